Context: an optimization exercise on an open-source flow, tuned for a short achievable clock period and few clock cycles. The choices shown serve that exercise and are no tape-out recipe. Function was checked by simulation only, so behaviour that the tests miss may differ from the original. Order is by start time. A run may have started before the one above it ended, and the first run may already hold edits. The series may have gaps, and a smaller design here may also do less where the tests do not look. No activity file was given, so power comes from the tool's default toggle rates.

## flow/design.v

```verilog
`timescale 1ns / 1ps
module register(
    input CLK,
    input WE,
    input wire [31:0] Data,
    output reg [31:0] Dout
    );
	 always @(posedge CLK) 
		if (WE) 
			Dout<=Data;
endmodule
`timescale 1ns / 1ps
module registerPC(
    input CLK,
    input WE,
	 input reset,
    input wire [31:0] Data,
    output reg [31:0] Dout
    );
	 wire resetin;
	 assign resetin=reset;
	 always @(posedge CLK) 
		if (WE& ~resetin) 
			Dout<=Data;
		else if (resetin) begin
			Dout<=32'b0; 
		end
endmodule
`timescale 1ns / 1ps
module AND_5_input(output g,
	input a,
	input b,
	input c,
	input d,
	input e);
  and  and1(f1,a,b,c,d),
            and2(g,f1,e);
endmodule
module decoder32(
    input [4:0] Awr,
    output out0,
    output out1,
    output out2,
    output out3,
    output out4,
    output out5,
    output out6,
    output out7,
    output out8,
    output out9,
    output out10,
    output out11,
    output out12,
    output out13,
    output out14,
    output out15,
    output out16,
    output out17,
    output out18,
    output out19,
    output out20,
    output out21,
    output out22,
    output out23,
    output out24,
    output out25,
    output out26,
    output out27,
    output out28,
    output out29,
    output out30,
    output out31
    );
	not  Inv4(Nota, Awr[4]);
	not  Inv3(Notb, Awr[3]);
	not  Inv2(Notc, Awr[2]);
	not  Inv1(Notd, Awr[1]);
	not  Inv0(Note, Awr[0]);
	AND_5_input a0(out0,  Nota,Notb,Notc,Notd,Note);  
	AND_5_input a1(out1,  Nota,Notb,Notc,Notd,Awr[0]);  
	AND_5_input a2(out2,  Nota,Notb,Notc,Awr[1],Note);  
	AND_5_input a3(out3,  Nota,Notb,Notc,Awr[1],Awr[0]);
	AND_5_input a4(out4,  Nota,Notb,Awr[2],Notd,Note);
	AND_5_input a5(out5,  Nota,Notb,Awr[2],Notd,Awr[0]);
	AND_5_input a6(out6,  Nota,Notb,Awr[2],Awr[1],Note);
	AND_5_input a7(out7,  Nota,Notb,Awr[2],Awr[1],Awr[0]);
	AND_5_input a8(out8,    Nota,Awr[3],Notc,Notd,Note);
	AND_5_input a9(out9,    Nota,Awr[3],Notc,Notd,Awr[0]);
	AND_5_input a10(out10,  Nota,Awr[3],Notc,Awr[1],Note);
	AND_5_input a11(out11,  Nota,Awr[3],Notc,Awr[1],Awr[0]);
	AND_5_input a12(out12,  Nota,Awr[3],Awr[2],Notd,Note);
	AND_5_input a13(out13,  Nota,Awr[3],Awr[2],Notd,Awr[0]);
	AND_5_input a14(out14,  Nota,Awr[3],Awr[2],Awr[1],Note);
	AND_5_input a15(out15,  Nota,Awr[3],Awr[2],Awr[1],Awr[0]);
	AND_5_input a16(out16,  Awr[4],Notb,Notc,Notd,Note);
	AND_5_input a17(out17,  Awr[4],Notb,Notc,Notd,Awr[0]);
	AND_5_input a18(out18,  Awr[4],Notb,Notc,Awr[1],Note);
	AND_5_input a19(out19,  Awr[4],Notb,Notc,Awr[1],Awr[0]);
	AND_5_input a20(out20,  Awr[4],Notb,Awr[2],Notd,Note);
	AND_5_input a21(out21,  Awr[4],Notb,Awr[2],Notd,Awr[0]);
	AND_5_input a22(out22,  Awr[4],Notb,Awr[2],Awr[1],Note);
	AND_5_input a23(out23,  Awr[4],Notb,Awr[2],Awr[1],Awr[0]);
	AND_5_input a24(out24,  Awr[4],Awr[3],Notc,Notd,Note);
	AND_5_input a25(out25,  Awr[4],Awr[3],Notc,Notd,Awr[0]);
	AND_5_input a26(out26,  Awr[4],Awr[3],Notc,Awr[1],Note);
	AND_5_input a27(out27,  Awr[4],Awr[3],Notc,Awr[1],Awr[0]);
	AND_5_input a28(out28,  Awr[4],Awr[3],Awr[2],Notd,Note);
	AND_5_input a29(out29,  Awr[4],Awr[3],Awr[2],Notd,Awr[0]);
	AND_5_input a30(out30,  Awr[4],Awr[3],Awr[2],Awr[1],Note);
	AND_5_input a31(out31,  Awr[4],Awr[3],Awr[2],Awr[1],Awr[0]);  
endmodule
`timescale 1ns / 1ps
module MUX(
    output [31:0] datout,
    input [31:0] datin0,
    input [31:0] datin1,
    input [31:0] datin2,
    input [31:0] datin3,
    input [31:0] datin4,
    input [31:0] datin5,
    input [31:0] datin6,
    input [31:0] datin7,
    input [31:0] datin8,
    input [31:0] datin9,
    input [31:0] datin10,
    input [31:0] datin11,
    input [31:0] datin12,
    input [31:0] datin13,
    input [31:0] datin14,
    input [31:0] datin15,
    input [31:0] datin16,
    input [31:0] datin17,
    input [31:0] datin18,
    input [31:0] datin19,
    input [31:0] datin20,
    input [31:0] datin21,
    input [31:0] datin22,
    input [31:0] datin23,
    input [31:0] datin24,
    input [31:0] datin25,
    input [31:0] datin26,
    input [31:0] datin27,
    input [31:0] datin28,
    input [31:0] datin29,
    input [31:0] datin30,
    input [31:0] datin31,
    input [4:0] sel
    );
	assign datout = (sel==5'b00000) ? datin0 :
							(sel==5'b00001) ? datin1 :
							(sel==5'b00010) ? datin2 :
							(sel==5'b00011) ? datin3 :
							(sel==5'b00100) ? datin4 :
							(sel==5'b00101) ? datin5 :
							(sel==5'b00110) ? datin6 :
							(sel==5'b00111) ? datin7 :
							(sel==5'b01000) ? datin8 :
							(sel==5'b01001) ? datin9 :
							(sel==5'b01010) ? datin10 :
							(sel==5'b01011) ? datin11 :
							(sel==5'b01100) ? datin12 :
							(sel==5'b01101) ? datin13 :
							(sel==5'b01110) ? datin14 :
							(sel==5'b01111) ? datin15 :
							(sel==5'b10000) ? datin16 :
							(sel==5'b10001) ? datin17 :
							(sel==5'b10010) ? datin18 :
							(sel==5'b10011) ? datin19 :
							(sel==5'b10100) ? datin20 :
							(sel==5'b10101) ? datin21 :
							(sel==5'b10110) ? datin22 :
							(sel==5'b10111) ? datin23 :
							(sel==5'b11000) ? datin24 :
							(sel==5'b11001) ? datin25 :
							(sel==5'b11010) ? datin26 :
							(sel==5'b11011) ? datin27 :
							(sel==5'b11100) ? datin28 :
							(sel==5'b11101) ? datin29 :
							(sel==5'b11110) ? datin30 :
							(sel==5'b11111) ? datin31 :
							32'bX;
endmodule
`timescale 1ns / 1ps
module MUX2_1(
			input [31:0] data0, 
			input [31:0] data1, 
			input  select,
			output [31:0] dataout
    );
	assign dataout = (select==0) ? data0 : 
						  (select==1) ? data1 : 
							32'bx;
endmodule
`timescale 1ns / 1ps
module MUX2_1_5b(
    		input [4:0] data0, 
			input [4:0] data1, 
			input  select,
			output [4:0] dataout
    );
	assign dataout = (select==0) ? data0 : 
						  (select==1) ? data1 : 
							5'bx;
endmodule
`timescale 1ns / 1ps
module registerfile(
    input wire [4:0] Adr1,		 
    input wire [4:0] Adr2,
    input wire [4:0] Awr,      
    input wire [31:0] Din,		 
    input wire WrEn,          
    input wire Clk,
    output wire [31:0] Dout1,  
    output wire [31:0] Dout2  
    );
	wire wren [0:31]; 
	wire decout [0:31]; 
	decoder32 dec(Awr,decout[0],decout[1],decout[2],decout[3],decout[4],decout[5],decout[6],decout[7],decout[8],decout[9],decout[10],decout[11],decout[12],decout[13],decout[14],decout[15],decout[16],decout[17],decout[18],decout[19],decout[20],decout[21],decout[22],decout[23],decout[24],decout[25],decout[26],decout[27],decout[28],decout[29],decout[30],decout[31]);
	assign wren[1]=decout[1]&WrEn;
	assign wren[2]=decout[2]&WrEn;
	assign wren[3]=decout[3]&WrEn;
	assign wren[4]=decout[4]&WrEn;
	assign wren[5]=decout[5]&WrEn;
	assign wren[6]=decout[6]&WrEn;
	assign wren[7]=decout[7]&WrEn;
	assign wren[8]=decout[8]&WrEn;
	assign wren[9]=decout[9]&WrEn;
	assign wren[10]=decout[10]&WrEn;
	assign wren[11]=decout[11]&WrEn;
	assign wren[12]=decout[12]&WrEn;
	assign wren[13]=decout[13]&WrEn;
	assign wren[14]=decout[14]&WrEn;
	assign wren[15]=decout[15]&WrEn;
	assign wren[16]=decout[16]&WrEn;
	assign wren[17]=decout[17]&WrEn;
	assign wren[18]=decout[18]&WrEn;
	assign wren[19]=decout[19]&WrEn;
	assign wren[20]=decout[20]&WrEn;
	assign wren[21]=decout[21]&WrEn;
	assign wren[22]=decout[22]&WrEn;
	assign wren[23]=decout[23]&WrEn;
	assign wren[24]=decout[24]&WrEn;
	assign wren[25]=decout[25]&WrEn;
	assign wren[26]=decout[26]&WrEn;
	assign wren[27]=decout[27]&WrEn;
	assign wren[28]=decout[28]&WrEn;
	assign wren[29]=decout[29]&WrEn;
	assign wren[30]=decout[30]&WrEn;
	assign wren[31]=decout[31]&WrEn;
	wire [31:0] dout [0:31]; 
   register re0(Clk, 1'b1, 32'd0, dout[0]); 
	register re1(Clk, wren[1], Din, dout[1]);
	register re2(Clk, wren[2], Din, dout[2]);
	register re3(Clk, wren[3], Din, dout[3]);
	register re4(Clk, wren[4], Din, dout[4]);
	register re5(Clk, wren[5], Din, dout[5]);
	register re6(Clk, wren[6], Din, dout[6]);
	register re7(Clk, wren[7], Din, dout[7]);
	register re8(Clk, wren[8], Din, dout[8]);
	register re9(Clk, wren[9], Din, dout[9]);
	register re10(Clk, wren[10], Din, dout[10]);
	register re11(Clk, wren[11], Din, dout[11]);
	register re12(Clk, wren[12], Din, dout[12]);
	register re13(Clk, wren[13], Din, dout[13]);
	register re14(Clk, wren[14], Din, dout[14]);
	register re15(Clk, wren[15], Din, dout[15]);
	register re16(Clk, wren[16], Din, dout[16]);
	register re17(Clk, wren[17], Din, dout[17]);
	register re18(Clk, wren[18], Din, dout[18]);
	register re19(Clk, wren[19], Din, dout[19]);
	register re20(Clk, wren[20], Din, dout[20]);
	register re21(Clk, wren[21], Din, dout[21]);
	register re22(Clk, wren[22], Din, dout[22]);
	register re23(Clk, wren[23], Din, dout[23]);
	register re24(Clk, wren[24], Din, dout[24]);
	register re25(Clk, wren[25], Din, dout[25]);
	register re26(Clk, wren[26], Din, dout[26]);
	register re27(Clk, wren[27], Din, dout[27]);
	register re28(Clk, wren[28], Din, dout[28]);
	register re29(Clk, wren[29], Din, dout[29]);
	register re30(Clk, wren[30], Din, dout[30]);
	register re31(Clk, wren[31], Din, dout[31]);
	MUX mux1(Dout1,dout[0],dout[1],dout[2],dout[3],dout[4],dout[5],dout[6],dout[7],dout[8],dout[9],dout[10],dout[11],dout[12],dout[13],dout[14],dout[15],dout[16],dout[17],dout[18],dout[19],dout[20],dout[21],dout[22],dout[23],dout[24],dout[25],dout[26],dout[27],dout[28],dout[29],dout[30],dout[31] ,Adr1);
	MUX mux2(Dout2,dout[0],dout[1],dout[2],dout[3],dout[4],dout[5],dout[6],dout[7],dout[8],dout[9],dout[10],dout[11],dout[12],dout[13],dout[14],dout[15],dout[16],dout[17],dout[18],dout[19],dout[20],dout[21],dout[22],dout[23],dout[24],dout[25],dout[26],dout[27],dout[28],dout[29],dout[30],dout[31] ,Adr2);
endmodule
`timescale 1ns / 1ps
module Imm_conv_16_32(
    input wire [5:0] Opcode,
    input wire [15:0] Immed_in,
    output wire [31:0] Immed_out
    );
	 wire [31:0] pre_Immed_out;
assign pre_Immed_out = ((Opcode==6'b111000)||(Opcode==6'b110000)||(Opcode==6'b000011)||(Opcode==6'b000111)||(Opcode==6'b001111)||(Opcode==6'b011111)||(Opcode==6'b111111)||(Opcode==6'b000000)||(Opcode==6'b000001)) ? {{16{Immed_in[15]}}, Immed_in} :  
						     ((Opcode==6'b110010)||(Opcode==6'b110011)) ? {16'b0000000000000000, Immed_in} :   
							  ((Opcode==6'b111001)) ? {Immed_in, 16'b0000000000000000} :   
							  32'b0;
assign Immed_out =     ((Opcode==6'b111000)||(Opcode==6'b110000)||(Opcode==6'b000011)||(Opcode==6'b000111)||(Opcode==6'b001111)||(Opcode==6'b011111)) ? pre_Immed_out :  
						     ((Opcode==6'b110010)||(Opcode==6'b110011)) ? pre_Immed_out :   
							  ((Opcode==6'b111001)) ? pre_Immed_out :   
							  ((Opcode==6'b111111)||(Opcode==6'b000000)||(Opcode==6'b000001))? {pre_Immed_out<<2}: 
							  32'b0;
endmodule
`timescale 1ns / 1ps
module DECSTAGE(
        input wire [31:0] Instr,
    input wire RF_WrEn,
    input wire [31:0] ALU_out,
    input wire [31:0] MEM_out,
    input wire RF_WrData_sel,
    input wire RF_B_sel,
    input wire Clk,
    output wire [31:0] Immed,
    output wire [31:0] RF_A,
    output wire [31:0] RF_B
    );
wire [4:0] readre2;
wire [31:0] Writedat;
wire [4:0] Instr_part1; 
assign Instr_part1 = {Instr[15:11]};
wire [4:0] Instr_part2; 
assign Instr_part2 = {Instr[20:16]};
wire [4:0] Instr_part3; 
assign Instr_part3 = {Instr[25:21]};  
wire [15:0] Instr_part4; 
assign Instr_part4 = {Instr[15:0]};
wire [5:0] Opcode; 
assign Opcode = {Instr[31:26]};
Imm_conv_16_32 converter(Opcode,Instr_part4,Immed);
MUX2_1 mult_input(ALU_out,MEM_out,RF_WrData_sel,Writedat); 
MUX2_1_5b multi_addr(Instr_part1,Instr_part2,RF_B_sel, readre2); 
registerfile registers(Instr_part3,readre2,Instr_part2,Writedat,RF_WrEn,Clk,RF_A,RF_B);
endmodule
`timescale 1ns / 1ps
module ALU(
    input [31:0] A,
    input [31:0] B,
    input [3:0] Op,
    output reg [31:0] Out,
    output reg Zero
    );
reg [31:0] TEMP; 
always @(A or B or Op) begin
	case(Op)
	4'b0000: TEMP = (A + B);
	4'b0001: TEMP = (A - B);
	4'b0010: TEMP = (A & B);
	4'b0011: TEMP = (A | B);
	4'b0100: TEMP = ~A;
	4'b1000: TEMP = {A[31], A[31:1]};
	4'b1010: TEMP = (A >> 1);
	4'b1001: TEMP = (A << 1);
	4'b1100: TEMP = {A[30:0], A[31]};
	4'b1101: TEMP = {A[0], A[31:1]};
	default: TEMP = 32'b0;
	endcase
	Out <= TEMP;
	Zero <= ~( |TEMP);
end
endmodule
`timescale 1ns / 1ps
module ALUSTAGE(
    input [31:0] RF_A,
    input [31:0] RF_B,
    input [31:0] Immed,
    input ALU_Bin_sel,
    input [3:0] ALU_func,
    output [31:0] ALU_out
    );
reg [31:0]TEMP;
reg [31:0]TEMP2;
wire Zero;
always @(RF_B or Immed or ALU_Bin_sel) begin
	case(ALU_Bin_sel)
	1'b0: TEMP = RF_B;
	1'b1: TEMP = Immed;
	endcase
end
ALU alu_Ins(
			.A (RF_A),
			.B (TEMP),
			.Op (ALU_func),
			.Out (ALU_out),
			.Zero (Zero)
			);
endmodule
`timescale 1ns / 1ps
module Dir_or_ZeroF(
			input wire sel,
			input wire [31:0] Inp,
			output wire [31:0] Out
    );
	assign Out = (sel==1'b1) ? Inp : 
					 {{24'b000000000000000000000000}, {Inp[7:0]}}; 
endmodule
`timescale 1ns / 1ps
module IFSTAGE(
    input wire [31:0] PC_Immed,
    input wire PC_sel,
    input wire PC_LdEn,
    input wire Reset,
    input wire Clk,
    output wire [9:0] Imem_addr
    );
	wire [31:0] PCin;
	wire [31:0] PCout;
	wire [31:0] datain0;
	wire [31:0] datain1;
	wire resetin;
	assign resetin=Reset;
	registerPC PC(Clk,PC_LdEn,resetin,PCin,PCout);
	wire [31:0]adder4;
	wire [31:0]plus4;
	assign plus4 = 32'b00000000000000000000000000000100;
	assign adder4 = PCout + plus4;
	assign datain0 = adder4; 
	assign datain1 = adder4 + PC_Immed; 
	MUX2_1 multip( datain0, datain1,PC_sel,PCin);
	wire [9:0]addr10bits;
	assign addr10bits = {PCout[11:2]};
	assign Imem_addr = addr10bits;
endmodule
`timescale 1ns / 1ps
module datapath(
			input wire Clk,
			output wire [31:0] Instrsave, 
			output wire [31:0] RF_Asave,
			output wire [31:0] RF_Bsave,
			output wire [9:0] Imem_addr,
			input wire [31:0] Imem_data,
			output wire [9:0] Dmem_addr,
			output wire [31:0] Dmem_wdata,
			output wire Dmem_we,
			input wire [31:0] Dmem_rdata,
			input wire PC_sel, 
			input wire PC_LdEn, 
			input wire Reset, 
			input wire RF_B_sel, 
			input wire RF_WrEn, 
		   input wire RF_WrData_sel, 
			input wire ALU_Bin_sel, 
			input wire [3:0] ALU_func, 
			input wire MEM_WrEn, 
			input wire MEM_out_sel, 
			input wire RF_B2_seldir 
    );
	 wire [31:0] Immed; 
	 wire [31:0] Instr;
IFSTAGE ifstg(Immed,PC_sel,PC_LdEn,Reset,Clk,Imem_addr);
assign Instr = Imem_data;
wire WE;
assign WE=1'b1;
register InstrReg(Clk,WE, Instr, Instrsave);
     wire [31:0] ALU_outsave;
     wire [31:0] MEM_out2save;
     wire [31:0] RF_A;
     wire [31:0] RF_B;
DECSTAGE decstg(Instrsave ,RF_WrEn , ALU_outsave, MEM_out2save, RF_WrData_sel, RF_B_sel, Clk, Immed, RF_A, RF_B );
register RF_AReg(Clk,WE, RF_A, RF_Asave);
register RF_BReg(Clk,WE, RF_B, RF_Bsave);
wire [31:0] ALU_out;
wire [31:0] MEM_out2;
register ALU_outReg(Clk,WE, ALU_out, ALU_outsave);
register MEM_out2Reg(Clk,WE, MEM_out2, MEM_out2save);
ALUSTAGE alustg(RF_Asave, RF_Bsave, Immed, ALU_Bin_sel, ALU_func, ALU_out);
    wire [9:0] ALU_MEM_Addr;
	 assign ALU_MEM_Addr = {ALU_out[11:2]}; 
	 wire [31:0] RF_B2;
	wire [31:0] MEM_out;
	assign Dmem_addr = ALU_MEM_Addr;
	assign Dmem_wdata = RF_B2;
	assign Dmem_we = MEM_WrEn;
	assign MEM_out = Dmem_rdata;
	Dir_or_ZeroF MemOutSelection(MEM_out_sel, MEM_out,MEM_out2);
	Dir_or_ZeroF RFB2Selection(RF_B2_seldir, RF_B,RF_B2);
endmodule
`timescale 1ns / 1ps
module CONTROL(
		input wire Clk,
		input wire [31:0] Instr,
		input wire Resetin,
		input wire [31:0] RF_A,
		input wire [31:0] RF_B,
		output reg PC_sel,
		output reg PC_LdEn,
		output wire Reset,
		output reg RF_B_sel,
		output reg  RF_WrEn,
		output reg  RF_WrData_sel,
		output reg ALU_Bin_sel,
		output reg [3:0] ALU_func,
		output reg MEM_WrEn,
		output reg MEM_out_sel,
		output reg RF_B2_seldir
    );
assign Reset=Resetin;
wire [5:0] Opcode; 
assign Opcode = {Instr[31:26]};
wire is_alu    = (Opcode==6'b100000);
wire is_imm    = (Opcode==6'b111000) || (Opcode==6'b111001) || (Opcode==6'b110000) || (Opcode==6'b110010) || (Opcode==6'b110011);
wire is_load   = (Opcode==6'b000011) || (Opcode==6'b001111);
wire is_store  = (Opcode==6'b000111) || (Opcode==6'b011111);
wire is_b      = (Opcode==6'b111111);
wire is_beq    = (Opcode==6'b000000); 
wire is_bne    = (Opcode==6'b000001);
localparam S_IF  = 3'd0; 
localparam S_DEC = 3'd1; 
localparam S_EX  = 3'd2; 
localparam S_MEM = 3'd3; 
localparam S_WB  = 3'd4; 
reg [2:0] state;
reg [2:0] next_state;
always @(posedge Clk)
	if (Reset==1'b1)
		state <= S_IF;
	else
		state <= next_state;
always @(*) begin
	RF_B_sel = is_store || is_b || is_beq || is_bne; 
	ALU_Bin_sel = !is_alu; 
	if (is_alu)
		ALU_func = {Instr[3:0]}; 
	else if (Opcode==6'b110010)
		ALU_func = 4'b0010; 
	else if (Opcode==6'b110011)
		ALU_func = 4'b0011; 
	else
		ALU_func = 4'b0000; 
	MEM_out_sel = (Opcode==6'b001111); 
	RF_B2_seldir = (Opcode==6'b011111); 
	RF_WrData_sel = is_load; 
	PC_sel = 1'b0;
	PC_LdEn = 1'b0;
	RF_WrEn = 1'b0;
	MEM_WrEn = 1'b0;
	next_state = S_IF;
	case (state)
	S_IF: next_state = S_DEC;
	S_DEC: next_state = S_EX;
	S_EX: begin
		if (is_alu || is_imm || is_load || is_store)
			next_state = (is_alu || is_imm) ? S_WB : S_MEM;
		else begin
			PC_LdEn = 1'b1;
			PC_sel = is_b || (is_beq && (RF_A==RF_B)) || (is_bne && (RF_A!=RF_B));
			next_state = S_IF;
		end
	end
	S_MEM: begin
		if (is_store) begin
			MEM_WrEn = 1'b1;
			PC_LdEn = 1'b1;
			next_state = S_IF;
		end
		else
			next_state = S_WB;
	end
	S_WB: begin
		RF_WrEn = 1'b1;
		PC_LdEn = 1'b1;
		next_state = S_IF;
	end
	default: next_state = S_IF;
	endcase
end
endmodule
`timescale 1ns / 1ps
module PROCESSOR(
			input wire Clk,
			input wire Resetin,
			output wire [9:0] imem_addr,
			input wire [31:0] imem_data,
			output wire [9:0] dmem_addr,
			output wire [31:0] dmem_wdata,
			output wire dmem_we,
			input wire [31:0] dmem_rdata
    );
	wire [31:0] Instr;
	wire [31:0] RF_A;
	wire [31:0] RF_B;
	wire PC_sel;
	wire PC_LdEn;
	wire Reset;
	wire RF_B_sel;
	wire  RF_WrEn;
	wire  RF_WrData_sel;
	wire ALU_Bin_sel;
	wire [3:0] ALU_func;
	wire MEM_WrEn;
	wire MEM_out_sel;
	wire RF_B2_seldir;
	datapath DATA_PATH_STAGE(Clk, Instr, RF_A, RF_B, imem_addr, imem_data, dmem_addr, dmem_wdata, dmem_we, dmem_rdata, PC_sel, PC_LdEn, Reset, RF_B_sel, RF_WrEn, RF_WrData_sel, ALU_Bin_sel, ALU_func, MEM_WrEn, MEM_out_sel, RF_B2_seldir);
	CONTROL  control_stage(Clk, Instr, Resetin, RF_A, RF_B,PC_sel, PC_LdEn, Reset, RF_B_sel, RF_WrEn, RF_WrData_sel, ALU_Bin_sel, ALU_func, MEM_WrEn, MEM_out_sel, RF_B2_seldir);
endmodule
```

## flow/run.sh

```bash
#!/bin/bash
# synth_recipe.tcl (not shown) runs the flow's synth.tcl, then flattens the netlist and writes it again
# the make line also repeats each setting of config.mk as NAME=value (left out here)
make -C /OpenROAD-flow-scripts/flow DESIGN_CONFIG=/design/flow/config.mk WORK_HOME=/design/flow/orfs CLKGATE_MAP_FILE= SYNTH_SCRIPT=/design/flow/synth_recipe.tcl finish
```

## flow/config.mk

```make
export PLATFORM = sky130hd
export DESIGN_NAME = PROCESSOR
export DESIGN_NICKNAME = PROCESSOR
export VERILOG_FILES = /design/flow/design.v
export SDC_FILE = /design/flow/constraint.sdc
export NUM_CORES = 4
export LEC_CHECK = 0
export CAP_MARGIN = 20
export CORE_MARGIN = 2
export CORE_UTILIZATION = 40
export PLACE_DENSITY = 0.6
export SLEW_MARGIN = 20
```

## flow/constraint.sdc

```tcl
create_clock -name core_clock -period 10.0 [get_ports {Clk}]
set_input_delay 2.0000 -clock core_clock [delete_from_list [all_inputs] [get_ports {Clk}]]
set_output_delay 2.0000 -clock core_clock [all_outputs]
set_load 0.01 [all_outputs]
```

==> results of run 1 <==
==> final timing paths <==
kind                                                         from                                  end  slack [ns]  depth (start not counted)
worst min-delay path                       control_stage.state[1]               control_stage.state[0]        0.55                          1
worst max-delay path            DATA_PATH_STAGE.InstrReg.Dout[27]                        dmem_wdata[2]        1.06                         12
worst min register to register             control_stage.state[1]               control_stage.state[0]        0.55                          1
worst max register to register  DATA_PATH_STAGE.InstrReg.Dout[31]  DATA_PATH_STAGE.ALU_outReg.Dout[30]        3.13                         21
==> per-stage QoR <==
stage	setup slack (ns)	cell area, sq um
floorplan	3.754	55460
global placement	2.119	58920
detailed placement	2.065	58920
CTS	1.217	63110
global route	0.9741	63130
finish	1.059	63130
==> routing by layer <==
layer / track usage / vias to the layer above / share of wire / wire [um]
li1: - / 19040 / - / -
met1: 0.4215 / 22510 / 0.40 / 86750
met2: 0.4324 / 3503 / 0.43 / 92230
met3: 0.06389 / 536 / 0.12 / 26600
met4: 0.1293 / 6 / 0.048 / 10280
met5: 0 / - / 0.00019 / 41
==> kinds of logic after synthesis <==
family                   after synthesis  synth area share
AO/OA/AOI/OAI                       1649            0.2043
buffers and inverters                441           0.03316
multiplexers                         118           0.02211
AND/OR/NAND/NOR                     1234            0.1067
adder cells (fa/ha/maj)               67           0.01453
XOR/XNOR                             106           0.01674
flip-flops                          1167            0.6025
==> worst max-delay path, cell delays in order, from the launching register on <==
cell and delay, ns:
dfxtp_1 0.69, nand3_1 0.29, or2_0 0.35, buf_4 0.26, nand2_1 0.48, buf_4 0.33, a21o_2 0.56, buf_4 0.48
a221oi_1 0.14, a2111oi_0 1.04, nor2_1 0.36, o21ai_0 0.48, clkdlybuf4s50_1 0.63
==> synthesized netlist by cell type (14+ instances only) <==
master     instances
a221o_1           15
o22a_1            18
o31ai_1           15
inv_1             57
a2111oi_0         15
o21ai_0          228
a221oi_1         145
buf_2             39
a31oi_1           66
clkbuf_1         283
o211ai_1          32
nand4_1           58
or4_1             20
dfxtp_1          163
ha_1              46
a21oi_1          252
a21o_1            59
xnor2_1           45
nand2b_1          26
nor2b_1           20
a22oi_1          179
nand2_1          294
a311oi_1          17
a22o_1            18
o211a_1           14
a211oi_1          16
mux2_2            36
buf_4             30
nand3_1           99
a211o_1           33
o221ai_1          70
xor2_1            61
o22ai_1          331
mux2i_1           82
and3_1            30
a222oi_1          15
edfxtp_1        1004
nor3_1           123
maj3_1            19
nor4_1            66
buf_1             29
nor2_1           374
and2_1            54
==> cell type report <==
| type | instances | area (sq um) | share of cell area |
|---|---|---|---|
| well taps | 1794 | 2245 | 0.03556 |
| flip-flops and latches | 1167 | 33410 | 0.5293 |
| clock buffers | 177 | 3635 | 0.05758 |
| clock inverters | 63 | 554.3 | 0.008780 |
| repair buffers | 258 | 2240 | 0.03548 |
| inverters | 57 | 214.0 | 0.003389 |
| multi-input cells | 3174 | 20830 | 0.3299 |
==> report_power, final <==
part           total, W  internal (W)  switching [W]
logic           0.00225      0.000651        0.00160
registers       0.00621       0.00602       0.000190
clock network   0.00472       0.00264        0.00208
==> reports/metrics.csv, run 1 <==
metric,value,unit
routabilityCongestion,1.002,
cts.root.buffer_cell,clkbuf_16,
fmaxAchievable,0.1118,GHz
viasPerCell,6.815,
tritoncts,done,
hpwl,142000,um
worst_skew_pair.late_latency,0.79,ns
synth.ff_latch_count,1167,
max_cap_violations,0,
drc,0,
synth.top_cell.area_share,0.5436,
first_global_vias,42560,
drt_pre_antenna_iters,10,
fin_hold_ws,0.5474,ns
wirelength,215900,um
setup_failing_eps_final,0,
synth_edf_count,1004,
postCtsSetupRepairBufs,0,
core_region_area,137500,sq um
grt_usage,0.2957,
port-buffer-count,118,
dr.first_iter.drc_count,7792,
htreeDepth,4,
ant_nets,0,
start_util,0.4034,
critical_path_class,reg -> out,
timing.critical_path.to_type,output port,
final.setup.tns,0,ns
synthDominantAreaCellType,edfxtp_1,
utilization,0.4591,
grt.overflow.total,0,
die_w,376.4,um
mostFrequentLayoutCell,edfxtp_1,
cts.hold.buffers_added,0,
drive_gt1_frac,0.1044,
timing_max_transition_violations_final,0,
placed_cells,6449,
most_frequent_cells_in_the_layout,"1004 x edfxtp_1, 337 x nor2_1, 331 x o22ai_1, 284 x nand2_1, 249 x a21oi_1",
leakage,20.96,nW
cts_resized,0,
path_clk_slew,0.06,ns
die_y_extent,376.4,um
dieArea,141600,sq um
grt_antenna_before_repair,2,
synth_warnings,12,
final_net_count,4903,
antenna_cells_inserted,0,
synthesis.nets,4896,
timing.critical_path.arrival,6.94,ns
power-per-cell-area,208.7,nW/um^2
yosys-top-cells-area,"edfxtp_1 54%, dfxtp_1 5.9%, o22ai_1 3.7%, nor2_1 2.5%, a22oi_1 2.4%",
area_delta_synth_final,13.83,%
final.min_clock_period,8.941,ns
synth-seq-area-share,0.6025,
design.portCount,119,
syn_inst,4782,
cts_sinks,1167,
std_cell_rows,136,
critical_path.startpoint_type,register,
peak_supply_drop,0.1427,mV
final_cell_count_no_fill,6690,
max-clock-path-buffers,3,
worstPathMaxFanout,31,
vias,45590,
finalPower,0.01318,W
grt_max_degree,65,
post-route-period-util,0.8941,
run_status,timing/DRC/antenna clean,
synthArstFlopShare,0,
synth.avg_cell_area,11.60,sq um
rsz0062_at_grt,no,
grt_first_pass_wirelength,306000,um
ys.flop_type,edfxtp_1,
worst_ep_required_time,8.00,ns
worst_slew_margin_rel,0.1751,
synth_area,55460,sq um
min_path_type,reg -> reg,
hold_viol_final,0,
worst-slew-pin-transition,1.227,ns
final.setup_skew,0.03839,ns
wire_per_inst,32.27,um
synth.distinct_cells,91,
numCtsBuffers,131,
fill_cells,12300,
Testbench counts, summed over its fixed seeds: cycles 128,148.
==> inputs of run 2 (changes only) <==
==> flow/design.v (replaced) <==
`timescale 1ns / 1ps
module PROCESSOR(
			input wire Clk,
			input wire Resetin,
			output wire [9:0] imem_addr,
			input wire [31:0] imem_data,
			output wire [9:0] dmem_addr,
			output wire [31:0] dmem_wdata,
			output wire dmem_we,
			input wire [31:0] dmem_rdata
    );
localparam OP_ALU  = 6'b100000;
localparam OP_LI   = 6'b111000;
localparam OP_LUI  = 6'b111001;
localparam OP_ADDI = 6'b110000;
localparam OP_ANDI = 6'b110010;
localparam OP_ORI  = 6'b110011;
localparam OP_LB   = 6'b000011;
localparam OP_LW   = 6'b001111;
localparam OP_SB   = 6'b000111;
localparam OP_SW   = 6'b011111;
localparam OP_B    = 6'b111111;
localparam OP_BEQ  = 6'b000000;
localparam OP_BNE  = 6'b000001;
wire       stall_d;
wire       redirect_e;
reg  [9:0] rtgt_e, rtgtp1_e;
reg  [9:0] pc_f, pcp1_f;
wire [5:0] op_f   = imem_data[31:26];
wire       pred_f = (op_f == OP_B) | (((op_f == OP_BEQ) | (op_f == OP_BNE)) & imem_data[15]);
wire [9:0] tgt_f   = pcp1_f + imem_data[9:0];
wire [9:0] tgtp1_f = pcp1_f + imem_data[9:0] + 10'd1;
assign imem_addr = pc_f;
always @(posedge Clk) begin
	if (Resetin) begin
		pc_f   <= 10'd0;
		pcp1_f <= 10'd1;
	end else if (redirect_e) begin
		pc_f   <= rtgt_e;
		pcp1_f <= rtgtp1_e;
	end else if (!stall_d) begin
		if (pred_f) begin
			pc_f   <= tgt_f;
			pcp1_f <= tgtp1_f;
		end else begin
			pc_f   <= pcp1_f;
			pcp1_f <= pcp1_f + 10'd1;
		end
	end
end
reg [31:0] ir_d;
reg  [9:0] pcp1_d;
reg        v_d;
always @(posedge Clk) begin
	if (Resetin | redirect_e)
		v_d <= 1'b0;
	else if (!stall_d)
		v_d <= 1'b1;
	if (!stall_d) begin
		ir_d   <= imem_data;
		pcp1_d <= pcp1_f;
	end
end
wire [5:0] op_d = ir_d[31:26];
wire [4:0] rs_d = ir_d[25:21];
wire [4:0] rd_d = ir_d[20:16];
wire [4:0] rt_d = ir_d[15:11];
wire [3:0] fn_d = ir_d[3:0];
wire is_alu_d  = (op_d == OP_ALU);
wire is_li_d   = (op_d == OP_LI) | (op_d == OP_ADDI);
wire is_lui_d  = (op_d == OP_LUI);
wire is_andi_d = (op_d == OP_ANDI);
wire is_ori_d  = (op_d == OP_ORI);
wire is_imm_d  = is_li_d | is_lui_d | is_andi_d | is_ori_d;
wire is_lb_d   = (op_d == OP_LB);
wire is_lw_d   = (op_d == OP_LW);
wire is_ld_d   = is_lb_d | is_lw_d;
wire is_sb_d   = (op_d == OP_SB);
wire is_sw_d   = (op_d == OP_SW);
wire is_st_d   = is_sb_d | is_sw_d;
wire is_b_d    = (op_d == OP_B);
wire is_beq_d  = (op_d == OP_BEQ);
wire is_bne_d  = (op_d == OP_BNE);
wire is_br_d   = is_b_d | is_beq_d | is_bne_d;
wire f_add_d = is_alu_d & (fn_d == 4'b0000);
wire f_sub_d = is_alu_d & (fn_d == 4'b0001);
wire f_and_d = is_alu_d & (fn_d == 4'b0010);
wire f_or_d  = is_alu_d & (fn_d == 4'b0011);
wire f_not_d = is_alu_d & (fn_d == 4'b0100);
wire f_sra_d = is_alu_d & (fn_d == 4'b1000);
wire f_srl_d = is_alu_d & (fn_d == 4'b1010);
wire f_sll_d = is_alu_d & (fn_d == 4'b1001);
wire f_rol_d = is_alu_d & (fn_d == 4'b1100);
wire f_ror_d = is_alu_d & (fn_d == 4'b1101);
wire one_op_d = f_not_d | f_sra_d | f_srl_d | f_sll_d | f_rol_d | f_ror_d;
wire use1_d   = !is_b_d;
wire use2_d   = (is_alu_d & !one_op_d) | is_st_d | is_beq_d | is_bne_d;
wire [4:0] r2_d = is_alu_d ? rt_d : rd_d;
wire wr_d     = v_d & (is_alu_d | is_imm_d | is_ld_d) & (rd_d != 5'd0);
wire useimm_d = is_imm_d | is_ld_d | is_st_d;
wire [31:0] imm_d = is_lui_d ? {ir_d[15:0], 16'b0} :
                    (is_andi_d | is_ori_d) ? {16'b0, ir_d[15:0]} :
                    {{16{ir_d[15]}}, ir_d[15:0]};
wire       pred_d  = is_b_d | ((is_beq_d | is_bne_d) & ir_d[15]);
wire       nz_d    = |ir_d[9:0];
wire [9:0] tgt_d   = pcp1_d + ir_d[9:0];
wire [9:0] rtgt_d  = pred_d ? pcp1_d : tgt_d;
reg [31:0] rf [1:31];
wire [31:0] rf1 = (rs_d == 5'd0) ? 32'd0 : rf[rs_d];
wire [31:0] rf2 = (r2_d == 5'd0) ? 32'd0 : rf[r2_d];
reg        wr_m, ld_m, lb_m, we_m;
reg  [4:0] rd_m;
reg [31:0] res_m, wdata_m;
wire [31:0] ldv_m = lb_m ? {24'b0, dmem_rdata[7:0]} : dmem_rdata;
wire [31:0] wbv_m = ld_m ? ldv_m : res_m;
reg        v_e, wr_e, ld_e;
reg  [4:0] rd_e;
wire hitE1 = wr_e & (rd_e == rs_d);
wire hitE2 = wr_e & (rd_e == r2_d);
wire hitM1 = wr_m & (rd_m == rs_d);
wire hitM2 = wr_m & (rd_m == r2_d);
assign stall_d = v_d & ld_e & ((use1_d & hitE1) | (use2_d & hitE2));
wire [31:0] a_d  = hitM1 ? wbv_m : rf1;
wire [31:0] r2v_d = hitM2 ? wbv_m : rf2;
reg [31:0] a_e, b_e, r2_e;
reg        fa_e, fb_e, fr2_e;
reg        st_e, sb_e, lb_e, beq_e, bne_e, brc_e, pred_e;
reg        s_add, s_sub, s_and, s_or, s_not, s_sra, s_srl, s_sll, s_rol, s_ror;
wire go_d = v_d & !stall_d & !redirect_e;
always @(posedge Clk) begin
	if (Resetin) begin
		v_e  <= 1'b0;
		wr_e <= 1'b0;
		ld_e <= 1'b0;
		st_e <= 1'b0;
		brc_e <= 1'b0;
	end else begin
		v_e  <= go_d;
		wr_e <= go_d & wr_d;
		ld_e <= go_d & is_ld_d;
		st_e <= go_d & is_st_d;
		brc_e <= go_d & (is_beq_d | is_bne_d) & nz_d;
	end
	rd_e   <= rd_d;
	a_e    <= a_d;
	b_e    <= useimm_d ? imm_d : r2v_d;
	r2_e   <= r2v_d;
	fa_e   <= hitE1;
	fb_e   <= hitE2 & !useimm_d;
	fr2_e  <= hitE2;
	sb_e   <= is_sb_d;
	lb_e   <= is_lb_d;
	beq_e  <= is_beq_d;
	bne_e  <= is_bne_d;
	pred_e <= pred_d;
	rtgt_e <= rtgt_d;
	rtgtp1_e <= rtgt_d + 10'd1;
	s_add <= f_add_d | is_li_d | is_lui_d | is_ld_d | is_st_d;
	s_sub <= f_sub_d;
	s_and <= f_and_d | is_andi_d;
	s_or  <= f_or_d | is_ori_d;
	s_not <= f_not_d;
	s_sra <= f_sra_d;
	s_srl <= f_srl_d;
	s_sll <= f_sll_d;
	s_rol <= f_rol_d;
	s_ror <= f_ror_d;
end
wire [31:0] A  = fa_e  ? res_m : a_e;
wire [31:0] B  = fb_e  ? res_m : b_e;
wire [31:0] R2 = fr2_e ? res_m : r2_e;
wire [31:0] sum = A + B;
wire [31:0] dif = A - B;
wire [31:0] res_e = ({32{s_add}} & sum)
                  | ({32{s_sub}} & dif)
                  | ({32{s_and}} & (A & B))
                  | ({32{s_or}}  & (A | B))
                  | ({32{s_not}} & ~A)
                  | ({32{s_sra}} & {A[31], A[31:1]})
                  | ({32{s_srl}} & {1'b0, A[31:1]})
                  | ({32{s_sll}} & {A[30:0], 1'b0})
                  | ({32{s_rol}} & {A[30:0], A[31]})
                  | ({32{s_ror}} & {A[0], A[31:1]});
wire eq_e    = (A == R2);
wire taken_e = (beq_e & eq_e) | (bne_e & !eq_e);
assign redirect_e = brc_e & (taken_e != pred_e);
always @(posedge Clk) begin
	if (Resetin) begin
		wr_m <= 1'b0;
		we_m <= 1'b0;
	end else begin
		wr_m <= wr_e;
		we_m <= st_e;
	end
	ld_m    <= ld_e;
	lb_m    <= lb_e;
	rd_m    <= rd_e;
	res_m   <= res_e;
	wdata_m <= sb_e ? {24'b0, R2[7:0]} : R2;
end
always @(posedge Clk)
	if (wr_m)
		rf[rd_m] <= wbv_m;
assign dmem_addr  = res_m[11:2];
assign dmem_wdata = wdata_m;
assign dmem_we    = we_m;
endmodule
==> run 2 against run 1 <==
Still clean. Worst setup slack gained 3.2 ns. Maximum frequency grew 56%. Cell count grew 8.9%. Register-to-register slack gained 1.1 ns. Critical endpoint is now b_e[26]. Die area grew 16%. Combinational power is essentially flat. Critical path type is now reg -> reg. Sequential share of layout area shrank 3.7 points. Critical path depth shrank 2.
==> reports/metrics.csv, run 2 <==
metric,value,unit
run_status,timing/DRC/antenna clean,
timing.reg2reg.worst_path_depth,10,
grt_antenna_before_repair,2,
htreeDepth,4,
ant_nets,0,
timing.critical_path.to_type,register,
wire_per_inst,31.02,um
power_frac_comb,0.163,
synth-seq-area-share,0.5562,
synth.top_cell.area_share,0.4811,
timing.critical_path.cells,nor2_1 -> nand3_2 -> nand2_8 -> buf_4 -> mux4_2 -> a2111oi_0 -> o211ai_1 -> o211ai_1 -> o21ai_1 -> a2bb2oi_1,
setup.reg_to_reg.worst_slack,4.27,ns
leakage,25.33,nW
fill_cells,14330,
tritoncts,done,
port-buffer-count,118,
routabilityCongestion,0.9177,
cts.hold.buffers_added,0,
final_net_count,5193,
synth.ff_latch_count,1276,
power-per-cell-area,190.7,nW/um^2
syn_inst,5013,
internal_portion_of_total_power,0.01002,W
utilization,0.4551,
worst_skew_pair.late_latency,0.80,ns
power.switching,0.003896,W
post-route-period-util,0.5735,
fmaxAchievable,0.1744,GHz
worst_ep_required_time,10.67,ns
grt_usage,0.2709,
peak_supply_drop,0.1104,mV
hpwl,142100,um
critical-path-slowest-cell,nand2_8,
core_region_area,160400,sq um
area_delta_synth_final,13.10,%
most_frequent_cells_in_the_layout,"1034 x edfxtp_1, 508 x nand2_1, 324 x mux4_2, 316 x mux2i_1, 238 x a21oi_1",
max-clock-path-buffers,3,
wirelength,226100,um
hold_depth,0,
drt_pre_antenna_iters,6,
numCtsBuffers,139,
final.setup.tns,0,ns
yosys-top-cells-area,"edfxtp_1 48%, mux4_2 11%, dfxtp_1 7.5%, mux2i_1 4.9%, nand2_1 3.0%",
path_clk_slew,0.06,ns
register_with_the_most_flip_flops,rf,
vias,46540,
synth_edf_count,1034,
final.min_clock_period,5.735,ns
cts.root.buffer_cell,clkbuf_16,
critical-path-max-stage-delay,0.81,ns
setup_failing_eps_final,0,
grt_first_pass_wirelength,321600,um
synthesis.nets,5198,
synthDominantAreaCellType,edfxtp_1,
grt_max_degree,142,
ys.flop_type,edfxtp_1,
power_frac_clock,0.382,
rsz0062_at_grt,no,
critical_path.startpoint_type,register,
min_to,ld_m,
viasPerCell,6.386,
yosysMostFrequentCell,edfxtp_1,
reg2reg_from,ir_d[29],
synth.distinct_cells,93,
worst-slew-pin-transition,1.249,ns
dieArea,164600,sq um
min_path_type,reg -> reg,
synth_area,64540,sq um
std_cell_rows,147,
max_cap_violations,0,
first_global_vias,44580,
hold_viol_final,0,
critical_path_class,reg -> reg,
postCtsSetupRepairBufs,0,
drc,0,
timing_max_transition_violations_final,0,
synth_warnings,1,
cts_resized,0,
largest_register_ff_count,992,
mostFrequentLayoutCell,edfxtp_1,
worst_min_delay_path_startpoint,ld_e,
final.setup_skew,0.02872,ns
start_util,0.4024,
synth_top_cells_by_count,"1034 x edfxtp_1, 510 x nand2_1, 324 x mux4_2, 317 x mux2i_1, 259 x nor2_1",
share_seq_of_total_power,0.455,
synth.avg_cell_area,12.87,sq um
timing.critical_path.arrival,6.40,ns
critPathMostFrequentCell,o211ai_1,
die_w,405.7,um
grt.overflow.total,0,
cts_sinks,1276,
drive_gt1_frac,0.1608,
dpl_cell_area,68200,sq um
die_y_extent,405.7,um
synthArstFlopShare,0,
design.portCount,119,
dr.first_iter.drc_count,6305,
final_area,72990,sq um
worstPathMaxFanout,85,
switching_power_as_a_share_of_total_power,0.2799,
worst_slew_margin_rel,0.1672,
regToRegEndpoint,b_e[26],
## run 2: logic make-up (layout without fill, tap and decap cells)
group,after synthesis,after routing,synth area share
AO/OA/AOI/OAI,1057,1057,0.1147
other,0,3,0
multiplexers,676,676,0.1683
adder cells (fa/ha/maj),119,119,0.02354
XOR/XNOR,106,106,0.01439
AND/OR/NAND/NOR,1220,1220,0.08682
buffers and inverters,559,671,0.03600
flip-flops,1276,1276,0.5562
## run 2: stage by stage
step / setup WS (ns) / hold slack (ns) / instances / power, W
after global routing: 4.051 / 0.3454 / 7286 / 0.01432
after floorplan: 5.231 / 0.3096 / 5013 / 0.007775
after global placement: 4.176 / 0.3353 / 7019 / 0.008594
after CTS: 4.477 / 0.3439 / 7282 / 0.01388
final: 4.265 / 0.3420 / 7288 / 0.01392
after detailed placement: 4.241 / 0.3358 / 7024 / 0.008617
## run 2: layer usage
metal / vias to the layer above / share of wire / wire length (um) / GRT usage
met3: 515 / 0.11 / 25830 / 0.05924
li1: 19510 / - / - / -
met4: 2 / 0.046 / 10290 / 0.1180
met1: 23480 / 0.39 / 87940 / 0.3689
met5: - / 0.00015 / 35 / 0.002676
met2: 3031 / 0.45 / 102000 / 0.4164
## run 2: area by class of cell
cell class              count  area [sq um]  area share
clock buffers             184          3831     0.05249
multi-input cells        3178         26750      0.3664
diodes                      3         7.507   0.0001028
inverters                 173         649.4    0.008896
well taps                2160          2703     0.03702
repair buffers            240          2287     0.03133
clock inverters            74         854.6     0.01171
flip-flops and latches   1276         35920      0.4920
## run 2: worst max path at each step
stage / from / to / slack, ns
global placement: imem_data[27] / pcp1_f[8] / 4.18
detailed placement: imem_data[27] / pcp1_f[8] / 4.24
floorplan: imem_data[27] / pcp1_f[8] / 5.23
global route: ir_d[29] / b_e[26] / 4.05
CTS: ir_d[29] / b_e[26] / 4.48
finish: ir_d[29] / b_e[26] / 4.27
## run 2: power groups by stage
stage	Clock, W	Sequential [W]	Combinational, W
6_report	0.00532	0.00634	0.00226
5_1_grt	0.00555	0.00635	0.00241
3_3_place_gp	0	0.00645	0.00215
2_1_floorplan	0	0.00634	0.00144
4_1_cts	0.00537	0.00633	0.00218
3_5_place_dp	0	0.00645	0.00217
## run 2: worst max-delay path, delay by kind of cell (launching register included)
| family | cells | cell delay [ns] |
|---|---|---|
| buf+inv | 1 | 0.73 |
| mux | 1 | 0.60 |
| compound gates | 5 | 1.55 |
| flops | 1 | 0.57 |
| simple gates | 3 | 2.08 |
Testbench counts for the RTL of run 2, summed over its fixed seeds: cycles 35,596.
==> inputs of run 3 (changes only) <==
--- a/flow/design.v
+++ b/flow/design.v
@@ -48,19 +48,9 @@
 		end
 	end
 end
-reg [31:0] ir_d;
-reg  [9:0] pcp1_d;
-reg        v_d;
-always @(posedge Clk) begin
-	if (Resetin | redirect_e)
-		v_d <= 1'b0;
-	else if (!stall_d)
-		v_d <= 1'b1;
-	if (!stall_d) begin
-		ir_d   <= imem_data;
-		pcp1_d <= pcp1_f;
-	end
-end
+wire [31:0] ir_d   = imem_data;
+wire  [9:0] pcp1_d = pcp1_f;
+wire        v_d    = 1'b1;
 wire [5:0] op_d = ir_d[31:26];
 wire [4:0] rs_d = ir_d[25:21];
 wire [4:0] rd_d = ir_d[20:16];
@@ -101,10 +91,9 @@
 wire [31:0] imm_d = is_lui_d ? {ir_d[15:0], 16'b0} :
                     (is_andi_d | is_ori_d) ? {16'b0, ir_d[15:0]} :
                     {{16{ir_d[15]}}, ir_d[15:0]};
-wire       pred_d  = is_b_d | ((is_beq_d | is_bne_d) & ir_d[15]);
+wire       pred_d  = pred_f;
 wire       nz_d    = |ir_d[9:0];
-wire [9:0] tgt_d   = pcp1_d + ir_d[9:0];
-wire [9:0] rtgt_d  = pred_d ? pcp1_d : tgt_d;
+wire [9:0] rtgt_d  = pred_d ? pcp1_d : tgt_f;
 reg [31:0] rf [1:31];
 wire [31:0] rf1 = (rs_d == 5'd0) ? 32'd0 : rf[rs_d];
 wire [31:0] rf2 = (r2_d == 5'd0) ? 32'd0 : rf[r2_d];
--- a/flow/config.mk
+++ b/flow/config.mk
@@ -5,8 +5,10 @@
 export SDC_FILE = /design/flow/constraint.sdc
 export NUM_CORES = 4
 export LEC_CHECK = 0
+export ABC_CLOCK_PERIOD_IN_PS = 3000
 export CAP_MARGIN = 20
 export CORE_MARGIN = 2
 export CORE_UTILIZATION = 40
 export PLACE_DENSITY = 0.6
+export SETUP_SLACK_MARGIN = 5
 export SLEW_MARGIN = 20
==> run 3 against run 2 <==
Largest cell class unchanged. Critical path type is now in -> reg. Sequential share of layout area down 1.1 points. Sequential power down 3.6%. Clock-buffer cell count down 5. Register-to-register slack better by 0.87 ns. First-iteration DRC count up 21%. Sequential cell count down 48. Via count up 6.2%. Highest routed layer unchanged.
==> reports/metrics.csv, run 3 <==
metric,value,unit
drt_pre_antenna_iters,6,
ant_nets,0,
port-buffer-count,118,
synth_top_cells_by_count,"992 x edfxtp_1, 964 x nand2_1, 335 x mux2i_1, 323 x a21oi_1, 245 x nand3_1",
register_with_the_most_flip_flops,rf,
timing.critical_path.cells,dlygate4sd2_1 -> or4b_4 -> buf_4 -> o21ai_4 -> and2_4 -> buf_4 -> nand3_1 -> a31oi_1 -> a211oi_1 -> a21oi_2 -> a221oi_1,
yosys-top-cells-area,"edfxtp_1 47%, mux4_2 7.6%, dfxtp_1 7.5%, nand2_1 5.8%, mux2i_1 5.3%",
ys.flop_type,edfxtp_1,
syn_inst,5466,
synth_area,62740,sq um
wire_per_inst,31.95,um
die_w,400.1,um
path_clk_slew,0.06,ns
worst_min_delay_path_startpoint,lb_e,
leakage,25.48,nW
synthDominantAreaCellType,edfxtp_1,
worstPathMaxFanout,40,
viasPerCell,6.452,
first_global_vias,46850,
grt.overflow.total,0,
largest_register_ff_count,992,
std_cell_rows,145,
design.portCount,119,
dieArea,160000,sq um
numCtsBuffers,137,
cts.root.buffer_cell,clkbuf_16,
final.setup_skew,0.03381,ns
worst-slew-pin-transition,1.121,ns
critical-path-max-stage-delay,0.66,ns
synth.avg_cell_area,11.48,sq um
dr.first_iter.drc_count,7630,
post-route-period-util,0.5007,
critical_path_class,in -> reg,
reg2reg_from,fa_e,
yosysMostFrequentCell,edfxtp_1,
run_status,timing/DRC/antenna clean,
cts.hold.buffers_added,0,
grt_antenna_before_repair,8,
hpwl,144100,um
grt_max_degree,94,
timing.critical_path.from,imem_data[27],
grt_usage,0.2982,
area_delta_synth_final,14.29,%
drc,0,
routabilityCongestion,0.9651,
rsz0062_at_grt,yes,
critPathMostFrequentCell,buf_4,
worst_slew_margin_rel,0.2471,
max-clock-path-buffers,3,
synth-seq-area-share,0.5501,
power-per-cell-area,189.4,nW/um^2
die_y_extent,400.1,um
peak_supply_drop,0.1530,mV
setup_failing_eps_final,0,
timing_max_transition_violations_final,0,
cts_sinks,1228,
start_util,0.4021,
core_region_area,156000,sq um
synth.ff_latch_count,1228,
synth.top_cell.area_share,0.4748,
max_cap_violations,0,
worst_ep_required_time,10.64,ns
synthesis.nets,5641,
critical_path.startpoint_type,input pin,
timing.critical_path.arrival,5.64,ns
timing.critical_path.to_type,register,
fin_hold_ws,0.3331,ns
drive_gt1_frac,0.1309,
synth_edf_count,992,
synth_warnings,1,
wirelength,244700,um
tritoncts,done,
final_net_count,5654,
synth.distinct_cells,83,
vias,49410,
mostFrequentLayoutCell,edfxtp_1,
hold_viol_final,0,
critical-path-slowest-cell,or4b_4,
grt_first_pass_wirelength,341800,um
final.min_clock_period,5.007,ns
finalPower,0.01358,W
synthArstFlopShare,0,
min_path_type,reg -> reg,
htreeDepth,4,
worst_skew_pair.late_latency,0.80,ns
most_frequent_cells_in_the_layout,"992 x edfxtp_1, 961 x nand2_1, 325 x mux2i_1, 317 x a21oi_1, 242 x nand3_1",
final.setup.tns,0,ns
fmaxAchievable,0.1997,GHz
[run 3: cell types whose count changed in the layout (fill, tap and decap cells not counted), moves of 27 or more]
cell | before | now
nor3_1 | 54 | 81
o221ai_1 | 69 | 37
edfxtp_1 | 1034 | 992
a21oi_1 | 238 | 317
nor2_1 | 226 | 198
o21ai_0 | 129 | 158
a22oi_1 | 7 | 77
a31oi_1 | 30 | 57
nand3_1 | 120 | 242
nand2_1 | 508 | 961
and3_1 | 79 | 41
o22ai_1 | 81 | 44
mux4_2 | 324 | 213
[run 3: stage by stage]
| step | cells | worst slack (ns) | area [sq um] | utilization |
|---|---|---|---|---|
| after floorplan | 5466 | 5.009 | 62770 | - |
| after global placement | 7351 | 3.246 | 66230 | 0.4245 |
| after detailed placement | 7352 | 3.162 | 66240 | 0.4245 |
| after CTS | 7636 | 4.939 | 71410 | 0.4577 |
| after global routing | 7652 | 4.958 | 71690 | 0.4595 |
| final | 7659 | 4.993 | 71710 | 0.4596 |
[run 3: layout make-up]
| cell class | count | area [sq um] |
|---|---|---|
| Fill cell | 14020 | 84310 |
| Clock buffer | 179 | 3732 |
| Multi-Input combinational cell | 3669 | 26630 |
| Inverter | 169 | 639.4 |
| Antenna cell | 8 | 20.02 |
| Timing Repair Buffer | 274 | 2858 |
| Sequential cell | 1228 | 34520 |
| Clock inverter | 74 | 734.5 |
| Tap cell | 2058 | 2575 |
[run 3: worst paths after layout]
kind / endpoint / slack (ns) / cells after the start
max: b_e[14] / 4.99 / 11
min reg2reg: lb_m / 0.33 / 0
min: lb_m / 0.33 / 0
max reg2reg: ld_e / 5.14 / 12
[run 3: power by group]
group	switching [W]	internal, W
clock network	0.00214	0.00297
logic	0.00158	0.000770
registers	0.000213	0.00590
total	0.00394	0.00964
[run 3: repair_timing]
action                     in CTS  in global routing
pin swaps                       7                  6
gates cloned                   15                  3
setup buffers                  16                 12
gates resized for setup        55                 36
setup endpoints to repair      90                 81
[run 3: kinds of logic (layout without fill, tap and decap cells)]
group / after synthesis / after routing / synth area share
AND/OR/NAND/NOR: 1731 / 1737 / 0.1194
flip-flops: 1228 / 1228 / 0.5501
AO/OA/AOI/OAI: 1116 / 1118 / 0.1175
buffers and inverters: 577 / 696 / 0.03813
multiplexers: 573 / 573 / 0.1344
XOR/XNOR: 132 / 132 / 0.01843
adder cells (fa/ha/maj): 109 / 109 / 0.02210
other: 0 / 8 / 0
[run 3: critical path: cells and delay by family]
family,cells,cell delay [ns]
and+or+nand+nor,3,1.27
buffers and inverters,3,1.16
AOI/OAI and AO/OA,5,1.11
[run 3: layer usage]
metal	GRT usage	routed length, um	share of wire	vias up
met1	0.3850	90930	0.37	24550
met5	0	42	0.00017	-
li1	-	-	-	20620
met4	0.1658	14840	0.061	6
met2	0.4416	106700	0.44	3495
met3	0.09727	32180	0.13	744
Testbench counts for the RTL of run 3, summed over its fixed seeds: cycles 34,408.
==> inputs of run 4 (changes only) <==
==> flow/flow/run.sh (new file) <==
#!/bin/bash
# Standard layout, with repair_timing aiming for extra setup slack.
set -euo pipefail
bash standard.sh SETUP_SLACK_MARGIN=6.8 finish > standard.log 2>&1
==> flow/standard.sh (new file) <==
#!/bin/bash
# synth_recipe.tcl (not shown) runs the flow's synth.tcl, then flattens the netlist and writes it again
# the make line also repeats each setting of config.mk as NAME=value (left out here)
make -C /OpenROAD-flow-scripts/flow DESIGN_CONFIG=/design/flow/config.mk WORK_HOME=/design/flow/orfs CLKGATE_MAP_FILE= SYNTH_SCRIPT=/design/flow/synth_recipe.tcl "${@:-finish}"
--- a/flow/config.mk
+++ b/flow/config.mk
@@ -10,5 +10,4 @@
 export CORE_MARGIN = 2
 export CORE_UTILIZATION = 40
 export PLACE_DENSITY = 0.6
-export SETUP_SLACK_MARGIN = 5
 export SLEW_MARGIN = 20
removed: flow/run.sh
==> run 4 against run 3 <==
Highest routed layer unchanged. Global-route usage rose by 5.6 points. Worst setup slack improved by 0.65 ns. Still clean on timing, DRC and antenna. Critical endpoint is now b_e[4]. Maximum frequency rose by 15%. Worst hold slack got worse by 0.0066 ns. Core utilization rose by 8.2 points.
==> reports/metrics.csv, run 4 <==
metric,value,unit
die_y_extent,400.1,um
synth.top_cell.area_share,0.4748,
power.switching,0.004504,W
ys.flop_type,edfxtp_1,
wire_per_inst,36.55,um
largest_family_of_logic_cells_by_synthesized_area,multiplexers,
final_net_count,6215,
std_cell_rows,145,
tritoncts,done,
switching_power_as_a_share_of_total_power,0.3067,
post-route-period-util,0.4359,
largest_register_ff_count,992,
hold_viol_final,0,
internal_portion_of_total_power,0.01018,W
worstPathMaxFanout,32,
register_with_the_most_flip_flops,rf,
start_util,0.4021,
mostFrequentLayoutCell,edfxtp_1,
vias,55870,
setup_failing_eps_final,0,
max-clock-path-buffers,3,
die_w,400.1,um
synthAdderAreaFrac,0.02210,
synth_warnings,1,
max_cap_violations,0,
numCtsBuffers,135,
power_frac_comb,0.237,
final_area,84500,sq um
synth.avg_cell_area,11.48,sq um
synth_top_cells_by_count,"992 x edfxtp_1, 964 x nand2_1, 335 x mux2i_1, 323 x a21oi_1, 245 x nand3_1",
worst_slew_margin_rel,0.1706,
wirelength,300000,um
routabilityCongestion,0.9520,
drc,0,
yosysMostFrequentCell,edfxtp_1,
synth_area,62740,sq um
run_status,timing/DRC/antenna clean,
fraction_of_synthesized_area_in_multiplexers,0.1344,
rsz0062_at_grt,yes,
design.portCount,119,
min_path_type,reg -> reg,
synth-simple-area-share,0.1194,
final.min_clock_period,4.359,ns
grt_usage,0.3545,
cts.hold.buffers_added,0,
synthDominantAreaCellType,edfxtp_1,
timing.critical_path.to_type,register,
dr.first_iter.drc_count,10230,
first_global_vias,50840,
port-buffer-count,118,
dieArea,160000,sq um
worst-slew-pin-transition,1.243,ns
final.setup_skew,0.03078,ns
fmaxAchievable,0.2294,GHz
dpl_cell_area,66840,sq um
yosys-top-cells-area,"edfxtp_1 47%, mux4_2 7.6%, dfxtp_1 7.5%, nand2_1 5.8%, mux2i_1 5.3%",
final.setup.tns,0,ns
most_frequent_cells_in_the_layout,"992 x edfxtp_1, 920 x nand2_1, 370 x buf_4, 268 x mux2i_1, 229 x a21oi_1",
worst_ep_required_time,10.69,ns
leakage,30.65,nW
area_delta_synth_final,34.67,%
cts_sinks,1228,
syn_inst,5466,
synth_compound_area_frac,0.1175,
core_region_area,156000,sq um
grt_max_degree,73,
synth_xor_xnor_area_share,0.01843,
synth.ff_latch_count,1228,
hpwl,140900,um
worst_skew_pair.late_latency,0.82,ns
power_frac_clock,0.347,
cts.root.buffer_cell,clkbuf_16,
synth.distinct_cells,83,
htreeDepth,4,
timing_max_transition_violations_final,0,
synth_edf_count,992,
synthesis.nets,5641,
timing.critical_path.arrival,5.05,ns
viasPerCell,6.805,
drt_pre_antenna_iters,10,
critical_path_class,in -> reg,
peak_supply_drop,0.1126,mV
critical_path.startpoint_type,input pin,
finalPower,0.01469,W
ant_nets,0,
grt_antenna_before_repair,12,
grt.overflow.total,0,
path_clk_slew,0.06,ns
share_seq_of_total_power,0.416,
power-per-cell-area,173.8,nW/um^2
synthArstFlopShare,0,
synth-seq-area-share,0.5501,
grt_first_pass_wirelength,397100,um
drive_gt1_frac,0.3276,
run 4: cell counts after synthesis:
No cell type changed its count.
run 4: cell type report:
type | instances | area [sq um]
Inverter | 169 | 666.9
Tap cell | 2058 | 2575
Timing Repair inverter | 6 | 46.29
Timing Repair Buffer | 821 | 10920
Multi-Input combinational cell | 3679 | 31270
Clock buffer | 174 | 3649
Fill cell | 12480 | 71530
Antenna cell | 4 | 10.01
Clock inverter | 71 | 754.5
Sequential cell | 1228 | 34600
run 4: power groups by stage:
| stage | Sequential, W | Combinational [W] | Clock (W) |
|---|---|---|---|
| detailed placement | 0.00620 | 0.00228 | 0 |
| global route | 0.00611 | 0.00357 | 0.00527 |
| CTS | 0.00609 | 0.00298 | 0.00507 |
| finish | 0.00611 | 0.00348 | 0.00509 |
| floorplan | 0.00610 | 0.00153 | 0 |
| global placement | 0.00620 | 0.00225 | 0 |
run 4: cells by family after synthesis:
kind of cell | Yosys count
compound gates | 1116
xor+xnor | 132
fa+ha+maj | 109
buf+inv | 577
flops | 1228
mux | 573
simple gates | 1731
run 4: layer usage:
metal	GRT usage	share of wire	wire length [um]	vias up
met3	0.1338	0.16	46720	1599
met2	0.5090	0.41	123500	5301
met4	0.2753	0.10	31280	18
li1	-	-	-	21850
met5	0.01211	0.0014	421	-
met1	0.4273	0.33	98120	27100
run 4: worst max-delay path, cell delays in order:
cell and delay, ns:
buf_12 0.10, buf_4 0.14, nor4b_4 0.28, buf_6 0.17, nand2_8 0.13, a21oi_4 0.30, buf_12 0.32, buf_12 0.31
nand3_1 0.18, a31oi_4 0.34, a211oi_2 0.13, or3_4 0.35, a32o_1 0.23
run 4: worst paths after layout:
kind / from / end / slack, ns / cells after the start
setup / recovery: imem_data[30] / b_e[4] / 5.64 / 13
setup reg to reg: fa_e / pcp1_f[0] / 6.13 / 14
hold reg to reg: lb_e / lb_m / 0.33 / 0
hold / removal: lb_e / lb_m / 0.33 / 0
run 4: repair_timing:
action                     in CTS  in global routing
setup buffers                 298                182
resized for setup            1147                454
pin swaps                     220                251
setup endpoints to repair     299                641
cloned                        104                 21
run 4: stage by stage:
stage                 util  hold WS (ns)  instances  worst slack [ns]
global route        0.5415        0.3315       8209             5.681
finish              0.5416        0.3265       8210             5.641
detailed placement  0.4284        0.3138       7354             3.008
global placement    0.4284        0.3165       7354             3.172
CTS                 0.5160        0.3276       8001             5.750
floorplan                -        0.3096       5466             5.333
==> inputs of run 5 (changes only) <==
--- a/flow/design.v
+++ b/flow/design.v
@@ -26,10 +26,11 @@
 wire       redirect_e;
 reg  [9:0] rtgt_e, rtgtp1_e;
 reg  [9:0] pc_f, pcp1_f;
-wire [5:0] op_f   = imem_data[31:26];
-wire       pred_f = (op_f == OP_B) | (((op_f == OP_BEQ) | (op_f == OP_BNE)) & imem_data[15]);
-wire [9:0] tgt_f   = pcp1_f + imem_data[9:0];
-wire [9:0] tgtp1_f = pcp1_f + imem_data[9:0] + 10'd1;
+wire [31:0] ir_d = imem_data;
+wire [5:0] op_d  = ir_d[31:26];
+wire       pred_d  = (op_d == OP_B) | (((op_d == OP_BEQ) | (op_d == OP_BNE)) & ir_d[15]);
+wire [9:0] tgt_d   = pcp1_f + ir_d[9:0];
+wire [9:0] tgtp1_d = pcp1_f + ir_d[9:0] + 10'd1;
 assign imem_addr = pc_f;
 always @(posedge Clk) begin
 	if (Resetin) begin
@@ -39,19 +40,15 @@
 		pc_f   <= rtgt_e;
 		pcp1_f <= rtgtp1_e;
 	end else if (!stall_d) begin
-		if (pred_f) begin
-			pc_f   <= tgt_f;
-			pcp1_f <= tgtp1_f;
+		if (pred_d) begin
+			pc_f   <= tgt_d;
+			pcp1_f <= tgtp1_d;
 		end else begin
 			pc_f   <= pcp1_f;
 			pcp1_f <= pcp1_f + 10'd1;
 		end
 	end
 end
-wire [31:0] ir_d   = imem_data;
-wire  [9:0] pcp1_d = pcp1_f;
-wire        v_d    = 1'b1;
-wire [5:0] op_d = ir_d[31:26];
 wire [4:0] rs_d = ir_d[25:21];
 wire [4:0] rd_d = ir_d[20:16];
 wire [4:0] rt_d = ir_d[15:11];
@@ -71,7 +68,6 @@
 wire is_b_d    = (op_d == OP_B);
 wire is_beq_d  = (op_d == OP_BEQ);
 wire is_bne_d  = (op_d == OP_BNE);
-wire is_br_d   = is_b_d | is_beq_d | is_bne_d;
 wire f_add_d = is_alu_d & (fn_d == 4'b0000);
 wire f_sub_d = is_alu_d & (fn_d == 4'b0001);
 wire f_and_d = is_alu_d & (fn_d == 4'b0010);
@@ -84,38 +80,40 @@
 wire f_ror_d = is_alu_d & (fn_d == 4'b1101);
 wire one_op_d = f_not_d | f_sra_d | f_srl_d | f_sll_d | f_rol_d | f_ror_d;
 wire use1_d   = !is_b_d;
-wire use2_d   = (is_alu_d & !one_op_d) | is_st_d | is_beq_d | is_bne_d;
-wire [4:0] r2_d = is_alu_d ? rt_d : rd_d;
-wire wr_d     = v_d & (is_alu_d | is_imm_d | is_ld_d) & (rd_d != 5'd0);
+wire usert_d  = is_alu_d & !one_op_d;
+wire userd_d  = is_st_d | is_beq_d | is_bne_d;
+wire wr_d     = (is_alu_d | is_imm_d | is_ld_d) & (rd_d != 5'd0);
 wire useimm_d = is_imm_d | is_ld_d | is_st_d;
 wire [31:0] imm_d = is_lui_d ? {ir_d[15:0], 16'b0} :
                     (is_andi_d | is_ori_d) ? {16'b0, ir_d[15:0]} :
                     {{16{ir_d[15]}}, ir_d[15:0]};
-wire       pred_d  = pred_f;
-wire       nz_d    = |ir_d[9:0];
-wire [9:0] rtgt_d  = pred_d ? pcp1_d : tgt_f;
+wire       nz_d   = |ir_d[9:0];
+wire [9:0] rtgt_d = pred_d ? pcp1_f : tgt_d;
 reg [31:0] rf [1:31];
-wire [31:0] rf1 = (rs_d == 5'd0) ? 32'd0 : rf[rs_d];
-wire [31:0] rf2 = (r2_d == 5'd0) ? 32'd0 : rf[r2_d];
+wire [31:0] rf_rs = rf[rs_d];
+wire [31:0] rf_rt = rf[rt_d];
+wire [31:0] rf_rd = rf[rd_d];
 reg        wr_m, ld_m, lb_m, we_m;
 reg  [4:0] rd_m;
-reg [31:0] res_m, wdata_m;
+reg [31:0] res_m, wdata_m, wbv_w;
 wire [31:0] ldv_m = lb_m ? {24'b0, dmem_rdata[7:0]} : dmem_rdata;
 wire [31:0] wbv_m = ld_m ? ldv_m : res_m;
 reg        v_e, wr_e, ld_e;
 reg  [4:0] rd_e;
-wire hitE1 = wr_e & (rd_e == rs_d);
-wire hitE2 = wr_e & (rd_e == r2_d);
-wire hitM1 = wr_m & (rd_m == rs_d);
-wire hitM2 = wr_m & (rd_m == r2_d);
-assign stall_d = v_d & ld_e & ((use1_d & hitE1) | (use2_d & hitE2));
-wire [31:0] a_d  = hitM1 ? wbv_m : rf1;
-wire [31:0] r2v_d = hitM2 ? wbv_m : rf2;
-reg [31:0] a_e, b_e, r2_e;
-reg        fa_e, fb_e, fr2_e;
+wire hitE_s = wr_e & (rd_e == rs_d);
+wire hitE_t = wr_e & (rd_e == rt_d);
+wire hitE_d = wr_e & (rd_e == rd_d);
+wire hitM_s = wr_m & (rd_m == rs_d);
+wire hitM_t = wr_m & (rd_m == rt_d);
+wire hitM_d = wr_m & (rd_m == rd_d);
+assign stall_d = ld_e & ((use1_d & hitE_s) | (usert_d & hitE_t) | (userd_d & hitE_d));
+reg [31:0] rs_e, rt_e, rdv_e, imm_e;
+reg        a_res, a_w, a_rf;
+reg        b_res, b_w, b_rf, b_imm;
+reg        c_res, c_w, c_rf;
 reg        st_e, sb_e, lb_e, beq_e, bne_e, brc_e, pred_e;
 reg        s_add, s_sub, s_and, s_or, s_not, s_sra, s_srl, s_sll, s_rol, s_ror;
-wire go_d = v_d & !stall_d & !redirect_e;
+wire go_d = !stall_d & !redirect_e;
 always @(posedge Clk) begin
 	if (Resetin) begin
 		v_e  <= 1'b0;
@@ -131,12 +129,20 @@
 		brc_e <= go_d & (is_beq_d | is_bne_d) & nz_d;
 	end
 	rd_e   <= rd_d;
-	a_e    <= a_d;
-	b_e    <= useimm_d ? imm_d : r2v_d;
-	r2_e   <= r2v_d;
-	fa_e   <= hitE1;
-	fb_e   <= hitE2 & !useimm_d;
-	fr2_e  <= hitE2;
+	rs_e   <= rf_rs;
+	rt_e   <= rf_rt;
+	rdv_e  <= rf_rd;
+	imm_e  <= imm_d;
+	a_res  <= hitE_s;
+	a_w    <= !hitE_s & hitM_s;
+	a_rf   <= !hitE_s & !hitM_s & (rs_d != 5'd0);
+	b_imm  <= useimm_d;
+	b_res  <= !useimm_d & hitE_t;
+	b_w    <= !useimm_d & !hitE_t & hitM_t;
+	b_rf   <= !useimm_d & !hitE_t & !hitM_t & (rt_d != 5'd0);
+	c_res  <= hitE_d;
+	c_w    <= !hitE_d & hitM_d;
+	c_rf   <= !hitE_d & !hitM_d & (rd_d != 5'd0);
 	sb_e   <= is_sb_d;
 	lb_e   <= is_lb_d;
 	beq_e  <= is_beq_d;
@@ -155,9 +161,9 @@
 	s_rol <= f_rol_d;
 	s_ror <= f_ror_d;
 end
-wire [31:0] A  = fa_e  ? res_m : a_e;
-wire [31:0] B  = fb_e  ? res_m : b_e;
-wire [31:0] R2 = fr2_e ? res_m : r2_e;
+wire [31:0] A = ({32{a_res}} & res_m) | ({32{a_w}} & wbv_w) | ({32{a_rf}} & rs_e);
+wire [31:0] B = ({32{b_res}} & res_m) | ({32{b_w}} & wbv_w) | ({32{b_rf}} & rt_e) | ({32{b_imm}} & imm_e);
+wire [31:0] C = ({32{c_res}} & res_m) | ({32{c_w}} & wbv_w) | ({32{c_rf}} & rdv_e);
 wire [31:0] sum = A + B;
 wire [31:0] dif = A - B;
 wire [31:0] res_e = ({32{s_add}} & sum)
@@ -170,7 +176,7 @@
                   | ({32{s_sll}} & {A[30:0], 1'b0})
                   | ({32{s_rol}} & {A[30:0], A[31]})
                   | ({32{s_ror}} & {A[0], A[31:1]});
-wire eq_e    = (A == R2);
+wire eq_e    = (A == C);
 wire taken_e = (beq_e & eq_e) | (bne_e & !eq_e);
 assign redirect_e = brc_e & (taken_e != pred_e);
 always @(posedge Clk) begin
@@ -185,7 +191,8 @@
 	lb_m    <= lb_e;
 	rd_m    <= rd_e;
 	res_m   <= res_e;
-	wdata_m <= sb_e ? {24'b0, R2[7:0]} : R2;
+	wdata_m <= sb_e ? {24'b0, C[7:0]} : C;
+	wbv_w   <= wbv_m;
 end
 always @(posedge Clk)
 	if (wr_m)
==> run 5 against run 4 <==
Cell count decreased by 3.5%. Non-clock buffer count decreased by 203. Still clean. Clock skew increased by 0.0022 ns. Largest power group unchanged. Maximum frequency increased by 10%. Wire length decreased by 8.1%. Worst hold slack improved by 0.030 ns.
==> reports/metrics.csv, run 5 <==
metric,value,unit
core_region_area,174000,sq um
wirelength,275900,um
critical_path_class,reg -> reg,
register_with_the_most_flip_flops,rf,
wire_per_inst,34.83,um
worstPathMaxFanout,8,
synthArstFlopShare,0,
min_path_type,reg -> reg,
final_area,86650,sq um
yosys-top-cells-area,"edfxtp_1 42%, mux4_2 20%, dfxtp_1 8.8%, mux2i_1 6.2%, nor2_1 2.2%",
synth.distinct_cells,87,
hpwl,151000,um
largest_register_ff_count,992,
cp_top_family,compound AO/OA/AOI/OAI gates,
setup_failing_eps_final,0,
start_util,0.4033,
cts.hold.buffers_added,0,
design.portCount,119,
drc,0,
timing.critical_path.to_type,register,
timing.critical_path.cells,buf_12 -> buf_8 -> buf_12 -> buf_6 -> a222oi_1 -> buf_4 -> inv_4 -> ha_4 -> nor2b_4 -> o21ai_1 -> o211ai_1 -> buf_4 -> o21ai_4 -> a21oi_2 -> or3_4 -> a21oi_4 -> mux2_4 -> a211o_1,
switching_power_as_a_share_of_total_power,0.2884,
die_w,422.9,um
cts.root.buffer_cell,clkbuf_16,
run_status,timing/DRC/antenna clean,
syn_inst,5127,
timing.critical_path.arrival,4.64,ns
synth_top_cells_by_count,"992 x edfxtp_1, 623 x mux4_2, 437 x mux2i_1, 410 x nor2_1, 307 x dfxtp_1",
most_frequent_cells_in_the_layout,"992 x edfxtp_1, 623 x mux4_2, 428 x mux2i_1, 364 x nor2_1, 321 x buf_4",
drt_pre_antenna_iters,13,
synth-seq-area-share,0.5120,
synth.avg_cell_area,13.69,sq um
die_y_extent,422.9,um
critical-path-slowest-cell,or3_4,
hold_viol_final,0,
synth_edf_count,992,
cts_sinks,1299,
vias,53210,
std_cell_rows,153,
timing_max_transition_violations_final,0,
share_seq_of_total_power,0.437,
max_cap_violations,0,
dr.first_iter.drc_count,8122,
synthDominantAreaCellType,edfxtp_1,
yosysMostFrequentCell,edfxtp_1,
leakage,31.16,nW
grt_usage,0.2952,
power.switching,0.004238,W
synth.ff_latch_count,1299,
dieArea,178800,sq um
worst_slew_margin_rel,0.2824,
synthesis.nets,5302,
numCtsBuffers,142,
ant_nets,0,
max-clock-path-buffers,3,
worst_skew_pair.late_latency,0.81,ns
synth_area,70190,sq um
tritoncts,done,
dpl_cell_area,74470,sq um
power_frac_comb,0.207,
grt_antenna_before_repair,18,
path_clk_slew,0.06,ns
ys.flop_type,edfxtp_1,
worst-path-buf-inv,7,
fmaxAchievable,0.2523,GHz
mostFrequentLayoutCell,edfxtp_1,
worst-slew-pin-transition,1.072,ns
grt_first_pass_wirelength,378500,um
synth_warnings,1,
final.setup_skew,0.03299,ns
power_frac_clock,0.356,
grt_max_degree,56,
post-route-period-util,0.3964,
critical_path.startpoint_type,register,
final.setup.tns,0,ns
grt.overflow.total,0,
viasPerCell,6.718,
worst_ep_required_time,10.68,ns
htreeDepth,4,
area_delta_synth_final,23.46,%
port-buffer-count,118,
rsz0062_at_grt,yes,
final_net_count,5651,
peak_supply_drop,0.1730,mV
utilization,0.4980,
drive_gt1_frac,0.3367,
synth.top_cell.area_share,0.4244,
power-per-cell-area,169.6,nW/um^2
routabilityCongestion,0.9287,
first_global_vias,50680,
critical-path-max-stage-delay,0.39,ns
internal_portion_of_total_power,0.01046,W
final.min_clock_period,3.964,ns
-- run 5: cell types whose count changed after synthesis, moves of 71 or more --
cell / previous run / this run
dfxtp_1: 236 / 307
mux2i_1: 335 / 437
mux4_2: 213 / 623
nand2_1: 964 / 295
nand3_1: 245 / 36
nor2_1: 235 / 410
o221ai_1: 37 / 108
o31ai_1: 10 / 83
-- run 5: per-stage QoR --
| step | power (W) | cells | setup slack, ns | hold slack [ns] |
|---|---|---|---|---|
| after CTS | 0.01437 | 7782 | 6.229 | 0.3511 |
| after floorplan | 0.007949 | 5127 | 5.795 | 0.3096 |
| final | 0.01470 | 7920 | 6.036 | 0.3570 |
| after global routing | 0.01507 | 7915 | 5.958 | 0.3659 |
| after global placement | 0.008791 | 7294 | 4.562 | 0.3293 |
| after detailed placement | 0.008815 | 7294 | 4.523 | 0.3361 |
-- run 5: metal layers --
metal / vias up / track usage / share of wire
li1: 21340 / - / -
met2: 3799 / 0.4633 / 0.46
met4: 6 / 0.1770 / 0.074
met1: 27140 / 0.3708 / 0.35
met3: 919 / 0.07141 / 0.12
met5: - / 0 / 0.00015
-- run 5: repair_timing --
action,CTS,global route
setup buffers,176,112
setup endpoints to repair,310,239
gates resized for setup,798,298
pin swaps,121,136
gates cloned,55,20
-- run 5: worst paths after layout --
| check | from | slack, ns | endpoint | cells after the start |
|---|---|---|---|---|
| setup / recovery | a_w | 6.04 | res_m[31] | 18 |
| setup reg to reg | a_w | 6.04 | res_m[31] | 18 |
| hold / removal | lb_e | 0.36 | lb_m | 0 |
| hold reg to reg | lb_e | 0.36 | lb_m | 0 |
-- run 5: cell type report --
cell class              count  area [sq um]
repair buffers            618          7930
inverters                 149         596.8
clock inverters            68         618.1
clock buffers             189          3923
multi-input cells        3265         34630
repair inverters            1         3.754
fillers                 14500         87360
diodes                      6         15.01
flip-flops and latches   1299         36020
well taps                2325          2909
-- run 5: power groups by stage --
stage | Clock [W] | Combinational [W] | Sequential [W]
final | 0.00523 | 0.00305 | 0.00642
after floorplan | 0 | 0.00153 | 0.00642
after detailed placement | 0 | 0.00231 | 0.00651
after global routing | 0.00546 | 0.00318 | 0.00642
after global placement | 0 | 0.00228 | 0.00651
after CTS | 0.00526 | 0.00271 | 0.00640
-- run 5: cells by family after synthesis --
group	synth area share
flip-flops	0.5120
multiplexers	0.2637
AO/OA/AOI/OAI	0.1030
AND/OR/NAND/NOR	0.05772
buffers and inverters	0.03223
adder cells (fa/ha/maj)	0.01975
XOR/XNOR	0.01161
Testbench counts for the RTL of run 5, summed over its fixed seeds: cycles 34,408.
==> inputs of run 6 (changes only) <==
--- a/flow/design.v
+++ b/flow/design.v
@@ -22,8 +22,25 @@
 localparam OP_B    = 6'b111111;
 localparam OP_BEQ  = 6'b000000;
 localparam OP_BNE  = 6'b000001;
+function [31:0] ksadd(input [31:0] x, input [31:0] y, input cin);
+	reg [31:0] g, p, t;
+	integer i, d;
+	begin
+		g = x & y;
+		p = x ^ y;
+		t = p;
+		g[0] = g[0] | (p[0] & cin);
+		for (d = 1; d < 32; d = d * 2)
+			for (i = 31; i >= d; i = i - 1) begin
+				g[i] = g[i] | (p[i] & g[i-d]);
+				p[i] = p[i] & p[i-d];
+			end
+		ksadd = t ^ {g[30:0], cin};
+	end
+endfunction
 wire       stall_d;
-wire       redirect_e;
+wire       eq_e;
+reg        r_eq_e, r_ne_e;
 reg  [9:0] rtgt_e, rtgtp1_e;
 reg  [9:0] pc_f, pcp1_f;
 wire [31:0] ir_d = imem_data;
@@ -32,21 +49,19 @@
 wire [9:0] tgt_d   = pcp1_f + ir_d[9:0];
 wire [9:0] tgtp1_d = pcp1_f + ir_d[9:0] + 10'd1;
 assign imem_addr = pc_f;
+wire [9:0] pc_norm   = stall_d ? pc_f   : (pred_d ? tgt_d   : pcp1_f);
+wire [9:0] pcp1_norm = stall_d ? pcp1_f : (pred_d ? tgtp1_d : pcp1_f + 10'd1);
+wire [9:0] pc_eq     = r_eq_e ? rtgt_e   : pc_norm;
+wire [9:0] pc_ne     = r_ne_e ? rtgt_e   : pc_norm;
+wire [9:0] pcp1_eq   = r_eq_e ? rtgtp1_e : pcp1_norm;
+wire [9:0] pcp1_ne   = r_ne_e ? rtgtp1_e : pcp1_norm;
 always @(posedge Clk) begin
 	if (Resetin) begin
 		pc_f   <= 10'd0;
 		pcp1_f <= 10'd1;
-	end else if (redirect_e) begin
-		pc_f   <= rtgt_e;
-		pcp1_f <= rtgtp1_e;
-	end else if (!stall_d) begin
-		if (pred_d) begin
-			pc_f   <= tgt_d;
-			pcp1_f <= tgtp1_d;
-		end else begin
-			pc_f   <= pcp1_f;
-			pcp1_f <= pcp1_f + 10'd1;
-		end
+	end else begin
+		pc_f   <= eq_e ? pc_eq   : pc_ne;
+		pcp1_f <= eq_e ? pcp1_eq : pcp1_ne;
 	end
 end
 wire [4:0] rs_d = ir_d[25:21];
@@ -111,22 +126,27 @@
 reg        a_res, a_w, a_rf;
 reg        b_res, b_w, b_rf, b_imm;
 reg        c_res, c_w, c_rf;
-reg        st_e, sb_e, lb_e, beq_e, bne_e, brc_e, pred_e;
+reg        st_e, sb_e, lb_e;
 reg        s_add, s_sub, s_and, s_or, s_not, s_sra, s_srl, s_sll, s_rol, s_ror;
-wire go_d = !stall_d & !redirect_e;
+wire go_eq = !stall_d & !r_eq_e;
+wire go_ne = !stall_d & !r_ne_e;
+wire go_d  = eq_e ? go_eq : go_ne;
+wire brc_d = (is_beq_d | is_bne_d) & nz_d;
 always @(posedge Clk) begin
 	if (Resetin) begin
-		v_e  <= 1'b0;
-		wr_e <= 1'b0;
-		ld_e <= 1'b0;
-		st_e <= 1'b0;
-		brc_e <= 1'b0;
+		v_e    <= 1'b0;
+		wr_e   <= 1'b0;
+		ld_e   <= 1'b0;
+		st_e   <= 1'b0;
+		r_eq_e <= 1'b0;
+		r_ne_e <= 1'b0;
 	end else begin
-		v_e  <= go_d;
-		wr_e <= go_d & wr_d;
-		ld_e <= go_d & is_ld_d;
-		st_e <= go_d & is_st_d;
-		brc_e <= go_d & (is_beq_d | is_bne_d) & nz_d;
+		v_e    <= go_d;
+		wr_e   <= go_d & wr_d;
+		ld_e   <= go_d & is_ld_d;
+		st_e   <= go_d & is_st_d;
+		r_eq_e <= go_d & brc_d & (is_beq_d ? !pred_d : pred_d);
+		r_ne_e <= go_d & brc_d & (is_bne_d ? !pred_d : pred_d);
 	end
 	rd_e   <= rd_d;
 	rs_e   <= rf_rs;
@@ -145,9 +165,6 @@
 	c_rf   <= !hitE_d & !hitM_d & (rd_d != 5'd0);
 	sb_e   <= is_sb_d;
 	lb_e   <= is_lb_d;
-	beq_e  <= is_beq_d;
-	bne_e  <= is_bne_d;
-	pred_e <= pred_d;
 	rtgt_e <= rtgt_d;
 	rtgtp1_e <= rtgt_d + 10'd1;
 	s_add <= f_add_d | is_li_d | is_lui_d | is_ld_d | is_st_d;
@@ -164,8 +181,8 @@
 wire [31:0] A = ({32{a_res}} & res_m) | ({32{a_w}} & wbv_w) | ({32{a_rf}} & rs_e);
 wire [31:0] B = ({32{b_res}} & res_m) | ({32{b_w}} & wbv_w) | ({32{b_rf}} & rt_e) | ({32{b_imm}} & imm_e);
 wire [31:0] C = ({32{c_res}} & res_m) | ({32{c_w}} & wbv_w) | ({32{c_rf}} & rdv_e);
-wire [31:0] sum = A + B;
-wire [31:0] dif = A - B;
+wire [31:0] sum = ksadd(A, B, 1'b0);
+wire [31:0] dif = ksadd(A, ~B, 1'b1);
 wire [31:0] res_e = ({32{s_add}} & sum)
                   | ({32{s_sub}} & dif)
                   | ({32{s_and}} & (A & B))
@@ -176,9 +193,7 @@
                   | ({32{s_sll}} & {A[30:0], 1'b0})
                   | ({32{s_rol}} & {A[30:0], A[31]})
                   | ({32{s_ror}} & {A[0], A[31:1]});
-wire eq_e    = (A == C);
-wire taken_e = (beq_e & eq_e) | (bne_e & !eq_e);
-assign redirect_e = brc_e & (taken_e != pred_e);
+assign eq_e = (A == C);
 always @(posedge Clk) begin
 	if (Resetin) begin
 		wr_m <= 1'b0;
==> run 6 against run 5 <==
Critical path type unchanged. Worst setup slack improved by 0.22 ns. Wire length is 1.7% higher. Final area up 0.30%. Combinational power grew 4%. Synthesized area decreased by 1.0%.
==> reports/metrics.csv, run 6 <==
metric,value,unit
power_frac_clock,0.359,
timing.critical_path.to_type,register,
cp_top_family,compound AO/OA/AOI/OAI gates,
synth-seq-area-share,0.5166,
synth_top_cells_by_count,"992 x edfxtp_1, 692 x mux4_2, 305 x dfxtp_1, 285 x clkbuf_1, 268 x nor2_1",
final_area,86910,sq um
final.setup.tns,0,ns
critical_path_class,reg -> reg,
grt_use_met3,0.06872,
drt_pre_antenna_iters,8,
drive_gt1_frac,0.4132,
power.switching,0.004243,W
synthArstFlopShare,0,
worst_skew_pair.late_latency,0.81,ns
mostFrequentLayoutCell,edfxtp_1,
synth_area,69490,sq um
path_clk_slew,0.06,ns
area_delta_synth_final,25.08,%
grt.overflow.total,0,
wirelength,280500,um
timing.critical_path.cells,buf_12 -> buf_16 -> a222oi_1 -> buf_4 -> inv_1 -> ha_4 -> nand4_1 -> nor3_4 -> nand4_1 -> nand3_4 -> a31o_4 -> nand3_4 -> o211a_1 -> a2111oi_1 -> a31oi_1,
yosys-top-cells-area,"edfxtp_1 43%, mux4_2 22%, dfxtp_1 8.8%, mux2i_1 3.3%, mux2_2 2.6%",
wire_per_inst,37.32,um
regToRegEndpoint,res_m[27],
register_with_the_most_flip_flops,rf,
timing.reg2reg.worst_path_depth,15,
dieArea,177100,sq um
power-per-cell-area,171.5,nW/um^2
yosysMostFrequentCell,edfxtp_1,
vias,51490,
most_frequent_cells_in_the_layout,"992 x edfxtp_1, 692 x mux4_2, 318 x buf_4, 266 x dfxtp_1, 222 x mux2i_1",
core_region_area,172100,sq um
final.setup_skew,0.02875,ns
synthDominantAreaCellType,edfxtp_1,
setup_failing_eps_final,0,
ant_nets,0,
timing_max_transition_violations_final,0,
ys.flop_type,edfxtp_1,
grt_usage,0.3074,
die_y_extent,420.8,um
tritoncts,done,
design.portCount,119,
final.min_clock_period,3.741,ns
min_path_type,reg -> reg,
dpl_cell_area,74970,sq um
grt_first_pass_wirelength,381500,um
worst_slew_margin_rel,0.2444,
switching_power_as_a_share_of_total_power,0.2847,
use_met1,0.3739,
worst-slew-pin-transition,1.129,ns
htreeDepth,4,
worst_path_setup_slack_after_routing,6.259,ns
syn_inst,4728,
power_frac_comb,0.213,
critical-path-slowest-cell,dfxtp_4,
viasPerCell,6.851,
run_status,timing/DRC/antenna clean,
peak_supply_drop,0.1502,mV
critical_path.startpoint_type,register,
timing.critical_path.arrival,4.39,ns
start_util,0.4037,
first_global_vias,49440,
routabilityCongestion,0.9465,
grt_antenna_before_repair,20,
drc,0,
grt_max_degree,53,
max_cap_violations,0,
worst_setup_path_endpoint,res_m[27],
seq_area,35980,sq um
hold_viol_final,0,
worst_ep_required_time,10.65,ns
post-place-ws,4.287,ns
critical-path-max-stage-delay,0.38,ns
fin_hold_ws,0.3256,ns
cts_sinks,1297,
fill_cells,14080,
worst-path-buf-inv,4,
synthesis.nets,4903,
worstPathMaxFanout,8,
synth.avg_cell_area,14.70,sq um
cts.root.buffer_cell,clkbuf_16,
synth_warnings,1,
largest_register_ff_count,992,
setup.reg_to_reg.worst_slack,6.26,ns
post-route-period-util,0.3741,
std_cell_rows,152,
timing.critical_path.from,a_rf,
max-clock-path-buffers,3,
rsz0062_at_grt,yes,
reg2reg_from,a_rf,
fmaxAchievable,0.2673,GHz
port-buffer-count,118,
worst-path-stages,15,
synth.top_cell.area_share,0.4287,
synth.ff_latch_count,1297,
share_seq_of_total_power,0.427,
synth.distinct_cells,83,
hpwl,147300,um
synth_edf_count,992,
die_w,420.8,um
globalRoute.busiestLayer,met2,
internal_portion_of_total_power,0.01066,W
leakage,30.51,nW
final_net_count,5262,
dr.first_iter.drc_count,7552,
multiInputGateArea,34960,sq um
numCtsBuffers,140,
gr-usage-met2,0.4995,
[run 6: cell count changes after synthesis, sizes merged, moves of 29 or more]
cell    before  now
mux2         9  158
o221ai     108   74
o31ai       83   11
o22ai       95   14
xor2        67   38
nand2      295  192
a21oi      264  200
nor2       411  268
buf        151  117
xnor2       26   65
a221oi       9  124
mux4       623  692
mux2i      437  227
[run 6: stage by stage]
stage | utilization | power (W) | std cells
final | 0.5050 | 0.01490 | 7515
after global routing | 0.5049 | 0.01527 | 7512
after CTS | 0.4947 | 0.01462 | 7405
after detailed placement | 0.4356 | 0.008861 | 6899
after global placement | 0.4355 | 0.008842 | 6898
after floorplan | - | 0.008052 | 4728
[run 6: metal layers]
metal | up-vias | share of wire | wire length (um)
met3 | 945 | 0.11 | 30940
li1 | 20170 | - | -
met5 | - | 0.00015 | 42
met4 | 6 | 0.077 | 21570
met1 | 26600 | 0.34 | 96200
met2 | 3771 | 0.47 | 131700
[run 6: how the worst min path moves through the flow]
stage,start,to,slack (ns),cells after the start
floorplan,lb_e,lb_m,0.31,0
global placement,lb_e,lb_m,0.32,0
detailed placement,lb_e,lb_m,0.32,0
CTS,lb_e,lb_m,0.32,0
global route,lb_e,lb_m,0.34,0
finish,lb_e,lb_m,0.33,0
[run 6: cells by family (layout without fill, tap and decap cells)]
family	after synthesis	in the layout	synth area share
compound gates	916	918	0.09288
simple gates	684	686	0.04467
mux	1077	1077	0.2826
buf+inv	542	1009	0.03032
flops	1297	1297	0.5166
fa+ha+maj	109	109	0.01995
xor+xnor	103	103	0.01298
other cells	0	6	0
[run 6: final cells by class]
cell class,instances,share of cell area
well taps,2310,0.03325
clock buffers,197,0.04635
flip-flops and latches,1297,0.4140
repair buffers,614,0.09025
multi-input cells,2893,0.4023
inverters,140,0.006435
diodes,6,0.0001728
clock inverters,57,0.007256
repair inverters,1,0.00007198
[run 6: worst register-to-register path: stages (launching register included)]
cell and delay, ns:
dfxtp_4 0.38, buf_12 0.15, buf_16 0.14, a222oi_1 0.32, buf_4 0.19, inv_1 0.08, ha_4 0.33, nand4_1 0.18
nor3_4 0.33, nand4_1 0.24, nand3_4 0.22, a31o_4 0.20, nand3_4 0.12, o211a_1 0.25, a2111oi_1 0.29, a31oi_1 0.15
[run 6: power by group through the flow]
stage | Clock, W | Sequential, W | Combinational (W)
after floorplan | 0 | 0.00638 | 0.00167
after global placement | 0 | 0.00645 | 0.00239
after detailed placement | 0 | 0.00645 | 0.00241
after CTS | 0.00539 | 0.00635 | 0.00288
after global routing | 0.00559 | 0.00637 | 0.00331
final | 0.00536 | 0.00637 | 0.00318
[run 6: what timing repair did]
item,4_1_cts,5_1_grt
pin swaps,129,131
gates cloned,62,14
gates resized for setup,776,163
endpoints found under the setup margin,301,177
hold buffers,0,0
setup buffers,190,90
Testbench counts for the RTL of run 6, summed over its fixed seeds: cycles 34,408.
==> inputs of run 7 (changes only) <==
--- a/flow/design.v
+++ b/flow/design.v
@@ -38,6 +38,22 @@
 		ksadd = t ^ {g[30:0], cin};
 	end
 endfunction
+function [9:0] ksadd10(input [9:0] x, input [9:0] y, input cin);
+	reg [9:0] g, p, t;
+	integer i, d;
+	begin
+		g = x & y;
+		p = x ^ y;
+		t = p;
+		g[0] = g[0] | (p[0] & cin);
+		for (d = 1; d < 10; d = d * 2)
+			for (i = 9; i >= d; i = i - 1) begin
+				g[i] = g[i] | (p[i] & g[i-d]);
+				p[i] = p[i] & p[i-d];
+			end
+		ksadd10 = t ^ {g[8:0], cin};
+	end
+endfunction
 wire       stall_d;
 wire       eq_e;
 reg        r_eq_e, r_ne_e;
@@ -45,18 +61,24 @@
 reg  [9:0] pc_f, pcp1_f;
 wire [31:0] ir_d = imem_data;
 wire [5:0] op_d  = ir_d[31:26];
-wire       pred_d  = (op_d == OP_B) | (((op_d == OP_BEQ) | (op_d == OP_BNE)) & ir_d[15]);
-wire [9:0] tgt_d   = pcp1_f + ir_d[9:0];
-wire [9:0] tgtp1_d = pcp1_f + ir_d[9:0] + 10'd1;
+reg  [1:0] bht [0:63];
+reg [63:0] bht_v;
+wire [5:0] bidx_d = pcp1_f[5:0];
+wire       bpred_d = bht_v[bidx_d] ? bht[bidx_d][1] : ir_d[15];
+wire       pred_d  = (op_d == OP_B) | (((op_d == OP_BEQ) | (op_d == OP_BNE)) & bpred_d);
+wire [9:0] tgt_d   = ksadd10(pcp1_f, ir_d[9:0], 1'b0);
+wire [9:0] tgtp1_d = ksadd10(pcp1_f, ir_d[9:0], 1'b1);
+wire [9:0] pcp2_f  = pcp1_f + 10'd1;
 assign imem_addr = pc_f;
 wire [9:0] pc_norm   = stall_d ? pc_f   : (pred_d ? tgt_d   : pcp1_f);
-wire [9:0] pcp1_norm = stall_d ? pcp1_f : (pred_d ? tgtp1_d : pcp1_f + 10'd1);
+wire [9:0] pcp1_norm = stall_d ? pcp1_f : (pred_d ? tgtp1_d : pcp2_f);
 wire [9:0] pc_eq     = r_eq_e ? rtgt_e   : pc_norm;
 wire [9:0] pc_ne     = r_ne_e ? rtgt_e   : pc_norm;
 wire [9:0] pcp1_eq   = r_eq_e ? rtgtp1_e : pcp1_norm;
 wire [9:0] pcp1_ne   = r_ne_e ? rtgtp1_e : pcp1_norm;
 always @(posedge Clk) begin
-	if (Resetin) begin
+	if (Resetin)
+	begin
 		pc_f   <= 10'd0;
 		pcp1_f <= 10'd1;
 	end else begin
@@ -103,7 +125,8 @@
                     (is_andi_d | is_ori_d) ? {16'b0, ir_d[15:0]} :
                     {{16{ir_d[15]}}, ir_d[15:0]};
 wire       nz_d   = |ir_d[9:0];
-wire [9:0] rtgt_d = pred_d ? pcp1_f : tgt_d;
+wire [9:0] rtgt_d   = pred_d ? pcp1_f : tgt_d;
+wire [9:0] rtgtp1_d = pred_d ? pcp2_f : tgtp1_d;
 reg [31:0] rf [1:31];
 wire [31:0] rf_rs = rf[rs_d];
 wire [31:0] rf_rt = rf[rt_d];
@@ -111,6 +134,7 @@
 reg        wr_m, ld_m, lb_m, we_m;
 reg  [4:0] rd_m;
 reg [31:0] res_m, wdata_m, wbv_w;
+reg  [9:0] addr_m;
 wire [31:0] ldv_m = lb_m ? {24'b0, dmem_rdata[7:0]} : dmem_rdata;
 wire [31:0] wbv_m = ld_m ? ldv_m : res_m;
 reg        v_e, wr_e, ld_e;
@@ -125,9 +149,12 @@
 reg [31:0] rs_e, rt_e, rdv_e, imm_e;
 reg        a_res, a_w, a_rf;
 reg        b_res, b_w, b_rf, b_imm;
+reg        b_resn, b_wn, b_rfn, b_ones;
 reg        c_res, c_w, c_rf;
 reg        st_e, sb_e, lb_e;
-reg        s_add, s_sub, s_and, s_or, s_not, s_sra, s_srl, s_sll, s_rol, s_ror;
+reg        bc_e, beq_e;
+reg  [5:0] bidx_e;
+reg        s_ar, s_sub, s_and, s_or, s_not, s_sra, s_srl, s_sll, s_rol, s_ror;
 wire go_eq = !stall_d & !r_eq_e;
 wire go_ne = !stall_d & !r_ne_e;
 wire go_d  = eq_e ? go_eq : go_ne;
@@ -140,7 +167,9 @@
 		st_e   <= 1'b0;
 		r_eq_e <= 1'b0;
 		r_ne_e <= 1'b0;
+		bc_e   <= 1'b0;
 	end else begin
+		bc_e   <= go_d & brc_d;
 		v_e    <= go_d;
 		wr_e   <= go_d & wr_d;
 		ld_e   <= go_d & is_ld_d;
@@ -157,17 +186,23 @@
 	a_w    <= !hitE_s & hitM_s;
 	a_rf   <= !hitE_s & !hitM_s & (rs_d != 5'd0);
 	b_imm  <= useimm_d;
-	b_res  <= !useimm_d & hitE_t;
-	b_w    <= !useimm_d & !hitE_t & hitM_t;
-	b_rf   <= !useimm_d & !hitE_t & !hitM_t & (rt_d != 5'd0);
+	b_res  <= !useimm_d & !f_sub_d & hitE_t;
+	b_w    <= !useimm_d & !f_sub_d & !hitE_t & hitM_t;
+	b_rf   <= !useimm_d & !f_sub_d & !hitE_t & !hitM_t & (rt_d != 5'd0);
+	b_resn <= f_sub_d & hitE_t;
+	b_wn   <= f_sub_d & !hitE_t & hitM_t;
+	b_rfn  <= f_sub_d & !hitE_t & !hitM_t & (rt_d != 5'd0);
+	b_ones <= f_sub_d & !hitE_t & !hitM_t & (rt_d == 5'd0);
 	c_res  <= hitE_d;
 	c_w    <= !hitE_d & hitM_d;
 	c_rf   <= !hitE_d & !hitM_d & (rd_d != 5'd0);
 	sb_e   <= is_sb_d;
 	lb_e   <= is_lb_d;
-	rtgt_e <= rtgt_d;
-	rtgtp1_e <= rtgt_d + 10'd1;
-	s_add <= f_add_d | is_li_d | is_lui_d | is_ld_d | is_st_d;
+	rtgt_e   <= rtgt_d;
+	beq_e    <= is_beq_d;
+	bidx_e   <= bidx_d;
+	rtgtp1_e <= rtgtp1_d;
+	s_ar  <= f_add_d | f_sub_d | is_li_d | is_lui_d | is_ld_d | is_st_d;
 	s_sub <= f_sub_d;
 	s_and <= f_and_d | is_andi_d;
 	s_or  <= f_or_d | is_ori_d;
@@ -179,12 +214,11 @@
 	s_ror <= f_ror_d;
 end
 wire [31:0] A = ({32{a_res}} & res_m) | ({32{a_w}} & wbv_w) | ({32{a_rf}} & rs_e);
-wire [31:0] B = ({32{b_res}} & res_m) | ({32{b_w}} & wbv_w) | ({32{b_rf}} & rt_e) | ({32{b_imm}} & imm_e);
+wire [31:0] B = ({32{b_res}} & res_m) | ({32{b_w}} & wbv_w) | ({32{b_rf}} & rt_e) | ({32{b_imm}} & imm_e)
+              | ({32{b_resn}} & ~res_m) | ({32{b_wn}} & ~wbv_w) | ({32{b_rfn}} & ~rt_e) | {32{b_ones}};
 wire [31:0] C = ({32{c_res}} & res_m) | ({32{c_w}} & wbv_w) | ({32{c_rf}} & rdv_e);
-wire [31:0] sum = ksadd(A, B, 1'b0);
-wire [31:0] dif = ksadd(A, ~B, 1'b1);
-wire [31:0] res_e = ({32{s_add}} & sum)
-                  | ({32{s_sub}} & dif)
+wire [31:0] sum = ksadd(A, B, s_sub);
+wire [31:0] res_e = ({32{s_ar}} & sum)
                   | ({32{s_and}} & (A & B))
                   | ({32{s_or}}  & (A | B))
                   | ({32{s_not}} & ~A)
@@ -206,13 +240,39 @@
 	lb_m    <= lb_e;
 	rd_m    <= rd_e;
 	res_m   <= res_e;
+	if (ld_e | st_e)
+		addr_m <= res_e[11:2];
 	wdata_m <= sb_e ? {24'b0, C[7:0]} : C;
 	wbv_w   <= wbv_m;
 end
 always @(posedge Clk)
 	if (wr_m)
 		rf[rd_m] <= wbv_m;
-assign dmem_addr  = res_m[11:2];
+reg       bu_v, bu_t;
+reg [5:0] bu_idx;
+always @(posedge Clk) begin
+	if (Resetin)
+		bu_v <= 1'b0;
+	else
+		bu_v <= bc_e;
+	bu_t   <= !(beq_e ^ eq_e);
+	bu_idx <= bidx_e;
+end
+always @(posedge Clk) begin
+	if (Resetin)
+		bht_v <= 64'd0;
+	else if (bu_v)
+		bht_v[bu_idx] <= 1'b1;
+	if (bu_v) begin
+		if (!bht_v[bu_idx])
+			bht[bu_idx] <= bu_t ? 2'b10 : 2'b01;
+		else if (bu_t)
+			bht[bu_idx] <= (bht[bu_idx] == 2'b11) ? 2'b11 : bht[bu_idx] + 2'b01;
+		else
+			bht[bu_idx] <= (bht[bu_idx] == 2'b00) ? 2'b00 : bht[bu_idx] - 2'b01;
+	end
+end
+assign dmem_addr  = addr_m;
 assign dmem_wdata = wdata_m;
 assign dmem_we    = we_m;
 endmodule
==> flow/flow/run.sh (replaced) <==
#!/bin/bash
# Standard layout, with repair_timing aiming for extra setup slack.
set -euo pipefail
bash standard.sh SETUP_SLACK_MARGIN=7.0 finish > standard.log 2>&1
--- a/flow/config.mk
+++ b/flow/config.mk
@@ -5,7 +5,7 @@
 export SDC_FILE = /design/flow/constraint.sdc
 export NUM_CORES = 4
 export LEC_CHECK = 0
-export ABC_CLOCK_PERIOD_IN_PS = 3000
+export ABC_CLOCK_PERIOD_IN_PS = 1500
 export CAP_MARGIN = 20
 export CORE_MARGIN = 2
 export CORE_UTILIZATION = 40
==> run 7 against run 6 <==
Still clean on timing, DRC and antenna. Sequential power grew 12%. Clock-buffer cell count grew 41. Synthesized cell count grew 20%. Synthesized area grew 13%. Die area grew 13%. Critical path type unchanged. Critical endpoint is now res_m[30]. Largest power group unchanged.
==> reports/metrics.csv, run 7 <==
metric,value,unit
drc,0,
largest_register_ff_count,992,
die_y_extent,448.0,um
worstPathMaxFanout,16,
drt_pre_antenna_iters,10,
htreeDepth,4,
die_w,448.0,um
synth_top_cells_by_count,"1130 x edfxtp_1, 697 x mux4_2, 513 x nor2_1, 406 x mux2i_1, 389 x dfxtp_1",
grt_antenna_before_repair,28,
post-place-ws,4.506,ns
timing_max_transition_violations_final,0,
peak_supply_drop,0.2218,mV
synth.top_cell.area_share,0.4304,
worst_skew_pair.late_latency,0.88,ns
max-clock-path-buffers,3,
synth.distinct_cells,86,
synth_warnings,1,
hpwl,160500,um
grt_usage,0.3152,
core_region_area,195400,sq um
setup_failing_eps_final,0,
mostFrequentLayoutCell,edfxtp_1,
yosys-top-cells-area,"edfxtp_1 43%, mux4_2 20%, dfxtp_1 9.9%, mux2i_1 5.2%, nor2_1 2.4%",
synth.avg_cell_area,13.92,sq um
synthesis.nets,5811,
critical_path.startpoint_type,register,
syn_inst,5662,
numCtsBuffers,163,
largest_registers,"rf x992, bht x128, bht_v x64",
synth_area,78840,sq um
routabilityCongestion,0.9436,
timing.critical_path.arrival,4.24,ns
fmaxAchievable,0.2900,GHz
synth.ff_latch_count,1519,
grt_max_degree,80,
worst_path_setup_slack_after_routing,6.552,ns
first_global_vias,57690,
cts_sinks,1519,
synth_edf_count,1130,
yosysMostFrequentCell,edfxtp_1,
ys.flop_type,edfxtp_1,
wirelength,332300,um
max_cap_violations,0,
final.min_clock_period,3.448,ns
timing.critical_path.to_type,register,
most_frequent_cells_in_the_layout,"1130 x edfxtp_1, 698 x mux4_2, 466 x nor2_1, 395 x mux2i_1, 391 x buf_4",
register_with_the_most_flip_flops,rf,
worst-slew-pin-transition,1.144,ns
final.setup.tns,0,ns
area_delta_synth_final,27.72,%
grt_first_pass_wirelength,445700,um
final.setup_skew,0.05444,ns
final_cell_count_no_fill,9023,
synthArstFlopShare,0,
ant_nets,0,
path_clk_slew,0.07,ns
tritoncts,done,
port-buffer-count,118,
fill_cells,15980,
final_net_count,6399,
multiInputGateArea,37420,sq um
rsz0062_at_grt,yes,
vias,61810,
leakage,35.59,nW
cts.hold.buffers_added,0,
synthDominantAreaCellType,edfxtp_1,
std_cell_rows,162,
drive_gt1_frac,0.3595,
worst_slew_margin_rel,0.2371,
seq_area,41790,sq um
run_status,timing/DRC/antenna clean,
critical_path_class,reg -> reg,
min_path_type,reg -> reg,
viasPerCell,6.850,
hold_viol_final,0,
dieArea,200700,sq um
cts.root.buffer_cell,clkbuf_16,
dr.first_iter.drc_count,11260,
wire_per_inst,36.83,um
post-route-period-util,0.3448,
start_util,0.4035,
design.portCount,119,
power-per-cell-area,162.2,nW/um^2
worst_ep_required_time,10.79,ns
synth-seq-area-share,0.5292,
placed_cells,8088,
grt.overflow.total,0,
==> run 7: cell count changes after synthesis, sizes merged, moves of 46 or more <==
cell	delta
nor2	+246
mux2i	+179
edfxtp	+138
a21oi	+118
a221oi	-113
mux2	-112
nand2	+86
dfxtp	+84
o22ai	+66
o31ai	+62
clkbuf	+58
nand4	+46
==> run 7: critical path, stage by stage, from the launching register on <==
cell       delay (ns)
dfxtp_2          0.33
inv_4            0.06
buf_4            0.11
buf_4            0.14
bufbuf_16        0.33
o211a_1          0.19
nand4_1          0.14
ha_1             0.48
nand2_1          0.13
o21ai_2          0.26
or3_1            0.18
o21ai_2          0.16
nor4_4           0.37
nor3_2           0.07
or3_1            0.34
nand3_1          0.10
==> run 7: logic make-up after synthesis <==
kind of cell,Yosys count,share of synthesized area
mux,1158,0.2602
fa+ha+maj,83,0.01355
flops,1519,0.5292
compound gates,1077,0.09192
xor+xnor,114,0.01266
simple gates,1100,0.06242
buf+inv,611,0.03001
==> run 7: through the flow <==
step | cell area (sq um) | power (W) | util | hold slack (ns)
6_report | 100700 | 0.01633 | 0.5153 | 0.3246
2_1_floorplan | 80360 | 0.008521 | - | 0.3096
4_1_cts | 98040 | 0.01601 | 0.5017 | 0.3256
3_5_place_dp | 83380 | 0.009189 | 0.4267 | 0.3121
3_3_place_gp | 83350 | 0.009171 | 0.4265 | 0.3106
5_1_grt | 100700 | 0.01668 | 0.5153 | 0.3331
==> run 7: power by group <==
part | switching [W] | internal [W] | leakage [nW]
logic | 0.00157 | 0.00131 | 19.5
registers | 0.000183 | 0.00695 | 13.4
clock network | 0.00273 | 0.00358 | 2.73
total | 0.00449 | 0.0118 | 35.6
==> run 7: final cells by class <==
type	instances	share of cell area
antenna	12	0.0002982
clock buffer	238	0.04702
clock inverter	64	0.008202
inverter	143	0.005480
multi-input combinational	3546	0.3716
sequential	1519	0.4150
tap	2624	0.03261
timing repair buffer	877	0.1197
==> run 7: repair_timing <==
action | 4_1_cts | 5_1_grt
gates cloned | 125 | 25
resized for setup | 931 | 339
buffers inserted | 396 | 75
setup endpoints to repair | 546 | 389
pin swaps | 173 | 130
==> run 7: layer usage <==
metal  track usage  vias to the layer above  part of all wire
met1        0.4204                    31320              0.36
met3       0.09995                     1087              0.15
met2        0.4579                     5416              0.42
li1              -                    23970                 -
met4        0.1696                       16             0.065
met5             0                        -           0.00060
==> run 7: worst paths after layout <==
| kind | startpoint | end | depth (start not counted) | slack, ns |
|---|---|---|---|---|
| min reg2reg | bidx_e[2] | bu_idx[2] | 0 | 0.32 |
| max reg2reg | b_rfn | res_m[30] | 15 | 6.55 |
| min | bidx_e[2] | bu_idx[2] | 0 | 0.32 |
| max | b_rfn | res_m[30] | 15 | 6.55 |
Testbench counts for the RTL of run 7, summed over its fixed seeds: cycles 34,124.
==> inputs of run 8 (changes only) <==
==> flow/flow/run.sh (replaced) <==
#!/bin/bash
# Standard layout, with repair_timing aiming for extra setup slack, and
# adders left to ABC (no full/half adder cell extraction).
set -euo pipefail
bash standard.sh SETUP_SLACK_MARGIN=7.0 ADDER_MAP_FILE= finish > standard.log 2>&1
==> run 8 against run 7 <==
Maximum frequency down 5.0%. Total power fell by 1.3%. Wire length is 3.8% lower. Synthesized cell count decreased by 1.2%. Combinational power is 6% lower. Highest routed layer unchanged. Synthesized area is 0.58% lower. Clock skew grew 0.025 ns. Register-to-register slack got worse by 0.17 ns. Critical endpoint is now pcp1_f[8]. First-iteration DRC count down 15%. Cell count decreased by 1.9%. Worst setup slack worse by 0.18 ns. Core utilization shrank 0.39 points.
==> reports/metrics.csv, run 8 <==
metric,value,unit
synth-seq-area-share,0.5323,
grt_antenna_before_repair,18,
drt_pre_antenna_iters,12,
critical_path_class,in -> reg,
timing_max_transition_violations_final,0,
peak_supply_drop,0.2004,mV
syn_inst,5596,
ys.flop_type,edfxtp_1,
most_frequent_cells_in_the_layout,"1130 x edfxtp_1, 681 x mux4_2, 513 x mux2i_1, 498 x nor2_1, 369 x buf_4",
drc,0,
cts_sinks,1519,
final.setup.tns,0,ns
drive_gt1_frac,0.3683,
fmaxAchievable,0.2755,GHz
synth.ff_latch_count,1519,
design.portCount,119,
worst_path_setup_slack_after_routing,6.370,ns
final.min_clock_period,3.630,ns
largest_register_ff_count,992,
max_cap_violations,0,
rsz0062_at_grt,yes,
numCtsBuffers,163,
synth_top_cells_by_count,"1130 x edfxtp_1, 681 x mux4_2, 555 x nor2_1, 518 x mux2i_1, 389 x dfxtp_1",
wirelength,319700,um
cts.root.buffer_cell,clkbuf_16,
worst_ep_required_time,10.67,ns
die_w,446.7,um
worst_skew_pair.late_latency,0.85,ns
synth.avg_cell_area,14.01,sq um
final_net_count,6146,
routabilityCongestion,0.9538,
min_path_type,reg -> reg,
yosysMostFrequentCell,edfxtp_1,
area_delta_synth_final,27.09,%
synthArstFlopShare,0,
synth_area,78380,sq um
max-clock-path-buffers,3,
std_cell_rows,162,
register_with_the_most_flip_flops,rf,
vias,59700,
grt_first_pass_wirelength,431700,um
synth_edf_count,1130,
synthDominantAreaCellType,edfxtp_1,
dr.first_iter.drc_count,9583,
wire_per_inst,36.12,um
worstPathMaxFanout,11,
hold_viol_final,0,
first_global_vias,56560,
grt_usage,0.3061,
viasPerCell,6.746,
cts.hold.buffers_added,0,
critical_path.startpoint_type,input pin,
worst_slew_margin_rel,0.1859,
die_y_extent,446.7,um
leakage,34.92,nW
post-route-period-util,0.3630,
mostFrequentLayoutCell,edfxtp_1,
synth.top_cell.area_share,0.4329,
timing.critical_path.to_type,register,
largest_registers,"rf x992, bht x128, bht_v x64",
synthesis.nets,5662,
core_region_area,194800,sq um
post-place-ws,4.188,ns
run_status,timing/DRC/antenna clean,
power-per-cell-area,161.9,nW/um^2
path_clk_slew,0.06,ns
ant_nets,0,
hpwl,165700,um
final.setup_skew,0.07931,ns
port-buffer-count,118,
timing.reg2reg.worst_path_depth,13,
tritoncts,done,
dieArea,199500,sq um
hold_depth,0,
synth.distinct_cells,81,
grt_max_degree,90,
grt.overflow.total,0,
start_util,0.4024,
yosys-top-cells-area,"edfxtp_1 43%, mux4_2 20%, dfxtp_1 9.9%, mux2i_1 6.6%, nor2_1 2.7%",
worst-slew-pin-transition,1.217,ns
setup.reg_to_reg.worst_slack,6.38,ns
htreeDepth,4,
synth_warnings,1,
timing.critical_path.arrival,4.30,ns
setup_failing_eps_final,0,
run 8: cell types whose count changed after synthesis, sizes merged, moves of 25 or more:
cell | previous run | this run
a21oi | 318 | 272
xnor2 | 63 | 118
mux2 | 46 | 72
ha | 79 | 0
o211a | 32 | 2
mux4 | 706 | 681
a221oi | 11 | 79
nor2 | 514 | 555
nand2 | 278 | 223
o221ai | 86 | 112
a22oi | 87 | 12
inv | 141 | 82
mux2i | 406 | 519
run 8: final cells by class:
class                           instances  area (sq um)
Antenna cell                            5         12.51
Sequential cell                      1519         41790
Tap cell                             2624          3283
Clock inverter                         75         935.9
Fill cell                           15840         95180
Timing Repair Buffer                  778         10700
Multi-Input combinational cell       3536         37940
Clock buffer                          231          4603
Inverter                               82         345.3
run 8: layer usage:
| layer | vias up | share of wire | global-route usage |
|---|---|---|---|
| li1 | 23590 | - | - |
| met1 | 30460 | 0.36 | 0.4034 |
| met2 | 4639 | 0.43 | 0.4540 |
| met3 | 996 | 0.15 | 0.1028 |
| met4 | 16 | 0.058 | 0.1462 |
| met5 | - | 0.00030 | 0 |
run 8: per-stage QoR:
stage	power (W)	std cells	hold WS (ns)	util	instance area [sq um]
after floorplan	0.008498	5596	0.3096	-	80540
after global placement	0.009136	8009	0.3101	0.4275	83260
after detailed placement	0.009147	8011	0.3121	0.4276	83290
after CTS	0.01585	8721	0.3211	0.4974	96890
after global routing	0.01648	8846	0.3293	0.5113	99600
final	0.01612	8850	0.3202	0.5114	99610
run 8: repair_timing:
action,CTS,global route
cloned,116,34
gates resized for setup,961,262
buffers inserted,288,90
endpoints found under the setup margin,739,416
pin swaps,178,115
run 8: cell families (layout without fill, tap and decap cells):
logic type / Yosys count / count (layout) / share of synthesized area
DFF: 1519 / 1519 / 0.5323
muxes: 1272 / 1272 / 0.2724
and+or+nand+nor: 1040 / 1049 / 0.05806
AOI/OAI and AO/OA: 1004 / 1013 / 0.08614
buffers and inverters: 559 / 1166 / 0.02811
xor gates and xnor gates: 178 / 178 / 0.01989
adders and majority gates: 24 / 24 / 0.003129
other: 0 / 5 / 0
run 8: worst paths after layout:
kind | start | endpoint
worst max-delay path | imem_data[4] | pcp1_f[8]
worst min-delay path | bidx_e[1] | bu_idx[1]
worst max register to register | pcp1_f[0] | pcp1_f[6]
worst min register to register | bidx_e[1] | bu_idx[1]
run 8: power breakdown:
group	switching (W)	internal, W
Clock	0.00274	0.00354
Sequential	0.000190	0.00695
Combinational	0.00149	0.00122
run 8: critical path: stages:
cell and delay, ns:
buf_2 0.32, nor2_1 0.13, o21ai_0 0.29, a21o_1 0.24, o211ai_1 0.14, a31oi_1 0.35
maj3_2 0.29, xnor2_2 0.12, nand2_1 0.08, a21oi_2 0.13, xnor2_1 0.12, a211oi_1 0.09
==> inputs of run 9 (changes only) <==
--- a/flow/design.v
+++ b/flow/design.v
@@ -57,7 +57,10 @@
 wire       stall_d;
 wire       eq_e;
 reg        r_eq_e, r_ne_e;
-reg  [9:0] rtgt_e, rtgtp1_e;
+reg  [9:0] pcp1_e, off_e;
+reg        pred_e;
+wire [9:0] rtgt_e   = pred_e ? pcp1_e : ksadd10(pcp1_e, off_e, 1'b0);
+wire [9:0] rtgtp1_e = pred_e ? pcp1_e + 10'd1 : ksadd10(pcp1_e, off_e, 1'b1);
 reg  [9:0] pc_f, pcp1_f;
 wire [31:0] ir_d = imem_data;
 wire [5:0] op_d  = ir_d[31:26];
@@ -125,8 +128,6 @@
                     (is_andi_d | is_ori_d) ? {16'b0, ir_d[15:0]} :
                     {{16{ir_d[15]}}, ir_d[15:0]};
 wire       nz_d   = |ir_d[9:0];
-wire [9:0] rtgt_d   = pred_d ? pcp1_f : tgt_d;
-wire [9:0] rtgtp1_d = pred_d ? pcp2_f : tgtp1_d;
 reg [31:0] rf [1:31];
 wire [31:0] rf_rs = rf[rs_d];
 wire [31:0] rf_rt = rf[rt_d];
@@ -198,10 +199,11 @@
 	c_rf   <= !hitE_d & !hitM_d & (rd_d != 5'd0);
 	sb_e   <= is_sb_d;
 	lb_e   <= is_lb_d;
-	rtgt_e   <= rtgt_d;
+	pcp1_e   <= pcp1_f;
+	off_e    <= ir_d[9:0];
+	pred_e   <= pred_d;
 	beq_e    <= is_beq_d;
 	bidx_e   <= bidx_d;
-	rtgtp1_e <= rtgtp1_d;
 	s_ar  <= f_add_d | f_sub_d | is_li_d | is_lui_d | is_ld_d | is_st_d;
 	s_sub <= f_sub_d;
 	s_and <= f_and_d | is_andi_d;
==> run 9 against run 8 <==
Still clean. Non-clock buffer count is 49 higher. Cell count shrank 2.7%. Global-route usage grew 0.22 points. Sequential share of layout area is 0.18 points lower. Sequential cell count decreased by 5. Wire length down 0.26%. Worst setup slack lost 0.086 ns. Clock-buffer cell count fell by 11. Worst hold slack improved by 0.017 ns. Final area rose by 0.35%. Total power rose by 2.4%.
==> reports/metrics.csv, run 9 <==
metric,value,unit
grt_usage,0.3082,
cts_sinks,1514,
finalPower,0.01651,W
yosys-top-cells-area,"edfxtp_1 43%, mux4_2 24%, dfxtp_1 9.8%, mux2i_1 4.1%, nor2_1 2.5%",
drt_pre_antenna_iters,7,
synthesis.nets,5344,
routabilityCongestion,0.9274,
std_cell_rows,162,
synth-simple-area-share,0.05712,
first_global_vias,55490,
largest_register_ff_count,992,
leakage,34.42,nW
register_with_the_most_flip_flops,rf,
run_status,timing/DRC/antenna clean,
timing.critical_path.arrival,4.46,ns
final_net_count,5897,
regToRegEndpoint,pc_f[2],
fmaxAchievable,0.2691,GHz
worstPathMaxFanout,8,
synth_edf_count,1130,
rsz0062_at_grt,yes,
largest_registers,"rf x992, bht x128, bht_v x64",
final_area,99960,sq um
min_path_type,reg -> reg,
viasPerCell,6.757,
post-route-period-util,0.3716,
grt_max_degree,68,
fill_cells,15660,
worst_slew_margin_rel,0.1895,
area_delta_synth_final,27.61,%
dpl_cell_area,83070,sq um
synth_xor_xnor_area_share,0.02158,
dieArea,199400,sq um
drive_gt1_frac,0.4125,
multiInputGateArea,37280,sq um
gr-usage-met2,0.4679,
grt_use_met3,0.09975,
hpwl,167000,um
vias,58170,
ant_nets,0,
peak_supply_drop,0.1833,mV
synth.distinct_cells,76,
htreeDepth,4,
syn_inst,5278,
cts.hold.buffers_added,0,
timing.reg2reg.worst_path_depth,14,
synth.top_cell.area_share,0.4332,
grt.overflow.total,0,
wire_per_inst,37.03,um
use_met1,0.3830,
critical_path_class,reg -> reg,
die_y_extent,446.5,um
most_frequent_cells_in_the_layout,"1130 x edfxtp_1, 847 x mux4_2, 455 x nor2_1, 359 x buf_4, 313 x dfxtp_1",
final.setup_skew,0.05985,ns
grt_antenna_before_repair,19,
yosysMostFrequentCell,edfxtp_1,
seq_area,41750,sq um
tritoncts,done,
timing.critical_path.to_type,register,
synth.ff_latch_count,1514,
critical_path.startpoint_type,register,
die_w,446.5,um
design.portCount,119,
fraction_of_synthesized_area_in_multiplexers,0.2949,
cts.root.buffer_cell,clkbuf_16,
synth.avg_cell_area,14.84,sq um
final.min_clock_period,3.716,ns
synthArstFlopShare,0,
largest_family_of_logic_cells_by_synthesized_area,multiplexers,
ys.flop_type,edfxtp_1,
worst_ep_required_time,10.74,ns
numCtsBuffers,167,
hold_viol_final,0,
core_region_area,194800,sq um
port-buffer-count,118,
drc,0,
grt_first_pass_wirelength,430400,um
worst_skew_pair.late_latency,0.87,ns
setup_failing_eps_final,0,
worst_setup_path_endpoint,pc_f[2],
wirelength,318800,um
timing.critical_path.from,pcp1_f[0],
synth_compound_area_frac,0.06416,
worst-slew-pin-transition,1.211,ns
synth_top_cells_by_count,"1130 x edfxtp_1, 847 x mux4_2, 512 x nor2_1, 384 x dfxtp_1, 321 x mux2i_1",
start_util,0.4021,
setup.reg_to_reg.worst_slack,6.28,ns
synth_area,78330,sq um
max_cap_violations,0,
synth-seq-area-share,0.5313,
max-clock-path-buffers,3,
synth_warnings,1,
globalRoute.busiestLayer,met2,
power-per-cell-area,165.2,nW/um^2
mostFrequentLayoutCell,edfxtp_1,
reg2reg_from,pcp1_f[0],
synthAdderAreaFrac,0.003498,
path_clk_slew,0.06,ns
synthDominantAreaCellType,edfxtp_1,
dr.first_iter.drc_count,9251,
timing_max_transition_violations_final,0,
final.setup.tns,0,ns
==> run 9: cell families after synthesis <==
family,count (synthesis)
simple gates,1012
fa+ha+maj,27
flops,1514
compound gates,744
xor+xnor,193
mux,1240
buf+inv,548
==> run 9: worst min path at each step <==
stage / from / end / slack (ns) / cells after the start
after global placement: lb_e / lb_m / 0.32 / 0
after global routing: lb_e / lb_m / 0.35 / 0
final: lb_e / lb_m / 0.34 / 0
after floorplan: lb_e / lb_m / 0.31 / 0
after detailed placement: lb_e / lb_m / 0.32 / 0
after CTS: lb_e / lb_m / 0.34 / 0
==> run 9: critical path: stages, from the launching register on <==
cell,delay (ns)
dfxtp_4,0.42
buf_12,0.13
buf_16,0.15
mux4_2,0.50
mux4_2,0.52
mux4_2,0.54
mux2i_4,0.24
o21a_4,0.30
buf_6,0.14
buf_4,0.13
nor2_4,0.11
xnor2_2,0.09
a21oi_2,0.14
nor2_1,0.05
a211oi_1,0.16
==> run 9: final cells by class <==
class,instances,area share
sequential,1514,0.4177
timing repair buffer,827,0.1144
multi-input combinational,3234,0.3730
clock inverter,94,0.01214
antenna,9,0.0002253
tap,2624,0.03284
clock buffer,220,0.04615
inverter,87,0.003530
==> run 9: layer usage <==
| layer | up-vias | wire [um] |
|---|---|---|
| met2 | 4735 | 141100 |
| met3 | 1206 | 44320 |
| li1 | 22560 | - |
| met1 | 29660 | 108500 |
| met4 | 12 | 24900 |
| met5 | - | 77 |
==> run 9: report_power, final <==
part | switching, W | leakage (nW) | internal, W
Sequential | 0.000224 | 13.4 | 0.00693
Combinational | 0.00150 | 18.2 | 0.00131
Clock | 0.00274 | 2.82 | 0.00380
Total | 0.00446 | 34.4 | 0.0120
==> run 9: through the flow <==
stage	worst slack [ns]	util	hold slack, ns	instances
2_1_floorplan	6.078	-	0.3096	5278
3_3_place_gp	4.440	0.4264	0.3160	7714
3_5_place_dp	4.436	0.4265	0.3168	7716
4_1_cts	6.357	0.4983	0.3420	8435
5_1_grt	6.207	0.5131	0.3548	8601
6_report	6.284	0.5132	0.3373	8609
==> run 9: timing repair <==
item | CTS | global route
cloned | 120 | 26
pin swaps | 153 | 138
endpoints found under the hold margin | 0 | 0
setup buffers | 285 | 139
resized for setup | 949 | 228
endpoints found under the setup margin | 770 | 430
Testbench counts for the RTL of run 9, summed over its fixed seeds: cycles 34,124.
==> inputs of run 10 (changes only) <==
--- a/flow/design.v
+++ b/flow/design.v
@@ -64,10 +64,10 @@
 reg  [9:0] pc_f, pcp1_f;
 wire [31:0] ir_d = imem_data;
 wire [5:0] op_d  = ir_d[31:26];
-reg  [1:0] bht [0:63];
-reg [63:0] bht_v;
-wire [5:0] bidx_d = pcp1_f[5:0];
-wire       bpred_d = bht_v[bidx_d] ? bht[bidx_d][1] : ir_d[15];
+reg  [1:0] bht [0:31];
+reg [31:0] bht_v, tk_bk, tk_fw;
+wire [4:0] bidx_d = pcp1_f[4:0];
+wire       bpred_d = ir_d[15] ? tk_bk[bidx_d] : tk_fw[bidx_d];
 wire       pred_d  = (op_d == OP_B) | (((op_d == OP_BEQ) | (op_d == OP_BNE)) & bpred_d);
 wire [9:0] tgt_d   = ksadd10(pcp1_f, ir_d[9:0], 1'b0);
 wire [9:0] tgtp1_d = ksadd10(pcp1_f, ir_d[9:0], 1'b1);
@@ -154,7 +154,7 @@
 reg        c_res, c_w, c_rf;
 reg        st_e, sb_e, lb_e;
 reg        bc_e, beq_e;
-reg  [5:0] bidx_e;
+reg  [4:0] bidx_e;
 reg        s_ar, s_sub, s_and, s_or, s_not, s_sra, s_srl, s_sll, s_rol, s_ror;
 wire go_eq = !stall_d & !r_eq_e;
 wire go_ne = !stall_d & !r_ne_e;
@@ -251,7 +251,7 @@
 	if (wr_m)
 		rf[rd_m] <= wbv_m;
 reg       bu_v, bu_t;
-reg [5:0] bu_idx;
+reg [4:0] bu_idx;
 always @(posedge Clk) begin
 	if (Resetin)
 		bu_v <= 1'b0;
@@ -260,19 +260,22 @@
 	bu_t   <= !(beq_e ^ eq_e);
 	bu_idx <= bidx_e;
 end
-always @(posedge Clk) begin
-	if (Resetin)
-		bht_v <= 64'd0;
-	else if (bu_v)
+wire [1:0] bht_old = bht[bu_idx];
+wire [1:0] bht_new = !bht_v[bu_idx] ? (bu_t ? 2'b10 : 2'b01) :
+                     bu_t ? ((bht_old == 2'b11) ? 2'b11 : bht_old + 2'b01) :
+                            ((bht_old == 2'b00) ? 2'b00 : bht_old - 2'b01);
+always @(posedge Clk) begin
+	if (Resetin) begin
+		bht_v <= 32'd0;
+		tk_bk <= 32'hffffffff;
+		tk_fw <= 32'd0;
+	end else if (bu_v) begin
 		bht_v[bu_idx] <= 1'b1;
-	if (bu_v) begin
-		if (!bht_v[bu_idx])
-			bht[bu_idx] <= bu_t ? 2'b10 : 2'b01;
-		else if (bu_t)
-			bht[bu_idx] <= (bht[bu_idx] == 2'b11) ? 2'b11 : bht[bu_idx] + 2'b01;
-		else
-			bht[bu_idx] <= (bht[bu_idx] == 2'b00) ? 2'b00 : bht[bu_idx] - 2'b01;
-	end
+		tk_bk[bu_idx] <= bht_new[1];
+		tk_fw[bu_idx] <= bht_new[1];
+	end
+	if (bu_v)
+		bht[bu_idx] <= bht_new;
 end
 assign dmem_addr  = addr_m;
 assign dmem_wdata = wdata_m;
==> flow/flow/run.sh (replaced) <==
#!/bin/bash
# Standard layout, with repair_timing aiming for extra setup slack.
set -euo pipefail
bash standard.sh SETUP_SLACK_MARGIN=7.0 finish > standard.log 2>&1
==> run 10 against run 9 <==
Die area down 2.0%. Global-route usage down 1.4 points. Still clean. Maximum frequency up 0.91%. Sequential share of layout area up 0.078 points. Clock power down 7.0%. Synthesized cell count down 0.57%. Non-clock buffer count down 37. Cell count down 2.0%. Clock-buffer cell count down 3. Critical path depth down 3.
==> reports/metrics.csv, run 10 <==
metric,value,unit
largest_register_ff_count,992,
port-buffer-count,118,
design.portCount,119,
yosys-top-cells-area,"edfxtp_1 42%, mux4_2 24%, dfxtp_1 11%, mux2i_1 3.5%, nor2_1 2.1%",
drc,0,
rsz0062_at_grt,yes,
grt_usage,0.2937,
grt.overflow.total,0,
utilization,0.5071,
share_seq_of_total_power,0.439,
seq_area,40400,sq um
worst-path-buf-inv,4,
timing.critical_path.to_type,register,
placed_cells,7617,
grt_antenna_before_repair,17,
reg2reg_from,a_res,
die_y_extent,442.1,um
synth.avg_cell_area,14.63,sq um
synth.top_cell.area_share,0.4170,
first_global_vias,53770,
run_status,timing/DRC/antenna clean,
max_cap_violations,0,
worst_setup_path_endpoint,pcp1_f[6],
worst-slew-pin-transition,1.105,ns
synth_area,76760,sq um
register_with_the_most_flip_flops,rf,
power.switching,0.004297,W
start_util,0.4032,
routabilityCongestion,0.9622,
yosysMostFrequentCell,edfxtp_1,
timing.critical_path.cells,buf_8 -> buf_12 -> mux4_2 -> mux4_2 -> o31a_1 -> a21oi_4 -> buf_4 -> buf_6 -> a41oi_2 -> o22ai_2 -> a211oi_2,
area_delta_synth_final,25.78,%
wire_per_inst,35.74,um
synth_edf_count,1066,
min_path_type,reg -> reg,
ys.flop_type,edfxtp_1,
tritoncts,done,
regToRegEndpoint,pcp1_f[6],
worst_slew_margin_rel,0.2634,
dr.first_iter.drc_count,9079,
final_cell_count_no_fill,8434,
max-clock-path-buffers,3,
largest_registers,"rf x992, bht x64",
post-place-ws,4.141,ns
htreeDepth,4,
core_region_area,190400,sq um
setup_failing_eps_final,0,
critical_path.startpoint_type,input pin,
power-per-cell-area,164.1,nW/um^2
std_cell_rows,160,
timing.critical_path.arrival,4.37,ns
worst_path_setup_slack_after_routing,6.318,ns
worst_ep_required_time,10.69,ns
grt_max_degree,100,
vias,56850,
critical-path-slowest-cell,mux4_2,
final.setup.tns,0,ns
worst_skew_pair.late_latency,0.84,ns
post-route-period-util,0.3682,
synthDominantAreaCellType,edfxtp_1,
cp_top_family,compound AO/OA/AOI/OAI gates,
drt_pre_antenna_iters,10,
synth.distinct_cells,76,
fill_cells,15370,
numCtsBuffers,156,
cts_sinks,1481,
mostFrequentLayoutCell,edfxtp_1,
setup.reg_to_reg.worst_slack,6.39,ns
synth-seq-area-share,0.5253,
synth.ff_latch_count,1481,
path_clk_slew,0.06,ns
dieArea,195400,sq um
viasPerCell,6.740,
final_net_count,5946,
power_frac_clock,0.384,
synth_top_cells_by_count,"1066 x edfxtp_1, 807 x mux4_2, 425 x nor2_1, 415 x dfxtp_1, 298 x clkbuf_1",
timing_max_transition_violations_final,0,
die_w,442.1,um
worst-path-stages,11,
power_frac_comb,0.178,
internal_portion_of_total_power,0.01154,W
syn_inst,5248,
cts.root.buffer_cell,clkbuf_16,
worstPathMaxFanout,6,
multiInputGateArea,36360,sq um
synth_warnings,1,
peak_supply_drop,0.1420,mV
cts.hold.buffers_added,0,
timing.reg2reg.worst_path_depth,20,
final.setup_skew,0.04420,ns
grt_first_pass_wirelength,408900,um
critical-path-max-stage-delay,0.49,ns
synthArstFlopShare,0,
hold_viol_final,0,
hpwl,159200,um
timing.critical_path.from,imem_data[15],
most_frequent_cells_in_the_layout,"1066 x edfxtp_1, 807 x mux4_2, 381 x nor2_1, 369 x dfxtp_1, 359 x buf_4",
ant_nets,0,
fmaxAchievable,0.2716,GHz
leakage,34.21,nW
final.min_clock_period,3.682,ns
critical_path_class,in -> reg,
critPathMostFrequentCell,mux4_2,
wirelength,301400,um
drive_gt1_frac,0.3788,
synthesis.nets,5410,
switching_power_as_a_share_of_total_power,0.2713,
run 10: final cells by class:
class | count | share of cell area
Multi-Input combinational cell | 3208 | 0.3766
Clock buffer | 217 | 0.04608
Timing Repair Buffer | 790 | 0.1109
Clock inverter | 75 | 0.009318
Inverter | 147 | 0.006013
Antenna cell | 5 | 0.0001296
Tap cell | 2511 | 0.03254
Sequential cell | 1481 | 0.4185
run 10: worst min-delay path by stage:
stage               startpoint   end  slack [ns]  cells after the start
floorplan                 lb_e  lb_m        0.31                      0
global placement          lb_e  lb_m        0.32                      0
detailed placement        lb_e  lb_m        0.33                      0
CTS                       lb_e  lb_m        0.36                      0
global route              lb_e  lb_m        0.36                      0
finish                    lb_e  lb_m        0.36                      0
run 10: through the flow:
| step | power [W] | instance area (sq um) | hold WS (ns) |
|---|---|---|---|
| 2_1_floorplan | 0.008401 | 78310 | 0.3096 |
| 4_1_cts | 0.01557 | 93340 | 0.3595 |
| 3_5_place_dp | 0.009084 | 81290 | 0.3322 |
| 6_report | 0.01584 | 96550 | 0.3608 |
| 3_3_place_gp | 0.009069 | 81220 | 0.3167 |
| 5_1_grt | 0.01623 | 96540 | 0.3636 |
run 10: layer usage:
metal,vias up,global-route usage,share of wire
met4,14,0.1658,0.071
met3,1013,0.08502,0.13
met1,29000,0.3754,0.35
met2,4481,0.4485,0.45
met5,-,0,0.00030
li1,22340,-,-
run 10: what timing repair did:
item / 4_1_cts / 5_1_grt
cloned: 98 / 28
endpoints found under the setup margin: 855 / 320
buffers inserted: 236 / 158
pin swaps: 110 / 121
resized for setup: 746 / 280
run 10: worst register-to-register path: stages, from the launching register on:
cell and delay, ns:
dfxtp_4 0.40, buf_12 0.15, a222oi_1 0.37, buf_4 0.19
buf_6 0.09, buf_6 0.08, buf_4 0.09, buf_4 0.09
buf_4 0.10, buf_6 0.08, buf_6 0.08, buf_6 0.08
xnor2_2 0.09, nand4_1 0.12, nor4_2 0.21, nand2_2 0.19
mux2i_1 0.17, buf_6 0.14, buf_4 0.15, a211oi_1 0.48
a211oi_2 0.11
run 10: power by group through the flow:
stage	clock [W]	combinational [W]	sequential, W
after global routing	0.00637	0.00292	0.00694
after CTS	0.00612	0.00251	0.00693
after floorplan	0	0.00143	0.00697
after global placement	0	0.00201	0.00706
final	0.00608	0.00281	0.00695
after detailed placement	0	0.00202	0.00706
run 10: cell families after synthesis:
| family | synth area share |
|---|---|
| DFF | 0.5253 |
| buffers and inverters | 0.02874 |
| xor gates and xnor gates | 0.01483 |
| adders and majority gates | 0.01624 |
| and+or+nand+nor | 0.05434 |
| AOI/OAI and AO/OA | 0.07783 |
| muxes | 0.2828 |
Testbench counts for the RTL of run 10, summed over its fixed seeds: cycles 34,148.
==> inputs of run 11 (changes only) <==
--- a/flow/config.mk
+++ b/flow/config.mk
@@ -8,6 +8,6 @@
 export ABC_CLOCK_PERIOD_IN_PS = 1500
 export CAP_MARGIN = 20
 export CORE_MARGIN = 2
-export CORE_UTILIZATION = 40
-export PLACE_DENSITY = 0.6
+export CORE_UTILIZATION = 45
+export PLACE_DENSITY = 0.65
 export SLEW_MARGIN = 20
==> run 11 against run 10 <==
Still clean. Cell count fell by 3.6%. Wire length decreased by 1.2%. Maximum frequency shrank 0.40%. Combinational power about the same. Sequential power is 0.6% higher. Clock power increased by 1%. Final area is 0.45% lower. Total power up 0.75%. Non-clock buffer count decreased by 18. Critical endpoint is now res_m[31]. Largest cell class unchanged. Largest power group unchanged. Highest routed layer unchanged.
==> reports/metrics.csv, run 11 <==
metric,value,unit
run_status,timing/DRC/antenna clean,
timing.critical_path.from,b_wn,
critical_path.startpoint_type,register,
post-route-period-util,0.3697,
post-place-ws,4.057,ns
synth_top_cells_by_count,"1066 x edfxtp_1, 807 x mux4_2, 425 x nor2_1, 415 x dfxtp_1, 298 x clkbuf_1",
worst-path-buf-inv,2,
largest_register_ff_count,992,
max_cap_violations,0,
power_frac_comb,0.176,
yosys-top-cells-area,"edfxtp_1 42%, mux4_2 24%, dfxtp_1 11%, mux2i_1 3.5%, nor2_1 2.1%",
finalPower,0.01596,W
final_cell_count_no_fill,8132,
worst-path-stages,15,
wire_per_inst,36.61,um
worst_skew_pair.late_latency,0.84,ns
drt_pre_antenna_iters,12,
worst_path_setup_slack_after_routing,6.303,ns
cts.root.buffer_cell,clkbuf_16,
yosysMostFrequentCell,edfxtp_1,
critical_path_class,reg -> reg,
first_global_vias,54730,
grt_use_met3,0.1100,
timing.critical_path.arrival,4.42,ns
std_cell_rows,151,
fmaxAchievable,0.2705,GHz
synth_warnings,1,
viasPerCell,7.098,
reg2reg_from,b_wn,
share_seq_of_total_power,0.438,
syn_inst,5248,
placed_cells,7318,
tritoncts,done,
mostFrequentLayoutCell,edfxtp_1,
drc,0,
worstPathMaxFanout,9,
fill_cells,12730,
worst-slew-pin-transition,1.200,ns
grt_usage,0.3317,
final.setup_skew,0.07023,ns
timing.critical_path.cells,buf_12 -> buf_6 -> mux2i_2 -> o211a_1 -> nand4_1 -> ha_4 -> a21o_1 -> a41oi_2 -> o21ai_2 -> a21oi_2 -> nor3b_4 -> a21oi_4 -> o41ai_4 -> xnor2_1 -> a221o_1,
ant_nets,0,
start_util,0.4529,
synthesis.nets,5410,
final.min_clock_period,3.697,ns
numCtsBuffers,160,
synth-seq-area-share,0.5253,
worst_slew_margin_rel,0.1991,
hold_viol_final,0,
die_y_extent,417.0,um
timing.reg2reg.worst_path_depth,15,
largest_registers,"rf x992, bht x64",
area_delta_synth_final,25.21,%
timing_max_transition_violations_final,0,
fin_hold_ws,0.3429,ns
synth_edf_count,1066,
wirelength,297700,um
power-per-cell-area,166.0,nW/um^2
power_frac_clock,0.386,
die_w,417.0,um
regToRegEndpoint,res_m[31],
switching_power_as_a_share_of_total_power,0.2709,
setup_failing_eps_final,0,
internal_portion_of_total_power,0.01163,W
grt_first_pass_wirelength,407800,um
synth.top_cell.area_share,0.4170,
final.setup.tns,0,ns
setup.reg_to_reg.worst_slack,6.30,ns
htreeDepth,4,
min_path_type,reg -> reg,
peak_supply_drop,0.1255,mV
synth.avg_cell_area,14.63,sq um
grt_max_degree,97,
cts_sinks,1481,
cp_top_family,compound AO/OA/AOI/OAI gates,
critical-path-slowest-cell,o41ai_4,
critical-path-max-stage-delay,0.49,ns
synthDominantAreaCellType,edfxtp_1,
dr.first_iter.drc_count,9872,
gr-usage-met2,0.4927,
ys.flop_type,edfxtp_1,
globalRoute.busiestLayer,met2,
grt.overflow.total,0,
worst_ep_required_time,10.73,ns
timing.critical_path.to_type,register,
synth_area,76760,sq um
synth.distinct_cells,76,
path_clk_slew,0.06,ns
power.switching,0.004323,W
grt_antenna_before_repair,12,
synthArstFlopShare,0,
rsz0062_at_grt,yes,
most_frequent_cells_in_the_layout,"1066 x edfxtp_1, 807 x mux4_2, 382 x nor2_1, 366 x dfxtp_1, 352 x buf_4",
routabilityCongestion,0.9826,
register_with_the_most_flip_flops,rf,
vias,57720,
dieArea,173900,sq um
worst_setup_path_endpoint,res_m[31],
final_net_count,5934,
design.portCount,119,
use_met1,0.4222,
core_region_area,169500,sq um
synth.ff_latch_count,1481,
port-buffer-count,118,
drive_gt1_frac,0.3759,
max-clock-path-buffers,3,
leakage,34.20,nW
hpwl,152100,um
==> run 11: cell count changes in the layout (fill, tap and decap cells not counted), moves of 4 or more <==
| cell | change |
|---|---|
| buf_4 | -7 |
| dfxtp_2 | +4 |
| clkbuf_1 | +10 |
| clkinv_1 | +4 |
| bufbuf_16 | +10 |
| clkbuf_16 | -7 |
| clkbuf_8 | -6 |
| clkinv_2 | -5 |
| buf_12 | -4 |
| buf_2 | -6 |
| buf_6 | -5 |
| buf_8 | +11 |
==> run 11: power by group through the flow <==
| stage | Clock (W) | Combinational (W) | Sequential, W |
|---|---|---|---|
| after floorplan | 0 | 0.00143 | 0.00697 |
| after global placement | 0 | 0.00198 | 0.00708 |
| after detailed placement | 0 | 0.00200 | 0.00708 |
| after CTS | 0.00617 | 0.00255 | 0.00696 |
| after global routing | 0.00642 | 0.00290 | 0.00698 |
| final | 0.00617 | 0.00280 | 0.00699 |
==> run 11: metal layers <==
metal  up-vias  routed length, um
li1      22310                  -
met1     29200             100500
met2      5025             129300
met3      1184              44720
met4         4              23040
met5         -                 80
==> run 11: cell type report <==
| cell class | count | area [sq um] | area share |
|---|---|---|---|
| flip-flops and latches | 1481 | 40410 | 0.4204 |
| clock buffers | 230 | 4578 | 0.04764 |
| well taps | 2218 | 2775 | 0.02888 |
| inverters | 147 | 571.8 | 0.005950 |
| diodes | 5 | 12.51 | 0.0001302 |
| multi-input cells | 3210 | 36310 | 0.3778 |
| repair buffers | 772 | 10600 | 0.1103 |
| clock inverters | 69 | 860.8 | 0.008957 |
==> run 11: cell families after synthesis <==
kind of cell    share of synthesized area
fa+ha+maj                         0.01624
mux                                0.2828
flops                              0.5253
xor+xnor                          0.01483
simple gates                      0.05434
compound gates                    0.07783
buf+inv                           0.02874
==> run 11: worst min-delay path by stage <==
| stage | start | to | slack, ns | cells past startpoint |
|---|---|---|---|---|
| 2_1_floorplan | lb_e | lb_m | 0.31 | 0 |
| 3_3_place_gp | lb_e | lb_m | 0.32 | 0 |
| 3_5_place_dp | lb_e | lb_m | 0.33 | 0 |
| 4_1_cts | lb_e | lb_m | 0.35 | 0 |
| 5_1_grt | lb_e | lb_m | 0.35 | 0 |
| 6_report | lb_e | lb_m | 0.34 | 0 |
==> run 11: timing repair <==
item | in CTS | in global routing
gates cloned | 109 | 17
pin swaps | 114 | 96
endpoints found under the setup margin | 702 | 328
hold buffers | 0 | 0
resized for setup | 846 | 222
buffers inserted | 290 | 94
==> run 11: metrics by stage <==
stage | instance area (sq um) | utilization
after floorplan | 78310 | -
after global placement | 80800 | 0.4768
final | 96110 | 0.5671
after detailed placement | 80840 | 0.4770
after global routing | 96100 | 0.5670
after CTS | 94020 | 0.5548
==> inputs of run 12 (changes only) <==
--- a/flow/design.v
+++ b/flow/design.v
@@ -67,7 +67,8 @@
 reg  [1:0] bht [0:31];
 reg [31:0] bht_v, tk_bk, tk_fw;
 wire [4:0] bidx_d = pcp1_f[4:0];
-wire       bpred_d = ir_d[15] ? tk_bk[bidx_d] : tk_fw[bidx_d];
+reg        pk_v, pk_bk, pk_fw;
+wire       bpred_d = pk_v ? (ir_d[15] ? pk_bk : pk_fw) : ir_d[15];
 wire       pred_d  = (op_d == OP_B) | (((op_d == OP_BEQ) | (op_d == OP_BNE)) & bpred_d);
 wire [9:0] tgt_d   = ksadd10(pcp1_f, ir_d[9:0], 1'b0);
 wire [9:0] tgtp1_d = ksadd10(pcp1_f, ir_d[9:0], 1'b1);
@@ -87,6 +88,17 @@
 	end else begin
 		pc_f   <= eq_e ? pc_eq   : pc_ne;
 		pcp1_f <= eq_e ? pcp1_eq : pcp1_ne;
+	end
+end
+wire pk_norm = stall_d ? pk_v : !pred_d;
+always @(posedge Clk) begin
+	if (Resetin)
+		pk_v <= 1'b0;
+	else
+		pk_v <= eq_e ? (!r_eq_e & pk_norm) : (!r_ne_e & pk_norm);
+	if (!stall_d) begin
+		pk_bk <= tk_bk[pcp2_f[4:0]];
+		pk_fw <= tk_fw[pcp2_f[4:0]];
 	end
 end
 wire [4:0] rs_d = ir_d[25:21];
--- a/flow/config.mk
+++ b/flow/config.mk
@@ -8,6 +8,6 @@
 export ABC_CLOCK_PERIOD_IN_PS = 1500
 export CAP_MARGIN = 20
 export CORE_MARGIN = 2
-export CORE_UTILIZATION = 45
-export PLACE_DENSITY = 0.65
+export CORE_UTILIZATION = 40
+export PLACE_DENSITY = 0.6
 export SLEW_MARGIN = 20
==> run 12 against run 11 <==
Still clean. Final area grew 0.18%. Synthesized cell count grew 9.8%. Worst setup slack lost 0.22 ns. Clock skew shrank 0.034 ns. Critical path type unchanged.
==> reports/metrics.csv, run 12 <==
metric,value,unit
first_global_vias,57170,
grt_max_degree,68,
critPathMostFrequentCell,inv_2,
worst_min_delay_path_startpoint,lb_e,
power.switching,0.004326,W
critical-path-max-stage-delay,0.54,ns
largest_register_ff_count,992,
tritoncts,done,
power-per-cell-area,162.3,nW/um^2
final.setup.tns,0,ns
max-clock-path-buffers,3,
power_frac_comb,0.172,
worst_path_setup_slack_after_routing,6.084,ns
post-place-ws,4.609,ns
wirelength,322100,um
cts.root.buffer_cell,clkbuf_16,
die_w,444.0,um
critical-path-slowest-cell,or4b_4,
largest_registers,"rf x992, bht x64",
final_area,96280,sq um
worst-slew-pin-transition,1.343,ns
start_util,0.4025,
area_delta_synth_final,24.34,%
most_frequent_cells_in_the_layout,"1068 x edfxtp_1, 631 x mux4_2, 463 x mux2i_1, 421 x nor2_1, 373 x dfxtp_1",
min_path_type,reg -> reg,
drc,0,
viasPerCell,6.818,
reg2reg_from,b_rfn,
worst_slew_margin_rel,0.1036,
timing.critical_path.to_type,register,
ant_nets,0,
setup_failing_eps_final,0,
final.min_clock_period,3.916,ns
synth_top_cells_by_count,"1068 x edfxtp_1, 628 x mux4_2, 471 x mux2i_1, 460 x nor2_1, 416 x dfxtp_1",
cp_top_family,compound AO/OA/AOI/OAI gates,
use_met1,0.3970,
final.setup_skew,0.03591,ns
post-route-period-util,0.3916,
synth.distinct_cells,81,
power_frac_clock,0.382,
grt_usage,0.3146,
cts_sinks,1484,
max_cap_violations,0,
register_with_the_most_flip_flops,rf,
drt_pre_antenna_iters,10,
port-buffer-count,118,
mostFrequentLayoutCell,edfxtp_1,
leakage,34.52,nW
timing.reg2reg.worst_path_depth,17,
synth_warnings,1,
setup.reg_to_reg.worst_slack,6.08,ns
dpl_cell_area,82150,sq um
grt_antenna_before_repair,27,
run_status,timing/DRC/antenna clean,
numCtsBuffers,159,
peak_supply_drop,0.1999,mV
internal_portion_of_total_power,0.01130,W
wire_per_inst,36.38,um
ys.flop_type,edfxtp_1,
core_region_area,192400,sq um
critical_path.startpoint_type,register,
synth_area,77430,sq um
dieArea,197100,sq um
timing.critical_path.cells,inv_2 -> buf_12 -> o211a_4 -> nand4_1 -> inv_2 -> fa_2 -> inv_2 -> fa_2 -> a211o_1 -> a21oi_2 -> a211oi_4 -> o211ai_1 -> buf_4 -> a31oi_4 -> nor3_4 -> nor4_2 -> or4b_4,
synthesis.nets,5924,
globalRoute.busiestLayer,met2,
synthArstFlopShare,0,
hold_depth,0,
drive_gt1_frac,0.3293,
vias,60360,
routabilityCongestion,0.9291,
synth.top_cell.area_share,0.4142,
hold_viol_final,0,
synth-seq-area-share,0.5217,
synth.ff_latch_count,1484,
gr-usage-met2,0.4694,
critical_path_class,reg -> reg,
utilization,0.5005,
share_seq_of_total_power,0.446,
finalPower,0.01562,W
min_to,lb_m,
cts.hold.buffers_added,0,
worst_skew_pair.late_latency,0.85,ns
worst_ep_required_time,10.73,ns
grt.overflow.total,0,
synthDominantAreaCellType,edfxtp_1,
synth_edf_count,1068,
worstPathMaxFanout,16,
timing_max_transition_violations_final,0,
yosysMostFrequentCell,edfxtp_1,
synth.avg_cell_area,13.44,sq um
fmaxAchievable,0.2554,GHz
switching_power_as_a_share_of_total_power,0.2768,
grt_first_pass_wirelength,439300,um
dr.first_iter.drc_count,10710,
yosys-top-cells-area,"edfxtp_1 41%, mux4_2 18%, dfxtp_1 11%, mux2i_1 6.1%, a21oi_1 2.4%",
worst-path-buf-inv,5,
design.portCount,119,
htreeDepth,4,
rsz0062_at_grt,yes,
timing.critical_path.arrival,4.64,ns
hpwl,172100,um
die_y_extent,444.0,um
syn_inst,5761,
path_clk_slew,0.06,ns
final_net_count,6344,
grt_use_met3,0.09167,
regToRegEndpoint,res_m[28],
std_cell_rows,161,
[run 12: cell types whose count changed after synthesis, moves of 34 or more]
cell	delta
mux2i_1	+205
nand2_1	+85
o21ai_0	+65
a22oi_1	-34
nor2_1	+35
o221ai_1	+64
o31ai_1	+43
a21oi_1	+77
mux4_2	-179
[run 12: layer usage]
metal  vias to the layer above  part of all wire
li1                      23810                 -
met1                     30440              0.35
met2                      4885              0.43
met3                      1203              0.13
met4                        16             0.083
met5                         -           0.00052
[run 12: per-stage QoR]
step	hold WS, ns	cells
floorplan	0.3096	5761
CTS	0.3447	8703
global placement	0.3237	8094
detailed placement	0.3215	8100
global route	0.3573	8844
finish	0.3480	8853
[run 12: cells by family after synthesis]
logic type      synth area share
fa+ha+maj                0.01626
mux                       0.2520
buf+inv                  0.03169
flops                     0.5217
compound gates            0.1036
simple gates             0.06119
xor+xnor                 0.01357
[run 12: cell type report]
| class | instances | area (sq um) |
|---|---|---|
| fillers | 15980 | 96100 |
| flip-flops and latches | 1484 | 40490 |
| multi-input cells | 3648 | 37150 |
| repair buffers | 720 | 9593 |
| clock buffers | 226 | 4549 |
| well taps | 2526 | 3161 |
| inverters | 166 | 658.1 |
| clock inverters | 71 | 635.6 |
| diodes | 10 | 25.02 |
| repair inverters | 2 | 22.52 |
[run 12: power groups by stage]
stage                     registers [W]  clock network (W)  logic (W)
after CTS                       0.00694            0.00598    0.00245
after floorplan                 0.00697                  0    0.00139
after detailed placement        0.00706                  0    0.00203
final                           0.00697            0.00596    0.00269
after global placement          0.00707                  0    0.00201
after global routing            0.00696            0.00622    0.00279
[run 12: worst max-delay path by stage]
stage	from	end	slack, ns	cells after the start
2_1_floorplan	imem_data[16]	pcp1_f[6]	5.92	12
3_3_place_gp	imem_data[12]	rt_e[3]	4.69	7
6_report	b_rfn	res_m[28]	6.08	17
3_5_place_dp	imem_data[27]	st_e	4.61	9
5_1_grt	b_wn	res_m[28]	6.01	17
4_1_cts	b_wn	res_m[28]	6.18	17
[run 12: what timing repair did]
action,4_1_cts,5_1_grt
pin swaps,129,98
buffers inserted,222,124
setup endpoints to repair,716,411
resized for setup,848,262
gates cloned,84,16
Testbench counts for the RTL of run 12, summed over its fixed seeds: cycles 34,240.
==> inputs of run 13 (changes only) <==
--- a/flow/design.v
+++ b/flow/design.v
@@ -146,7 +146,7 @@
 wire [31:0] rf_rd = rf[rd_d];
 reg        wr_m, ld_m, lb_m, we_m;
 reg  [4:0] rd_m;
-reg [31:0] res_m, wdata_m, wbv_w;
+reg [31:0] res_m, wdata_m, wbv_w, wbvb_w;
 reg  [9:0] addr_m;
 wire [31:0] ldv_m = lb_m ? {24'b0, dmem_rdata[7:0]} : dmem_rdata;
 wire [31:0] wbv_m = ld_m ? ldv_m : res_m;
@@ -162,7 +162,7 @@
 reg [31:0] rs_e, rt_e, rdv_e, imm_e;
 reg        a_res, a_w, a_rf;
 reg        b_res, b_w, b_rf, b_imm;
-reg        b_resn, b_wn, b_rfn, b_ones;
+reg        b_resn, b_rfn;
 reg        c_res, c_w, c_rf;
 reg        st_e, sb_e, lb_e;
 reg        bc_e, beq_e;
@@ -194,18 +194,16 @@
 	rs_e   <= rf_rs;
 	rt_e   <= rf_rt;
 	rdv_e  <= rf_rd;
-	imm_e  <= imm_d;
+	imm_e  <= (f_sub_d & (rt_d == 5'd0)) ? 32'hffffffff : imm_d;
 	a_res  <= hitE_s;
 	a_w    <= !hitE_s & hitM_s;
 	a_rf   <= !hitE_s & !hitM_s & (rs_d != 5'd0);
-	b_imm  <= useimm_d;
+	b_imm  <= useimm_d | (f_sub_d & (rt_d == 5'd0));
 	b_res  <= !useimm_d & !f_sub_d & hitE_t;
-	b_w    <= !useimm_d & !f_sub_d & !hitE_t & hitM_t;
+	b_w    <= !useimm_d & !hitE_t & hitM_t;
 	b_rf   <= !useimm_d & !f_sub_d & !hitE_t & !hitM_t & (rt_d != 5'd0);
 	b_resn <= f_sub_d & hitE_t;
-	b_wn   <= f_sub_d & !hitE_t & hitM_t;
 	b_rfn  <= f_sub_d & !hitE_t & !hitM_t & (rt_d != 5'd0);
-	b_ones <= f_sub_d & !hitE_t & !hitM_t & (rt_d == 5'd0);
 	c_res  <= hitE_d;
 	c_w    <= !hitE_d & hitM_d;
 	c_rf   <= !hitE_d & !hitM_d & (rd_d != 5'd0);
@@ -228,8 +226,8 @@
 	s_ror <= f_ror_d;
 end
 wire [31:0] A = ({32{a_res}} & res_m) | ({32{a_w}} & wbv_w) | ({32{a_rf}} & rs_e);
-wire [31:0] B = ({32{b_res}} & res_m) | ({32{b_w}} & wbv_w) | ({32{b_rf}} & rt_e) | ({32{b_imm}} & imm_e)
-              | ({32{b_resn}} & ~res_m) | ({32{b_wn}} & ~wbv_w) | ({32{b_rfn}} & ~rt_e) | {32{b_ones}};
+wire [31:0] B = ({32{b_res}} & res_m) | ({32{b_w}} & wbvb_w) | ({32{b_rf}} & rt_e) | ({32{b_imm}} & imm_e)
+              | ({32{b_resn}} & ~res_m) | ({32{b_rfn}} & ~rt_e);
 wire [31:0] C = ({32{c_res}} & res_m) | ({32{c_w}} & wbv_w) | ({32{c_rf}} & rdv_e);
 wire [31:0] sum = ksadd(A, B, s_sub);
 wire [31:0] res_e = ({32{s_ar}} & sum)
@@ -258,6 +256,7 @@
 		addr_m <= res_e[11:2];
 	wdata_m <= sb_e ? {24'b0, C[7:0]} : C;
 	wbv_w   <= wbv_m;
+	wbvb_w  <= f_sub_d ? ~wbv_m : wbv_m;   
 end
 always @(posedge Clk)
 	if (wr_m)
==> run 13 against run 12 <==
Still clean. First-iteration DRC count fell by 1.3%. Clock-buffer cell count rose by 1. Non-clock buffer count rose by 44. Critical path type unchanged. Critical endpoint is now res_m[26].
==> reports/metrics.csv, run 13 <==
metric,value,unit
run_status,timing/DRC/antenna clean,
min_path_type,reg -> reg,
worst_skew_pair.late_latency,0.85,ns
post-route-period-util,0.3601,
worst-slew-pin-transition,1.111,ns
viasPerCell,6.806,
synthesis.nets,5943,
wire_per_inst,36.72,um
drt_pre_antenna_iters,15,
die_w,446.2,um
cts.root.buffer_cell,clkbuf_16,
ant_nets,0,
critical_path_class,reg -> reg,
final.setup.tns,0,ns
path_clk_slew,0.06,ns
peak_supply_drop,0.1137,mV
std_cell_rows,162,
synthDominantAreaCellType,edfxtp_1,
drive_gt1_frac,0.3311,
hold_viol_final,0,
synth-seq-area-share,0.5241,
ys.flop_type,edfxtp_1,
largest_register_ff_count,992,
numCtsBuffers,162,
start_util,0.4020,
grt_first_pass_wirelength,440600,um
hold_depth,0,
fmaxAchievable,0.2777,GHz
largest_registers,"rf x992, bht x64",
mostFrequentLayoutCell,edfxtp_1,
max_cap_violations,0,
timing.critical_path.arrival,4.29,ns
power-per-cell-area,164.5,nW/um^2
critPathMostFrequentCell,fa_2,
fill_cells,15980,
critical-path-max-stage-delay,0.41,ns
synth.avg_cell_area,13.53,sq um
regToRegEndpoint,res_m[26],
synth_warnings,1,
worstPathMaxFanout,5,
htreeDepth,4,
synth_top_cells_by_count,"1068 x edfxtp_1, 636 x mux4_2, 498 x mux2i_1, 450 x nor2_1, 446 x dfxtp_1",
setup.reg_to_reg.worst_slack,6.40,ns
register_with_the_most_flip_flops,rf,
synth.ff_latch_count,1514,
grt_max_degree,103,
min_to,lb_m,
grt_antenna_before_repair,9,
leakage,35.45,nW
hpwl,170500,um
worst_min_delay_path_startpoint,lb_e,
setup_failing_eps_final,0,
final.min_clock_period,3.601,ns
synth_area,78230,sq um
vias,60860,
synthArstFlopShare,0,
max-clock-path-buffers,3,
synth.top_cell.area_share,0.4100,
timing.critical_path.to_type,register,
worst_ep_required_time,10.69,ns
worst-path-buf-inv,4,
cts_sinks,1514,
routabilityCongestion,0.9312,
dieArea,199100,sq um
final_net_count,6422,
wirelength,328300,um
core_region_area,194600,sq um
die_y_extent,446.2,um
most_frequent_cells_in_the_layout,"1068 x edfxtp_1, 636 x mux4_2, 495 x mux2i_1, 408 x dfxtp_1, 403 x nor2_1",
rsz0062_at_grt,yes,
synth_edf_count,1068,
worst-path-stages,15,
area_delta_synth_final,26.07,%
grt_usage,0.3141,
first_global_vias,57560,
timing.critical_path.cells,buf_12 -> a222oi_1 -> buf_4 -> inv_4 -> fa_2 -> inv_2 -> fa_2 -> nor2b_4 -> o2111ai_4 -> a2111oi_4 -> o31ai_4 -> o21ai_2 -> a2111o_1 -> a221oi_2 -> o211ai_1,
reg2reg_from,a_rf,
yosys-top-cells-area,"edfxtp_1 41%, mux4_2 18%, dfxtp_1 11%, mux2i_1 6.4%, a21oi_1 2.3%",
grt.overflow.total,0,
critical-path-slowest-cell,a2111o_1,
utilization,0.5068,
syn_inst,5780,
critical_path.startpoint_type,register,
design.portCount,119,
yosysMostFrequentCell,edfxtp_1,
drc,0,
synth.distinct_cells,89,
worst_slew_margin_rel,0.2584,
port-buffer-count,118,
timing_max_transition_violations_final,0,
cp_top_family,compound AO/OA/AOI/OAI gates,
dr.first_iter.drc_count,10580,
timing.reg2reg.worst_path_depth,15,
final.setup_skew,0.06095,ns
tritoncts,done,
## run 13: how the worst max path moves through the flow
stage / startpoint / end
global route: a_rf / res_m[26]
floorplan: imem_data[28] / imm_e[30]
finish: a_rf / res_m[26]
global placement: imem_data[15] / pcp1_f[0]
CTS: a_rf / res_m[26]
detailed placement: imem_data[15] / pcp1_f[0]
## run 13: per-layer routing
layer  track usage  vias to the layer above  share of wire
li1              -                    23950              -
met1        0.3954                    30910           0.35
met2        0.4689                     4815           0.43
met3       0.09794                     1180           0.14
met4        0.2012                        4          0.079
met5             0                        -       0.000061
## run 13: layout make-up
cell class,instances,area (sq um),share of cell area
Antenna cell,4,10.01,0.0001015
Clock buffer,227,4582,0.04646
Clock inverter,74,794.5,0.008056
Inverter,174,684.4,0.006940
Multi-Input combinational cell,3643,37530,0.3806
Sequential cell,1514,41070,0.4164
Tap cell,2542,3181,0.03225
Timing Repair Buffer,764,10770,0.1092
## run 13: power by group
part | total (W) | switching, W | internal, W
Combinational | 0.00290 | 0.00165 | 0.00125
Clock | 0.00620 | 0.00265 | 0.00355
Sequential | 0.00712 | 0.000198 | 0.00692
Total | 0.0162 | 0.00450 | 0.0117
## run 13: per-stage QoR
step	instance area [sq um]	instances	setup WS, ns	hold WS, ns	total power, W
detailed placement	83110	8160	4.100	0.3201	0.009377
finish	98620	8942	6.399	0.3336	0.01622
floorplan	79790	5780	5.855	0.3096	0.008606
global placement	82990	8153	4.170	0.3204	0.009363
global route	98610	8939	6.308	0.3451	0.01659
CTS	95370	8785	6.430	0.3365	0.01591
## run 13: cell families (layout without fill, tap and decap cells)
| family | after synthesis | count (layout) | share of synthesized area |
|---|---|---|---|
| AND/OR/NAND/NOR | 1026 | 1032 | 0.05860 |
| buffers and inverters | 630 | 1239 | 0.03204 |
| XOR/XNOR | 161 | 161 | 0.01803 |
| adder cells (fa/ha/maj) | 97 | 97 | 0.01609 |
| multiplexers | 1181 | 1181 | 0.2537 |
| AO/OA/AOI/OAI | 1171 | 1172 | 0.09748 |
| flip-flops | 1514 | 1514 | 0.5241 |
| other | 0 | 4 | 0 |
## run 13: repair_timing
item | 4_1_cts | 5_1_grt
gates cloned | 98 | 34
setup endpoints to repair | 698 | 477
hold buffers | 0 | 0
buffers inserted | 226 | 119
resized for setup | 847 | 323
endpoints found under the hold margin | 0 | 0
pin swaps | 106 | 104
Testbench counts for the RTL of run 13, summed over its fixed seeds: cycles 34,240.
==> inputs of run 14 (changes only) <==
--- a/flow/design.v
+++ b/flow/design.v
@@ -230,15 +230,15 @@
               | ({32{b_resn}} & ~res_m) | ({32{b_rfn}} & ~rt_e);
 wire [31:0] C = ({32{c_res}} & res_m) | ({32{c_w}} & wbv_w) | ({32{c_rf}} & rdv_e);
 wire [31:0] sum = ksadd(A, B, s_sub);
-wire [31:0] res_e = ({32{s_ar}} & sum)
-                  | ({32{s_and}} & (A & B))
-                  | ({32{s_or}}  & (A | B))
-                  | ({32{s_not}} & ~A)
-                  | ({32{s_sra}} & {A[31], A[31:1]})
-                  | ({32{s_srl}} & {1'b0, A[31:1]})
-                  | ({32{s_sll}} & {A[30:0], 1'b0})
-                  | ({32{s_rol}} & {A[30:0], A[31]})
-                  | ({32{s_ror}} & {A[0], A[31:1]});
+wire [31:0] lres_e = ({32{s_and}} & (A & B))
+                   | ({32{s_or}}  & (A | B))
+                   | ({32{s_not}} & ~A)
+                   | ({32{s_sra}} & {A[31], A[31:1]})
+                   | ({32{s_srl}} & {1'b0, A[31:1]})
+                   | ({32{s_sll}} & {A[30:0], 1'b0})
+                   | ({32{s_rol}} & {A[30:0], A[31]})
+                   | ({32{s_ror}} & {A[0], A[31:1]});
+wire [31:0] res_e = s_ar ? sum : lres_e;
 assign eq_e = (A == C);
 always @(posedge Clk) begin
 	if (Resetin) begin
==> run 14 against run 13 <==
Still clean on timing, DRC and antenna. Synthesized cell count fell by 0.78%. Final area about the same. Clock skew is 0.0079 ns lower. Total power down 2.4%. Maximum frequency increased by 3.6%. Non-clock buffer count is 26 higher. Largest power group unchanged.
==> reports/metrics.csv, run 14 <==
metric,value,unit
run_status,timing/DRC/antenna clean,
synth.top_cell.area_share,0.4104,
largest_register_ff_count,992,
timing.critical_path.arrival,4.15,ns
grt_first_pass_wirelength,423300,um
mostFrequentLayoutCell,edfxtp_1,
final.setup.tns,0,ns
synth.distinct_cells,77,
hold_viol_final,0,
drc,0,
power-per-cell-area,160.6,nW/um^2
routabilityCongestion,0.9152,
min_path_type,reg -> reg,
setup.reg_to_reg.worst_slack,6.52,ns
finalPower,0.01584,W
final.min_clock_period,3.475,ns
ys.flop_type,edfxtp_1,
synthDominantAreaCellType,edfxtp_1,
synthesis.nets,5898,
max-clock-path-buffers,3,
largest_registers,"rf x992, bht x64",
timing.critical_path.to_type,register,
synth_warnings,1,
register_with_the_most_flip_flops,rf,
tritoncts,done,
yosysMostFrequentCell,edfxtp_1,
core_region_area,194600,sq um
hpwl,166900,um
dieArea,198900,sq um
viasPerCell,6.697,
setup_failing_eps_final,0,
synth_edf_count,1068,
port-buffer-count,118,
worst_ep_required_time,10.68,ns
area_delta_synth_final,26.19,%
design.portCount,119,
grt.overflow.total,0,
ant_nets,0,
synth_area,78140,sq um
syn_inst,5735,
final.setup_skew,0.05300,ns
synth_top_cells_by_count,"1068 x edfxtp_1, 640 x mux4_2, 494 x mux2i_1, 451 x nor2_1, 446 x dfxtp_1",
timing.reg2reg.worst_path_depth,16,
grt_max_degree,109,
yosys-top-cells-area,"edfxtp_1 41%, mux4_2 18%, dfxtp_1 11%, mux2i_1 6.3%, a21oi_1 2.5%",
timing.critical_path.from,a_rf,
reg2reg_from,a_rf,
wirelength,312600,um
numCtsBuffers,158,
synth.ff_latch_count,1514,
cts.hold.buffers_added,0,
htreeDepth,4,
critical_path_class,reg -> reg,
worst_slew_margin_rel,0.2229,
fin_hold_ws,0.3288,ns
timing_max_transition_violations_final,0,
die_w,446,um
leakage,35.35,nW
worst-slew-pin-transition,1.161,ns
max_cap_violations,0,
cts.root.buffer_cell,clkbuf_16,
post-route-period-util,0.3475,
regToRegEndpoint,res_m[23],
vias,59790,
synthArstFlopShare,0,
final_net_count,6399,
drt_pre_antenna_iters,7,
worst_skew_pair.late_latency,0.84,ns
std_cell_rows,162,
critical_path.startpoint_type,register,
worst_setup_path_endpoint,res_m[23],
wire_per_inst,35.01,um
die_y_extent,446,um
start_util,0.4016,
synth-seq-area-share,0.5247,
most_frequent_cells_in_the_layout,"1068 x edfxtp_1, 640 x mux4_2, 488 x mux2i_1, 400 x nor2_1, 399 x dfxtp_1",
cts_sinks,1514,
fmaxAchievable,0.2877,GHz
worstPathMaxFanout,6,
peak_supply_drop,0.1850,mV
grt_antenna_before_repair,24,
first_global_vias,56440,
drive_gt1_frac,0.3451,
dr.first_iter.drc_count,9038,
grt_usage,0.2989,
path_clk_slew,0.07,ns
synth.avg_cell_area,13.63,sq um
rsz0062_at_grt,yes,
-- run 14: cell types whose count changed after synthesis, sizes merged, moves of 12 or more --
cell	delta
a221o	+14
nand2	-78
a22oi	+12
nand3b	-14
a21oi	+31
o21ai	-42
-- run 14: metrics by stage --
step | util | instances | worst slack, ns | cell area, sq um
3_5_place_dp | 0.4253 | 8106 | 4.584 | 82750
6_report | 0.5068 | 8928 | 6.525 | 98610
3_3_place_gp | 0.4252 | 8105 | 4.636 | 82740
2_1_floorplan | - | 5735 | 6.112 | 79640
5_1_grt | 0.5067 | 8923 | 6.433 | 98600
4_1_cts | 0.4898 | 8757 | 6.558 | 95310
-- run 14: how the worst min path moves through the flow --
| stage | startpoint | endpoint | cells past startpoint |
|---|---|---|---|
| 6_report | lb_e | lb_m | 0 |
| 5_1_grt | lb_e | lb_m | 0 |
| 4_1_cts | lb_e | lb_m | 0 |
| 3_5_place_dp | lb_e | lb_m | 0 |
| 3_3_place_gp | lb_e | lb_m | 0 |
| 2_1_floorplan | lb_e | lb_m | 0 |
-- run 14: power breakdown --
part	switching [W]	internal, W	leakage (nW)
combinational	0.00154	0.00122	19.2
clock	0.00265	0.00339	2.58
sequential	0.000174	0.00686	13.5
total	0.00436	0.0115	35.3
-- run 14: critical path, cell delays in order, from the launching register on --
cell,delay [ns]
dfxtp_4,0.37
buf_12,0.15
a222oi_1,0.35
buf_4,0.22
inv_4,0.04
fa_2,0.45
buf_6,0.17
a211oi_4,0.23
o21ai_2,0.10
a221oi_2,0.25
buf_4,0.18
nor4b_4,0.07
o21ai_2,0.22
buf_4,0.18
o31ai_4,0.06
xnor2_1,0.18
a21oi_1,0.11
-- run 14: cells by family after synthesis --
logic type / after synthesis / synth area share
flip-flops: 1514 / 0.5247
AO/OA/AOI/OAI: 1218 / 0.1022
multiplexers: 1176 / 0.2538
AND/OR/NAND/NOR: 923 / 0.05239
buffers and inverters: 644 / 0.03258
XOR/XNOR: 163 / 0.01827
adder cells (fa/ha/maj): 97 / 0.01611
-- run 14: final cells by class --
type | instances | area [sq um]
diodes | 14 | 35.03
clock buffers | 217 | 4389
clock inverters | 79 | 838.3
fillers | 15950 | 95970
inverters | 185 | 730.7
multi-input cells | 3586 | 37680
flip-flops and latches | 1514 | 41090
well taps | 2542 | 3181
repair buffers | 790 | 10660
repair inverters | 1 | 7.507
-- run 14: what timing repair did --
action	in CTS	in global routing
buffers inserted	271	124
cloned	84	33
gates resized for setup	949	314
setup endpoints to repair	453	403
pin swaps	98	128
-- run 14: layer usage --
metal	GRT usage	share of wire	vias up
met5	0	0.00082	-
met1	0.3801	0.35	30280
li1	-	-	23960
met3	0.07772	0.13	1028
met4	0.1828	0.072	4
met2	0.4576	0.45	4528
Testbench counts for the RTL of run 14, summed over its fixed seeds: cycles 34,240.
==> inputs of run 15 (changes only) <==
--- a/flow/config.mk
+++ b/flow/config.mk
@@ -5,7 +5,7 @@
 export SDC_FILE = /design/flow/constraint.sdc
 export NUM_CORES = 4
 export LEC_CHECK = 0
-export ABC_CLOCK_PERIOD_IN_PS = 1500
+export ABC_CLOCK_PERIOD_IN_PS = 3000
 export CAP_MARGIN = 20
 export CORE_MARGIN = 2
 export CORE_UTILIZATION = 40
==> run 15 against run 14 <==
Synthesized area stayed put. Register-to-register slack hardly changed. Worst setup slack stayed put. Clock power hardly changed. Cell count stayed put. Synthesized cell count stayed put. Global-route usage stayed put. Critical path depth stayed put. Worst hold slack stayed put. Critical path type unchanged. Largest cell class unchanged. Highest routed layer unchanged.
==> reports/metrics.csv, run 15 <==
metric,value,unit
run_status,timing/DRC/antenna clean,
hold_viol_final,0,
design.portCount,119,
timing_max_transition_violations_final,0,
synth.top_cell.area_share,0.4104,
largest_register_ff_count,992,
synth_area,78140,sq um
peak_supply_drop,0.1850,mV
worst_ep_required_time,10.68,ns
leakage,35.35,nW
syn_inst,5735,
die_w,446,um
start_util,0.4016,
critical-path-slowest-cell,fa_2,
worst_slew_margin_rel,0.2229,
std_cell_rows,162,
dpl_cell_area,82750,sq um
critical_path_class,reg -> reg,
grt_first_pass_wirelength,423300,um
synth_top_cells_by_count,"1068 x edfxtp_1, 640 x mux4_2, 494 x mux2i_1, 451 x nor2_1, 446 x dfxtp_1",
routabilityCongestion,0.9152,
first_global_vias,56440,
critical_path.startpoint_type,register,
rsz0062_at_grt,yes,
dieArea,198900,sq um
synth.distinct_cells,77,
yosysMostFrequentCell,edfxtp_1,
most_frequent_cells_in_the_layout,"1068 x edfxtp_1, 640 x mux4_2, 488 x mux2i_1, 400 x nor2_1, 399 x dfxtp_1",
largest_registers,"rf x992, bht x64",
vias,59790,
timing.critical_path.arrival,4.15,ns
post-route-period-util,0.3475,
placed_cells,8106,
final_cell_count_no_fill,8928,
worst-slew-pin-transition,1.161,ns
yosys-top-cells-area,"edfxtp_1 41%, mux4_2 18%, dfxtp_1 11%, mux2i_1 6.3%, a21oi_1 2.5%",
grt_max_degree,109,
synth-seq-area-share,0.5247,
drive_gt1_frac,0.3451,
fmaxAchievable,0.2877,GHz
setup_failing_eps_final,0,
ant_nets,0,
grt_antenna_before_repair,24,
synthArstFlopShare,0,
synth_warnings,1,
synthesis.nets,5898,
max_cap_violations,0,
wirelength,312600,um
cts.hold.buffers_added,0,
power-per-cell-area,160.6,nW/um^2
final_net_count,6399,
path_clk_slew,0.07,ns
cts_sinks,1514,
drc,0,
hpwl,166900,um
synth_edf_count,1068,
cp_top_family,compound AO/OA/AOI/OAI gates,
final_area,98610,sq um
final.min_clock_period,3.475,ns
htreeDepth,4,
grt.overflow.total,0,
numCtsBuffers,158,
critPathMostFrequentCell,buf_4,
cts.root.buffer_cell,clkbuf_16,
die_y_extent,446,um
timing.critical_path.to_type,register,
core_region_area,194600,sq um
final.setup_skew,0.05300,ns
viasPerCell,6.697,
synth.avg_cell_area,13.63,sq um
timing.critical_path.cells,buf_12 -> a222oi_1 -> buf_4 -> inv_4 -> fa_2 -> buf_6 -> a211oi_4 -> o21ai_2 -> a221oi_2 -> buf_4 -> nor4b_4 -> o21ai_2 -> buf_4 -> o31ai_4 -> xnor2_1 -> a21oi_1,
worstPathMaxFanout,6,
worst-path-buf-inv,6,
register_with_the_most_flip_flops,rf,
wire_per_inst,35.01,um
ys.flop_type,edfxtp_1,
tritoncts,done,
min_path_type,reg -> reg,
area_delta_synth_final,26.19,%
drt_pre_antenna_iters,7,
port-buffer-count,118,
mostFrequentLayoutCell,edfxtp_1,
critical-path-max-stage-delay,0.45,ns
worst_skew_pair.late_latency,0.84,ns
synth.ff_latch_count,1514,
max-clock-path-buffers,3,
synthDominantAreaCellType,edfxtp_1,
grt_usage,0.2989,
dr.first_iter.drc_count,9038,
final.setup.tns,0,ns
==> run 15: cell counts in the layout (fill, tap and decap cells not counted) <==
No cell type changed its count.
==> run 15: layout make-up <==
class                   instances  area, sq um
flip-flops and latches       1514        41090
repair buffers                790        10660
well taps                    2542         3181
multi-input cells            3586        37680
clock buffers                 217         4389
repair inverters                1        7.507
diodes                         14        35.03
fillers                     15950        95970
inverters                     185        730.7
clock inverters                79        838.3
==> run 15: worst paths after layout <==
check        from   endpoint  slack (ns)  cells after the start
max          a_rf  res_m[23]        6.52                     16
min          lb_e       lb_m        0.33                      0
max reg2reg  a_rf  res_m[23]        6.52                     16
min reg2reg  lb_e       lb_m        0.33                      0
==> run 15: power by group <==
group	internal, W	switching, W	total [W]
Combinational	0.00122	0.00154	0.00276
Clock	0.00339	0.00265	0.00605
Sequential	0.00686	0.000174	0.00704
Total	0.0115	0.00436	0.0158
==> run 15: timing repair <==
item / in CTS / in global routing
cloned: 84 / 33
gates resized for setup: 949 / 314
hold endpoints to repair: 0 / 0
endpoints found under the setup margin: 453 / 403
setup buffers: 271 / 124
pin swaps: 98 / 128
==> run 15: per-layer routing <==
layer  part of all wire  routed length [um]  vias to the layer above  track usage
met5            0.00082                 255                        -            0
met4              0.072               22560                        4       0.1828
met3               0.13               40270                     1028      0.07772
met2               0.45              140600                     4528       0.4576
met1               0.35              108900                    30280       0.3801
li1                   -                   -                    23960            -
==> run 15: logic make-up (layout without fill, tap and decap cells) <==
family,Yosys count,count (layout),synth area share
flops,1514,1514,0.5247
compound gates,1218,1218,0.1022
mux,1176,1178,0.2538
simple gates,923,930,0.05239
buf+inv,644,1272,0.03258
xor+xnor,163,163,0.01827
fa+ha+maj,97,97,0.01611
other cells,0,14,0
==> run 15: worst register-to-register path, cell delays in order, from the launching register on <==
cell      delay, ns
dfxtp_4        0.37
buf_12         0.16
a222oi_1       0.35
buf_4          0.22
inv_4          0.04
fa_2           0.45
buf_6          0.17
a211oi_4       0.23
o21ai_2        0.10
a221oi_2       0.25
buf_4          0.18
nor4b_4        0.07
o21ai_2        0.22
buf_4          0.18
o31ai_4        0.06
xnor2_1        0.18
a21oi_1        0.11
==> run 15: through the flow <==
stage	total power, W	hold WS [ns]	setup WS [ns]	utilization
after CTS	0.01557	0.3314	6.558	0.4898
after detailed placement	0.009146	0.3158	4.584	0.4253
final	0.01584	0.3288	6.525	0.5068
after global routing	0.01622	0.3371	6.433	0.5067
after floorplan	0.008454	0.3096	6.112	-
after global placement	0.009129	0.3156	4.636	0.4252
==> inputs of run 16 (changes only) <==
==> flow/flow/run.sh (replaced) <==
#!/bin/bash
# Standard layout, with repair_timing aiming for extra setup slack.
set -euo pipefail
bash standard.sh SETUP_SLACK_MARGIN=6.6 finish > standard.log 2>&1
--- a/flow/config.mk
+++ b/flow/config.mk
@@ -5,7 +5,7 @@
 export SDC_FILE = /design/flow/constraint.sdc
 export NUM_CORES = 4
 export LEC_CHECK = 0
-export ABC_CLOCK_PERIOD_IN_PS = 3000
+export ABC_CLOCK_PERIOD_IN_PS = 1500
 export CAP_MARGIN = 20
 export CORE_MARGIN = 2
 export CORE_UTILIZATION = 40
==> run 16 against run 15 <==
Die area unchanged. Synthesized area unchanged. Critical path type unchanged. Non-clock buffer count down 356. Sequential power about the same. Total power down 1.1%. Sequential share of layout area up 3.0 points. Worst setup slack worse by 0.15 ns.
==> reports/metrics.csv, run 16 <==
metric,value,unit
final.min_clock_period,3.627,ns
critical_path.startpoint_type,register,
first_global_vias,54600,
wire_per_inst,33.39,um
synth_warnings,1,
area_delta_synth_final,17.48,%
leakage,32.22,nW
routabilityCongestion,0.8990,
wirelength,286000,um
synthArstFlopShare,0,
worst_slew_margin_rel,0.2214,
std_cell_rows,162,
final_net_count,6046,
synth.ff_latch_count,1514,
mostFrequentLayoutCell,edfxtp_1,
synth_edf_count,1068,
rsz0062_at_grt,yes,
worstPathMaxFanout,16,
ys.flop_type,edfxtp_1,
worst_path_setup_slack_after_routing,6.373,ns
worst-slew-pin-transition,1.168,ns
post-route-period-util,0.3627,
drt_pre_antenna_iters,9,
cts.root.buffer_cell,clkbuf_16,
max-clock-path-buffers,3,
synthesis.nets,5898,
yosys-top-cells-area,"edfxtp_1 41%, mux4_2 18%, dfxtp_1 11%, mux2i_1 6.3%, a21oi_1 2.5%",
synth_area,78140,sq um
synth-seq-area-share,0.5247,
design.portCount,119,
die_y_extent,446,um
synth.avg_cell_area,13.63,sq um
power.switching,0.004135,W
final_area,91810,sq um
share_seq_of_total_power,0.449,
largest_register_ff_count,992,
hpwl,161900,um
largest_registers,"rf x992, bht x64",
grt_first_pass_wirelength,399300,um
core_region_area,194600,sq um
fmaxAchievable,0.2757,GHz
hold_viol_final,0,
run_status,timing/DRC/antenna clean,
cts_sinks,1514,
vias,56520,
htreeDepth,4,
syn_inst,5735,
cts.hold.buffers_added,0,
critical_path_class,reg -> reg,
path_clk_slew,0.06,ns
timing.critical_path.arrival,4.29,ns
synth_top_cells_by_count,"1068 x edfxtp_1, 640 x mux4_2, 494 x mux2i_1, 451 x nor2_1, 446 x dfxtp_1",
final.setup_skew,0.04936,ns
most_frequent_cells_in_the_layout,"1068 x edfxtp_1, 640 x mux4_2, 493 x mux2i_1, 431 x dfxtp_1, 415 x nor2_1",
min_path_type,reg -> reg,
dpl_cell_area,82660,sq um
switching_power_as_a_share_of_total_power,0.2639,
ant_nets,0,
power_frac_clock,0.402,
worst_skew_pair.late_latency,0.82,ns
viasPerCell,6.598,
peak_supply_drop,0.2061,mV
max_cap_violations,0,
register_with_the_most_flip_flops,rf,
synthDominantAreaCellType,edfxtp_1,
grt_antenna_before_repair,18,
drive_gt1_frac,0.2665,
power_frac_comb,0.149,
dr.first_iter.drc_count,8240,
internal_portion_of_total_power,0.01153,W
post-place-ws,4.366,ns
yosysMostFrequentCell,edfxtp_1,
tritoncts,done,
fin_hold_ws,0.3421,ns
numCtsBuffers,162,
synth.distinct_cells,77,
fill_cells,16700,
grt.overflow.total,0,
synth.top_cell.area_share,0.4104,
grt_usage,0.2797,
dieArea,198900,sq um
timing.critical_path.to_type,register,
start_util,0.4016,
final.setup.tns,0,ns
timing_max_transition_violations_final,0,
worst_ep_required_time,10.66,ns
die_w,446,um
utilization,0.4718,
setup_failing_eps_final,0,
grt_max_degree,106,
port-buffer-count,118,
drc,0,
power-per-cell-area,170.7,nW/um^2
run 16: changes by cell type in the layout (fill, tap and decap cells not counted), sizes merged, moves of 3 or more:
cell,change
bufinv,+11
clkinvlp,+10
buf,-339
clkdlybuf4s15,+6
diode,-8
clkinv,-13
clkbuf,-16
bufbuf,-10
inv,-3
run 16: power groups by stage:
stage	Combinational (W)	Clock (W)	Sequential, W
after floorplan	0.00138	0	0.00706
after global placement	0.00196	0	0.00715
after detailed placement	0.00197	0	0.00715
after CTS	0.00219	0.00636	0.00702
after global routing	0.00245	0.00659	0.00703
final	0.00233	0.00630	0.00703
run 16: cell type report:
type                    count  area, sq um  share of cell area
flip-flops and latches   1514        41020              0.4468
multi-input cells        3584        36250              0.3949
repair buffers            434         5065             0.05517
clock buffers             216         4431             0.04826
well taps                2542         3181             0.03464
clock inverters            83         1092             0.01190
inverters                 185        728.2            0.007932
repair inverters            2        16.27           0.0001772
diodes                      6        15.01           0.0001635
run 16: per-stage QoR:
stage | instances | power [W]
6_report | 8566 | 0.01567
5_1_grt | 8564 | 0.01608
3_5_place_dp | 8099 | 0.009118
2_1_floorplan | 5735 | 0.008434
3_3_place_gp | 8098 | 0.009108
4_1_cts | 8511 | 0.01556
run 16: worst paths after layout:
check | from | endpoint | slack (ns) | cells past startpoint
min reg2reg | lb_e | lb_m | 0.34 | 0
min | lb_e | lb_m | 0.34 | 0
max reg2reg | a_res | res_m[30] | 6.37 | 15
max | a_res | res_m[30] | 6.37 | 15
run 16: critical path, stage by stage (launching register included):
cell and delay, ns:
dfxtp_4 0.40, buf_6 0.14, buf_16 0.15, a222oi_1 0.36
buf_4 0.20, inv_1 0.06, ha_4 0.29, nand2_2 0.11
or4_4 0.54, a211oi_4 0.24, nand3b_1 0.16, buf_6 0.14
a21oi_4 0.08, o311ai_2 0.31, xnor2_1 0.16, a21oi_1 0.11
run 16: kinds of logic after synthesis:
family          Yosys count  synth area share
compound gates         1218            0.1022
xor+xnor                163           0.01827
fa+ha+maj                97           0.01611
buf+inv                 644           0.03258
flops                  1514            0.5247
mux                    1176            0.2538
simple gates            923           0.05239
run 16: metal layers:
layer / share of wire / track usage / vias to the layer above
met5: 0.00027 / 0 / -
met4: 0.058 / 0.1465 / 10
met3: 0.12 / 0.07303 / 774
met2: 0.45 / 0.4282 / 3749
met1: 0.37 / 0.3656 / 28790
li1: - / - / 23190
run 16: repair_timing:
action	4_1_cts	5_1_grt
gates cloned	33	10
gates resized for setup	527	123
setup endpoints to repair	341	186
pin swaps	74	64
setup buffers	80	37
==> inputs of run 17 (changes only) <==
==> flow/flow/run.sh (replaced) <==
#!/bin/bash
# Standard layout, with repair_timing aiming for extra setup slack.
set -euo pipefail
bash standard.sh SETUP_SLACK_MARGIN=7.5 finish > standard.log 2>&1
==> run 17 against run 16 <==
Clock-buffer cell count is 3 higher. Synthesized area stayed put. Still clean on timing, DRC and antenna. Worst hold slack worse by 0.0034 ns. Total power is 6.3% higher. Final area is 14% higher. First-iteration DRC count is 26% higher. Clock power hardly changed. Critical endpoint is now wr_e. Sequential power is 0.6% higher. Core utilization is 6.6 points higher. Clock skew is 0.0096 ns higher. Via count is 12% higher.
==> reports/metrics.csv, run 17 <==
metric,value,unit
run_status,timing/DRC/antenna clean,
timing.critical_path.arrival,4.44,ns
syn_inst,5735,
worst_slew_margin_rel,0.2089,
ys.flop_type,edfxtp_1,
grt_antenna_before_repair,30,
final_net_count,6603,
synth.top_cell.area_share,0.4104,
design.portCount,119,
synthDominantAreaCellType,edfxtp_1,
port-buffer-count,118,
synth-seq-area-share,0.5247,
worstPathMaxFanout,7,
yosys-top-cells-area,"edfxtp_1 41%, mux4_2 18%, dfxtp_1 11%, mux2i_1 6.3%, a21oi_1 2.5%",
max-clock-path-buffers,3,
wire_per_inst,38.55,um
register_with_the_most_flip_flops,rf,
die_w,446,um
viasPerCell,6.922,
max_cap_violations,0,
power-per-cell-area,159.0,nW/um^2
final.setup.tns,0,ns
hpwl,163600,um
final.min_clock_period,3.684,ns
grt.overflow.total,0,
grt_first_pass_wirelength,470000,um
cts.root.buffer_cell,clkbuf_16,
core_region_area,194600,sq um
wirelength,352200,um
fill_cells,15300,
synth.ff_latch_count,1514,
final.setup_skew,0.05899,ns
synth_edf_count,1068,
path_clk_slew,0.06,ns
dr.first_iter.drc_count,10380,
worst_ep_required_time,10.76,ns
synth.distinct_cells,77,
dieArea,198900,sq um
ant_nets,0,
synth_top_cells_by_count,"1068 x edfxtp_1, 640 x mux4_2, 494 x mux2i_1, 451 x nor2_1, 446 x dfxtp_1",
rsz0062_at_grt,yes,
setup_failing_eps_final,0,
die_y_extent,446,um
grt_usage,0.3384,
start_util,0.4016,
area_delta_synth_final,34.01,%
critical_path_class,reg -> reg,
drive_gt1_frac,0.4014,
first_global_vias,59840,
timing.critical_path.to_type,register,
drt_pre_antenna_iters,9,
min_path_type,reg -> reg,
timing_max_transition_violations_final,0,
worst-slew-pin-transition,1.187,ns
synth_area,78140,sq um
largest_register_ff_count,992,
drc,0,
largest_registers,"rf x992, bht x64",
final_cell_count_no_fill,9138,
most_frequent_cells_in_the_layout,"1068 x edfxtp_1, 640 x mux4_2, 485 x mux2i_1, 393 x dfxtp_1, 383 x nor2_1",
routabilityCongestion,0.9176,
htreeDepth,4,
vias,63250,
synth_warnings,1,
worst_skew_pair.late_latency,0.86,ns
hold_viol_final,0,
synthesis.nets,5898,
placed_cells,8089,
synth.avg_cell_area,13.63,sq um
critical_path.startpoint_type,register,
fmaxAchievable,0.2714,GHz
cts_sinks,1514,
post-route-period-util,0.3684,
grt_max_degree,66,
tritoncts,done,
synthArstFlopShare,0,
mostFrequentLayoutCell,edfxtp_1,
peak_supply_drop,0.1818,mV
std_cell_rows,162,
leakage,37.63,nW
yosysMostFrequentCell,edfxtp_1,
numCtsBuffers,167,
-- run 17: cell counts after synthesis --
No cell type changed its count.
-- run 17: per-stage QoR --
step / instance area, sq um / hold WS (ns) / setup WS [ns] / util / power [W]
floorplan: 80960 / 0.3096 / 6.112 / - / 0.008498
global placement: 83460 / 0.3118 / 4.347 / 0.4289 / 0.009174
detailed placement: 83470 / 0.3216 / 4.324 / 0.4290 / 0.009187
CTS: 101100 / 0.3411 / 6.502 / 0.5197 / 0.01623
global route: 104700 / 0.3600 / 6.269 / 0.5380 / 0.01697
finish: 104700 / 0.3387 / 6.316 / 0.5382 / 0.01665
-- run 17: kinds of logic after synthesis --
family                   count (synthesis)  share of synthesized area
flip-flops                            1514                     0.5247
AO/OA/AOI/OAI                         1218                     0.1022
multiplexers                          1176                     0.2538
AND/OR/NAND/NOR                        923                    0.05239
buffers and inverters                  644                    0.03258
XOR/XNOR                               163                    0.01827
adder cells (fa/ha/maj)                 97                    0.01611
-- run 17: power breakdown --
part / switching, W / total [W] / internal [W]
Combinational: 0.00178 / 0.00326 / 0.00148
Sequential: 0.000205 / 0.00707 / 0.00687
Clock: 0.00274 / 0.00633 / 0.00359
-- run 17: metal layers --
layer  global-route usage  up-vias  wire length (um)
met3               0.1519     1500             56490
met1               0.4028    31900            117000
met2               0.4934     5384            149800
met5             0.004151        -               858
met4               0.2223       37             28010
li1                     -    24430                 -
-- run 17: final timing paths --
check        start    to  slack [ns]  depth (start not counted)
max reg2reg   a_rf  wr_e        6.32                         22
min           lb_e  lb_m        0.34                          0
max           a_rf  wr_e        6.32                         22
min reg2reg   lb_e  lb_m        0.34                          0
-- run 17: critical path, stage by stage, from the launching register on --
cell,delay (ns)
dfxtp_4,0.36
buf_12,0.15
a222oi_1,0.41
buf_4,0.20
buf_6,0.09
buf_6,0.08
buf_6,0.08
buf_6,0.08
buf_6,0.08
buf_6,0.09
buf_6,0.09
buf_6,0.09
buf_6,0.08
buf_6,0.08
xnor2_2,0.10
nand4_1,0.11
nor4_2,0.33
nand2_4,0.23
mux2i_4,0.25
buf_12,0.17
buf_12,0.11
nand3_4,0.15
nor3_2,0.15
-- run 17: cell type report --
cell class | count | area [sq um] | area share
timing repair buffer | 959 | 14220 | 0.1358
timing repair inverter | 2 | 12.51 | 0.0001195
antenna | 17 | 42.54 | 0.0004062
sequential | 1514 | 41100 | 0.3925
tap | 2542 | 3181 | 0.03037
multi-input combinational | 3611 | 39880 | 0.3809
clock inverter | 89 | 909.6 | 0.008686
clock buffer | 219 | 4631 | 0.04422
inverter | 185 | 744.5 | 0.007109
-- run 17: what timing repair did --
item | CTS | global route
pin swaps | 244 | 182
resized for setup | 1353 | 346
setup endpoints to repair | 1820 | 1210
endpoints found under the hold margin | 0 | 0
hold buffers | 0 | 0
buffers inserted | 389 | 148
cloned | 163 | 22
==> inputs of run 18 (changes only) <==
==> flow/design.v: back to that of run 7 <==
==> run 18 against run 17 <==
Clock skew shrank 0.0097 ns. Highest routed layer unchanged. Maximum frequency grew 7.0%. Synthesized cell count shrank 1.3%. Sequential share of layout area grew 1.6 points. Non-clock buffer count shrank 63. Cell count shrank 0.77%.
==> reports/metrics.csv, run 18 <==
metric,value,unit
timing_max_transition_violations_final,0,
synth.distinct_cells,86,
hpwl,163200,um
final_area,102300,sq um
dpl_cell_area,83670,sq um
setup_failing_eps_final,0,
area_delta_synth_final,29.78,%
worst-slew-pin-transition,1.103,ns
core_region_area,195400,sq um
multiInputGateArea,38420,sq um
worst_slew_margin_rel,0.2619,
min_path_type,reg -> reg,
worst_skew_pair.late_latency,0.85,ns
drive_gt1_frac,0.3716,
peak_supply_drop,0.1776,mV
rsz0062_at_grt,yes,
mostFrequentLayoutCell,edfxtp_1,
cts_sinks,1519,
utilization,0.5236,
final_cell_count_no_fill,9068,
final.setup_skew,0.04931,ns
grt.overflow.total,0,
yosys-top-cells-area,"edfxtp_1 43%, mux4_2 20%, dfxtp_1 9.9%, mux2i_1 5.2%, nor2_1 2.4%",
synth.avg_cell_area,13.92,sq um
numCtsBuffers,162,
timing.reg2reg.worst_path_depth,16,
max-clock-path-buffers,3,
timing.critical_path.to_type,register,
cts.hold.buffers_added,0,
placed_cells,8059,
synth_compound_area_frac,0.09192,
ant_nets,0,
run_status,timing/DRC/antenna clean,
synth_warnings,1,
worst_ep_required_time,10.72,ns
drt_pre_antenna_iters,8,
register_with_the_most_flip_flops,rf,
power-per-cell-area,159.2,nW/um^2
syn_inst,5662,
min_to,bu_idx[4],
grt_max_degree,80,
wire_per_inst,37.94,um
std_cell_rows,162,
grt_usage,0.3277,
synth-seq-area-share,0.5292,
drc,0,
vias,62770,
cts.root.buffer_cell,clkbuf_16,
final_net_count,6439,
regToRegEndpoint,res_m[28],
design.portCount,119,
fill_cells,15740,
reg2reg_from,b_w,
grt_antenna_before_repair,32,
synth-simple-area-share,0.06242,
finalPower,0.01628,W
dieArea,200700,sq um
fmaxAchievable,0.2905,GHz
synthAdderAreaFrac,0.01355,
port-buffer-count,118,
synth_xor_xnor_area_share,0.01266,
post-route-period-util,0.3442,
worst_min_delay_path_startpoint,bidx_e[4],
final.setup.tns,0,ns
yosysMostFrequentCell,edfxtp_1,
synthesis.nets,5811,
timing.critical_path.arrival,4.16,ns
htreeDepth,4,
routabilityCongestion,0.9330,
tritoncts,done,
dr.first_iter.drc_count,10960,
synthDominantAreaCellType,edfxtp_1,
wirelength,344100,um
synth.top_cell.area_share,0.4304,
synth.ff_latch_count,1519,
fraction_of_synthesized_area_in_multiplexers,0.2602,
leakage,36.19,nW
synthArstFlopShare,0,
largest_register_ff_count,992,
synth_top_cells_by_count,"1130 x edfxtp_1, 697 x mux4_2, 513 x nor2_1, 406 x mux2i_1, 389 x dfxtp_1",
start_util,0.4035,
largest_registers,"rf x992, bht x128, bht_v x64",
worstPathMaxFanout,22,
critical_path_class,in -> reg,
path_clk_slew,0.06,ns
max_cap_violations,0,
seq_area,41790,sq um
hold_depth,0,
most_frequent_cells_in_the_layout,"1130 x edfxtp_1, 699 x mux4_2, 457 x nor2_1, 399 x mux2i_1, 354 x dfxtp_1",
die_y_extent,448.0,um
final.min_clock_period,3.442,ns
critical_path.startpoint_type,input pin,
grt_first_pass_wirelength,461000,um
viasPerCell,6.922,
synth_area,78840,sq um
first_global_vias,59350,
hold_viol_final,0,
ys.flop_type,edfxtp_1,
die_w,448.0,um
largest_family_of_logic_cells_by_synthesized_area,multiplexers,
synth_edf_count,1130,
setup.reg_to_reg.worst_slack,6.60,ns
## run 18: changes by cell type in the layout (fill, tap and decap cells not counted), moves of 35 or more
cell | before | now
a21oi_2 | 97 | 20
a22oi_1 | 34 | 82
dfxtp_1 | 393 | 354
edfxtp_1 | 1068 | 1130
mux2i_1 | 485 | 399
mux4_2 | 640 | 699
nand2_1 | 104 | 189
nand3_1 | 83 | 27
nand4_1 | 23 | 58
nor2_1 | 383 | 457
o21ai_0 | 114 | 77
## run 18: logic make-up after synthesis
| kind of cell | Yosys count |
|---|---|
| buf+inv | 611 |
| flops | 1519 |
| compound gates | 1077 |
| fa+ha+maj | 83 |
| xor+xnor | 114 |
| mux | 1158 |
| simple gates | 1100 |
## run 18: how the worst max path moves through the flow
stage / startpoint / to / slack, ns / cells after the start
floorplan: imem_data[28] / pc_f[2] / 5.94 / 10
global placement: imem_data[16] / rdv_e[29] / 4.45 / 6
detailed placement: imem_data[16] / rdv_e[29] / 4.45 / 6
CTS: addr_m[1] / dmem_addr[1] / 6.60 / 1
global route: b_w / res_m[28] / 6.51 / 15
finish: imem_data[14] / pcp1_f[2] / 6.56 / 10
## run 18: routing by layer
| layer | global-route usage | routed length, um | vias to the layer above |
|---|---|---|---|
| li1 | - | - | 24170 |
| met1 | 0.4182 | 116400 | 31680 |
| met2 | 0.4773 | 145500 | 5576 |
| met3 | 0.1240 | 57910 | 1319 |
| met4 | 0.1879 | 24090 | 24 |
| met5 | 0 | 187 | - |
## run 18: layout make-up
type,instances,area share
clock inverters,75,0.007606
well taps,2624,0.03209
inverters,143,0.005576
clock buffers,226,0.04404
multi-input cells,3568,0.3755
repair buffers,896,0.1263
flip-flops and latches,1519,0.4084
diodes,17,0.0004158
## run 18: where the power goes
| part | total [W] | internal, W | switching, W |
|---|---|---|---|
| Combinational | 0.00303 | 0.00136 | 0.00167 |
| Clock | 0.00612 | 0.00341 | 0.00272 |
| Sequential | 0.00713 | 0.00695 | 0.000181 |
## run 18: worst max-delay path, stage by stage
cell	delay, ns
buf_12	0.15
xor2_2	0.23
nor4_1	0.31
and3_2	0.30
o2111a_1	0.24
o21a_4	0.25
buf_12	0.17
nor4_4	0.05
nor4bb_1	0.32
nor2_1	0.08
## run 18: repair_timing
action / 4_1_cts / 5_1_grt
pin swaps: 199 / 147
resized for setup: 1128 / 257
setup buffers: 408 / 96
endpoints found under the setup margin: 1931 / 866
gates cloned: 164 / 23
## run 18: through the flow
step                hold slack (ns)  worst slack (ns)
finish                       0.3256             6.558
global route                 0.3324             6.509
detailed placement           0.3132             4.455
global placement             0.3116             4.446
floorplan                    0.3095             5.944
CTS                          0.3263             6.598
Testbench counts for the RTL of run 18, summed over its fixed seeds: cycles 34,124.

[re-timing with driven ports]
Ports are ideal in the flow. The routed layouts listed here were re-timed in OpenROAD. Step 1, drivers: a clkbuf_16 drives Clk and a buf_2 each remaining input, both assumed. Step 2 moves the port delays by t, midway between the first and last clock arrival at a register: inputs arrive t later, outputs are due t later. That takes back most of the time a late clock gives input paths. Slacks: ideal / step 1 / step 2; pairs: ideal / step 1.
run	t (ns)	setup slack, ns	worst setup path after step 2	cell pins on the clock port's net
run 1	0.843	1.059 / 0.985 / 1.827	register to output	1
run 2	0.865	4.265 / 4.265 / 4.191	input to register	1
run 3	0.857	4.993 / 5.044 / 4.187	input to register	1
run 4	0.877	5.641 / 5.658 / 4.782	input to register	1
run 5	0.877	6.036 / 6.036 / 5.413	input to register	1
run 6	0.886	6.259 / 6.259 / 5.432	input to register	1
run 7	0.935	6.552 / 6.403 / 5.468	input to register	1
run 8	0.923	6.370 / 6.206 / 5.283	input to register	1
run 9	0.942	6.284 / 6.284 / 5.593	input to register	1
run 10	0.907	6.318 / 6.367 / 5.460	input to register	1
run 11	0.899	6.303 / 6.303 / 5.437	input to register	1
run 12	0.925	6.084 / 6.084 / 5.619	input to register	1
run 13	0.914	6.399 / 6.399 / 5.653	input to register	1
run 14	0.903	6.525 / 6.475 / 5.572	input to register	1
run 15	0.903	6.525 / 6.475 / 5.572	input to register	1
run 16	0.887	6.373 / 6.373 / 5.528	input to register	1
run 17	0.922	6.316 / 6.316 / 5.405	input to register	1
run 18	0.920	6.558 / 6.346 / 5.426	input to register	1
After both steps setup and hold are still met in every run listed. The setup slack of run 18, which loses most, moves by -0.212 ns with the drivers and by -1.132 ns with both steps.
